From an optimization exercise on the open Yosys and OpenROAD flow, aimed at small area; shortcuts taken in it are not production practice. At most, simulation tests tie the RTL to the original design; equivalence was not proved. The runs stand in the order in which they began. Some may have run side by side, so a run need not build on the results above it, and the first need not be the original design. The series may have gaps, and a smaller design here may also do less where the tests do not look. Function not checked in runs 3 and 4: the RTL went through the layout flow alone. The clock port is modelled as an ideal driver; clocking choices that lean on that would not hold on a real chip.

$ cat design/flow/design.v
module uart_rx #(parameter CLKS_PER_BIT = 870)(
    input i_Clock,
    input i_Reset,
    input i_Rx_Serial,
    output o_Rx_DV,
    output [7:0] o_Rx_Byte
);
    parameter s_IDLE         = 3'b000;
    parameter s_RX_START_BIT = 3'b001;
    parameter s_RX_DATA_BITS = 3'b010;
    parameter s_RX_STOP_BIT  = 3'b011;
    parameter s_CLEANUP      = 3'b100;
    reg r_Rx_Data_R;
    reg r_Rx_Data;
    reg [31:0] r_Clock_Count;
    reg [2:0] r_Bit_Index;  
    reg [7:0] r_Rx_Byte;
    reg r_Rx_DV;
    reg [2:0] r_SM_Main;
    always @(posedge i_Clock)
    begin
        if (i_Reset)
        begin
            r_Rx_Data_R <= 1'b1;
            r_Rx_Data   <= 1'b1;
        end
        else
        begin
            r_Rx_Data_R <= i_Rx_Serial;
            r_Rx_Data   <= r_Rx_Data_R;
        end
    end
    always @(posedge i_Clock)
    begin
        if (i_Reset)
        begin
            r_Clock_Count <= 0;
            r_Bit_Index   <= 0;
            r_Rx_Byte     <= 0;
            r_Rx_DV       <= 1'b0;
            r_SM_Main     <= s_IDLE;
        end
        else
        case (r_SM_Main)
            s_IDLE :
            begin
                r_Rx_DV       <= 1'b0;
                r_Clock_Count <= 0;
                r_Bit_Index   <= 0;
                if (r_Rx_Data == 1'b0)  
                    r_SM_Main <= s_RX_START_BIT;
                else
                    r_SM_Main <= s_IDLE;
            end
            s_RX_START_BIT :
            begin
                if (r_Clock_Count == (CLKS_PER_BIT-1)/2)
                begin
                    if (r_Rx_Data == 1'b0)
                    begin
                        r_Clock_Count <= 0;  
                        r_SM_Main     <= s_RX_DATA_BITS;
                    end
                    else
                        r_SM_Main <= s_IDLE;
                end
                else
                begin
                    r_Clock_Count <= r_Clock_Count + 1;
                    r_SM_Main     <= s_RX_START_BIT;
                end
            end  
            s_RX_DATA_BITS :
            begin
                if (r_Clock_Count < CLKS_PER_BIT-1)
                begin
                    r_Clock_Count <= r_Clock_Count + 1;
                    r_SM_Main     <= s_RX_DATA_BITS;
                end
                else
                begin
                    r_Clock_Count          <= 0;
                    r_Rx_Byte[r_Bit_Index] <= r_Rx_Data;
                    if (r_Bit_Index < 7)
                    begin
                        r_Bit_Index <= r_Bit_Index + 1;
                        r_SM_Main   <= s_RX_DATA_BITS;
                    end
                    else
                    begin
                        r_Bit_Index <= 0;
                        r_SM_Main   <= s_RX_STOP_BIT;
                    end
                end
            end  
            s_RX_STOP_BIT :
            begin
                if (r_Clock_Count < CLKS_PER_BIT-1)
                begin
                    r_Clock_Count <= r_Clock_Count + 1;
                    r_SM_Main     <= s_RX_STOP_BIT;
                end
                else
                begin
                    r_Rx_DV       <= 1'b1;
                    r_Clock_Count <= 0;
                    r_SM_Main     <= s_CLEANUP;
                end
            end  
            s_CLEANUP :
            begin
                r_SM_Main <= s_IDLE;
                r_Rx_DV   <= 1'b0;
            end
            default :
            r_SM_Main <= s_IDLE;
        endcase
    end
    assign o_Rx_DV   = r_Rx_DV;
    assign o_Rx_Byte = r_Rx_Byte;
endmodule
module uart_tx #(parameter CLKS_PER_BIT = 870) (
    input i_Clock,
    input i_Reset,
    input i_Tx_DV,
    input [7:0] i_Tx_Byte,
    output o_Tx_Active,
    output reg o_Tx_Serial,
    output o_Tx_Done
);
    parameter s_IDLE         = 3'b000;
    parameter s_TX_START_BIT = 3'b001;
    parameter s_TX_DATA_BITS = 3'b010;
    parameter s_TX_STOP_BIT  = 3'b011;
    parameter s_CLEANUP      = 3'b100;
    reg [2:0] r_SM_Main;
    reg [31:0] r_Clock_Count;
    reg [2:0] r_Bit_Index;
    reg [7:0] r_Tx_Data;
    reg r_Tx_Done;
    reg r_Tx_Active;
    always @(posedge i_Clock)
    begin
        if (i_Reset)
        begin
            o_Tx_Serial   <= 1'b1;
            r_SM_Main     <= s_IDLE;
            r_Clock_Count <= 0;
            r_Bit_Index   <= 0;
            r_Tx_Data     <= 0;
            r_Tx_Done     <= 1'b0;
            r_Tx_Active   <= 1'b0;
        end
        else
        case (r_SM_Main)
            s_IDLE :
            begin
                o_Tx_Serial   <= 1'b1;  
                r_Tx_Done     <= 1'b0;
                r_Clock_Count <= 0;
                r_Bit_Index   <= 0;
                if (i_Tx_DV == 1'b1)
                begin
                    r_Tx_Active <= 1'b1;
                    r_Tx_Data   <= i_Tx_Byte;
                    r_SM_Main   <= s_TX_START_BIT;
                end
                else
                    r_SM_Main <= s_IDLE;
            end  
            s_TX_START_BIT :
            begin
                o_Tx_Serial <= 1'b0;
                if (r_Clock_Count < CLKS_PER_BIT-1)
                begin
                    r_Clock_Count <= r_Clock_Count + 1;
                    r_SM_Main     <= s_TX_START_BIT;
                end
                else
                begin
                    r_Clock_Count <= 0;
                    r_SM_Main     <= s_TX_DATA_BITS;
                end
            end  
            s_TX_DATA_BITS :
            begin
                o_Tx_Serial <= r_Tx_Data[r_Bit_Index];
                if (r_Clock_Count < CLKS_PER_BIT-1)
                begin
                    r_Clock_Count <= r_Clock_Count + 1;
                    r_SM_Main     <= s_TX_DATA_BITS;
                end
                else
                begin
                    r_Clock_Count <= 0;
                    if (r_Bit_Index < 7)
                    begin
                        r_Bit_Index <= r_Bit_Index + 1;
                        r_SM_Main   <= s_TX_DATA_BITS;
                    end
                    else
                    begin
                        r_Bit_Index <= 0;
                        r_SM_Main   <= s_TX_STOP_BIT;
                    end
                end
            end  
            s_TX_STOP_BIT :
            begin
                o_Tx_Serial <= 1'b1;
                if (r_Clock_Count < CLKS_PER_BIT-1)
                begin
                    r_Clock_Count <= r_Clock_Count + 1;
                    r_SM_Main     <= s_TX_STOP_BIT;
                end
                else
                begin
                    r_Tx_Done     <= 1'b1;
                    r_Clock_Count <= 0;
                    r_SM_Main     <= s_CLEANUP;
                    r_Tx_Active   <= 1'b0;
                end
            end  
            s_CLEANUP :
            begin
                r_Tx_Done <= 1'b1;
                r_SM_Main <= s_IDLE;
            end
            default :
            r_SM_Main <= s_IDLE;
        endcase
    end
    assign o_Tx_Active = r_Tx_Active;
    assign o_Tx_Done   = r_Tx_Done;
endmodule
module uart_rx_typed_chunker #(
	parameter CONTENT_BUFFER_BYTE_SIZE = 3,
	parameter CONTENT_BUFFER_INDEX_SIZE = 32
)(
	input CLK,
	input rst,
	input [7:0] rx_data,
	input is_rx_ready,
	output [7:0] chunk_type,
	output [(CONTENT_BUFFER_BYTE_SIZE * 8) - 1:0] chunk_bytes,
	output [CONTENT_BUFFER_INDEX_SIZE - 1:0] chunk_byte_size,
	output is_chunk_ready
);
	reg r_is_chunk_done;
	reg [7:0] r_chunk_type;
	reg [(CONTENT_BUFFER_BYTE_SIZE * 8) - 1:0] r_chunk_bytes;
	reg [CONTENT_BUFFER_INDEX_SIZE - 1:0] r_next_byte_index;
	parameter R_CHUNKER_STATE_SIZE = 3;
	parameter R_CHUNKER_IDLE = 0;
	parameter R_CHUNKER_READING_TYPE = 1;
	parameter R_CHUNKER_READING_BYTE = 2;
	parameter R_CHUNKER_READING_ESCAPED_BYTE = 3;
	parameter R_CHUNKER_FINISHED_CHUNK = 4;  
	parameter R_CHUNKER_PARSE_ERROR = 5;	 
	reg [R_CHUNKER_STATE_SIZE - 1:0] r_chunker_state;
	integer buffer_iterator;
	always @(posedge CLK)
	begin
		if (rst) begin
			r_chunk_type <= 0;
			r_chunk_bytes <= 0;
			r_next_byte_index <= 0;
			r_chunker_state <= R_CHUNKER_IDLE;
		end else
		case (r_chunker_state)
			R_CHUNKER_IDLE: begin
				if (is_rx_ready == 1 && rx_data == 0) begin
					r_chunker_state <= R_CHUNKER_READING_TYPE;
				end
			end
			R_CHUNKER_READING_TYPE: begin
				if (is_rx_ready == 1 && rx_data == 0) begin
					r_chunker_state <= R_CHUNKER_PARSE_ERROR;
				end else if (is_rx_ready == 1 && rx_data != 0) begin
					r_chunk_type <= rx_data;
					r_chunker_state <= R_CHUNKER_READING_BYTE;
				end
			end
			R_CHUNKER_READING_BYTE: begin
				if (is_rx_ready == 1 && rx_data == 0) begin
					r_chunker_state <= R_CHUNKER_READING_ESCAPED_BYTE;
				end else if (is_rx_ready == 1 && rx_data != 0) begin
					for (buffer_iterator = 0; buffer_iterator < CONTENT_BUFFER_BYTE_SIZE; buffer_iterator = buffer_iterator + 1)
						if (r_next_byte_index == buffer_iterator) begin
							r_chunk_bytes[buffer_iterator * 8 +: 8] <= rx_data;
							r_next_byte_index <= buffer_iterator + 1;
						end
					r_chunker_state <= R_CHUNKER_READING_BYTE;
				end
			end
			R_CHUNKER_READING_ESCAPED_BYTE: begin
				if (is_rx_ready == 1 && rx_data == 0) begin
					for (buffer_iterator = 0; buffer_iterator < CONTENT_BUFFER_BYTE_SIZE; buffer_iterator = buffer_iterator + 1)
						if (r_next_byte_index == buffer_iterator) begin
							r_chunk_bytes[buffer_iterator * 8 +: 8] <= 0;
							r_next_byte_index <= buffer_iterator + 1;
						end
					r_chunker_state <= R_CHUNKER_READING_BYTE;
				end else if (is_rx_ready == 1 && rx_data == 1) begin
					r_chunker_state <= R_CHUNKER_FINISHED_CHUNK;
				end else if (is_rx_ready) begin
					r_chunker_state <= R_CHUNKER_PARSE_ERROR;
				end
			end
			R_CHUNKER_FINISHED_CHUNK: begin
				r_chunker_state <= R_CHUNKER_IDLE;
				r_next_byte_index <= 0;
			end
			R_CHUNKER_PARSE_ERROR: begin
				r_chunker_state <= R_CHUNKER_IDLE;
				r_next_byte_index <= 0;
			end
		endcase
	end
	assign chunk_type = r_chunk_type;
	assign chunk_bytes = r_chunk_bytes;
	assign chunk_byte_size = r_next_byte_index;
	assign is_chunk_ready = r_chunker_state == R_CHUNKER_FINISHED_CHUNK;
endmodule
module uart_tx_typed_chunker #(
	parameter CONTENT_BUFFER_BYTE_SIZE = 3,
	parameter CONTENT_BUFFER_INDEX_SIZE = 32
)(
	input CLK,
	input rst,
	input is_chunk_ready,
	input [CONTENT_BUFFER_INDEX_SIZE - 1:0] chunk_byte_size,
	input is_tx_done,
	input [(CONTENT_BUFFER_BYTE_SIZE * 8) - 1:0] chunk_bytes,
	input [7:0] chunk_type,
	output is_tx_ready,
	output [7:0] tx_data,
	output is_chunker_done
);
	reg r_tx_ready;
	reg [7:0] r_tx_data;
	reg [CONTENT_BUFFER_INDEX_SIZE - 1:0] r_chunk_final_byte_index;
	reg [CONTENT_BUFFER_INDEX_SIZE - 1:0] r_chunk_byte_index;
	reg r_did_we_escape_null_already;
	reg is_type_escape_sent;
	reg is_type_value_sent;
	reg is_eoc_escape_sent;
	reg is_eoc_value_sent;
	parameter R_CHUNKER_STATE_SIZE = 3;
	parameter R_CHUNKER_IDLE = 0;
	parameter R_CHUNKER_LOADING = 1;
	parameter R_CHUNKER_TRIGGERING = 2;
	parameter R_CHUNKER_TRIGGERED = 3;
	parameter R_CHUNKER_TRANSMITTING = 4;
	reg [R_CHUNKER_STATE_SIZE - 1:0] r_chunker_state;
	wire [7:0] active_chunk;
	assign active_chunk[0] = chunk_bytes[(r_chunk_byte_index * 8) + 0];
	assign active_chunk[1] = chunk_bytes[(r_chunk_byte_index * 8) + 1];
	assign active_chunk[2] = chunk_bytes[(r_chunk_byte_index * 8) + 2];
	assign active_chunk[3] = chunk_bytes[(r_chunk_byte_index * 8) + 3];
	assign active_chunk[4] = chunk_bytes[(r_chunk_byte_index * 8) + 4];
	assign active_chunk[5] = chunk_bytes[(r_chunk_byte_index * 8) + 5];
	assign active_chunk[6] = chunk_bytes[(r_chunk_byte_index * 8) + 6];
	assign active_chunk[7] = chunk_bytes[(r_chunk_byte_index * 8) + 7];
	always @(posedge CLK) begin
		if (rst) begin
			r_tx_ready <= 0;
			r_tx_data <= 0;
			r_chunk_final_byte_index <= 0;
			r_chunk_byte_index <= 0;
			r_did_we_escape_null_already <= 0;
			is_type_escape_sent <= 0;
			is_type_value_sent <= 0;
			is_eoc_escape_sent <= 0;
			is_eoc_value_sent <= 0;
			r_chunker_state <= R_CHUNKER_IDLE;
		end else
		case (r_chunker_state)
			R_CHUNKER_IDLE: begin
				if (is_chunk_ready == 1) begin
					r_chunker_state <= R_CHUNKER_LOADING;
					r_chunk_final_byte_index <= chunk_byte_size - 1;
				end
			end
			R_CHUNKER_LOADING: begin
				if (!is_type_escape_sent) begin
					r_tx_data <= 0;
				end else if (!is_type_value_sent) begin
					r_tx_data <= chunk_type;
				end else if (r_chunk_byte_index == (r_chunk_final_byte_index + 1) && !is_eoc_escape_sent) begin
					r_tx_data <= 0;
					is_eoc_escape_sent <= 1;
				end else if (r_chunk_byte_index == (r_chunk_final_byte_index + 1) && !is_eoc_value_sent) begin
					r_tx_data <= 1;
					is_eoc_value_sent <= 1;
				end else if (active_chunk == 0 && r_did_we_escape_null_already == 0) begin
					r_tx_data <= 0;
				end else begin
					r_tx_data <= active_chunk;
				end
				r_chunker_state <= R_CHUNKER_TRIGGERING;
			end
			R_CHUNKER_TRIGGERING: begin
				r_tx_ready <= 1;
				r_chunker_state <= R_CHUNKER_TRIGGERED;
			end
			R_CHUNKER_TRIGGERED: begin
				r_tx_ready <= 0;
				r_chunker_state <= R_CHUNKER_TRANSMITTING;
			end
			R_CHUNKER_TRANSMITTING: begin
				if (is_tx_done == 1) begin
					if (!is_type_escape_sent) begin
						is_type_escape_sent <= 1;
						r_chunker_state <= R_CHUNKER_LOADING;
					end else if (!is_type_value_sent) begin
						is_type_value_sent <= 1;
						r_chunker_state <= R_CHUNKER_LOADING;
					end else if (active_chunk == 0 && r_did_we_escape_null_already == 0) begin
						r_did_we_escape_null_already <= 1;
						r_chunker_state <= R_CHUNKER_LOADING;
					end else if (r_chunk_byte_index <= r_chunk_final_byte_index) begin
						r_did_we_escape_null_already <= 0;
						r_chunk_byte_index <= r_chunk_byte_index + 1;
						r_chunker_state <= R_CHUNKER_LOADING;
					end else if (r_chunk_byte_index == (r_chunk_final_byte_index + 1)) begin
						if (!is_eoc_escape_sent) begin
							r_chunker_state <= R_CHUNKER_LOADING;
						end else if (!is_eoc_value_sent) begin
							r_chunker_state <= R_CHUNKER_LOADING;
						end else begin
							r_did_we_escape_null_already <= 0;
							r_chunker_state <= R_CHUNKER_IDLE;
							r_chunk_byte_index <= 0;
							is_type_escape_sent <= 0;
							is_type_value_sent <= 0;
							is_eoc_escape_sent <= 0;
							is_eoc_value_sent <= 0;
						end
					end
				end
			end
		endcase
	end
	assign is_tx_ready = r_tx_ready;
	assign tx_data = r_tx_data;
	assign is_chunker_done = r_chunker_state == R_CHUNKER_IDLE;
endmodule
module v_leds #(
	parameter [7:0] INTERFACE_TX_CHUNK_TYPE = 2
)(
	input CLK,
	input rst,
	input [7:0] leds,
	output should_update,
	output [7:0] tx_chunk_type,
	output [7:0] tx_chunk_bytes,
	input reset
);
	reg [7:0] r_last_leds;
	wire [7:0] r_tx_chunk_type = INTERFACE_TX_CHUNK_TYPE;
	parameter R_VLEDS_STATE_SIZE = 1;
	parameter R_VLEDS_IDLE = 0;
	parameter R_VLEDS_SHOULD_UPDATE = 1;
	reg [R_VLEDS_STATE_SIZE - 1:0] r_vleds_state;
	always @(posedge CLK)
	begin
		if (rst) begin
			r_last_leds <= 0;
			r_vleds_state <= R_VLEDS_SHOULD_UPDATE;
		end else
		case (r_vleds_state)
			R_VLEDS_IDLE: begin
				if (leds != r_last_leds) begin
					r_last_leds <= leds;
					r_vleds_state <= R_VLEDS_SHOULD_UPDATE; 
				end
			end
			R_VLEDS_SHOULD_UPDATE: begin
				if (reset) begin
					r_vleds_state <= R_VLEDS_IDLE;
				end
			end
		endcase
	end
	assign should_update = r_vleds_state == R_VLEDS_SHOULD_UPDATE;
	assign tx_chunk_type = r_tx_chunk_type;
	assign tx_chunk_bytes = r_last_leds;
endmodule
module v_switches #(
	parameter [7:0] INTERFACE_RX_CHUNK_TYPE = 4,
	parameter RX_CONTENT_BUFFER_BYTE_SIZE = 3,
	parameter RX_CONTENT_BUFFER_INDEX_SIZE = 32
)(
	input CLK,
	input rst,
	input [7:0] rx_chunk_type,
	input [(RX_CONTENT_BUFFER_BYTE_SIZE * 8) - 1:0] rx_chunk_bytes,
	input [RX_CONTENT_BUFFER_INDEX_SIZE - 1:0] rx_chunk_byte_size,
	input rx_is_chunk_ready,
	output [7:0] switches
);
	reg [7:0] r_last_switches;
	wire [7:0] r_rx_chunk_type = INTERFACE_RX_CHUNK_TYPE;
	always @(posedge CLK)
	begin
		if (rst) begin
			r_last_switches <= 0;
		end else if (rx_is_chunk_ready && rx_chunk_type == r_rx_chunk_type && rx_chunk_byte_size == 1) begin
			r_last_switches[7:0] <= rx_chunk_bytes[7:0];
		end
	end
	assign switches = r_last_switches;
endmodule
module v_display #(
	parameter [7:0] INTERFACE_TX_CHUNK_TYPE = 6,
	parameter DISPLAY_BUFFER_BYTE_SIZE = 64,
	parameter DISPLAY_BUFFER_INDEX_SIZE = 8
)(
	input CLK,
	input rst,
	input [(DISPLAY_BUFFER_BYTE_SIZE * 8) - 1:0] display,
	output should_update,
	output [7:0] tx_chunk_type,
	output [15:0] tx_chunk_bytes,
	input reset
);
	reg [(DISPLAY_BUFFER_BYTE_SIZE * 8) - 1:0] r_new_display;
	reg [(DISPLAY_BUFFER_BYTE_SIZE * 8) - 1:0] r_display;
	reg [DISPLAY_BUFFER_INDEX_SIZE - 1:0] r_update_index;
	reg [15:0] r_update_value;
	wire [7:0] r_tx_chunk_type = INTERFACE_TX_CHUNK_TYPE;
	parameter R_VDISPLAY_STATE_SIZE = 3;
	parameter R_VDISPLAY_IDLE = 0;
	parameter R_VDISPLAY_SHOULD_PREPARE_UPDATE = 1;
	parameter R_VDISPLAY_SHOULD_UPDATE = 2;
	parameter R_VDISPLAY_FINISH = 3;
	reg [R_VDISPLAY_STATE_SIZE - 1:0] r_vdisplay_state;
 	integer buffer_iterator;
	always @(posedge CLK)
	begin
		if (rst) begin
			r_new_display <= 0;
			r_display <= 0;
			r_update_index <= 0;
			r_update_value <= 0;
			r_vdisplay_state <= R_VDISPLAY_IDLE;
		end else
		case (r_vdisplay_state)
			R_VDISPLAY_IDLE: begin
				if (display != r_display) begin
					r_new_display <= display;
					r_update_index <= 0;
					r_vdisplay_state <= R_VDISPLAY_SHOULD_PREPARE_UPDATE;
				end
			end
			R_VDISPLAY_SHOULD_PREPARE_UPDATE: begin
				for (buffer_iterator = 0; buffer_iterator < DISPLAY_BUFFER_BYTE_SIZE; buffer_iterator = buffer_iterator + 1)
					if (r_update_index == buffer_iterator) begin
						r_update_value[7:0] <= r_update_index;
						r_update_value[15:8] <= r_new_display[buffer_iterator * 8 +: 8];
					end
				r_vdisplay_state <= R_VDISPLAY_SHOULD_UPDATE;
			end
			R_VDISPLAY_SHOULD_UPDATE: begin
				if (reset) begin
					if (r_update_index <= (DISPLAY_BUFFER_BYTE_SIZE - 1)) begin
						r_update_index <= r_update_index + 1;
						r_vdisplay_state <= R_VDISPLAY_SHOULD_PREPARE_UPDATE;
					end else begin
						r_vdisplay_state <= R_VDISPLAY_FINISH;
					end
				end
			end
			R_VDISPLAY_FINISH: begin
				r_display <= r_new_display;
				r_vdisplay_state <= R_VDISPLAY_IDLE;
			end
		endcase
	end
	assign should_update = r_vdisplay_state == R_VDISPLAY_SHOULD_UPDATE;
	assign tx_chunk_type = r_tx_chunk_type;
	assign tx_chunk_bytes = r_update_value;
endmodule
module v_buttons #(
	parameter [7:0] INTERFACE_RX_CHUNK_TYPE = 3,
	parameter RX_CONTENT_BUFFER_BYTE_SIZE = 3,
	parameter RX_CONTENT_BUFFER_INDEX_SIZE = 32
)(
	input CLK,
	input rst,
	input [7:0] rx_chunk_type,
	input [(RX_CONTENT_BUFFER_BYTE_SIZE * 8) - 1:0] rx_chunk_bytes,
	input [RX_CONTENT_BUFFER_INDEX_SIZE - 1:0] rx_chunk_byte_size,
	input rx_is_chunk_ready,
	output [7:0] button_index,
	output button_pressed
);
	reg [7:0] r_button_index;
	wire [7:0] r_rx_chunk_type = INTERFACE_RX_CHUNK_TYPE;
	parameter R_VBUTTONS_STATE_SIZE = 1;
	parameter R_VBUTTONS_IDLE = 0;
	parameter R_VBUTTONS_BUTTON_PRESSED = 1;
	reg [R_VBUTTONS_STATE_SIZE - 1:0] r_vbuttons_state;
	always @(posedge CLK)
	begin
		if (rst) begin
			r_button_index <= 0;
			r_vbuttons_state <= R_VBUTTONS_IDLE;
		end else
		case (r_vbuttons_state)
			R_VBUTTONS_IDLE: begin
				if (rx_is_chunk_ready && rx_chunk_type == r_rx_chunk_type && rx_chunk_byte_size == 1) begin
					r_button_index[7:0] <= rx_chunk_bytes[7:0];
					r_vbuttons_state <= R_VBUTTONS_BUTTON_PRESSED;
				end
			end
			R_VBUTTONS_BUTTON_PRESSED: begin
				r_vbuttons_state <= R_VBUTTONS_IDLE;
			end
		endcase
	end
	assign button_index = r_button_index;
	assign button_pressed = r_vbuttons_state == R_VBUTTONS_BUTTON_PRESSED;
endmodule
module min_os(
	input CLK,
	input rst,
	input T19,
	output T20,
	input [7:0] leds,
	input [511:0] display,  
	output [7:0] switches,
	output [7:0] button_index,
	output button_pressed
);
	parameter UART_CLKS_PER_BIT = 16;
	wire [7:0] rx_data;
	wire rx_ready;
	uart_rx #(
		.CLKS_PER_BIT(UART_CLKS_PER_BIT)
	) uart_rx_instance (
		.i_Clock(CLK),
		.i_Reset(rst),
		.i_Rx_Serial(T19),
		.o_Rx_DV(rx_ready),
		.o_Rx_Byte(rx_data)
	);
	parameter RX_CONTENT_BUFFER_BYTE_SIZE = 3;
	parameter RX_CONTENT_BUFFER_INDEX_SIZE = 32;
	wire [7:0] rx_chunk_type;
	wire [(RX_CONTENT_BUFFER_BYTE_SIZE * 8) - 1:0] rx_chunk_bytes;
	wire [RX_CONTENT_BUFFER_INDEX_SIZE - 1:0] rx_chunk_byte_size;
	wire rx_is_chunk_ready;
	uart_rx_typed_chunker #(
		.CONTENT_BUFFER_BYTE_SIZE(RX_CONTENT_BUFFER_BYTE_SIZE),
		.CONTENT_BUFFER_INDEX_SIZE(RX_CONTENT_BUFFER_INDEX_SIZE)
	) uart_rx_typed_chunker_instance (
		.CLK(CLK),
		.rst(rst),
		.rx_data(rx_data),
		.is_rx_ready(rx_ready),
		.chunk_type(rx_chunk_type),
		.chunk_bytes(rx_chunk_bytes),
		.chunk_byte_size(rx_chunk_byte_size),
		.is_chunk_ready(rx_is_chunk_ready)
	);
	wire is_tx_ready;
	wire [7:0] tx_data;
	wire is_tx_done;
	uart_tx #(
		.CLKS_PER_BIT(UART_CLKS_PER_BIT)
	) uart_tx_instance (
		.i_Clock(CLK),
		.i_Reset(rst),
		.i_Tx_DV(is_tx_ready),
		.i_Tx_Byte(tx_data),
		.o_Tx_Active(),
		.o_Tx_Serial(T20),
		.o_Tx_Done(is_tx_done)
	);
	parameter TX_CONTENT_BUFFER_BYTE_SIZE = 5;
	parameter TX_CONTENT_BUFFER_INDEX_SIZE = 32;
	reg r_tx_is_chunk_ready;
	reg [7:0] r_tx_chunk_type;
	reg [TX_CONTENT_BUFFER_INDEX_SIZE - 1:0] r_tx_chunk_byte_size;
	reg [(TX_CONTENT_BUFFER_BYTE_SIZE * 8) - 1:0] r_tx_chunk_bytes;
	wire chunk_is_tx_ready;
	wire [7:0] chunk_tx_data;
	wire is_tx_chunker_done;
	uart_tx_typed_chunker #(
		.CONTENT_BUFFER_BYTE_SIZE(TX_CONTENT_BUFFER_BYTE_SIZE),
		.CONTENT_BUFFER_INDEX_SIZE(TX_CONTENT_BUFFER_INDEX_SIZE)
	) uart_tx_typed_chunker_instance (
		.CLK(CLK),
		.rst(rst),
		.is_chunk_ready(r_tx_is_chunk_ready),
		.chunk_byte_size(r_tx_chunk_byte_size),
		.is_tx_done(is_tx_done),
		.chunk_bytes(r_tx_chunk_bytes),
		.chunk_type(r_tx_chunk_type),
		.is_tx_ready(chunk_is_tx_ready),
		.tx_data(chunk_tx_data),
		.is_chunker_done(is_tx_chunker_done)
	);
	assign is_tx_ready = chunk_is_tx_ready;
	assign tx_data = chunk_tx_data;
	parameter LEDS_INTERFACE_TX_CHUNK_TYPE = 2;
	reg r_leds_reset;
	wire leds_should_update;
	wire [7:0] leds_tx_chunk_type;
	wire [7:0] leds_tx_chunk_bytes;
	v_leds #(
		.INTERFACE_TX_CHUNK_TYPE(LEDS_INTERFACE_TX_CHUNK_TYPE)
	) v_leds_instance (
		.CLK(CLK),
		.rst(rst),
		.leds(leds),
		.should_update(leds_should_update),
		.tx_chunk_type(leds_tx_chunk_type),
		.tx_chunk_bytes(leds_tx_chunk_bytes),
		.reset(r_leds_reset)
	);
	parameter DISPLAY_INTERFACE_TX_CHUNK_TYPE = 6;
	parameter DISPLAY_BUFFER_BYTE_SIZE = 64;
	parameter DISPLAY_BUFFER_INDEX_SIZE = 32;
	reg r_display_reset;
	wire display_should_update;
	wire [7:0] display_tx_chunk_type;
	wire [15:0] display_tx_chunk_bytes;
	v_display #(
		.INTERFACE_TX_CHUNK_TYPE(DISPLAY_INTERFACE_TX_CHUNK_TYPE),
		.DISPLAY_BUFFER_BYTE_SIZE(DISPLAY_BUFFER_BYTE_SIZE),
		.DISPLAY_BUFFER_INDEX_SIZE(DISPLAY_BUFFER_INDEX_SIZE)
	) v_display_instance (
		.CLK(CLK),
		.rst(rst),
		.display(display),
		.should_update(display_should_update),
		.tx_chunk_type(display_tx_chunk_type),
		.tx_chunk_bytes(display_tx_chunk_bytes),
		.reset(r_display_reset)
	);
	parameter SWITCHES_INTERFACE_RX_CHUNK_TYPE = 4;
	v_switches #(
		.INTERFACE_RX_CHUNK_TYPE(SWITCHES_INTERFACE_RX_CHUNK_TYPE),
		.RX_CONTENT_BUFFER_BYTE_SIZE(RX_CONTENT_BUFFER_BYTE_SIZE),
		.RX_CONTENT_BUFFER_INDEX_SIZE(RX_CONTENT_BUFFER_INDEX_SIZE)
	) v_switches_instance (
		.CLK(CLK),
		.rst(rst),
		.rx_chunk_type(rx_chunk_type),
		.rx_chunk_bytes(rx_chunk_bytes),
		.rx_chunk_byte_size(rx_chunk_byte_size),
		.rx_is_chunk_ready(rx_is_chunk_ready),
		.switches(switches)
	);
	parameter BUTTONS_INTERFACE_RX_CHUNK_TYPE = 3;
	v_buttons #(
		.INTERFACE_RX_CHUNK_TYPE(BUTTONS_INTERFACE_RX_CHUNK_TYPE),
		.RX_CONTENT_BUFFER_BYTE_SIZE(RX_CONTENT_BUFFER_BYTE_SIZE),
		.RX_CONTENT_BUFFER_INDEX_SIZE(RX_CONTENT_BUFFER_INDEX_SIZE)
	) v_buttons_instance (
		.CLK(CLK),
		.rst(rst),
		.rx_chunk_type(rx_chunk_type),
		.rx_chunk_bytes(rx_chunk_bytes),
		.rx_chunk_byte_size(rx_chunk_byte_size),
		.rx_is_chunk_ready(rx_is_chunk_ready),
		.button_index(button_index),
		.button_pressed(button_pressed)
	);
	parameter R_MINOS_STATE_SIZE = 4;
	parameter R_MINOS_IDLE = 0;
	parameter R_MINOS_LEDS_CHECK = 1;
	parameter R_MINOS_LEDS_START_WRITING = 2;
	parameter R_MINOS_LEDS_STOP_WRITING = 3;
	parameter R_MINOS_LEDS_WAIT_TRANSMISSION = 4;
	parameter R_MINOS_DISPLAY_CHECK = 5;
	parameter R_MINOS_DISPLAY_START_WRITING = 6;
	parameter R_MINOS_DISPLAY_STOP_WRITING = 7;
	parameter R_MINOS_DISPLAY_WAIT_TRANSMISSION = 8;
	parameter R_MINOS_FINISHED = 9;
	reg [R_MINOS_STATE_SIZE - 1:0] r_minos_state;
	always @(posedge CLK)
	begin
		if (rst) begin
			r_tx_is_chunk_ready <= 0;
			r_tx_chunk_type <= 0;
			r_tx_chunk_byte_size <= 0;
			r_tx_chunk_bytes <= 0;
			r_leds_reset <= 0;
			r_display_reset <= 0;
			r_minos_state <= R_MINOS_IDLE;
		end else
		case (r_minos_state)
			R_MINOS_IDLE: begin
				if (leds_should_update || display_should_update) begin
					r_minos_state <= R_MINOS_LEDS_CHECK;
				end
			end
			R_MINOS_LEDS_CHECK: begin
				if (leds_should_update) begin
					r_minos_state <= R_MINOS_LEDS_START_WRITING;
				end else begin
					r_minos_state <= R_MINOS_DISPLAY_CHECK;
				end
			end
			R_MINOS_LEDS_START_WRITING: begin
				r_tx_chunk_type <= leds_tx_chunk_type;
				r_tx_chunk_bytes[7:0] <= leds_tx_chunk_bytes;
				r_tx_is_chunk_ready <= 1;
				r_tx_chunk_byte_size <= 1;
				r_leds_reset <= 1;
				r_minos_state <= R_MINOS_LEDS_STOP_WRITING;
			end
			R_MINOS_LEDS_STOP_WRITING: begin
				r_tx_is_chunk_ready <= 0;
				r_tx_chunk_byte_size <= 0;
				r_leds_reset <= 0;
				r_minos_state <= R_MINOS_LEDS_WAIT_TRANSMISSION;
			end
			R_MINOS_LEDS_WAIT_TRANSMISSION: begin
				if (is_tx_chunker_done) begin
					r_minos_state <= R_MINOS_DISPLAY_CHECK;
				end
			end
			R_MINOS_DISPLAY_CHECK: begin
				if (display_should_update) begin
					r_minos_state <= R_MINOS_DISPLAY_START_WRITING;
				end else begin
					r_minos_state <= R_MINOS_FINISHED;
				end
			end
			R_MINOS_DISPLAY_START_WRITING: begin
				r_tx_chunk_type <= display_tx_chunk_type;
				r_tx_chunk_bytes[15:0] <= display_tx_chunk_bytes;
				r_tx_is_chunk_ready <= 1;
				r_tx_chunk_byte_size <= 2;
				r_display_reset <= 1;
				r_minos_state <= R_MINOS_DISPLAY_STOP_WRITING;
			end
			R_MINOS_DISPLAY_STOP_WRITING: begin
				r_tx_is_chunk_ready <= 0;
				r_tx_chunk_byte_size <= 0;
				r_display_reset <= 0;
				r_minos_state <= R_MINOS_DISPLAY_WAIT_TRANSMISSION;
			end
			R_MINOS_DISPLAY_WAIT_TRANSMISSION: begin
				if (is_tx_chunker_done) begin
					r_minos_state <= R_MINOS_FINISHED;
				end
			end
			R_MINOS_FINISHED: begin
				r_minos_state <= R_MINOS_IDLE;
			end
		endcase
	end
endmodule
module main(
	input CLK,
	input rst,
	input T19,
	output T20,
	output LD0,
	output LD1,
	output LD2,
	output LD3,
	output LD4,
	output LD5,
	output LD6,
	output LD7
);
	reg [7:0] r_counter; 
	reg r_flipper;
	reg r_flipper_changed;
	parameter sleep_ticks = 32'd20000;
	reg [31:0] r_ticks;
	always @(posedge CLK)
	begin
		if (rst) begin
			r_counter <= 0;
			r_flipper <= 0;
			r_flipper_changed <= 0;
			r_ticks = 0;
		end else if (r_ticks < sleep_ticks) begin
			r_ticks = r_ticks + 1;
		end else if (r_ticks == sleep_ticks) begin
			r_ticks = r_ticks + 1;
			r_counter <= r_counter + 1;
			r_flipper <= !r_flipper;
			r_flipper_changed <= 1;
		end else if (r_ticks > sleep_ticks) begin
			r_ticks = 0;
			r_flipper_changed <= 0;
		end
	end
	wire [7:0] output_byte = switches == 0 ? r_counter : switches;
	reg r_indexes_changed;
	reg [7:0] a_index;
	parameter A_LEFT = 8;
	parameter A_RIGHT = 10;
	parameter A_UP = 1;
	parameter A_DOWN = 9;
	reg [7:0] b_index;
	parameter B_LEFT = 11;
	parameter B_RIGHT = 13;
	parameter B_UP = 4;
	parameter B_DOWN = 12;
	always @(posedge CLK)
	begin
		if (rst) begin
			a_index <= 9;
			b_index <= 14;
			r_indexes_changed <= 0;
		end else if (button_pressed) begin
			if (button_index == A_LEFT && (a_index % 8) > 0) begin
				a_index <= a_index - 1;
			end else if (button_pressed && button_index == A_RIGHT && (a_index % 8) < 7) begin
				a_index <= a_index + 1;
			end else if (button_pressed && button_index == A_UP && (a_index / 8) > 0) begin
				a_index <= a_index - 8;
			end else if (button_pressed && button_index == A_DOWN && (a_index / 8) < 7) begin
				a_index <= a_index + 8;
			end else if (button_index == B_LEFT && (b_index % 8) > 0) begin
				b_index <= b_index - 1;
			end else if (button_pressed && button_index == B_RIGHT && (b_index % 8) < 7) begin
				b_index <= b_index + 1;
			end else if (button_pressed && button_index == B_UP && (b_index / 8) > 0) begin
				b_index <= b_index - 8;
			end else if (button_pressed && button_index == B_DOWN && (b_index / 8) < 7) begin
				b_index <= b_index + 8;
			end 
			r_indexes_changed <= 1;
		end else if (display_logic_changed) begin
			r_indexes_changed <= 0;
		end
	end
	wire display_logic_changed = r_flipper_changed || r_indexes_changed;
	reg [511:0] r_display;  
	integer display_iterator;
	always @(posedge CLK)
	begin
		if (rst)
			r_display <= 0;
		else
		for (display_iterator = 0; display_iterator < 64; display_iterator = display_iterator + 1)
			if (display_logic_changed) begin
				if (a_index == display_iterator) begin
					r_display[display_iterator * 8 +: 8] <= 8'b00111111;
				end else if (b_index == display_iterator) begin
					r_display[display_iterator * 8 +: 8] <= 8'b00010101;
				end else if (0 == display_iterator && r_flipper) begin
					r_display[display_iterator * 8 +: 8] <= 8'b00110000;
				end else if (7 == display_iterator && r_flipper) begin
					r_display[display_iterator * 8 +: 8] <= 8'b00001100;
				end else if (56 == display_iterator && r_flipper) begin
					r_display[display_iterator * 8 +: 8] <= 8'b00000011;
				end else begin
					r_display[display_iterator * 8 +: 8] <= 8'b00000000;
				end
			end
	end
	wire [7:0] switches;
	wire [7:0] button_index;
	wire button_pressed;
	min_os min_os_instance (
		.CLK(CLK),
		.rst(rst),
		.T19(T19),
		.T20(T20),
		.leds(output_byte),
		.display(r_display),
		.switches(switches),
		.button_index(button_index),
		.button_pressed(button_pressed)
	);
	assign LD0 = output_byte[0];
	assign LD1 = output_byte[1];
	assign LD2 = output_byte[2];
	assign LD3 = output_byte[3];
	assign LD4 = output_byte[4];
	assign LD5 = output_byte[5];
	assign LD6 = output_byte[6];
	assign LD7 = output_byte[7];
endmodule
$ cat design/flow/run.sh
#!/bin/bash
# synth_recipe.tcl (not shown) runs the flow's synth.tcl, then flattens the netlist and writes it again
# the make line also repeats each setting of config.mk as NAME=value (left out here)
make -C /OpenROAD-flow-scripts/flow DESIGN_CONFIG=/design/flow/config.mk WORK_HOME=/design/flow/orfs CLKGATE_MAP_FILE= SYNTH_SCRIPT=/design/flow/synth_recipe.tcl finish
$ cat design/flow/config.mk
export PLATFORM = sky130hd
export DESIGN_NAME = main
export DESIGN_NICKNAME = main
export VERILOG_FILES = /design/flow/design.v
export SDC_FILE = /design/flow/constraint.sdc
export NUM_CORES = 4
export LEC_CHECK = 0
export CAP_MARGIN = 20
export CORE_MARGIN = 2
export CORE_UTILIZATION = 40
export SLEW_MARGIN = 20
$ cat design/flow/constraint.sdc
create_clock -name core_clock -period 10.0 [get_ports {CLK}]
set_input_delay 2.0000 -clock core_clock [delete_from_list [all_inputs] [get_ports {CLK}]]
set_output_delay 2.0000 -clock core_clock [all_outputs]
set_load 0.01 [all_outputs]
==> reports/results.txt, run 1 <==
GRT Total Usage -> 0.251
Yosys top cell by area -> dfxtp_1
Post-synth EDFFs -> 0
Final setup skew -> 55.7 ps
CP arrival -> 5580 ps
Final wirelength -> 117000 microns
# setup viols final -> 0
Pre-Repair DR Iteration Count -> 6
Rel. slew slack -> 0.194
Largest net degree at the start of global routing -> 169
Hold Path Origin -> min_os_instance.uart_rx_instance.r_Rx_Data_R
Worst Path Max Fanout -> 124
Synth area leaders -> dfxtp_1 (41%), nor2_1 (6.9%), a21oi_1 (6.3%)
Final period utilization -> 0.511
Syn Inst Count -> 4423
Ports -> 12
Starting Density -> 0.405
Die H -> 301 microns
Core Box Area -> 87200 sq um
Seq/Total Area, Yosys -> 0.414
Total grt overflow -> 0
Leading cell type in the layout, fill and taps excluded -> dfxtp_1
Max Slew Vio Count -> 0
Async set or reset register ratio after synthesis -> 0
Post-DRT Antenna Nets -> 0
Number of DRC markers in iteration 0 -> 3040
CTS Sinks -> 730
Max Cap Viol -> 0
TritonCTS clock tree -> done
Critical path type -> register to register
WHS Endpoint -> min_os_instance.uart_rx_instance.r_Rx_Data
Setup slack, reg-to-reg -> 4890 ps
DR DRC count -> 0
Setup Fix Bufs, Post-CTS -> 0
Distinct cells, synth -> 87
Area growth from synthesis to layout -> 10.7%
Die area -> 90600 sq um
Top FF cell, synth -> dfxtp_1
Post-synthesis register bit count -> 730
Root Driver -> clkbuf_16
Number of global-route vias before repair -> 29200
Clock tree buffer depth -> 3
Top-area cell type share of the netlist area -> 0.414
Yosys warning count -> 10
Hold crit path type -> register to register
FP Rows -> 108
Worst-Margin Slew -> 1210 ps
Worst Reg-to-Reg Cells -> 9
Initial antenna violation count -> 2
DP HPWL -> 80900 microns
Post-CTS sizing -> 0
Routability Congestion -> 1.04
# port buffers -> 11
DR vias/cell -> 5.80
Worst-skew pair later-pin latency -> 670 ps
Die Span X -> 301 microns
Commonest non-fill, non-tap cells in the layout -> dfxtp_1 (729), nor2_1 (647), nand2_1 (570)
Final core utilization -> 0.448
Cell total after placement -> 5363
First-pass GRT wire length -> 179000 microns
Seq. cell area -> 14600 sq um
Mapped Area -> 35300 sq um
N_diodes -> 0
RSZ-0062 raised after global routing -> no
Fmax -> 0.196 GHz
Detailed-route via count -> 32000
Hold Slack -> 407 ps
# fillers -> 8737
Critical Path Start -> r_display[52]
Hold_buf cts -> 0
Nets -> 4362
FF-to-FF Start -> r_display[52]
Critical Path End Type -> register
Worst-path clk slew -> 60 ps
Multi-input logic area -> 19400 sq um
Syn_area_per_cell -> 7.98 sq um
CP startpoint kind -> register
Hold Vio Cnt, Final -> 0
Setup TNS -> 0 ps
CTS HTree Levels -> 3
Status -> timing/DRC/antenna clean
TritonCTS buffer count -> 82
Layout cells sized above 1 -> 0.0532
Post-DR wirelength/cell -> 21.2 microns
WP data required -> 10470 ps
Min Tclk post-route -> 5110 ps
Post-Layout Cell Count -> 5512
Worst hold path cell count -> 1
-- routing by layer --
| layer | track usage | up-vias | share of wire |
|---|---|---|---|
| li1 | - | 15300 | - |
| met1 | 0.349 | 15200 | 0.45 |
| met2 | 0.372 | 1215 | 0.42 |
| met3 | 0.0490 | 309 | 0.078 |
| met4 | 0.122 | 4 | 0.052 |
| met5 | 0 | - | 0.00023 |
-- flip-flops by register name, indices dropped and copies added (netlist names), 14 cells and up, named ones only --
name,count
min_os_instance.r_tx_chunk_bytes,14
min_os_instance.uart_rx_instance.r_Clock_Count,32
min_os_instance.uart_tx_instance.r_Clock_Count,32
min_os_instance.v_display_instance.r_display,134
min_os_instance.v_display_instance.r_new_display,134
min_os_instance.v_display_instance.r_update_index,32
min_os_instance.v_display_instance.r_update_value,14
r_display,134
r_ticks,32
-- critical path, cell delays in order (launching register included) --
cell and delay, ps:
dfxtp_1 370, inv_1 60, a22o_1 220, a2111oi_0 900, nand4_1 460, nor4_1 980, or3_4 640, buf_12 560
mux2i_1 280, nor2_1 70
-- cells by family (layout without fill, tap and decap cells) --
family,after synthesis,in the layout,synth area share
AND/OR/NAND/NOR,1864,1864,0.244
AO/OA/AOI/OAI,993,993,0.170
flip-flops,730,730,0.414
buffers and inverters,368,286,0.0405
XOR/XNOR,208,208,0.0516
multiplexers,192,192,0.0553
adder cells (fa/ha/maj),67,67,0.0238
other,1,17,0.000106
-- worst max path at each step --
stage / to / cells after the start / slack, ps
after detailed placement: register / 9 / 5250
final: register / 9 / 4890
after floorplan: LD0 / 5 / 6370
after global routing: LD6 / 6 / 4820
after CTS: LD5 / 6 / 4960
after global placement: register / 9 / 5260
-- layout make-up --
class,instances,share of cell area
clock buffers,115,0.0614
inverters,82,0.00788
multi-input cells,3341,0.496
repair buffers,55,0.0128
clock inverters,34,0.0110
well taps,1155,0.0370
flip-flops and latches,730,0.374
-- synthesized netlist by cell type, types with 8 or more instances --
cell       number
a2111oi_0      12
a211oi_1       27
a21o_1         12
a21oi_1       444
a22oi_1        14
a311oi_1       11
a31oi_1        47
and2_1         26
and3_1         79
buf_1          22
buf_2          24
clkbuf_1      237
dfxtp_1       730
ha_1           67
inv_1          81
mux2i_1       186
nand2_1       571
nand2b_1       32
nand3_1       101
nand3b_1       26
nand4_1        78
nor2_1        648
nor2b_1        31
nor3_1         73
nor3b_1        15
nor4_1         65
o211ai_1       79
o21a_1         18
o21ai_0       179
o22ai_1        12
o31ai_1        37
o41ai_1         8
or2_2          14
or3_1          29
or3b_2          8
or4_1          31
xnor2_1       166
xor2_1         42
-- per-stage QoR --
| step | instance area (sq um) | setup slack, ps |
|---|---|---|
| floorplan | 35400 | 6370 |
| global placement | 36200 | 5260 |
| detailed placement | 36200 | 5250 |
| CTS | 39100 | 4960 |
| global route | 39100 | 4820 |
| finish | 39100 | 4890 |
Power of run 1 is not shown: the default activity estimate is doubtful for this run.
==> run 2, diff against run 1 <==
==> design/flow/design.v (replaced) <==
module main(
	input CLK,
	input rst,
	input T19,
	output T20,
	output LD0,
	output LD1,
	output LD2,
	output LD3,
	output LD4,
	output LD5,
	output LD6,
	output LD7
);
	localparam RX_IDLE = 3'd0, RX_START = 3'd1, RX_DATA = 3'd2, RX_STOP = 3'd3, RX_CLEAN = 3'd4;
	reg rx_r, rx_d;
	reg [2:0] rx_st;
	reg [6:0] rx_cnt;  
	reg [7:0] rx_byte;
	always @(posedge CLK)
		if (rst) begin
			rx_r <= 1'b1;
			rx_d <= 1'b1;
		end else begin
			rx_r <= T19;
			rx_d <= rx_r;
		end
	always @(posedge CLK)
		if (rst)
			rx_st <= RX_IDLE;
		else case (rx_st)
			RX_IDLE:  if (!rx_d) rx_st <= RX_START;
			RX_START: if (rx_cnt[2:0] == 3'd7) rx_st <= rx_d ? RX_IDLE : RX_DATA;
			RX_DATA:  if (rx_cnt == 7'h7f) rx_st <= RX_STOP;
			RX_STOP:  if (rx_cnt[3:0] == 4'hf) rx_st <= RX_CLEAN;
			default:  rx_st <= RX_IDLE;
		endcase
	always @(posedge CLK)
		if (rx_st == RX_IDLE || (rx_st == RX_START && rx_cnt[2:0] == 3'd7))
			rx_cnt <= 0;
		else
			rx_cnt <= rx_cnt + 1'b1;
	always @(posedge CLK)
		if (rx_st == RX_DATA && rx_cnt[3:0] == 4'hf)
			rx_byte <= {rx_d, rx_byte[7:1]};
	wire rx_dv = rx_st == RX_CLEAN;
	wire rx_zero = rx_byte == 8'd0;
	wire rx_one = rx_byte == 8'd1;
	localparam CK_IDLE = 3'd0, CK_TYPE = 3'd1, CK_BYTE = 3'd2, CK_ESC = 3'd3,
		CK_FIN = 3'd4, CK_F2 = 3'd5, CK_F3 = 3'd6;
	reg [2:0] ck_st;
	reg typ3, typ4;
	reg [1:0] ck_idx;  
	reg [7:0] b0;
	always @(posedge CLK)
		if (rst)
			ck_st <= CK_IDLE;
		else case (ck_st)
			CK_IDLE: if (rx_dv && rx_zero) ck_st <= CK_TYPE;
			CK_TYPE: if (rx_dv) ck_st <= rx_zero ? CK_IDLE : CK_BYTE;
			CK_BYTE: if (rx_dv && rx_zero) ck_st <= CK_ESC;
			CK_ESC:  if (rx_dv) ck_st <= rx_zero ? CK_BYTE : (rx_one ? CK_FIN : CK_IDLE);
			CK_FIN:  ck_st <= CK_F2;
			CK_F2:   ck_st <= CK_F3;
			default: ck_st <= CK_IDLE;
		endcase
	wire ck_write = rx_dv && ((ck_st == CK_BYTE && !rx_zero) || (ck_st == CK_ESC && rx_zero));
	always @(posedge CLK) begin
		if (ck_st == CK_TYPE && rx_dv) begin
			typ3 <= rx_byte == 8'd3;
			typ4 <= rx_byte == 8'd4;
			ck_idx <= 2'd0;
		end else if (ck_write) begin
			ck_idx <= {ck_idx != 2'd0, ck_idx == 2'd0};
		end
		if (ck_write && ck_idx == 2'd0)
			b0 <= rx_byte;
	end
	wire ck_one = ck_idx == 2'd1;
	reg [7:0] sw;
	always @(posedge CLK)
		if (rst)
			sw <= 8'd0;
		else if (ck_st == CK_FIN && typ4 && ck_one)
			sw <= b0;
	wire press = ck_st == CK_F3 && typ3 && ck_one;
	reg [14:0] ticks;  
	reg [7:0] counter;
	wire t20000 = ticks == 15'd20000;
	wire t20001 = ticks == 15'd20001;
	always @(posedge CLK)
		if (rst || t20001)
			ticks <= 0;
		else
			ticks <= ticks + 1'b1;
	always @(posedge CLK)
		if (rst)
			counter <= 0;
		else if (t20000)
			counter <= counter + 1'b1;
	wire [7:0] leds = (sw == 8'd0) ? counter : sw;
	assign {LD7, LD6, LD5, LD4, LD3, LD2, LD1, LD0} = leds;
	reg v, f;
	reg [2:0] ar, ac, br, bc;
	always @(posedge CLK)
		if (rst) begin
			v <= 1'b0;
			f <= 1'b0;
			ar <= 3'd1; ac <= 3'd1;  
			br <= 3'd1; bc <= 3'd6;  
		end else begin
			if (t20001 || press) v <= 1'b1;
			if (t20001) f <= !f;
			if (press) begin
				if (b0 == 8'd8  && ac != 3'd0) ac <= ac - 1'b1;
				if (b0 == 8'd10 && ac != 3'd7) ac <= ac + 1'b1;
				if (b0 == 8'd1  && ar != 3'd0) ar <= ar - 1'b1;
				if (b0 == 8'd9  && ar != 3'd7) ar <= ar + 1'b1;
				if (b0 == 8'd11 && bc != 3'd0) bc <= bc - 1'b1;
				if (b0 == 8'd13 && bc != 3'd7) bc <= bc + 1'b1;
				if (b0 == 8'd4  && br != 3'd0) br <= br - 1'b1;
				if (b0 == 8'd12 && br != 3'd7) br <= br + 1'b1;
			end
		end
	localparam M_IDLE = 4'd0, M_LCHK = 4'd1, M_LSTART = 4'd2, M_LSTOP = 4'd3, M_LWAIT = 4'd4,
		M_DCHK = 4'd5, M_DSTART = 4'd6, M_DSTOP = 4'd7, M_DWAIT = 4'd8, M_FIN = 4'd9;
	reg [3:0] mo;
	reg [7:0] last_leds;
	reg led_su;
	always @(posedge CLK)
		if (rst) begin
			last_leds <= 8'd0;
			led_su <= 1'b1;
		end else if (!led_su) begin
			if (leds != last_leds) begin
				last_leds <= leds;
				led_su <= 1'b1;
			end
		end else if (mo == M_LSTOP)
			led_su <= 1'b0;
	localparam VD_IDLE = 2'd0, VD_PREP = 2'd1, VD_UPD = 2'd2, VD_FIN = 2'd3;
	reg [1:0] vd;
	reg sv, sf;
	reg [5:0] sa, sb;
	reg [6:0] vidx;
	always @(posedge CLK)
		if (rst) begin
			vd <= VD_IDLE;
			sv <= 1'b0;
			sf <= 1'b0;
			sa <= 6'd9;
			sb <= 6'd14;
		end else case (vd)
			VD_IDLE:
				if ({v, ar, ac, br, bc, f} != {sv, sa, sb, sf}) begin
					{sv, sa, sb, sf} <= {v, ar, ac, br, bc, f};
					vidx <= 7'd0;
					vd <= VD_PREP;
				end
			VD_PREP: vd <= VD_UPD;
			VD_UPD:
				if (mo == M_DSTOP) begin
					if (!vidx[6]) begin
						vidx <= vidx + 1'b1;
						vd <= VD_PREP;
					end else
						vd <= VD_FIN;
				end
			default: vd <= VD_IDLE;
		endcase
	wire disp_su = vd == VD_UPD;
	wire [5:0] pix_i = vidx[5:0] | {6{vidx[6]}};  
	wire pix_a = sv && pix_i == sa;
	wire pix_b = sv && !pix_a && pix_i == sb;
	localparam P_IDLE = 4'd0, P_TESC = 4'd1, P_TYPE = 4'd2, P_ESC0 = 4'd3, P_C0 = 4'd4,
		P_ESC1 = 4'd5, P_C1 = 4'd6, P_EESC = 4'd7, P_EOC = 4'd8;
	reg [3:0] pos;
	wire tx_done = pos == P_IDLE;
	reg [7:0] c0;
	reg c1a, c1b, c1f;
	always @(posedge CLK)
		if (rst)
			mo <= M_IDLE;
		else case (mo)
			M_IDLE:   if (led_su || disp_su) mo <= M_LCHK;
			M_LCHK:   mo <= led_su ? M_LSTART : M_DCHK;
			M_LSTART: mo <= M_LSTOP;
			M_LSTOP:  mo <= M_LWAIT;
			M_LWAIT:  if (tx_done) mo <= M_DCHK;
			M_DCHK:   mo <= disp_su ? M_DSTART : M_FIN;
			M_DSTART: mo <= M_DSTOP;
			M_DSTOP:  mo <= M_DWAIT;
			M_DWAIT:  if (tx_done) mo <= M_FIN;
			default:  mo <= M_IDLE;
		endcase
	always @(posedge CLK)
		if (mo == M_LSTART)
			c0 <= last_leds;
		else if (mo == M_DSTART) begin
			c0 <= {2'b00, pix_i};
			c1a <= pix_a;
			c1b <= pix_b;
			c1f <= sv && sf;
		end
	wire is_disp = mo == M_DWAIT;
	wire c0z = c0 == 8'd0;
	reg [7:0] c1;
	always @(*)
		if (c1a) c1 = 8'h3f;
		else if (c1b) c1 = 8'h15;
		else if (c1f && c0 == 8'd0) c1 = 8'h30;
		else if (c1f && c0 == 8'd7) c1 = 8'h0c;
		else if (c1f && c0 == 8'd56) c1 = 8'h03;
		else c1 = 8'h00;
	wire c1z = c1 == 8'd0;
	reg [7:0] tc;
	always @(posedge CLK)
		if (pos == P_IDLE)
			tc <= 8'ha0;
		else if (tc == 8'ha3)
			tc <= 8'h00;
		else
			tc <= tc + 1'b1;
	always @(posedge CLK)
		if (rst)
			pos <= P_IDLE;
		else if (pos == P_IDLE) begin
			if (mo == M_LSTOP || mo == M_DSTOP) pos <= P_TESC;
		end else if (tc == 8'h9f) case (pos)
			P_TESC: pos <= P_TYPE;
			P_TYPE: pos <= c0z ? P_ESC0 : P_C0;
			P_ESC0: pos <= P_C0;
			P_C0:   pos <= is_disp ? (c1z ? P_ESC1 : P_C1) : P_EESC;
			P_ESC1: pos <= P_C1;
			P_C1:   pos <= P_EESC;
			P_EESC: pos <= P_EOC;
			default: pos <= P_IDLE;
		endcase
	reg [7:0] tx_byte;
	always @(*)
		case (pos)
			P_TYPE:  tx_byte = is_disp ? 8'd6 : 8'd2;
			P_C0:    tx_byte = c0;
			P_C1:    tx_byte = c1;
			P_EOC:   tx_byte = 8'd1;
			default: tx_byte = 8'd0;
		endcase
	wire [3:0] slot = tc[7:4];
	assign T20 = (pos == P_IDLE) ? 1'b1 :
		(slot == 4'd0) ? 1'b0 :
		(slot <= 4'd8) ? tx_byte[slot - 1'b1] : 1'b1;
endmodule
==> run 2 against run 1 <==
Net effect:
- still clean on timing, DRC and antenna
- sequential cell count is 591 lower
- hold slack better by 14 ps
- critical path depth decreased by 2
- area after synthesis is 80% lower
- synthesized cell count is 83% lower
- via count shrank 83%
- critical path type is now register to output pin
==> reports/results.txt, run 2 <==
Top reg by flops -> ticks
Post-synth EDFFs -> 36 (+36)
Post-DRT Antenna Nets -> 0 (unchanged)
DR vias/cell -> 5.35 (-7.9%)
GRT Total Usage -> 0.167 (-0.0844)
Critical Path End Type -> output pin
Worst-path clk slew -> 60 ps (about the same)
Number of global-route vias before repair -> 5244 (-82%)
Status -> timing/DRC/antenna clean
Synth area leaders -> dfxtp_1 (29%), edfxtp_1 (15%), nor2_1 (6.3%)
DR DRC count -> 0 (unchanged)
# fillers -> 1658 (-81%)
Flip-flop count of the largest register after layout -> 15
# setup viols final -> 0 (unchanged)
Ports -> 12 (unchanged)
Largest net degree at the start of global routing -> 79 (-53%)
Min Tclk post-route -> 4930 ps (-188 ps)
Detailed-route via count -> 5349 (-83%)
Top FF cell, synth -> dfxtp_1
Post-synthesis compound-gate area fraction -> 0.115 (-0.0553)
Total grt overflow -> 0 (unchanged)
Routability Congestion -> 0.800 (-23%)
Post-CTS sizing -> 0 (unchanged)
Mux contribution to synthesized area -> 0.0483 (-0.00704)
Synth Area in Simple Gates -> 0.238 (-0.00648)
Final WS setup -> 5070 ps (+188 ps)
Top-area cell type share of the netlist area -> 0.287 (-0.127)
Critical path type -> register to output pin
DP HPWL -> 10500 microns (-87%)
Hold Vio Cnt, Final -> 0 (unchanged)
Syn Inst Count -> 762 (-83%)
Post-Synth XOR/XNOR Area -> 0.0927 (+0.0411)
Commonest non-fill, non-tap cells in the layout -> nor2_1 (121), dfxtp_1 (103), xor2_1 (46)
CTS Sinks -> 139 (-81%)
Rel. slew slack -> 0.358 (+0.164)
Final core utilization -> 0.463 (+0.0149)
Die Span X -> 138 microns (-54%)
Worst-skew pair later-pin latency -> 420 ps (-250 ps)
Hold crit path type -> register to register
CTS HTree Levels -> 4 (+1)
First-pass GRT wire length -> 25100 microns (-86%)
Setup Fix Bufs, Post-CTS -> 0 (unchanged)
Pre-Repair DR Iteration Count -> 4 (-2)
Syn_area_per_cell -> 9.42 sq um (+18%)
Post-synthesis register bit count -> 139 (-81%)
Final setup skew -> 12.1 ps (-43.6 ps)
Max Cap Viol -> 0 (unchanged)
TritonCTS clock tree -> done
Most numerous cell in the Yosys netlist -> nor2_1
Area growth from synthesis to layout -> 12.3%
Final period utilization -> 0.493 (-0.0188)
Root Driver -> clkbuf_16
Yosys warning count -> 1 (-9)
Die area -> 19000 sq um (-79%)
Commonest cells post-synth -> nor2_1 (121), dfxtp_1 (103), xor2_1 (46), edfxtp_1 (36), a21oi_1 (34)
Distinct cells, synth -> 70 (-20%)
Worst Path Max Fanout -> 5 (-96%)
Die H -> 138 microns (-54%)
# port buffers -> 11 (unchanged)
Clock tree buffer depth -> 2 (-1)
TritonCTS buffer count -> 17 (-79%)
Core Box Area -> 17400 sq um (-80%)
Nets -> 782 (-82%)
Largest family of logic cells by synthesized area -> simple AND/OR/NAND/NOR gates
Leading cell type in the layout, fill and taps excluded -> nor2_1
Adder-cell area share of the yosys netlist -> 0.0338 (+0.0101)
Worst-Margin Slew -> 956 ps (-254 ps)
RSZ-0062 raised after global routing -> no
Pre-CTS setup slack -> 5530 ps (+286 ps)
N_diodes -> 0 (unchanged)
CP startpoint kind -> register
Mapped Area -> 7180 sq um (-80%)
Seq/Total Area, Yosys -> 0.438 (+0.0236)
Final wirelength -> 14700 microns (-87%)
FP Rows -> 48 (-56%)
Fmax -> 0.203 GHz (+3.8%)
Hold_buf cts -> 0 (unchanged)
Post-DR wirelength/cell -> 14.7 microns (-30%)
Hold Slack -> 420 ps (+13.5 ps)
Async set or reset register ratio after synthesis -> 0 (unchanged)
WP data required -> 8000 ps (-2470 ps)
Layout cells sized above 1 -> 0.0787 (+0.0255)
Yosys top cell by area -> dfxtp_1
Initial antenna violation count -> 0 (-2)
CP arrival -> 2930 ps (-2650 ps)
Number of DRC markers in iteration 0 -> 334 (-89%)
Max Slew Vio Count -> 0 (unchanged)
Setup TNS -> 0 ps (unchanged)
Starting Density -> 0.412 (+0.00735)
run 2: final timing paths:
check	start	to	slack [ps]	cells after the start
max	c0[1]	T20	5070	7
min reg2reg	rx_r	rx_d	420	1
min	rx_r	rx_d	420	1
max reg2reg	rx_byte[7]	b0[3]	7150	5
run 2: metrics by stage:
stage                     area (sq um)  cells
after floorplan                   7180    762
after detailed placement          7460    968
after global placement            7450    968
final                             8070   1000
after CTS                         8060   1000
after global routing              8070   1000
run 2: cell families after synthesis:
family / count (synthesis)
DFF: 139
AOI/OAI and AO/OA: 116
muxes: 32
and+or+nand+nor: 317
buffers and inverters: 65
xor gates and xnor gates: 76
adders and majority gates: 17
run 2: layer usage:
layer  track usage  routed length, microns  vias to the layer above
met3        0.0329                     311                       21
met1         0.198                    6660                     2552
met2         0.294                    7460                       52
met5             0                       0                        -
met4        0.0697                     304                        0
li1              -                       -                     2724
run 2: final cells by class:
cell class,instances,area [sq um],share of cell area
Clock inverter,15,178,0.0220
Tap cell,225,282,0.0349
Sequential cell,139,3140,0.390
Inverter,34,128,0.0158
Multi-Input combinational cell,558,3800,0.471
Clock buffer,17,425,0.0527
Timing Repair Buffer,12,113,0.0140
run 2: worst max-delay path, cell delays in order, from the launching register on:
cell and delay, ps:
edfxtp_1 420, or3_1 470, or3_1 430, o31ai_1 210, a211oi_1 110, nor3_1 170
a221o_1 180, clkdlybuf4s50_1 530
Power of run 2 is not shown: the default activity estimate is doubtful for this run.
==> run 3, diff against run 2 <==
--- a/design/flow/design.v
+++ b/design/flow/design.v
@@ -51,3 +51,3 @@
 	reg [2:0] ck_st;
-	reg typ3, typ4;
+	reg typ3;          
 	reg [1:0] ck_idx;  
@@ -70,4 +70,3 @@
 			typ3 <= rx_byte == 8'd3;
-			typ4 <= rx_byte == 8'd4;
-			ck_idx <= 2'd0;
+			ck_idx <= (rx_byte == 8'd3 || rx_byte == 8'd4) ? 2'd0 : 2'd2;
 		end else if (ck_write) begin
@@ -83,9 +82,9 @@
 			sw <= 8'd0;
-		else if (ck_st == CK_FIN && typ4 && ck_one)
+		else if (ck_st == CK_FIN && !typ3 && ck_one)
 			sw <= b0;
 	wire press = ck_st == CK_F3 && typ3 && ck_one;
-	reg [14:0] ticks;  
+	reg [14:0] ticks;
+	reg t20001;
 	reg [7:0] counter;
-	wire t20000 = ticks == 15'd20000;
-	wire t20001 = ticks == 15'd20001;
+	wire t20000 = ticks == 15'h45e6;
 	always @(posedge CLK)
@@ -94,3 +93,5 @@
 		else
-			ticks <= ticks + 1'b1;
+			ticks <= {ticks[13:0], ~(ticks[14] ^ ticks[13])};
+	always @(posedge CLK)
+		t20001 <= !rst && t20000;
 	always @(posedge CLK)
@@ -146,2 +147,7 @@
 	always @(posedge CLK)
+		if (rst)
+			vidx <= 7'd0;
+		else if (mo == M_DWAIT && tx_done)
+			vidx <= vidx[6] ? 7'd0 : vidx + 1'b1;
+	always @(posedge CLK)
 		if (rst) begin
@@ -149,10 +155,6 @@
 			sv <= 1'b0;
-			sf <= 1'b0;
-			sa <= 6'd9;
-			sb <= 6'd14;
 		end else case (vd)
 			VD_IDLE:
-				if ({v, ar, ac, br, bc, f} != {sv, sa, sb, sf}) begin
+				if (v != sv || (v && {ar, ac, br, bc, f} != {sa, sb, sf})) begin
 					{sv, sa, sb, sf} <= {v, ar, ac, br, bc, f};
-					vidx <= 7'd0;
 					vd <= VD_PREP;
@@ -161,9 +163,4 @@
 			VD_UPD:
-				if (mo == M_DSTOP) begin
-					if (!vidx[6]) begin
-						vidx <= vidx + 1'b1;
-						vd <= VD_PREP;
-					end else
-						vd <= VD_FIN;
-				end
+				if (mo == M_DSTOP)
+					vd <= vidx[6] ? VD_FIN : VD_PREP;
 			default: vd <= VD_IDLE;
@@ -179,3 +176,3 @@
 	reg [7:0] c0;
-	reg c1a, c1b, c1f;
+	reg c1a, c1b, c1c;
 	always @(posedge CLK)
@@ -198,10 +195,12 @@
 			c0 <= last_leds;
-		else if (mo == M_DSTART) begin
-			c0 <= {2'b00, pix_i};
+	always @(posedge CLK)
+		if (mo == M_DSTART) begin
 			c1a <= pix_a;
 			c1b <= pix_b;
-			c1f <= sv && sf;
+			c1c <= sv && sf && !pix_a && !pix_b &&
+				(pix_i == 6'd0 || pix_i == 6'd7 || pix_i == 6'd56);
 		end
 	wire is_disp = mo == M_DWAIT;
-	wire c0z = c0 == 8'd0;
+	wire [7:0] d0 = is_disp ? {2'b00, pix_i} : c0;
+	wire c0z = d0 == 8'd0;
 	reg [7:0] c1;
@@ -210,7 +209,5 @@
 		else if (c1b) c1 = 8'h15;
-		else if (c1f && c0 == 8'd0) c1 = 8'h30;
-		else if (c1f && c0 == 8'd7) c1 = 8'h0c;
-		else if (c1f && c0 == 8'd56) c1 = 8'h03;
+		else if (c1c) c1 = pix_i[5] ? 8'h03 : (pix_i[0] ? 8'h0c : 8'h30);
 		else c1 = 8'h00;
-	wire c1z = c1 == 8'd0;
+	wire c1z = !(c1a || c1b || c1c);
 	reg [7:0] tc;
@@ -242,3 +239,3 @@
 			P_TYPE:  tx_byte = is_disp ? 8'd6 : 8'd2;
-			P_C0:    tx_byte = c0;
+			P_C0:    tx_byte = d0;
 			P_C1:    tx_byte = c1;
==> design/flow/flow/run.sh (new file) <==
#!/bin/bash
# Standard ORFS layout (standard.sh, unchanged synthesis) with small port
# buffers and a clock tree of small buffers without dummy loads.
set -euo pipefail
export BUFFER_PORTS_ARGS="-buffer_cell sky130_fd_sc_hd__buf_1"
export CTS_ARGS="-sink_clustering_enable -repair_clock_nets -dont_use_dummy_load -buf_list sky130_fd_sc_hd__clkbuf_8 -sink_clustering_size 16"
bash standard.sh finish > flow.log 2>&1
==> design/flow/standard.sh (new file) <==
#!/bin/bash
# synth_recipe.tcl (not shown) runs the flow's synth.tcl, then flattens the netlist and writes it again
# the make line also repeats each setting of config.mk as NAME=value (left out here)
make -C /OpenROAD-flow-scripts/flow DESIGN_CONFIG=/design/flow/config.mk WORK_HOME=/design/flow/orfs CLKGATE_MAP_FILE= SYNTH_SCRIPT=/design/flow/synth_recipe.tcl "${@:-finish}"
removed: design/flow/run.sh
==> run 3 against run 2 <==
Net effect:
- die area fell by 5.2%
- first-iteration DRC count fell by 30%
- utilization fell by 2.6 points
- sequential cell count did not move
- setup slack improved by 220 ps
- via count fell by 9.2%
- area after synthesis fell by 5.3%
- hold slack improved by 3.2 ps
- critical endpoint unchanged
- largest cell class unchanged
==> reports/results.txt, run 3 <==
DR vias/cell -> 5.35 (about the same)
Fmax -> 0.212 GHz (+4.7%)
Nets -> 706 (-9.7%)
Setup slack, reg-to-reg -> 7360 ps (+210 ps)
CP arrival -> 2710 ps (-220 ps)
Routability Congestion -> 0.910 (+14%)
Critical path type -> register to output pin
First-pass GRT wire length -> 22600 microns (-9.8%)
Hold crit path type -> register to register
Min Tclk post-route -> 4710 ps (-219 ps)
Post-DR wirelength/cell -> 14.8 microns (about the same)
Worst Path Max Fanout -> 10 (+5)
Number of DRC markers in iteration 0 -> 233 (-30%)
Starting Density -> 0.410 (-0.00237)
Critical Path End Type -> output pin
Final period utilization -> 0.471 (-0.0219)
Hold Vio Cnt, Final -> 0 (unchanged)
Status -> timing/DRC/antenna clean
Ports -> 12 (unchanged)
Die Span X -> 134 microns (-2.6%)
Post-CTS sizing -> 0 (unchanged)
Syn Inst Count -> 689 (-9.6%)
Die H -> 134 microns (-2.6%)
TritonCTS clock tree -> done
Adder-cell area share of the yosys netlist -> 0.0302 (-0.00362)
Setup TNS -> 0 ps (unchanged)
N_diodes -> 0 (unchanged)
FP Rows -> 47 (-2.1%)
Initial antenna violation count -> 0 (unchanged)
Top reg by flops -> ticks
Critical Path Max Stage Delay -> 540 ps (about the same)
Leading cell type in the layout, fill and taps excluded -> dfxtp_1
Async set or reset register ratio after synthesis -> 0 (unchanged)
Setup Fix Bufs, Post-CTS -> 0 (unchanged)
DP HPWL -> 9690 microns (-7.9%)
Pre-Repair DR Iteration Count -> 4 (unchanged)
Largest family of logic cells by synthesized area -> simple AND/OR/NAND/NOR gates
Post-DRT Antenna Nets -> 0 (unchanged)
CP startpoint kind -> register
Post-synthesis register bit count -> 139 (unchanged)
Most numerous cell in the Yosys netlist -> dfxtp_1
Core Box Area -> 16600 sq um (-4.8%)
Final wirelength -> 13400 microns (-9.2%)
Worst-skew pair later-pin latency -> 440 ps (+20 ps)
RSZ-0062 raised after global routing -> no
Final core utilization -> 0.437 (-0.0258)
Worst-path clk slew -> 70 ps (about the same)
Rel. slew slack -> 0.428 (+0.0695)
WP data required -> 8000 ps (about the same)
Syn_area_per_cell -> 9.87 sq um (+4.7%)
# fillers -> 1596 (-3.7%)
Area growth from synthesis to layout -> 6.70%
Die area -> 18100 sq um (-5.2%)
Hold_buf cts -> 0 (unchanged)
# port buffers -> 11 (unchanged)
Total grt overflow -> 0 (unchanged)
Distinct cells, synth -> 75 (+7.1%)
Commonest non-fill, non-tap cells in the layout -> dfxtp_1 (96), nor2_1 (76), edfxtp_1 (43)
Largest net degree at the start of global routing -> 70 (-11%)
DR DRC count -> 0 (unchanged)
Max Slew Vio Count -> 0 (unchanged)
Flip-flop count of the largest register after layout -> 15 (unchanged)
Post-synth EDFFs -> 43 (+19%)
Pre-CTS setup slack -> 5720 ps (+183 ps)
Commonest cells post-synth -> dfxtp_1 (96), nor2_1 (76), edfxtp_1 (43), a21oi_1 (42), xnor2_1 (42)
Synth Area in Simple Gates -> 0.238 (about the same)
Yosys warning count -> 1 (unchanged)
Seq/Total Area, Yosys -> 0.473 (+0.0350)
Max Cap Viol -> 0 (unchanged)
Top-area cell type share of the netlist area -> 0.283 (-0.00444)
CTS HTree Levels -> 4 (unchanged)
Post-Synth XOR/XNOR Area -> 0.0799 (-0.0128)
Clock tree buffer depth -> 2 (unchanged)
Layout cells sized above 1 -> 0.0655 (-0.0132)
CTS Sinks -> 139 (unchanged)
Worst-Margin Slew -> 854 ps (-102 ps)
Slowest-stage cell, CP -> dfxtp_1
GRT Total Usage -> 0.156 (-0.0106)
Detailed-route via count -> 4856 (-9.2%)
Final WS setup -> 5290 ps (+219 ps)
Synth area leaders -> dfxtp_1 (28%), edfxtp_1 (19%), xnor2_1 (5.4%)
Final setup skew -> 36.7 ps (+24.6 ps)
Post-synthesis compound-gate area fraction -> 0.115 (+0.000403)
Root Driver -> clkbuf_8
Top FF cell, synth -> dfxtp_1
Number of global-route vias before repair -> 4700 (-10%)
Mux contribution to synthesized area -> 0.0353 (-0.0129)
CP cell instances -> clkinv_1 -> ha_1 -> nor2b_1 -> nor3_1 -> a21oi_1 -> or4_1 -> o21ai_1 -> buf_1
Mapped Area -> 6800 sq um (-5.3%)
# setup viols final -> 0 (unchanged)
Yosys top cell by area -> dfxtp_1
TritonCTS buffer count -> 17 (unchanged)
-- run 3: cell count changes after synthesis, moves of 7 or more --
cell	change
dfxtp_1	-7
inv_1	-12
nor2_1	-45
o21ai_0	+10
xor2_1	-26
nand4_1	-8
xnor2_1	+12
and2_1	+8
mux2i_1	-11
edfxtp_1	+7
and3_1	-9
o21ai_1	-10
a21oi_1	+8
-- run 3: area by class of cell --
type	instances	area [sq um]	share of cell area
multi-input cells	500	3410	0.470
flip-flops and latches	139	3210	0.443
well taps	220	275	0.0380
clock buffers	17	234	0.0323
inverters	18	67.6	0.00932
repair buffers	13	57.6	0.00794
-- run 3: cells by family after synthesis --
| logic type | count (synthesis) |
|---|---|
| simple gates | 286 |
| flops | 139 |
| compound gates | 117 |
| xor+xnor | 62 |
| buf+inv | 50 |
| mux | 21 |
| fa+ha+maj | 14 |
-- run 3: per-stage QoR --
stage               std cells  instance area, sq um  hold WS (ps)
finish                    907                  7250           423
global route              907                  7250           449
CTS                       907                  7240           428
detailed placement        890                  7000           405
global placement          890                  7000           401
floorplan                 689                  6800           389
-- run 3: worst paths after layout --
kind / endpoint / cells after the start / from
worst max-delay path: T20 / 8 / tc[4]
worst min-delay path: rx_d / 1 / rx_r
worst max register to register: ar[2] / 8 / b0[4]
worst min register to register: rx_d / 1 / rx_r
-- run 3: critical path, delay by kind of cell (launching register included) --
kind	cells	cell delay, ps
and+or+nand+nor	3	780
DFF	1	540
buffers and inverters	2	500
adders and majority gates	1	300
AOI/OAI and AO/OA	2	170
-- run 3: layer usage --
| metal | up-vias | routed length, microns | track usage |
|---|---|---|---|
| li1 | 2467 | - | - |
| met1 | 2323 | 6450 | 0.199 |
| met2 | 52 | 6370 | 0.255 |
| met3 | 14 | 365 | 0.0420 |
| met4 | 0 | 192 | 0.0591 |
| met5 | - | 0 | 0 |
Power of run 3 is not shown: the default activity estimate is doubtful for this run.
==> run 4, diff against run 3 <==
==> design/flow/flow/run.sh (replaced) <==
#!/bin/bash
# Own layout flow: the standard ORFS flow (standard.sh) with
#  - the standard synthesis, whose combinational logic is then re-mapped
#    for area by yosys/abc (flip-flops untouched),
#  - 1x buffers on the ports,
#  - a clock tree of clkbuf_8 without dummy loads.
# Each tool's output goes to a log file in this folder.
set -euo pipefail
HERE=$(pwd)
LIB=$FLOW_HOME/platforms/sky130hd/lib/sky130_fd_sc_hd__tt_025C_1v80.lib
R=$HERE/orfs/results/$FLOW_PLATFORM/main/base
YOSYS=$FLOW_HOME/../tools/install/yosys/bin/yosys
[ -x "$YOSYS" ] || YOSYS=yosys
export BUFFER_PORTS_ARGS="-buffer_cell sky130_fd_sc_hd__buf_1"
export CTS_ARGS="-sink_clustering_enable -repair_clock_nets -dont_use_dummy_load -buf_list sky130_fd_sc_hd__clkbuf_8 -sink_clustering_size 16"

bash standard.sh synth > synth.log 2>&1
python3 flow/libmodels.py "$LIB" > comb_models.v 2> libmodels.log
cp "$R/1_2_yosys.v" std_1_2_yosys.v
sed -e "s#@LIB@#$LIB#g" -e "s#@IN@#std_1_2_yosys.v#" -e "s#@OUT@#$R/1_2_yosys.v#" flow/resyn.ys > resyn.ys
"$YOSYS" -s resyn.ys > resyn.log 2>&1
rm -f "$R/1_synth.odb" "$R/1_synth.sdc"
bash standard.sh finish > flow.log 2>&1
==> design/flow/flow/libmodels.py (new file) <==
# Emit Verilog models of the combinational cells of a liberty file.
import re, sys
src = open(sys.argv[1]).read()
out = []
pos = 0
for m in re.finditer(r'\n\s*cell\s*\(\s*"?(\w+)"?\s*\)\s*\{', src):
    name = m.group(1)
    # find the cell body by brace matching
    i = m.end(); depth = 1
    while depth:
        c = src[i]
        if c == '{': depth += 1
        elif c == '}': depth -= 1
        i += 1
    body = src[m.end():i]
    if re.search(r'\b(ff|latch|statetable)\s*\(', body): continue
    pins = []
    for pm in re.finditer(r'\bpin\s*\(\s*"?(\w+)"?\s*\)\s*\{', body):
        j = pm.end(); d = 1
        while d:
            c = body[j]
            if c == '{': d += 1
            elif c == '}': d -= 1
            j += 1
        pb = body[pm.end():j]
        dm = re.search(r'direction\s*:\s*"?(\w+)"?', pb)
        fm = re.search(r'\bfunction\s*:\s*"([^"]*)"', pb)
        pins.append((pm.group(1), dm.group(1) if dm else None, fm.group(1) if fm else None))
    outs = [p for p in pins if p[1] == 'output']
    ins = [p for p in pins if p[1] == 'input']
    if not outs or any(o[2] is None for o in outs): continue
    def conv(f):
        f = f.replace('!', '~').replace('*', '&').replace('+', '|').replace('^', '^')
        f = re.sub(r"(\w+)'", r"(~\1)", f)
        # implicit AND: "A B" -> "A & B"
        f = re.sub(r'(\w|\))\s+(?=[\w(~])', r'\1 & ', f)
        return f
    ports = ', '.join([p[0] for p in ins] + [p[0] for p in outs])
    out.append('module %s(%s);' % (name, ports))
    for p in ins: out.append('  input %s;' % p[0])
    for p in outs: out.append('  output %s;' % p[0])
    for p in outs: out.append('  assign %s = %s;' % (p[0], conv(p[2])))
    out.append('endmodule')
print('\n'.join(out))
==> design/flow/flow/resyn.ys (new file) <==
# Re-map the combinational logic of the standard synthesis for area.
# The flip-flops stay as they are (same instances, names and cell types).
read_verilog comb_models.v
read_liberty -lib -ignore_redef @LIB@
read_verilog @IN@
hierarchy -check -top main
flatten
techmap
opt -fast -full
abc -liberty @LIB@ -dont_use *lpflow* -dont_use *probe* -dont_use *clkbuf* -dont_use *dly* -dont_use *einv* -dont_use *ebuf* -dont_use *conb* -script +strash;&get,-n;&deepsyn,-T,60;&put;dch,-f;amap;topo
read_liberty -lib -ignore_redef @LIB@
splitnets
opt_clean -purge
hilomap -singleton -hicell sky130_fd_sc_hd__conb_1 HI -locell sky130_fd_sc_hd__conb_1 LO
insbuf -buf sky130_fd_sc_hd__buf_1 A X
check -assert
tee -o resyn_stat.txt stat -liberty @LIB@
write_verilog -noattr -nohex -nodec @OUT@
==> run 4 against run 3 <==
Net effect:
- via count increased by 0.82%
- setup slack got worse by 11 ps
- first-iteration DRC count increased by 96%
- maximum frequency decreased by 0.22%
- design area decreased by 11%
- sequential cell count unchanged
- utilization increased by 0.65 points
- largest cell class is now sequential cells
- register-to-register slack improved by 50 ps
- still clean
- die area decreased by 13%
==> reports/results.txt, run 4 <==
Pre-Repair DR Iteration Count -> 5 (+1)
Post-CTS sizing -> 0 (unchanged)
Syn_area_per_cell -> 8.87 sq um (-10%)
Setup TNS -> 0 ps (unchanged)
Rel. slew slack -> 0.392 (-0.0353)
DR vias/cell -> 5.56 (+3.9%)
DP HPWL -> 9800 microns (+1.2%)
DR DRC count -> 0 (unchanged)
Worst Reg-to-Reg Cells -> 11 (+3)
Design area -> 6430 sq um (-11%)
Starting Density -> 0.407 (-0.00298)
Nets -> 701 (-0.71%)
Clock tree buffer depth -> 2 (unchanged)
CP startpoint kind -> register
Critical path type -> register to output pin
Final setup skew -> 23.6 ps (-13.1 ps)
Status -> timing/DRC/antenna clean
Worst-Margin Slew -> 902 ps (+48.6 ps)
Largest net degree at the start of global routing -> 27 (-61%)
Die Span X -> 125 microns (-6.7%)
Cell total after placement -> 863 (-3.0%)
Ports -> 12 (unchanged)
Setup Fix Bufs, Post-CTS -> 0 (unchanged)
RSZ-0062 raised after global routing -> no
Post-DR wirelength/cell -> 14.7 microns (-0.17%)
# setup viols final -> 0 (unchanged)
Max Slew Vio Count -> 0 (unchanged)
Worst Path Max Fanout -> 13 (+3)
GRT Total Usage -> 0.175 (+0.0189)
Root Driver -> clkbuf_8
Total grt overflow -> 0 (unchanged)
Hold Slack -> 407 ps (-16.3 ps)
Multi-input logic area -> 2320 sq um (-32%)
Number of global-route vias before repair -> 4662 (-0.81%)
Post-Layout Cell Count -> 880 (-3.0%)
Critical Path Start -> mo[2]
Core Box Area -> 14500 sq um (-13%)
Min Tclk post-route -> 4720 ps (+10.6 ps)
Leading cell type in the layout, fill and taps excluded -> nor2_1
Mapped Area -> 5890 sq um (-13%)
Worst-path clk slew -> 70 ps (about the same)
Syn Inst Count -> 664 (-3.6%)
Final wirelength -> 13000 microns (-3.1%)
Setup crit end -> T20
Setup slack, reg-to-reg -> 7410 ps (+50 ps)
Routability Congestion -> 0.864 (-5.0%)
FF-to-FF Start -> ck_idx[1]
Critical Path End Type -> output pin
FF-to-FF End -> bc[1]
Final period utilization -> 0.472 (+0.00106)
Top reg by flops -> ticks
TritonCTS clock tree -> done
Post-DRT Antenna Nets -> 0 (unchanged)
# port buffers -> 11 (unchanged)
Fmax -> 0.212 GHz (-0.22%)
DP Area -> 6190 sq um (-12%)
Initial antenna violation count -> 0 (unchanged)
Number of DRC markers in iteration 0 -> 456 (+96%)
FP Rows -> 44 (-6.4%)
TritonCTS buffer count -> 17 (unchanged)
Hold Vio Cnt, Final -> 0 (unchanged)
Layout cells sized above 1 -> 0.0302 (-0.0353)
CTS HTree Levels -> 4 (unchanged)
Die area -> 15700 sq um (-13%)
Hold crit path type -> register to register
# fillers -> 1454 (-8.9%)
Hold_buf cts -> 0 (unchanged)
N_diodes -> 0 (unchanged)
WP data required -> 8000 ps (about the same)
First-pass GRT wire length -> 22200 microns (-1.9%)
Flip-flop count of the largest register after layout -> 15 (unchanged)
Max Cap Viol -> 0 (unchanged)
Yosys warning count -> 1 (unchanged)
CP arrival -> 2720 ps (about the same)
CTS Sinks -> 139 (unchanged)
Seq. cell area -> 3210 sq um (unchanged)
Worst-skew pair later-pin latency -> 450 ps (about the same)
Die H -> 125 microns (-6.7%)
Area growth from synthesis to layout -> 9.09%
Commonest non-fill, non-tap cells in the layout -> nor2_1 (111), dfxtp_1 (96), clkinv_1 (95)
Detailed-route via count -> 4896 (+0.82%)
==> run 4: worst min-delay path by stage <==
stage / cells past startpoint / to / start
final: 1 / rx_d / rx_r
after global routing: 2 / ticks[1] / ticks[0]
after CTS: 1 / rx_d / rx_r
after detailed placement: 1 / rx_d / rx_r
after global placement: 2 / ticks[5] / ticks[4]
after floorplan: 1 / rx_d / rx_r
==> run 4: layout make-up <==
cell class,instances,share of cell area
clock buffers,17,0.0364
inverters,95,0.0555
multi-input cells,430,0.361
flip-flops and latches,139,0.500
well taps,184,0.0358
repair buffers,15,0.0111
==> run 4: through the flow <==
step / worst slack [ps] / util
CTS: 5300 / 0.444
finish: 5280 / 0.444
floorplan: 6160 / -
global route: 5030 / 0.444
detailed placement: 5550 / 0.428
global placement: 5660 / 0.428
==> run 4: layer usage <==
layer,GRT usage,wire (microns),share of wire,vias to the layer above
met5,0,0,0,-
met4,0.0686,252,0.019,0
met3,0.0509,626,0.048,21
met2,0.294,6250,0.48,121
met1,0.212,5840,0.45,2298
li1,-,-,-,2456
==> run 4: critical path, cell delays in order (launching register included) <==
cell and delay, ps:
dfxtp_1 400, clkinv_1 190, nand4_1 170, clkinv_1 290, nand2_1 190, o22ai_1 80, nand3_1 90, o221ai_1 120
a21oi_1 200, nor2_1 60, nor2_1 90, nor2_1 40, o21ai_0 190, buf_1 180
Power of run 4 is not shown: the default activity estimate is doubtful for this run.
==> run 5, diff against run 4 <==
--- a/design/flow/design.v
+++ b/design/flow/design.v
@@ -14,6 +14,4 @@
 );
-	localparam RX_IDLE = 3'd0, RX_START = 3'd1, RX_DATA = 3'd2, RX_STOP = 3'd3, RX_CLEAN = 3'd4;
 	reg rx_r, rx_d;
-	reg [2:0] rx_st;
-	reg [6:0] rx_cnt;  
+	reg [7:0] rx_c;
 	reg [7:0] rx_byte;
@@ -27,21 +25,11 @@
 		end
-	always @(posedge CLK)
-		if (rst)
-			rx_st <= RX_IDLE;
-		else case (rx_st)
-			RX_IDLE:  if (!rx_d) rx_st <= RX_START;
-			RX_START: if (rx_cnt[2:0] == 3'd7) rx_st <= rx_d ? RX_IDLE : RX_DATA;
-			RX_DATA:  if (rx_cnt == 7'h7f) rx_st <= RX_STOP;
-			RX_STOP:  if (rx_cnt[3:0] == 4'hf) rx_st <= RX_CLEAN;
-			default:  rx_st <= RX_IDLE;
-		endcase
-	always @(posedge CLK)
-		if (rx_st == RX_IDLE || (rx_st == RX_START && rx_cnt[2:0] == 3'd7))
-			rx_cnt <= 0;
+	wire rx_dv = rx_c == 8'ha0;
+	always @(posedge CLK)
+		if (rst || rx_dv || (rx_d && (rx_c == 8'h07 || rx_c == 8'h0f)))
+			rx_c <= 8'h07;
 		else
-			rx_cnt <= rx_cnt + 1'b1;
-	always @(posedge CLK)
-		if (rx_st == RX_DATA && rx_cnt[3:0] == 4'hf)
+			rx_c <= rx_c + 1'b1;
+	always @(posedge CLK)
+		if (rx_c[3:0] == 4'hf && rx_c[7:4] != 4'd0 && rx_c[7:4] <= 4'd8)
 			rx_byte <= {rx_d, rx_byte[7:1]};
-	wire rx_dv = rx_st == RX_CLEAN;
 	wire rx_zero = rx_byte == 8'd0;
@@ -114,16 +102,25 @@
 			if (t20001) f <= !f;
-			if (press) begin
-				if (b0 == 8'd8  && ac != 3'd0) ac <= ac - 1'b1;
-				if (b0 == 8'd10 && ac != 3'd7) ac <= ac + 1'b1;
-				if (b0 == 8'd1  && ar != 3'd0) ar <= ar - 1'b1;
-				if (b0 == 8'd9  && ar != 3'd7) ar <= ar + 1'b1;
-				if (b0 == 8'd11 && bc != 3'd0) bc <= bc - 1'b1;
-				if (b0 == 8'd13 && bc != 3'd7) bc <= bc + 1'b1;
-				if (b0 == 8'd4  && br != 3'd0) br <= br - 1'b1;
-				if (b0 == 8'd12 && br != 3'd7) br <= br + 1'b1;
-			end
-		end
-	localparam M_IDLE = 4'd0, M_LCHK = 4'd1, M_LSTART = 4'd2, M_LSTOP = 4'd3, M_LWAIT = 4'd4,
-		M_DCHK = 4'd5, M_DSTART = 4'd6, M_DSTOP = 4'd7, M_DWAIT = 4'd8, M_FIN = 4'd9;
+			if (mv_ac) ac <= mv_y;
+			if (mv_ar) ar <= mv_y;
+			if (mv_bc) bc <= mv_y;
+			if (mv_br) br <= mv_y;
+		end
+	wire bt = press && b0[7:4] == 4'd0;
+	wire s_ac = bt && (b0[3:0] == 4'd8 || b0[3:0] == 4'd10);
+	wire s_ar = bt && (b0[3:0] == 4'd1 || b0[3:0] == 4'd9);
+	wire s_bc = bt && (b0[3:0] == 4'd11 || b0[3:0] == 4'd13);
+	wire s_br = bt && (b0[3:0] == 4'd4 || b0[3:0] == 4'd12);
+	wire mv_up = b0[3:0] == 4'd10 || b0[3:0] == 4'd9 || b0[3:0] == 4'd13 || b0[3:0] == 4'd12;
+	wire [2:0] mv_x = s_ac ? ac : s_ar ? ar : s_bc ? bc : br;
+	wire mv_ok = mv_up ? mv_x != 3'd7 : mv_x != 3'd0;
+	wire [2:0] mv_y = mv_up ? mv_x + 1'b1 : mv_x - 1'b1;
+	wire mv_ac = s_ac && mv_ok;
+	wire mv_ar = s_ar && mv_ok;
+	wire mv_bc = s_bc && mv_ok;
+	wire mv_br = s_br && mv_ok;
+	localparam M_IDLE = 4'b0000, M_LCHK = 4'b0001, M_LSTART = 4'b0010, M_LSTOP = 4'b0011, M_LWAIT = 4'b0100,
+		M_DCHK = 4'b1001, M_DSTART = 4'b1010, M_DSTOP = 4'b1011, M_DWAIT = 4'b1100, M_FIN = 4'b1000;
 	reg [3:0] mo;
+	wire mo_stop = mo[2:0] == 3'b011;
+	wire mo_wait = mo[2:0] == 3'b100;
 	reg [7:0] last_leds;
@@ -135,6 +132,5 @@
 		end else if (!led_su) begin
-			if (leds != last_leds) begin
-				last_leds <= leds;
+			last_leds <= leds;
+			if (leds != last_leds)
 				led_su <= 1'b1;
-			end
 		end else if (mo == M_LSTOP)
@@ -157,6 +153,7 @@
 			VD_IDLE:
-				if (v != sv || (v && {ar, ac, br, bc, f} != {sa, sb, sf})) begin
-					{sv, sa, sb, sf} <= {v, ar, ac, br, bc, f};
+			begin
+				{sv, sa, sb, sf} <= {v, ar, ac, br, bc, f};
+				if (v != sv || (v && {ar, ac, br, bc, f} != {sa, sb, sf}))
 					vd <= VD_PREP;
-				end
+			end
 			VD_PREP: vd <= VD_UPD;
@@ -171,6 +168,4 @@
 	wire pix_b = sv && !pix_a && pix_i == sb;
-	localparam P_IDLE = 4'd0, P_TESC = 4'd1, P_TYPE = 4'd2, P_ESC0 = 4'd3, P_C0 = 4'd4,
-		P_ESC1 = 4'd5, P_C1 = 4'd6, P_EESC = 4'd7, P_EOC = 4'd8;
 	reg [3:0] pos;
-	wire tx_done = pos == P_IDLE;
+	wire tx_done = !pos[3];
 	reg [7:0] c0;
@@ -202,3 +197,3 @@
 		end
-	wire is_disp = mo == M_DWAIT;
+	wire is_disp = mo[3];
 	wire [7:0] d0 = is_disp ? {2'b00, pix_i} : c0;
@@ -214,3 +209,3 @@
 	always @(posedge CLK)
-		if (pos == P_IDLE)
+		if (!pos[3])
 			tc <= 8'ha0;
@@ -222,26 +217,27 @@
 		if (rst)
-			pos <= P_IDLE;
-		else if (pos == P_IDLE) begin
-			if (mo == M_LSTOP || mo == M_DSTOP) pos <= P_TESC;
-		end else if (tc == 8'h9f) case (pos)
-			P_TESC: pos <= P_TYPE;
-			P_TYPE: pos <= c0z ? P_ESC0 : P_C0;
-			P_ESC0: pos <= P_C0;
-			P_C0:   pos <= is_disp ? (c1z ? P_ESC1 : P_C1) : P_EESC;
-			P_ESC1: pos <= P_C1;
-			P_C1:   pos <= P_EESC;
-			P_EESC: pos <= P_EOC;
-			default: pos <= P_IDLE;
-		endcase
+			pos <= 4'b0000;
+		else if (!pos[3]) begin
+			if (mo_stop) pos <= 4'b1100;  
+		end else if (tc == 8'h9f) begin
+			if (pos[2])                   
+				pos[2] <= 1'b0;
+			else case (pos[1:0])
+				2'd0: pos <= {2'b10 | c0z, 2'd1};
+				2'd1: pos <= is_disp ? {2'b10 | c1z, 2'd2} : 4'b1111;
+				2'd2: pos <= 4'b1111;
+				2'd3: pos <= 4'b0000;
+			endcase
+		end
 	reg [7:0] tx_byte;
 	always @(*)
-		case (pos)
-			P_TYPE:  tx_byte = is_disp ? 8'd6 : 8'd2;
-			P_C0:    tx_byte = d0;
-			P_C1:    tx_byte = c1;
-			P_EOC:   tx_byte = 8'd1;
-			default: tx_byte = 8'd0;
+		if (pos[2])
+			tx_byte = 8'd0;
+		else case (pos[1:0])
+			2'd0: tx_byte = is_disp ? 8'd6 : 8'd2;
+			2'd1: tx_byte = d0;
+			2'd2: tx_byte = c1;
+			default: tx_byte = 8'd1;
 		endcase
 	wire [3:0] slot = tc[7:4];
-	assign T20 = (pos == P_IDLE) ? 1'b1 :
+	assign T20 = !pos[3] ? 1'b1 :
 		(slot == 4'd0) ? 1'b0 :
==> run 5 against run 4 <==
Net effect:
- area after synthesis is 3.0% lower
- first-iteration DRC count is 27% lower
- still clean
- critical path type unchanged
- sequential share of layout area is 0.80 points higher
- critical endpoint unchanged
- sequential cell count is 2 lower
- wire length is 4.2% lower
- critical path depth is 4 lower
- maximum frequency is 2.3% lower
- synthesized cell count is 3.2% lower
- register-to-register slack worse by 270 ps
- count of clock-buffer cells in the layout stayed put
- hold slack worse by 7.4 ps
- non-clock buffer count is 2 lower
==> reports/results.txt, run 5 <==
Max Slew Vio Count -> 0 (unchanged)
Post-CTS sizing -> 0 (unchanged)
Critical path type -> register to output pin
TritonCTS clock tree -> done
Worst-path clk slew -> 80 ps (about the same)
Setup Fix Bufs, Post-CTS -> 0 (unchanged)
Final setup skew -> 20.0 ps (-3.57 ps)
Hold Vio Cnt, Final -> 0 (unchanged)
WP data required -> 8000 ps (about the same)
Top routing layer in use -> met4
Pre-Repair DR Iteration Count -> 7 (+2)
Hold Slack -> 400 ps (-7.40 ps)
Number of DRC markers in iteration 0 -> 333 (-27%)
Flip-flop count of the largest register after layout -> 15 (unchanged)
FP Rows -> 43 (-2.3%)
Area growth from synthesis to layout -> 9.30%
Clock tree buffer depth -> 2 (unchanged)
Top reg by flops -> ticks
Die H -> 124 microns (-1.5%)
Ports -> 12 (unchanged)
DR vias/cell -> 5.49 (-1.3%)
Worst Path Max Fanout -> 11 (-2)
Die Span X -> 124 microns (-1.5%)
CTS HTree Levels -> 4 (unchanged)
Fmax -> 0.207 GHz (-2.3%)
FF-to-FF End -> ac[0]
Detailed-route via count -> 4683 (-4.4%)
Mapped Area -> 5720 sq um (-3.0%)
Layout cells sized above 1 -> 0.0312 (+0.00103)
N_diodes -> 0 (unchanged)
Met3 wire len -> 631 microns (+0.80%)
Post-DRT Antenna Nets -> 0 (unchanged)
CTS Sinks -> 137 (-1.4%)
Final wirelength -> 12400 microns (-4.2%)
Hold crit path type -> register to register
Starting Density -> 0.410 (+0.00323)
Die area -> 15300 sq um (-2.9%)
DP HPWL -> 9330 microns (-4.8%)
Routability Congestion -> 0.904 (+4.5%)
Syn_area_per_cell -> 8.89 sq um (+0.17%)
Pre-CTS setup slack -> 5710 ps (+158 ps)
Commonest non-fill, non-tap cells in the layout -> clkinv_1 (111), nor2_1 (103), dfxtp_1 (94)
# setup viols final -> 0 (unchanged)
Largest net degree at the start of global routing -> 28 (+3.7%)
Worst-skew pair later-pin latency -> 430 ps (-20 ps)
Min Tclk post-route -> 4830 ps (+112 ps)
RSZ-0062 raised after global routing -> no
Leading cell type in the layout, fill and taps excluded -> clkinv_1
Yosys warning count -> 1 (unchanged)
GRT Total Usage -> 0.176 (+0.000510)
Setup slack, reg-to-reg -> 7140 ps (-270 ps)
DR DRC count -> 0 (unchanged)
Rel. slew slack -> 0.486 (+0.0937)
Total grt overflow -> 0 (unchanged)
Worst-Margin Slew -> 763 ps (-139 ps)
Critical Path Start -> mo[3]
Setup crit end -> T20
Syn Inst Count -> 643 (-3.2%)
Final period utilization -> 0.483 (+0.0112)
Status -> timing/DRC/antenna clean
CP startpoint kind -> register
Initial antenna violation count -> 0 (unchanged)
Setup TNS -> 0 ps (unchanged)
Core Box Area -> 13900 sq um (-3.8%)
Max Cap Viol -> 0 (unchanged)
Metal-1 WL -> 5700 microns (-2.4%)
WL met2 -> 5940 microns (-5.0%)
CP arrival -> 2830 ps (+110 ps)
Number of global-route vias before repair -> 4375 (-6.2%)
# port buffers -> 11 (unchanged)
Post-DR wirelength/cell -> 14.6 microns (-1.2%)
Final WS setup -> 5170 ps (-112 ps)
First-pass GRT wire length -> 20700 microns (-6.7%)
FF-to-FF Start -> b0[2]
Critical Path End Type -> output pin
Root Driver -> clkbuf_8
Hold_buf cts -> 0 (unchanged)
TritonCTS buffer count -> 17 (unchanged)
Nets -> 678 (-3.3%)
Worst Reg-to-Reg Cells -> 10 (-1)
## run 5: metrics by stage
| step | instances | utilization | cell area (sq um) |
|---|---|---|---|
| after floorplan | 643 | - | 5720 |
| after global placement | 836 | 0.431 | 6000 |
| after detailed placement | 836 | 0.431 | 6000 |
| after CTS | 853 | 0.448 | 6240 |
| after global routing | 853 | 0.448 | 6250 |
| final | 853 | 0.448 | 6250 |
## run 5: layout make-up
cell class | instances | area, sq um
flip-flops and latches | 137 | 3170
fillers | 1330 | 7690
clock buffers | 17 | 234
multi-input cells | 395 | 2140
well taps | 180 | 225
repair buffers | 13 | 56.3
inverters | 111 | 417
## run 5: worst min path at each step
stage	startpoint	depth (start not counted)	endpoint
2_1_floorplan	rx_c[0]	1	rx_c[0]
3_3_place_gp	rx_c[0]	1	rx_c[0]
3_5_place_dp	rx_c[0]	1	rx_c[0]
4_1_cts	rx_c[0]	1	rx_c[0]
5_1_grt	rx_c[0]	1	rx_c[0]
6_report	rx_c[0]	1	rx_c[0]
## run 5: worst max-delay path, cell delays in order (launching register included)
cell	delay, ps
dfxtp_1	550
clkinv_1	270
nor2_1	190
clkinv_1	150
a221o_1	300
a31oi_1	160
a2111oi_0	80
nor4b_1	370
or3_1	170
buf_1	150
## run 5: layer usage
metal | track usage | up-vias
met1 | 0.225 | 2198
met2 | 0.286 | 101
met3 | 0.0521 | 16
met4 | 0.0533 | 0
met5 | 0 | -
li1 | - | 2368
Power of run 5 is not shown: the default activity estimate is doubtful for this run.
==> run 6, diff against run 5 <==
--- a/design/flow/flow/resyn.ys
+++ b/design/flow/flow/resyn.ys
@@ -9,3 +9,3 @@
 opt -fast -full
-abc -liberty @LIB@ -dont_use *lpflow* -dont_use *probe* -dont_use *clkbuf* -dont_use *dly* -dont_use *einv* -dont_use *ebuf* -dont_use *conb* -script +strash;&get,-n;&deepsyn,-T,60;&put;dch,-f;amap;topo
+abc -liberty @LIB@ -dont_use *lpflow* -dont_use *probe* -dont_use *clkbuf* -dont_use *dly* -dont_use *einv* -dont_use *ebuf* -dont_use *conb* -script +strash;&get,-n;&deepsyn,-J,50,-T,300;&put;dch,-f;amap;topo
 read_liberty -lib -ignore_redef @LIB@
--- a/design/flow/config.mk
+++ b/design/flow/config.mk
@@ -9,3 +9,3 @@
 export CORE_MARGIN = 2
-export CORE_UTILIZATION = 40
+export CORE_UTILIZATION = 65
 export SLEW_MARGIN = 20
==> run 6 against run 5 <==
Net effect:
- utilization is 27 points higher
- hold slack better by 3.6 ps
- final cell count down 7.7%
- sequential share of layout area rose by 0.66 points
- synthesized cell count is 0.78% higher
- area after synthesis increased by 0.28%
==> reports/results.txt, run 6 <==
Fmax -> 0.221 GHz (+6.6%)
Yosys warning count -> 1 (unchanged)
Min Tclk post-route -> 4530 ps (-300 ps)
TritonCTS clock tree -> done
FP Rows -> 34 (-21%)
Largest net degree at the start of global routing -> 29 (+3.6%)
Worst-skew pair later-pin latency -> 440 ps (about the same)
Clock tree buffer depth -> 2 (unchanged)
CP arrival -> 2530 ps (-300 ps)
N_diodes -> 0 (unchanged)
Worst Path Max Fanout -> 12 (+1)
Post-DRT Antenna Nets -> 0 (unchanged)
Die area -> 9590 sq um (-37%)
GRT Total Usage -> 0.273 (+0.0971)
Detailed-route via count -> 4789 (+2.3%)
RSZ-0062 raised after global routing -> no
Slowest-stage cell, CP -> dfxtp_1
Syn_area_per_cell -> 8.85 sq um (-0.49%)
Syn Inst Count -> 648 (+0.78%)
Post-DR wirelength/cell -> 15.8 microns (+8.6%)
Ports -> 12 (unchanged)
CP startpoint kind -> register
Setup TNS -> 0 ps (unchanged)
Critical path type -> register to output pin
Final setup skew -> 29.2 ps (+9.16 ps)
Max Cap Viol -> 0 (unchanged)
DP HPWL -> 9200 microns (-1.4%)
Initial antenna violation count -> 0 (unchanged)
CTS HTree Levels -> 4 (unchanged)
CP cell instances -> clkinv_1 -> nor2_1 -> clkinv_1 -> o221a_1 -> nor3_1 -> nor3_1 -> a21oi_1 -> o21ai_0 -> buf_1
Hold crit path type -> register to register
Mapped Area -> 5730 sq um (+0.28%)
Commonest non-fill, non-tap cells in the layout -> clkinv_1 (117), nor2_1 (104), dfxtp_1 (94)
CTS Sinks -> 137 (unchanged)
Core Box Area -> 8640 sq um (-38%)
Status -> timing/DRC/antenna clean
Area growth from synthesis to layout -> 7.60%
Die Span X -> 97.9 microns (-21%)
Rel. slew slack -> 0.309 (-0.177)
Post-CTS sizing -> 0 (unchanged)
Hold Vio Cnt, Final -> 0 (unchanged)
Root Driver -> clkbuf_8
Hold_buf cts -> 0 (unchanged)
Starting Density -> 0.664 (+0.254)
Max Slew Vio Count -> 0 (unchanged)
# fillers -> 690 (-48%)
TritonCTS buffer count -> 17 (unchanged)
DR DRC count -> 0 (unchanged)
Total grt overflow -> 0 (unchanged)
Critical Path End Type -> output pin
Number of DRC markers in iteration 0 -> 239 (-28%)
Top reg by flops -> ticks
Nets -> 684 (+0.88%)
Worst-path clk slew -> 60 ps (-20 ps)
Final period utilization -> 0.453 (-0.0300)
Leading cell type in the layout, fill and taps excluded -> clkinv_1
# port buffers -> 11 (unchanged)
Final wirelength -> 12400 microns (+0.24%)
Flip-flop count of the largest register after layout -> 15 (unchanged)
Worst-Margin Slew -> 1030 ps (+268 ps)
Critical Path Max Stage Delay -> 550 ps (about the same)
DR vias/cell -> 6.09 (+11%)
Routability Congestion -> 0.952 (+5.3%)
Die H -> 97.9 microns (-21%)
Setup Fix Bufs, Post-CTS -> 0 (unchanged)
Layout cells sized above 1 -> 0.0309 (-0.000276)
WP data required -> 8000 ps (about the same)
Number of global-route vias before repair -> 4600 (+5.1%)
# setup viols final -> 0 (unchanged)
Pre-Repair DR Iteration Count -> 5 (-2)
First-pass GRT wire length -> 20800 microns (+0.63%)
run 6: worst max-delay path: cells and delay by family (launching register included):
family	cells	cell delay [ps]
DFF	1	550
AOI/OAI and AO/OA	3	520
and+or+nand+nor	3	560
buffers and inverters	3	490
run 6: through the flow:
step                      hold slack [ps]  setup WS, ps  std cells  cell area [sq um]  utilization
final                                 403          5470        787               6170        0.714
after global routing                  418          5230        787               6170        0.714
after CTS                             408          5480        786               6160        0.714
after detailed placement              393          5700        769               5930        0.686
after global placement                377          5840        769               5930        0.686
after floorplan                       367          6310        648               5730            -
run 6: path summary, 6_finish.rpt:
path	start	endpoint	slack (ps)	cells after the start
max	mo[3]	T20	5470	9
min reg2reg	rx_c[0]	rx_c[0]	400	1
max reg2reg	b0[2]	bc[2]	6640	13
min	rx_c[0]	rx_c[0]	400	1
run 6: final cells by class:
| type | instances | area [sq um] | area share |
|---|---|---|---|
| Clock buffer | 17 | 234 | 0.0379 |
| Tap cell | 108 | 135 | 0.0219 |
| Sequential cell | 137 | 3170 | 0.515 |
| Inverter | 117 | 439 | 0.0712 |
| Timing Repair Buffer | 14 | 61.3 | 0.00994 |
| Multi-Input combinational cell | 394 | 2120 | 0.344 |
run 6: metal layers:
metal / track usage / vias to the layer above / wire, microns
li1: - / 2385 / -
met1: 0.328 / 2210 / 5250
met2: 0.464 / 161 / 6260
met3: 0.0744 / 33 / 632
met4: 0.113 / 0 / 299
met5: 0 / - / 0
Power of run 6 is not shown: the default activity estimate is doubtful for this run.
==> run 7, diff against run 6 <==
--- a/design/flow/design.v
+++ b/design/flow/design.v
@@ -31,37 +31,46 @@
 			rx_c <= rx_c + 1'b1;
-	always @(posedge CLK)
-		if (rx_c[3:0] == 4'hf && rx_c[7:4] != 4'd0 && rx_c[7:4] <= 4'd8)
+	wire rx_samp = rx_c[3:0] == 4'hf && rx_c[7:4] != 4'd0 && rx_c[7:4] <= 4'd8;
+	wire rx_first = rx_c[7:4] == 4'd1;
+	wire rx_hold;
+	reg rx_z, rx_o;
+	always @(posedge CLK)
+		if (rx_samp) begin
+			rx_z <= !rx_d && (rx_first || rx_z);
+			rx_o <= rx_first ? rx_d : (rx_o && !rx_d);
+		end
+	always @(posedge CLK)
+		if (rx_samp && !rx_hold)
 			rx_byte <= {rx_d, rx_byte[7:1]};
-	wire rx_zero = rx_byte == 8'd0;
-	wire rx_one = rx_byte == 8'd1;
-	localparam CK_IDLE = 3'd0, CK_TYPE = 3'd1, CK_BYTE = 3'd2, CK_ESC = 3'd3,
-		CK_FIN = 3'd4, CK_F2 = 3'd5, CK_F3 = 3'd6;
-	reg [2:0] ck_st;
-	reg typ3;          
-	reg [1:0] ck_idx;  
-	reg [7:0] b0;
-	always @(posedge CLK)
-		if (rst)
-			ck_st <= CK_IDLE;
-		else case (ck_st)
-			CK_IDLE: if (rx_dv && rx_zero) ck_st <= CK_TYPE;
-			CK_TYPE: if (rx_dv) ck_st <= rx_zero ? CK_IDLE : CK_BYTE;
-			CK_BYTE: if (rx_dv && rx_zero) ck_st <= CK_ESC;
-			CK_ESC:  if (rx_dv) ck_st <= rx_zero ? CK_BYTE : (rx_one ? CK_FIN : CK_IDLE);
-			CK_FIN:  ck_st <= CK_F2;
-			CK_F2:   ck_st <= CK_F3;
-			default: ck_st <= CK_IDLE;
-		endcase
-	wire ck_write = rx_dv && ((ck_st == CK_BYTE && !rx_zero) || (ck_st == CK_ESC && rx_zero));
-	always @(posedge CLK) begin
-		if (ck_st == CK_TYPE && rx_dv) begin
-			typ3 <= rx_byte == 8'd3;
-			ck_idx <= (rx_byte == 8'd3 || rx_byte == 8'd4) ? 2'd0 : 2'd2;
-		end else if (ck_write) begin
-			ck_idx <= {ck_idx != 2'd0, ck_idx == 2'd0};
-		end
-		if (ck_write && ck_idx == 2'd0)
-			b0 <= rx_byte;
-	end
-	wire ck_one = ck_idx == 2'd1;
+	wire rx_zero = rx_z;
+	wire rx_one = rx_o;
+	reg [3:0] ck;
+	wire [7:0] b0 = rx_byte;
+	assign rx_hold = (ck[3] && ck[2]) || (!ck[3] && (ck[2] || ck[1]));
+	always @(posedge CLK)
+		if (rst)
+			ck <= 4'b0000;
+		else if (ck[3]) begin
+			if (rx_dv) begin
+				if (!ck[0]) begin
+					if (rx_zero) ck[0] <= 1'b1;
+					else ck <= ck[2] ? 4'b0010 : (4'b1100 | {2'b00, ck[1], 1'b0});
+				end else if (rx_zero)
+					ck <= ck[2] ? 4'b0010 : (4'b1100 | {2'b00, ck[1], 1'b0});
+				else if (rx_one && ck[2])
+					ck <= ck[1] ? 4'b0101 : 4'b0100;
+				else
+					ck <= 4'b0000;
+			end
+		end else case (ck[2:0])
+			3'b000: if (rx_dv && rx_zero) ck <= 4'b0001;
+			3'b001: if (rx_dv)
+					ck <= rx_zero ? 4'b0000 :
+						(rx_byte == 8'd3) ? 4'b1010 :
+						(rx_byte == 8'd4) ? 4'b1000 : 4'b0010;
+			3'b010: if (rx_dv && rx_zero) ck <= 4'b0011;
+			3'b011: if (rx_dv) ck <= rx_zero ? 4'b0010 : 4'b0000;
+			3'b101: ck <= 4'b0110;
+			3'b110: ck <= 4'b0111;
+			default: ck <= 4'b0000;  
+		endcase
 	reg [7:0] sw;
@@ -70,5 +79,5 @@
 			sw <= 8'd0;
-		else if (ck_st == CK_FIN && !typ3 && ck_one)
+		else if (ck == 4'b0100)
 			sw <= b0;
-	wire press = ck_st == CK_F3 && typ3 && ck_one;
+	wire press = ck == 4'b0111;
 	reg [14:0] ticks;
--- a/design/flow/flow/run.sh
+++ b/design/flow/flow/run.sh
@@ -5,3 +5,4 @@
 #  - 1x buffers on the ports,
-#  - a clock tree of clkbuf_8 without dummy loads.
+#  - a clock tree of clkbuf_8 without dummy loads, whose buffers are then
+#    downsized where the flip-flops' clock slew stays low (clk_downsize.tcl).
 # Each tool's output goes to a log file in this folder.
@@ -16,2 +17,4 @@
 
+export POST_CTS_TCL=$HERE/flow/clk_downsize.tcl
+
 bash standard.sh synth > synth.log 2>&1
==> design/flow/flow/clk_downsize.tcl (new file) <==
# Downsize the clock tree's buffers, one at a time, to the smallest of
# clkbuf_2 / clkbuf_4 / clkbuf_8 that keeps every flip-flop clock pin's
# slew (placement estimate) under my_clk_slew_limit.
proc my_worst_clk_slew {} {
  set worst 0
  foreach pin [get_pins -hierarchical */CLK] {
    set s [get_property $pin slew_max]
    if {$s > $worst} { set worst $s }
  }
  return $worst
}
set my_clk_slew_limit 0.110
estimate_parasitics -placement
foreach inst [get_cells clkbuf_*] {
  set orig [get_property $inst ref_name]
  foreach cand {sky130_fd_sc_hd__clkbuf_2 sky130_fd_sc_hd__clkbuf_4 sky130_fd_sc_hd__clkbuf_8} {
    if {$cand eq $orig} { break }
    replace_cell $inst $cand
    estimate_parasitics -placement
    if {[my_worst_clk_slew] <= $my_clk_slew_limit} { break }
    replace_cell $inst $orig
    estimate_parasitics -placement
  }
  puts "clock buffer [get_property $inst full_name]: $orig -> [get_property $inst ref_name]"
}
puts "worst clock pin slew [my_worst_clk_slew]"
--- a/design/flow/config.mk
+++ b/design/flow/config.mk
@@ -9,3 +9,3 @@
 export CORE_MARGIN = 2
-export CORE_UTILIZATION = 65
+export CORE_UTILIZATION = 60
 export SLEW_MARGIN = 20
==> run 7 against run 6 <==
Net effect:
- still clean
- sequential share of layout area decreased by 1.0 points
- non-clock buffer count fell by 1
- maximum frequency shrank 6.8%
- setup slack got worse by 330 ps
- via count fell by 2.7%
- area after synthesis down 5.0%
- hold slack got worse by 2.6 ps
- critical path depth up 3
- count of clock-buffer cells in the layout unchanged
- final cell count down 4.2%
- global-route usage down 0.74 points
- critical endpoint unchanged
- largest cell class unchanged
==> reports/results.txt, run 7 <==
# setup viols final -> 0 (unchanged)
Worst-Margin Slew -> 866 ps (-165 ps)
Core Box Area -> 8760 sq um (+1.5%)
Min Tclk post-route -> 4860 ps (+330 ps)
Number of DRC markers in iteration 0 -> 301 (+26%)
Total grt overflow -> 0 (unchanged)
Hold crit path type -> register to register
Commonest non-fill, non-tap cells in the layout -> nor2_1 (102), dfxtp_1 (95), clkinv_1 (92)
FF-to-FF End -> bc[0]
Nets -> 651 (-4.8%)
Multi-input logic area -> 2200 sq um (+3.4%)
Flip-flop count of the largest register after layout -> 15 (unchanged)
Post-DR wirelength/cell -> 16.3 microns (+3.1%)
DR vias/cell -> 6.18 (+1.5%)
Layout cells sized above 1 -> 0.0325 (+0.00158)
Hold Vio Cnt, Final -> 0 (unchanged)
CP arrival -> 2860 ps (+330 ps)
# fillers -> 739 (+7.1%)
Critical path type -> register to output pin
Critical Path End Type -> output pin
Syn_area_per_cell -> 8.84 sq um (about the same)
Routability Congestion -> 0.879 (-7.6%)
Die Span X -> 99.3 microns (+1.4%)
RSZ-0062 raised after global routing -> no
Setup crit end -> T20
Initial antenna violation count -> 0 (unchanged)
Setup slack, reg-to-reg -> 6980 ps (+340 ps)
Worst Reg-to-Reg Cells -> 10 (-3)
Pre-Repair DR Iteration Count -> 5 (unchanged)
Max Slew Vio Count -> 0 (unchanged)
WP data required -> 8000 ps (about the same)
Worst Path Max Fanout -> 8 (-4)
Die area -> 9860 sq um (+2.8%)
Starting Density -> 0.622 (-0.0421)
Worst-skew pair later-pin latency -> 680 ps (+240 ps)
Fmax -> 0.206 GHz (-6.8%)
DP HPWL -> 9010 microns (-2.1%)
CP startpoint kind -> register
Top reg by flops -> ticks
DR DRC count -> 0 (unchanged)
Setup TNS -> 0 ps (unchanged)
Number of global-route vias before repair -> 4544 (-1.2%)
Final setup skew -> 70.2 ps (+41.0 ps)
N_diodes -> 0 (unchanged)
FP Rows -> 34 (unchanged)
Syn Inst Count -> 616 (-4.9%)
Worst-path clk slew -> 100 ps (+40 ps)
Leading cell type in the layout, fill and taps excluded -> nor2_1
CTS Sinks -> 129 (-5.8%)
GRT Total Usage -> 0.265 (-0.00736)
Largest net degree at the start of global routing -> 29 (unchanged)
Area growth from synthesis to layout -> 6.34%
Rel. slew slack -> 0.417 (+0.108)
Seq. cell area -> 2920 sq um (-7.9%)
FF-to-FF Start -> rx_byte[0]
Ports -> 12 (unchanged)
Final wirelength -> 12300 microns (-1.2%)
Status -> timing/DRC/antenna clean
Die H -> 99.3 microns (+1.4%)
Critical Path Start -> vidx[6]
# port buffers -> 11 (unchanged)
Max Cap Viol -> 0 (unchanged)
First-pass GRT wire length -> 20900 microns (+0.40%)
Yosys warning count -> 1 (unchanged)
Post-DRT Antenna Nets -> 0 (unchanged)
TritonCTS clock tree -> done
Final period utilization -> 0.486 (+0.0330)
Mapped Area -> 5450 sq um (-5.0%)
Detailed-route via count -> 4659 (-2.7%)
==> run 7: changes by cell type in the layout (fill, tap and decap cells not counted), sizes merged, moves of 4 or more <==
cell	before	now
o22ai	38	26
a32o	0	4
nand3	5	13
nor3	26	18
clkinv	117	92
edfxtp	43	34
nand2	49	44
==> run 7: worst min path at each step <==
stage,slack [ps],from,depth (start not counted),to
finish,400,last_leds[3],0,c0[3]
detailed placement,420,ticks[11],2,ticks[12]
floorplan,390,rx_r,1,rx_d
global placement,400,rx_r,1,rx_d
global route,420,last_leds[3],0,c0[3]
==> run 7: worst max-delay path, stage by stage, from the launching register on <==
cell	delay (ps)
dfxtp_1	380
nor2_1	340
clkinv_1	200
o21ai_0	230
a21oi_1	60
a2111o_1	280
o21ai_0	90
a21oi_1	90
a31oi_1	140
nor4_1	70
nor2_1	90
o21ai_0	90
buf_1	130
==> run 7: layout make-up <==
cell class	instances	share of cell area
clock buffer	17	0.0238
multi-input combinational	395	0.379
sequential	129	0.505
inverter	92	0.0596
timing repair buffer	13	0.00972
tap	108	0.0233
==> run 7: per-stage QoR <==
stage	hold WS [ps]	util	cells	worst slack (ps)	instance area [sq um]
finish	401	0.661	754	5140	5790
floorplan	391	-	616	6230	5450
detailed placement	417	0.644	737	5900	5640
global placement	397	0.644	737	5940	5640
global route	423	0.661	754	4800	5790
==> run 7: per-layer routing <==
layer  wire, microns  track usage
met1            5390        0.335
met2            6050        0.436
met3             588       0.0611
met4             262        0.120
met5               0            0
Power of run 7 is not shown: the default activity estimate is doubtful for this run.
==> run 8, diff against run 7 <==
--- a/design/flow/flow/clk_downsize.tcl
+++ b/design/flow/flow/clk_downsize.tcl
@@ -11,3 +11,3 @@
 }
-set my_clk_slew_limit 0.110
+set my_clk_slew_limit 0.105
 estimate_parasitics -placement
==> run 8 against run 7 <==
Net effect:
- via count is 0.60% lower
- hold slack better by 1.9 ps
- maximum frequency is 0.66% higher
- critical endpoint unchanged
- utilization is 0.24 points higher
- global-route usage hardly changed
- clock skew is 9.2 ps lower
- sequential cell count stayed put
- still clean on timing, DRC and antenna
- die area stayed put
- wire length is 0.76% lower
- register-to-register slack worse by 50 ps
- design area is 0.37% higher
==> reports/results.txt, run 8 <==
DR DRC count -> 0 (unchanged)
Top reg by flops -> ticks
RSZ-0062 raised after global routing -> no
CP arrival -> 2830 ps (-30 ps)
Top routing layer in use -> met4
Core Box Area -> 8760 sq um (unchanged)
Fmax -> 0.207 GHz (+0.66%)
Number of global-route vias before repair -> 4527 (-0.37%)
Hold Vio Cnt, Final -> 0 (unchanged)
Number of DRC markers in iteration 0 -> 330 (+9.6%)
Initial antenna violation count -> 0 (unchanged)
Met3 wire len -> 558 microns (-5.1%)
Pre-Repair DR Iteration Count -> 7 (+2)
Critical path type -> register to output pin
Critical path's most frequent cell -> o21ai_0
TritonCTS clock tree -> done
Die area -> 9860 sq um (unchanged)
Routability Congestion -> 0.879 (unchanged)
Syn Inst Count -> 616 (unchanged)
Final wirelength -> 12200 microns (-0.76%)
Syn_area_per_cell -> 8.84 sq um (unchanged)
Layout cells sized above 1 -> 0.0325 (unchanged)
Worst-Margin Slew -> 876 ps (+10.5 ps)
Total grt overflow -> 0 (unchanged)
CP startpoint kind -> register
CP cell instances -> nor2_1 -> clkinv_1 -> o21ai_0 -> a21oi_1 -> a2111o_1 -> o21ai_0 -> a21oi_1 -> a31oi_1 -> nor4_1 -> nor2_1 -> o21ai_0 -> buf_1
Yosys warning count -> 1 (unchanged)
Post-DR wirelength/cell -> 16.2 microns (-0.76%)
Rel. slew slack -> 0.410 (-0.00705)
Mapped Area -> 5450 sq um (unchanged)
Hold crit path type -> register to register
Post-DRT Antenna Nets -> 0 (unchanged)
Metal-1 WL -> 5380 microns (-0.17%)
Worst Path Max Fanout -> 8 (unchanged)
# port buffers -> 11 (unchanged)
Starting Density -> 0.622 (unchanged)
# setup viols final -> 0 (unchanged)
Worst-skew pair later-pin latency -> 690 ps (about the same)
Die Span X -> 99.3 microns (unchanged)
Min Tclk post-route -> 4830 ps (-32.0 ps)
WP data required -> 8000 ps (about the same)
FP Rows -> 34 (unchanged)
Leading cell type in the layout, fill and taps excluded -> nor2_1
Critical Path Max Stage Delay -> 370 ps (about the same)
DP HPWL -> 9010 microns (unchanged)
Commonest non-fill, non-tap cells in the layout -> nor2_1 (102), dfxtp_1 (95), clkinv_1 (92)
Max Cap Viol -> 0 (unchanged)
Nets -> 651 (unchanged)
CTS Sinks -> 129 (unchanged)
WL met2 -> 6020 microns (-0.59%)
Worst-path clk slew -> 90 ps (about the same)
N_diodes -> 0 (unchanged)
Status -> timing/DRC/antenna clean
Critical Path End Type -> output pin
Slowest-stage cell, CP -> dfxtp_1
Detailed-route via count -> 4631 (-0.60%)
Max Slew Vio Count -> 0 (unchanged)
Ports -> 12 (unchanged)
Flip-flop count of the largest register after layout -> 15 (unchanged)
GRT Total Usage -> 0.266 (+0.000299)
Final period utilization -> 0.483 (-0.00320)
Area growth from synthesis to layout -> 6.73%
# fillers -> 737 (-0.27%)
Die H -> 99.3 microns (unchanged)
Final setup skew -> 61.0 ps (-9.17 ps)
DR vias/cell -> 6.14 (-0.60%)
First-pass GRT wire length -> 20900 microns (about the same)
Setup TNS -> 0 ps (unchanged)
Largest net degree at the start of global routing -> 29 (unchanged)
[run 8: critical path, delay by kind of cell, from the launching register on]
kind,cells,cell delay [ps]
AOI/OAI and AO/OA,7,950
buffers and inverters,2,330
DFF,1,370
and+or+nand+nor,3,510
[run 8: cell type report]
class	count	area (sq um)	share of cell area
Inverter	92	345	0.0594
Timing Repair Buffer	13	56.3	0.00968
Sequential cell	129	2920	0.503
Clock buffer	17	159	0.0273
Tap cell	108	135	0.0232
Multi-Input combinational cell	395	2200	0.378
[run 8: final timing paths]
kind | startpoint | endpoint | slack, ps | cells past startpoint
worst max-delay path | vidx[6] | T20 | 5170 | 12
worst min-delay path | last_leds[3] | c0[3] | 400 | 0
worst max register to register | rx_byte[2] | bc[0] | 6930 | 11
worst min register to register | last_leds[3] | c0[3] | 400 | 0
[run 8: routing by layer]
layer / up-vias / track usage
met5: - / 0
met4: 0 / 0.114
met3: 25 / 0.0647
met2: 161 / 0.436
met1: 2144 / 0.336
li1: 2301 / -
[run 8: per-stage QoR]
stage | std cells | utilization | hold slack, ps | setup slack [ps] | instance area [sq um]
after floorplan | 616 | - | 391 | 6230 | 5450
after global placement | 737 | 0.644 | 397 | 5940 | 5640
after detailed placement | 737 | 0.644 | 417 | 5900 | 5640
after global routing | 754 | 0.663 | 421 | 4830 | 5810
final | 754 | 0.663 | 403 | 5170 | 5810
Power of run 8 is not shown: the default activity estimate is doubtful for this run.
==> run 9, diff against run 8 <==
--- a/design/flow/flow/resyn.ys
+++ b/design/flow/flow/resyn.ys
@@ -9,3 +9,3 @@
 opt -fast -full
-abc -liberty @LIB@ -dont_use *lpflow* -dont_use *probe* -dont_use *clkbuf* -dont_use *dly* -dont_use *einv* -dont_use *ebuf* -dont_use *conb* -script +strash;&get,-n;&deepsyn,-J,50,-T,300;&put;dch,-f;amap;topo
+abc -liberty @LIB@ -dont_use *lpflow* -dont_use *probe* -dont_use *clkbuf* -dont_use *dly* -dont_use *einv* -dont_use *ebuf* -dont_use *conb* -script +strash;&get,-n;&deepsyn,-J,50,-T,300;&put;&get,-n;&dch,-f;&nf,-p,-a,-C,32,-R,1000;&put;topo
 read_liberty -lib -ignore_redef @LIB@
==> run 9 against run 8 <==
Net effect:
- setup slack got worse by 280 ps
- still clean on timing, DRC and antenna
- maximum frequency fell by 5.5%
- first-iteration DRC count fell by 29%
- synthesized cell count fell by 7.1%
- count of clock-buffer cells in the layout did not move
- via count fell by 4.7%
- hold slack improved by 18 ps
- final cell count fell by 5.6%
- sequential share of layout area fell by 0.23 points
- global-route usage fell by 2.1 points
- highest routed layer unchanged
==> reports/results.txt, run 9 <==
Initial antenna violation count -> 1 (+1)
Worst-path clk slew -> 90 ps (about the same)
Post-DRT Antenna Nets -> 0 (unchanged)
Syn Inst Count -> 572 (-7.1%)
TritonCTS clock tree -> done
Yosys warning count -> 1 (unchanged)
Core Box Area -> 8760 sq um (unchanged)
Rel. slew slack -> 0.325 (-0.0843)
Min Tclk post-route -> 5110 ps (+279 ps)
Worst-skew pair later-pin latency -> 660 ps (-30 ps)
Pre-Repair DR Iteration Count -> 5 (-2)
# setup viols final -> 0 (unchanged)
CP startpoint kind -> register
Detailed-route via count -> 4413 (-4.7%)
Die Span X -> 99.5 microns (+0.18%)
Hold Vio Cnt, Final -> 0 (unchanged)
Worst-Margin Slew -> 1010 ps (+130 ps)
CTS Sinks -> 129 (unchanged)
# port buffers -> 11 (unchanged)
Commonest non-fill, non-tap cells in the layout -> dfxtp_1 (95), nor2_1 (59), a21oi_1 (46)
Hold crit path type -> register to register
Starting Density -> 0.624 (+0.00228)
GRT Total Usage -> 0.245 (-0.0207)
Total grt overflow -> 0 (unchanged)
Slowest-stage cell, CP -> dfxtp_1
Mapped Area -> 5470 sq um (+0.37%)
Final wirelength -> 11500 microns (-6.1%)
Final period utilization -> 0.511 (+0.0279)
Number of global-route vias before repair -> 4099 (-9.5%)
CP cell instances -> nor2b_1 -> nor2b_1 -> a31oi_1 -> o22ai_1 -> nor2_1 -> o21ai_0 -> a32oi_1 -> a31oi_1 -> or4_1 -> nand3_1 -> buf_1
Layout cells sized above 1 -> 0.0398 (+0.00729)
Fmax -> 0.196 GHz (-5.5%)
Area growth from synthesis to layout -> 6.82% (about the same)
Post-DR wirelength/cell -> 16.1 microns (-0.51%)
Setup slack, reg-to-reg -> 6870 ps (-60 ps)
Flip-flop count of the largest register after layout -> 15 (unchanged)
Critical Path End Type -> output pin
Number of DRC markers in iteration 0 -> 234 (-29%)
WP data required -> 8000 ps (about the same)
Setup TNS -> 0 ps (unchanged)
Critical path type -> register to output pin
Leading cell type in the layout, fill and taps excluded -> dfxtp_1
Status -> timing/DRC/antenna clean
First-pass GRT wire length -> 19400 microns (-7.3%)
Ports -> 12 (unchanged)
Worst Path Max Fanout -> 20 (+12)
Top reg by flops -> ticks
DR vias/cell -> 6.20 (+0.91%)
Syn_area_per_cell -> 9.56 sq um (+8.1%)
DR DRC count -> 0 (unchanged)
Critical Path Max Stage Delay -> 710 ps (+340 ps)
Max Cap Viol -> 0 (unchanged)
Final setup skew -> 55.4 ps (-5.63 ps)
DP HPWL -> 8230 microns (-8.6%)
Largest net degree at the start of global routing -> 52 (+79%)
Max Slew Vio Count -> 0 (unchanged)
Die area -> 9890 sq um (+0.35%)
Die H -> 99.5 microns (+0.18%)
CP arrival -> 3110 ps (+280 ps)
Nets -> 608 (-6.6%)
Routability Congestion -> 0.902 (+2.6%)
RSZ-0062 raised after global routing -> no
FP Rows -> 34 (unchanged)
==> run 9: worst paths after layout <==
| check | from | to | depth (start not counted) |
|---|---|---|---|
| min reg2reg | rx_c[0] | rx_c[0] | 1 |
| min | rx_c[0] | rx_c[0] | 1 |
| max | mo[3] | T20 | 11 |
| max reg2reg | rx_byte[1] | br[2] | 10 |
==> run 9: metal layers <==
metal | share of wire | up-vias | global-route usage
met5 | 0 | - | 0
met4 | 0.015 | 0 | 0.0938
met3 | 0.044 | 17 | 0.0478
met2 | 0.48 | 107 | 0.400
met1 | 0.46 | 2105 | 0.324
li1 | - | 2184 | -
==> run 9: critical path: cells and delay by family (launching register included) <==
| kind | cells | cell delay, ps |
|---|---|---|
| buffers and inverters | 1 | 150 |
| AOI/OAI and AO/OA | 5 | 580 |
| and+or+nand+nor | 5 | 1050 |
| DFF | 1 | 710 |
==> run 9: final cells by class <==
type	instances	area [sq um]
sequential	129	2920
fill	753	2920
multi-input combinational	414	2450
clock buffer	17	154
tap	108	135
inverter	29	109
timing repair buffer	14	65.1
antenna	1	2.50
==> run 9: per-stage QoR <==
stage                util  area, sq um  hold slack (ps)  cells  setup slack, ps
floorplan               -         5470              376    572             5910
global placement    0.647         5670              388    694             5640
detailed placement  0.648         5680              397    694             5570
global route        0.666         5840              438    712             4580
finish              0.666         5840              420    712             4890
Power of run 9 is not shown: the default activity estimate is doubtful for this run.
==> run 10, diff against run 9 <==
--- a/design/flow/flow/run.sh
+++ b/design/flow/flow/run.sh
@@ -3,3 +3,4 @@
 #  - the standard synthesis, whose combinational logic is then re-mapped
-#    for area by yosys/abc (flip-flops untouched),
+#    for area by yosys/abc (flip-flops untouched; the smallest of several
+#    abc runs is kept),
 #  - 1x buffers on the ports,
@@ -22,4 +23,29 @@
 cp "$R/1_2_yosys.v" std_1_2_yosys.v
-sed -e "s#@LIB@#$LIB#g" -e "s#@IN@#std_1_2_yosys.v#" -e "s#@OUT@#$R/1_2_yosys.v#" flow/resyn.ys > resyn.ys
-"$YOSYS" -s resyn.ys > resyn.log 2>&1
+# Several abc runs (deepsyn seeds, two mappers); keep the smallest netlist.
+MAPS=("dch,-f;amap;topo" "&get,-n;&dch,-f;&nf,-p,-a,-C,32,-R,1000;&put;topo")
+runs=()
+for seed in 0 1 2 3; do
+  for m in 0 1; do
+    tag=s${seed}m${m}
+    sed -e "s#@LIB@#$LIB#g" -e "s#@IN@#std_1_2_yosys.v#" -e "s#@OUT@#resyn_$tag.v#" \
+        -e "s#resyn_stat.txt#resyn_stat_$tag.txt#" \
+        -e "s#@SCRIPT@#+strash;\&get,-n;\&deepsyn,-J,50,-S,$seed,-T,300;\&put;${MAPS[$m]}#" \
+        flow/resyn.ys > resyn_$tag.ys
+    runs+=($tag)
+  done
+done
+for tag in "${runs[@]}"; do
+  "$YOSYS" -s resyn_$tag.ys > resyn_$tag.log 2>&1 &
+  while [ "$(jobs -rp | wc -l)" -ge "${NUM_CORES:-4}" ]; do sleep 1; done
+done
+wait
+best=""; best_area=""
+for tag in "${runs[@]}"; do
+  [ -s resyn_$tag.v ] || continue
+  a=$(awk '/Chip area/ {print $NF}' resyn_stat_$tag.txt)
+  echo "$tag $a" >> resyn_areas.txt
+  if [ -z "$best" ] || awk -v a="$a" -v b="$best_area" 'BEGIN {exit !(a < b)}'; then best=$tag; best_area=$a; fi
+done
+echo "best $best $best_area" >> resyn_areas.txt
+cp resyn_$best.v "$R/1_2_yosys.v"
 rm -f "$R/1_synth.odb" "$R/1_synth.sdc"
==> design/flow/flow/resyn.ys (replaced) <==
# Re-map the combinational logic of the standard synthesis for area
# (run.sh fills in the abc script, tries several and keeps the smallest).
# The flip-flops stay as they are (same instances, names and cell types).
read_verilog comb_models.v
read_liberty -lib -ignore_redef @LIB@
read_verilog @IN@
hierarchy -check -top main
flatten
techmap
opt -fast -full
abc -liberty @LIB@ -dont_use *lpflow* -dont_use *probe* -dont_use *clkbuf* -dont_use *dly* -dont_use *einv* -dont_use *ebuf* -dont_use *conb* -script @SCRIPT@
read_liberty -lib -ignore_redef @LIB@
splitnets
opt_clean -purge
hilomap -singleton -hicell sky130_fd_sc_hd__conb_1 HI -locell sky130_fd_sc_hd__conb_1 LO
insbuf -buf sky130_fd_sc_hd__buf_1 A X
check -assert
tee -o resyn_stat.txt stat -liberty @LIB@
write_verilog -noattr -nohex -nodec @OUT@
==> run 10 against run 9 <==
Net effect:
- first-iteration DRC count grew 41%
- utilization shrank 0.30 points
- highest routed layer unchanged
- design area decreased by 0.45%
- final cell count is 5.9% higher
- still clean on timing, DRC and antenna
- sequential cell count unchanged
- critical endpoint unchanged
- synthesized cell count grew 7.7%
- register-to-register slack improved by 60 ps
- wire length is 6.4% higher
==> reports/results.txt, run 10 <==
Min Tclk post-route -> 4830 ps (-279 ps)
Flip-flop count of the largest register after layout -> 15 (unchanged)
Top reg by flops -> ticks
Rel. slew slack -> 0.410 (+0.0843)
Critical path type -> register to output pin
DR DRC count -> 0 (unchanged)
Die area -> 9860 sq um (-0.35%)
CP arrival -> 2830 ps (-280 ps)
Yosys warning count -> 1 (unchanged)
Area growth from synthesis to layout -> 6.73% (about the same)
Critical Path Max Stage Delay -> 370 ps (-340 ps)
Syn_area_per_cell -> 8.84 sq um (-7.5%)
Hold Vio Cnt, Final -> 0 (unchanged)
Seq. cell area -> 2920 sq um (unchanged)
Post-DR wirelength/cell -> 16.2 microns (+0.51%)
Pre-Repair DR Iteration Count -> 7 (+2)
Max Cap Viol -> 0 (unchanged)
DR vias/cell -> 6.14 (-0.91%)
DP Area -> 5640 sq um (-0.62%)
Final setup skew -> 61.0 ps (+5.63 ps)
CTS Sinks -> 129 (unchanged)
Initial antenna violation count -> 0 (-1)
Multi-input logic area -> 2200 sq um (-10%)
Setup slack, reg-to-reg -> 6930 ps (+60 ps)
TritonCTS clock tree -> done
# fillers -> 737 (-2.1%)
Post-DRT Antenna Nets -> 0 (unchanged)
Syn Inst Count -> 616 (+7.7%)
CP startpoint kind -> register
WP data required -> 8000 ps (about the same)
RSZ-0062 raised after global routing -> no
Ports -> 12 (unchanged)
Layout cells sized above 1 -> 0.0325 (-0.00729)
Worst Path Max Fanout -> 8 (-60%)
GRT Total Usage -> 0.266 (+0.0207)
Die H -> 99.3 microns (-0.18%)
Slowest-stage cell, CP -> dfxtp_1
# port buffers -> 11 (unchanged)
Max Slew Vio Count -> 0 (unchanged)
Final period utilization -> 0.483 (-0.0279)
Routability Congestion -> 0.879 (-2.6%)
N_diodes -> 0 (-1)
Setup TNS -> 0 ps (unchanged)
Die Span X -> 99.3 microns (-0.18%)
FP Rows -> 34 (unchanged)
Leading cell type in the layout, fill and taps excluded -> nor2_1
Number of DRC markers in iteration 0 -> 330 (+41%)
DP HPWL -> 9010 microns (+9.4%)
Critical Path End Type -> output pin
Largest net degree at the start of global routing -> 29 (-44%)
Mapped Area -> 5450 sq um (-0.37%)
Nets -> 651 (+7.1%)
Number of global-route vias before repair -> 4527 (+10%)
Fmax -> 0.207 GHz (+5.8%)
Total grt overflow -> 0 (unchanged)
# setup viols final -> 0 (unchanged)
Final wirelength -> 12200 microns (+6.4%)
Critical path's most frequent cell -> o21ai_0
Worst-Margin Slew -> 876 ps (-130 ps)
Hold crit path type -> register to register
Core Box Area -> 8760 sq um (unchanged)
Status -> timing/DRC/antenna clean
CP cell instances -> nor2_1 -> clkinv_1 -> o21ai_0 -> a21oi_1 -> a2111o_1 -> o21ai_0 -> a21oi_1 -> a31oi_1 -> nor4_1 -> nor2_1 -> o21ai_0 -> buf_1
First-pass GRT wire length -> 20900 microns (+7.9%)
Design area -> 5810 sq um (-0.45%)
Worst-skew pair later-pin latency -> 690 ps (+30 ps)
Detailed-route via count -> 4631 (+4.9%)
Starting Density -> 0.622 (-0.00228)
Worst-path clk slew -> 90 ps (about the same)
Commonest non-fill, non-tap cells in the layout -> nor2_1 (102), dfxtp_1 (95), clkinv_1 (92)
==> run 10: changes by cell type in the layout (fill, tap and decap cells not counted), moves of 6 or more <==
cell / delta
clkinv_1: +63
nor2_1: +43
a21oi_1: -24
xnor2_1: -22
o22ai_1: +20
a211oi_1: +17
and2_0: -17
a22o_1: -16
nor2b_1: -11
a221oi_1: +10
nor3_1: -9
and3_1: -7
nand2_1: +7
nand2b_1: -6
==> run 10: worst paths after layout <==
check                from    end  depth (start not counted)
max reg2reg    rx_byte[2]  bc[0]                         11
min          last_leds[3]  c0[3]                          0
min reg2reg  last_leds[3]  c0[3]                          0
max               vidx[6]    T20                         12
==> run 10: routing by layer <==
metal  routed length [microns]  track usage  share of wire
met5                         0            0              0
met4                       243        0.114          0.020
met3                       558       0.0647          0.046
met2                      6020        0.436           0.49
met1                      5380        0.336           0.44
==> run 10: area by class of cell <==
type	count	area share
tap	108	0.0232
sequential	129	0.503
clock buffer	17	0.0273
timing repair buffer	13	0.00968
multi-input combinational	395	0.378
inverter	92	0.0594
==> run 10: stage by stage <==
stage	cells	hold WS [ps]	setup WS, ps	util
floorplan	616	391	6230	-
global placement	737	397	5940	0.644
detailed placement	737	417	5900	0.644
global route	754	421	4830	0.663
finish	754	403	5170	0.663
==> run 10: critical path: cells and delay by family (launching register included) <==
kind	cells	cell delay, ps
AOI/OAI and AO/OA	7	950
and+or+nand+nor	3	510
DFF	1	370
buffers and inverters	2	330
Power of run 10 is not shown: the default activity estimate is doubtful for this run.
==> run 11, diff against run 10 <==
--- a/design/flow/flow/run.sh
+++ b/design/flow/flow/run.sh
@@ -24,5 +24,5 @@
 # Several abc runs (deepsyn seeds, two mappers); keep the smallest netlist.
-MAPS=("dch,-f;amap;topo" "&get,-n;&dch,-f;&nf,-p,-a,-C,32,-R,1000;&put;topo")
+MAPS=("dch,-f;amap;topo" "\&get,-n;\&dch,-f;\&nf,-p,-a,-C,32,-R,1000;\&put;topo")
 runs=()
-for seed in 0 1 2 3; do
+for seed in 0 1 2 3 4 5; do
   for m in 0 1; do
--- a/design/flow/flow/clk_downsize.tcl
+++ b/design/flow/flow/clk_downsize.tcl
@@ -11,3 +11,3 @@
 }
-set my_clk_slew_limit 0.105
+set my_clk_slew_limit 0.110
 estimate_parasitics -placement
==> run 11 against run 10 <==
Net effect:
- wire length fell by 4.5%
- non-clock buffer count fell by 1
- synthesized cell count fell by 7.1%
- critical path type unchanged
==> reports/results.txt, run 11 <==
Die area -> 9830 sq um (-0.28%)
Layout cells sized above 1 -> 0.0316 (-0.000894)
Die Span X -> 99.1 microns (-0.14%)
Fmax -> 0.215 GHz (+3.6%)
Die H -> 99.1 microns (-0.14%)
Status -> timing/DRC/antenna clean
Critical Path End Type -> output pin
Post-DR wirelength/cell -> 16.4 microns (+1.5%)
Largest net degree at the start of global routing -> 36 (+24%)
Mapped Area -> 5430 sq um (-0.30%)
Met2 Resource Use GR -> 0.428 (-0.00780)
Ports -> 12 (unchanged)
Worst-path clk slew -> 80 ps (about the same)
Leading cell type in the layout, fill and taps excluded -> dfxtp_1
Commonest non-fill, non-tap cells in the layout -> dfxtp_1 (95), nand2_1 (54), nor2_1 (53)
Final period utilization -> 0.466 (-0.0169)
# port buffers -> 11 (unchanged)
Nets -> 606 (-6.9%)
RSZ-0062 raised after global routing -> no
FF-to-FF End -> ac[0]
Grt peak-use layer -> met2
Max Cap Viol -> 0 (unchanged)
Core Box Area -> 8760 sq um (unchanged)
Worst-skew pair later-pin latency -> 650 ps (-40 ps)
Rel. slew slack -> 0.465 (+0.0555)
WP data required -> 8000 ps (about the same)
Total grt overflow -> 0 (unchanged)
Number of global-route vias before repair -> 4184 (-7.6%)
CP startpoint kind -> register
Syn Inst Count -> 572 (-7.1%)
FF-to-FF Start -> rx_byte[1]
Met1 usage in global routing -> 0.314 (-0.0226)
DR DRC count -> 0 (unchanged)
Number of DRC markers in iteration 0 -> 260 (-21%)
Top reg by flops -> ticks
CP arrival -> 2660 ps (-170 ps)
Area growth from synthesis to layout -> 6.22%
DR vias/cell -> 6.26 (+1.9%)
Max Slew Vio Count -> 0 (unchanged)
Final setup skew -> 62.8 ps (+1.75 ps)
Worst Reg-to-Reg Cells -> 9 (-2)
Hold Path Origin -> rx_c[0]
CTS Sinks -> 129 (unchanged)
GRT Total Usage -> 0.251 (-0.0143)
Yosys warning count -> 1 (unchanged)
Initial antenna violation count -> 0 (unchanged)
Setup TNS -> 0 ps (unchanged)
WHS Endpoint -> rx_c[0]
FP Rows -> 34 (unchanged)
Routability Congestion -> 0.857 (-2.5%)
Critical path type -> register to output pin
# setup viols final -> 0 (unchanged)
Final wirelength -> 11600 microns (-4.5%)
Detailed-route via count -> 4436 (-4.2%)
Post-DRT Antenna Nets -> 0 (unchanged)
TritonCTS clock tree -> done
Starting Density -> 0.620 (-0.00186)
Pre-Repair DR Iteration Count -> 5 (-2)
N_diodes -> 0 (unchanged)
First-pass GRT wire length -> 19900 microns (-5.0%)
Routing usage on met3 -> 0.0618 (-0.00281)
Hold crit path type -> register to register
Worst hold path cell count -> 1 (+1)
Setup slack, reg-to-reg -> 6940 ps (about the same)
DP HPWL -> 8400 microns (-6.7%)
Flip-flop count of the largest register after layout -> 15 (unchanged)
Hold Vio Cnt, Final -> 0 (unchanged)
Min Tclk post-route -> 4660 ps (-169 ps)
Syn_area_per_cell -> 9.50 sq um (+7.4%)
Worst Path Max Fanout -> 14 (+6)
Worst-Margin Slew -> 796 ps (-80.1 ps)
## run 11: worst max path at each step
| stage | start | to | slack (ps) | cells after the start |
|---|---|---|---|---|
| floorplan | pos[0] | T20 | 6230 | 6 |
| global placement | pos[0] | T20 | 6020 | 7 |
| detailed placement | rst | sw[7] | 5960 | 7 |
| global route | vidx[6] | T20 | 5020 | 9 |
| finish | vidx[6] | T20 | 5340 | 9 |
## run 11: metal layers
| layer | vias up | routed length (microns) |
|---|---|---|
| met4 | 0 | 171 |
| met3 | 22 | 546 |
| met2 | 122 | 5780 |
| met5 | - | 0 |
| li1 | 2181 | - |
| met1 | 2111 | 5150 |
## run 11: worst max-delay path, stage by stage, from the launching register on
cell and delay (ps):
dfxtp_1 600, nor2_1 180, a21oi_1 170, o21ai_0 80, a22oi_1 210, o221ai_1 130
a32oi_1 220, a31oi_1 60, o211ai_1 190, buf_1 170
## run 11: per-stage QoR
step / instances / hold WS (ps) / utilization / cell area [sq um] / setup slack (ps)
final: 709 / 408 / 0.658 / 5770 / 5340
after floorplan: 572 / 376 / - / 5430 / 6230
after detailed placement: 692 / 392 / 0.641 / 5620 / 5960
after global placement: 692 / 389 / 0.641 / 5620 / 6020
after global routing: 709 / 445 / 0.658 / 5770 / 5020
## run 11: area by class of cell
cell class              count  area [sq um]
inverters                  28           105
clock buffers              17           143
fillers                   760          2990
repair buffers             12          48.8
flip-flops and latches    129          2920
multi-input cells         415          2410
well taps                 108           135
Power of run 11 is not shown: the default activity estimate is doubtful for this run.
==> run 12, diff against run 11 <==
--- a/design/flow/config.mk
+++ b/design/flow/config.mk
@@ -9,3 +9,3 @@
 export CORE_MARGIN = 2
-export CORE_UTILIZATION = 60
+export CORE_UTILIZATION = 72
 export SLEW_MARGIN = 20
==> run 12 against run 11 <==
Net effect:
- clock skew fell by 8.8 ps
- wire length increased by 5.4%
- synthesized cell count is the same
- non-clock buffer count up 1
- first-iteration DRC count increased by 53%
- area after synthesis unchanged
- critical path type unchanged
- design area down 0.13%
- setup slack got worse by 120 ps
- critical path depth down 1
- final cell count shrank 1.1%
==> reports/results.txt, run 12 <==
# port buffers -> 11 (unchanged)
First-pass GRT wire length -> 20500 microns (+3.3%)
FF-to-FF End -> ac[0]
Worst-path clk slew -> 100 ps (+20 ps)
Critical Path Start -> mo[3]
Ports -> 12 (unchanged)
Area growth from synthesis to layout -> 6.08%
Pre-Repair DR Iteration Count -> 6 (+1)
N_diodes -> 0 (unchanged)
Die H -> 90.9 microns (-8.4%)
TritonCTS clock tree -> done
DP HPWL -> 8780 microns (+4.6%)
Min Tclk post-route -> 4780 ps (+124 ps)
Post-DR wirelength/cell -> 17.5 microns (+6.6%)
Setup slack, reg-to-reg -> 7070 ps (+130 ps)
Critical Path Max Stage Delay -> 730 ps (+130 ps)
Critical path type -> register to output pin
Mapped Area -> 5430 sq um (unchanged)
WP data required -> 8000 ps (about the same)
Yosys warning count -> 1 (unchanged)
Max Cap Viol -> 0 (unchanged)
Final wirelength -> 12300 microns (+5.4%)
Largest net degree at the start of global routing -> 36 (unchanged)
Setup TNS -> 0 ps (unchanged)
# setup viols final -> 0 (unchanged)
Hold Vio Cnt, Final -> 0 (unchanged)
Die Span X -> 90.9 microns (-8.4%)
Flip-flop count of the largest register after layout -> 15 (unchanged)
Fmax -> 0.209 GHz (-2.6%)
Starting Density -> 0.745 (+0.125)
FP Rows -> 31 (-8.8%)
Initial antenna violation count -> 0 (unchanged)
Final setup skew -> 54.0 ps (-8.76 ps)
Routability Congestion -> 0.915 (+6.7%)
Post-DRT Antenna Nets -> 0 (unchanged)
Slowest-stage cell, CP -> dfxtp_1
Top reg by flops -> ticks
Syn Inst Count -> 572 (unchanged)
FF-to-FF Start -> rx_byte[1]
GRT Total Usage -> 0.311 (+0.0598)
Critical path's most frequent cell -> o221ai_1
Status -> timing/DRC/antenna clean
DR vias/cell -> 6.51 (+4.1%)
Hold crit path type -> register to register
Commonest non-fill, non-tap cells in the layout -> dfxtp_1 (95), nand2_1 (54), nor2_1 (53)
Leading cell type in the layout, fill and taps excluded -> dfxtp_1
RSZ-0062 raised after global routing -> no
Core Box Area -> 7290 sq um (-17%)
Number of global-route vias before repair -> 4416 (+5.5%)
Worst Path Max Fanout -> 22 (+8)
Rel. slew slack -> 0.402 (-0.0630)
Worst Reg-to-Reg Cells -> 9 (unchanged)
DR DRC count -> 0 (unchanged)
Worst-skew pair later-pin latency -> 690 ps (+40 ps)
Final period utilization -> 0.478 (+0.0124)
Number of DRC markers in iteration 0 -> 399 (+53%)
CP arrival -> 2780 ps (+120 ps)
Nets -> 607 (+0.17%)
Max Slew Vio Count -> 0 (unchanged)
CP cell instances -> nand2b_1 -> o221ai_1 -> a22oi_1 -> o221ai_1 -> a32oi_1 -> a31oi_1 -> o211ai_1 -> buf_1
CP startpoint kind -> register
Worst-Margin Slew -> 890 ps (+93.9 ps)
Die area -> 8250 sq um (-16%)
Total grt overflow -> 0 (unchanged)
Worst hold path cell count -> 1 (unchanged)
Detailed-route via count -> 4567 (+3.0%)
Layout cells sized above 1 -> 0.0332 (+0.00161)
Setup crit end -> T20
DP Area -> 5610 sq um (-0.20%)
Design area -> 5760 sq um (-0.13%)
Final core utilization -> 0.790 (+0.132)
Critical Path End Type -> output pin
CTS Sinks -> 129 (unchanged)
Syn_area_per_cell -> 9.50 sq um (unchanged)
[run 12: critical path: cells and delay by family (launching register included)]
family	cells	cell delay, ps
AOI/OAI and AO/OA	6	1020
DFF	1	730
and+or+nand+nor	1	200
buffers and inverters	1	150
[run 12: area by class of cell]
| type | count | area (sq um) |
|---|---|---|
| timing repair buffer | 13 | 56.3 |
| inverter | 28 | 105 |
| tap | 99 | 124 |
| sequential | 129 | 2920 |
| fill | 525 | 1530 |
| clock buffer | 17 | 145 |
| multi-input combinational | 415 | 2410 |
[run 12: through the flow]
stage	hold slack [ps]	cells	worst slack (ps)
finish	428	701	5220
global route	444	701	5010
detailed placement	407	683	5920
global placement	389	683	6040
floorplan	376	572	6230
[run 12: worst min path at each step]
stage | start | end | slack, ps
2_1_floorplan | rx_c[0] | rx_c[0] | 380
6_report | rx_c[0] | rx_c[0] | 430
3_3_place_gp | rx_c[0] | rx_c[0] | 390
3_5_place_dp | rx_c[0] | rx_c[0] | 410
5_1_grt | ticks[2] | ticks[3] | 440
[run 12: layer usage]
metal  global-route usage  routed length [microns]  vias up
li1                     -                        -     2175
met1                0.365                     5010     2125
met2                0.535                     6100      217
met3               0.0785                      785       50
met4                0.145                      389        0
met5                    0                        0        -
Power of run 12 is not shown: the default activity estimate is doubtful for this run.
==> run 13, diff against run 12 <==
--- a/design/flow/design.v
+++ b/design/flow/design.v
@@ -176,3 +176,3 @@
 	wire pix_a = sv && pix_i == sa;
-	wire pix_b = sv && !pix_a && pix_i == sb;
+	wire pix_b = sv && pix_i == sb;
 	reg [3:0] pos;
@@ -203,4 +203,3 @@
 			c1b <= pix_b;
-			c1c <= sv && sf && !pix_a && !pix_b &&
-				(pix_i == 6'd0 || pix_i == 6'd7 || pix_i == 6'd56);
+			c1c <= sv && sf && (pix_i == 6'd0 || pix_i == 6'd7 || pix_i == 6'd56);
 		end
--- a/design/flow/flow/run.sh
+++ b/design/flow/flow/run.sh
@@ -26,8 +26,10 @@
 runs=()
-for seed in 0 1 2 3 4 5; do
+for run in 0 1 2 3 4 5 6 7 8; do
+  # deepsyn: seeds 0-5 with 50 steps without gain, seeds 0-2 with 200
+  seed=$((run % 6)); steps=50; [ $run -ge 6 ] && steps=200
   for m in 0 1; do
-    tag=s${seed}m${m}
+    tag=r${run}m${m}
     sed -e "s#@LIB@#$LIB#g" -e "s#@IN@#std_1_2_yosys.v#" -e "s#@OUT@#resyn_$tag.v#" \
         -e "s#resyn_stat.txt#resyn_stat_$tag.txt#" \
-        -e "s#@SCRIPT@#+strash;\&get,-n;\&deepsyn,-J,50,-S,$seed,-T,300;\&put;${MAPS[$m]}#" \
+        -e "s#@SCRIPT@#+strash;\&get,-n;\&deepsyn,-J,$steps,-S,$seed,-T,300;\&put;${MAPS[$m]}#" \
         flow/resyn.ys > resyn_$tag.ys
==> design/flow/flow/clk_downsize.tcl (replaced) <==
# Downsize the clock tree's buffers, one at a time (leaf buffers first, then
# the ones above them), to the smallest clkbuf that keeps every flip-flop
# clock pin's slew (placement estimate) under my_clk_slew_limit.
proc my_worst_clk_slew {} {
  set worst 0
  foreach pin [get_pins -hierarchical */CLK] {
    set s [get_property $pin slew_max]
    if {$s > $worst} { set worst $s }
  }
  return $worst
}
set my_clk_slew_limit 0.110
estimate_parasitics -placement
set my_bufs {}
foreach c [get_cells clkbuf_*] { lappend my_bufs [get_full_name $c] }
set my_bufs [lsort -decreasing -dictionary $my_bufs]
foreach name $my_bufs {
  set inst [get_cells $name]
  set orig [get_property $inst ref_name]
  foreach cand {sky130_fd_sc_hd__clkbuf_1 sky130_fd_sc_hd__clkbuf_2 sky130_fd_sc_hd__clkbuf_4 sky130_fd_sc_hd__clkbuf_8} {
    if {$cand eq $orig} { break }
    replace_cell $inst $cand
    estimate_parasitics -placement
    if {[my_worst_clk_slew] <= $my_clk_slew_limit} { break }
    replace_cell $inst $orig
    estimate_parasitics -placement
  }
  puts "clock buffer $name: $orig -> [get_property $inst ref_name]"
}
puts "worst clock pin slew [my_worst_clk_slew]"
--- a/design/flow/config.mk
+++ b/design/flow/config.mk
@@ -9,3 +9,3 @@
 export CORE_MARGIN = 2
-export CORE_UTILIZATION = 72
+export CORE_UTILIZATION = 60
 export SLEW_MARGIN = 20
==> run 13 against run 12 <==
Net effect:
- critical path type unchanged
- hold slack got worse by 14 ps
- first-iteration DRC count fell by 55%
- critical path depth fell by 2
- highest routed layer unchanged
- global-route usage fell by 5.9 points
- non-clock buffer count rose by 1
- via count fell by 7.6%
- setup slack improved by 160 ps
- register-to-register slack got worse by 490 ps
==> reports/results.txt, run 13 <==
Status -> timing/DRC/antenna clean
Ports -> 12 (unchanged)
Hold Vio Cnt, Final -> 0 (unchanged)
CP arrival -> 2620 ps (-160 ps)
FP Rows -> 34 (+9.7%)
CP startpoint kind -> register
RSZ-0062 raised after global routing -> no
Top reg by flops -> ticks
Detailed-route via count -> 4218 (-7.6%)
Worst-path clk slew -> 90 ps (about the same)
Number of DRC markers in iteration 0 -> 180 (-55%)
Syn Inst Count -> 546 (-4.5%)
First-pass GRT wire length -> 19600 microns (-4.4%)
Rel. slew slack -> 0.485 (+0.0833)
Die Span X -> 98.4 microns (+8.3%)
WP data required -> 8000 ps (about the same)
Die H -> 98.4 microns (+8.3%)
Hold crit path type -> register to register
Post-DR wirelength/cell -> 16.9 microns (-3.3%)
Initial antenna violation count -> 0 (unchanged)
Number of global-route vias before repair -> 4104 (-7.1%)
Critical path type -> register to output pin
Commonest non-fill, non-tap cells in the layout -> dfxtp_1 (95), nor2_1 (54), a21oi_1 (51)
Max Slew Vio Count -> 0 (unchanged)
Worst-Margin Slew -> 765 ps (-125 ps)
Area growth from synthesis to layout -> 6.41%
DR DRC count -> 0 (unchanged)
Layout cells sized above 1 -> 0.0364 (+0.00317)
Yosys warning count -> 1 (unchanged)
DP HPWL -> 8250 microns (-6.1%)
Mapped Area -> 5350 sq um (-1.5%)
Largest net degree at the start of global routing -> 33 (-8.3%)
Syn_area_per_cell -> 9.80 sq um (+3.2%)
Fmax -> 0.216 GHz (+3.5%)
Max Cap Viol -> 0 (unchanged)
Worst-skew pair later-pin latency -> 650 ps (-40 ps)
DR vias/cell -> 6.16 (-5.5%)
Routability Congestion -> 0.902 (-1.4%)
Setup TNS -> 0 ps (unchanged)
Die area -> 9690 sq um (+17%)
Nets -> 582 (-4.1%)
Min Tclk post-route -> 4620 ps (-160 ps)
N_diodes -> 0 (unchanged)
Core Box Area -> 8680 sq um (+19%)
GRT Total Usage -> 0.252 (-0.0592)
# port buffers -> 11 (unchanged)
# setup viols final -> 0 (unchanged)
Leading cell type in the layout, fill and taps excluded -> dfxtp_1
Final wirelength -> 11600 microns (-5.5%)
Pre-Repair DR Iteration Count -> 5 (-1)
Flip-flop count of the largest register after layout -> 15 (unchanged)
Critical Path End Type -> output pin
CTS Sinks -> 129 (unchanged)
Final setup skew -> 78.4 ps (+24.4 ps)
TritonCTS clock tree -> done
Post-DRT Antenna Nets -> 0 (unchanged)
Total grt overflow -> 0 (unchanged)
Final period utilization -> 0.462 (-0.0161)
Starting Density -> 0.617 (-0.128)
Worst Path Max Fanout -> 7 (-68%)
## run 13: cell count changes in the layout (fill, tap and decap cells not counted), sizes merged, moves of 4 or more
cell,delta
a211oi,+5
a221oi,+6
a222oi,-5
a22o,+7
a31oi,-5
and3,+4
clkinv,-9
nand2,-12
o211ai,-4
o21ai,-10
o221ai,+4
## run 13: worst paths after layout
check | startpoint | to | slack, ps | cells past startpoint
worst max register to register | rx_byte[1] | bc[2] | 6580 | 11
worst min-delay path | rx_c[0] | rx_c[0] | 410 | 1
worst max-delay path | sw[7] | LD4 | 5380 | 6
worst min register to register | rx_c[0] | rx_c[0] | 410 | 1
## run 13: cell type report
type	instances	area, sq um
repair buffers	14	63.8
inverters	19	71.3
clock buffers	17	139
multi-input cells	398	2360
fillers	719	2980
flip-flops and latches	129	2920
well taps	108	135
## run 13: worst max-delay path, cell delays in order, from the launching register on
cell and delay, ps:
dfxtp_1 330, or4_1 510, nor4_1 250, nor2b_1 430, a21oi_1 240, clkinv_1 80
buf_1 150
## run 13: routing by layer
layer / up-vias / wire length, microns / global-route usage
li1: 2093 / - / -
met3: 20 / 357 / 0.0475
met2: 93 / 5720 / 0.418
met4: 0 / 177 / 0.100
met5: - / 0 / 0
met1: 2012 / 5340 / 0.329
## run 13: stage by stage
step	utilization	hold WS (ps)	cells	setup WS [ps]	area (sq um)
2_1_floorplan	-	376	546	6390	5350
3_3_place_gp	0.640	387	668	6110	5550
3_5_place_dp	0.640	402	668	6100	5560
5_1_grt	0.656	458	685	5240	5690
6_report	0.656	414	685	5380	5690
Power of run 13 is not shown: the default activity estimate is doubtful for this run.
==> run 14, diff against run 13 <==
--- a/design/flow/design.v
+++ b/design/flow/design.v
@@ -100,3 +100,4 @@
 	assign {LD7, LD6, LD5, LD4, LD3, LD2, LD1, LD0} = leds;
-	reg v, f;
+	reg v;
+	wire f = counter[0] ^ t20001;
 	reg [2:0] ar, ac, br, bc;
@@ -105,3 +106,2 @@
 			v <= 1'b0;
-			f <= 1'b0;
 			ar <= 3'd1; ac <= 3'd1;  
@@ -110,3 +110,2 @@
 			if (t20001 || press) v <= 1'b1;
-			if (t20001) f <= !f;
 			if (mv_ac) ac <= mv_y;
==> run 14 against run 13 <==
Net effect:
- still clean on timing, DRC and antenna
- sequential cell count shrank 1
- clock skew shrank 6.2 ps
- first-iteration DRC count grew 83%
- die area shrank 0.27%
- non-clock buffer count shrank 2
- hold slack gained 9.6 ps
- design area shrank 0.42%
- via count grew 3.9%
- utilization shrank 0.27 points
- setup slack lost 45 ps
- count of clock-buffer cells in the layout is the same
- highest routed layer unchanged
==> reports/results.txt, run 14 <==
CP arrival -> 2670 ps (+50 ps)
Commonest non-fill, non-tap cells in the layout -> dfxtp_1 (94), nor2_1 (57), a21oi_1 (54)
Total grt overflow -> 0 (unchanged)
Initial antenna violation count -> 0 (unchanged)
Syn_area_per_cell -> 9.56 sq um (-2.4%)
CTS Sinks -> 128 (-0.78%)
Number of global-route vias before repair -> 4185 (+2.0%)
Largest net degree at the start of global routing -> 32 (-3.0%)
Hold crit path type -> register to register
Max Slew Vio Count -> 0 (unchanged)
Leading cell type in the layout, fill and taps excluded -> dfxtp_1
Worst-path clk slew -> 110 ps (+20 ps)
Top reg by flops -> ticks
Fmax -> 0.214 GHz (-0.96%)
DP Area -> 5530 sq um (-0.54%)
Final period utilization -> 0.467 (+0.00446)
Final wirelength -> 11600 microns (-0.28%)
Syn Inst Count -> 558 (+2.2%)
DR vias/cell -> 6.31 (+2.4%)
Ports -> 12 (unchanged)
Area growth from synthesis to layout -> 6.26%
Worst Reg-to-Reg Cells -> 11 (unchanged)
GRT Total Usage -> 0.254 (+0.00250)
Starting Density -> 0.615 (-0.00173)
Critical Path End Type -> output pin
Final core utilization -> 0.653 (-0.00274)
Setup TNS -> 0 ps (unchanged)
Max Cap Viol -> 0 (unchanged)
DR DRC count -> 0 (unchanged)
Design area -> 5670 sq um (-0.42%)
RSZ-0062 raised after global routing -> no
Final setup skew -> 72.2 ps (-6.20 ps)
Setup crit end -> T20
# port buffers -> 11 (unchanged)
Routability Congestion -> 0.924 (+2.5%)
Setup slack, reg-to-reg -> 6990 ps (+410 ps)
FF-to-FF Start -> rx_byte[2]
Post-DR wirelength/cell -> 16.6 microns (-1.7%)
Rel. slew slack -> 0.458 (-0.0276)
Die Span X -> 98.3 microns (-0.14%)
Nets -> 592 (+1.7%)
First-pass GRT wire length -> 20000 microns (+2.2%)
Die area -> 9660 sq um (-0.27%)
Worst-Margin Slew -> 809 ps (+44.7 ps)
Min Tclk post-route -> 4670 ps (+44.6 ps)
DP HPWL -> 8320 microns (+0.85%)
CP startpoint kind -> register
Worst-skew pair later-pin latency -> 500 ps (-150 ps)
WP data required -> 8000 ps (about the same)
Core Box Area -> 8680 sq um (unchanged)
Status -> timing/DRC/antenna clean
Critical Path Start -> mo[3]
Die H -> 98.3 microns (-0.14%)
# setup viols final -> 0 (unchanged)
Post-DRT Antenna Nets -> 0 (unchanged)
Layout cells sized above 1 -> 0.0358 (-0.000620)
N_diodes -> 0 (unchanged)
Yosys warning count -> 1 (unchanged)
TritonCTS clock tree -> done
FF-to-FF End -> ac[2]
FP Rows -> 34 (unchanged)
Critical path type -> register to output pin
Number of DRC markers in iteration 0 -> 329 (+83%)
Worst Path Max Fanout -> 15 (+8)
Flip-flop count of the largest register after layout -> 15 (unchanged)
Mapped Area -> 5340 sq um (-0.28%)
Pre-Repair DR Iteration Count -> 5 (unchanged)
Detailed-route via count -> 4384 (+3.9%)
Hold Vio Cnt, Final -> 0 (unchanged)
[run 14: how the worst min path moves through the flow]
| stage | startpoint | endpoint | slack [ps] | cells after the start |
|---|---|---|---|---|
| floorplan | rx_c[0] | rx_c[0] | 380 | 1 |
| global placement | rx_c[0] | rx_c[0] | 390 | 1 |
| detailed placement | rx_c[0] | rx_c[0] | 400 | 1 |
| global route | rx_c[0] | rx_c[0] | 460 | 1 |
| finish | rx_c[0] | rx_c[0] | 420 | 1 |
[run 14: per-stage QoR]
stage	worst slack [ps]	hold slack, ps	cells
finish	5330	423	695
global route	5060	457	695
detailed placement	5900	404	678
global placement	5970	387	678
floorplan	6070	376	558
[run 14: worst max-delay path: stages, from the launching register on]
cell,delay [ps]
dfxtp_1,630
clkinv_1,300
o311ai_0,400
o211ai_1,150
a21oi_1,150
a21oi_1,50
o311ai_0,300
buf_1,190
[run 14: cell type report]
cell class	count	area (sq um)
clock buffer	17	128
multi-input combinational	404	2360
tap	108	135
timing repair buffer	12	48.8
inverter	26	97.6
sequential	128	2900
fill	758	3010
[run 14: metal layers]
layer / wire [microns] / part of all wire / vias up / track usage
met3: 630 / 0.054 / 12 / 0.0594
met1: 5140 / 0.44 / 2087 / 0.329
met5: 0 / 0 / - / 0
met4: 135 / 0.012 / 0 / 0.0717
met2: 5660 / 0.49 / 139 / 0.430
li1: - / - / 2146 / -
Power of run 14 is not shown: the default activity estimate is doubtful for this run.
==> run 15, diff against run 14 <==
--- a/design/flow/design.v
+++ b/design/flow/design.v
@@ -179,3 +179,3 @@
 	reg [7:0] c0;
-	reg c1a, c1b, c1c;
+	wire c1a = c0[2], c1b = c0[1], c1c = c0[0];
 	always @(posedge CLK)
@@ -198,8 +198,4 @@
 			c0 <= last_leds;
-	always @(posedge CLK)
-		if (mo == M_DSTART) begin
-			c1a <= pix_a;
-			c1b <= pix_b;
-			c1c <= sv && sf && (pix_i == 6'd0 || pix_i == 6'd7 || pix_i == 6'd56);
-		end
+		else if (mo == M_DSTART)
+			c0[2:0] <= {pix_a, pix_b, sv && sf && (pix_i == 6'd0 || pix_i == 6'd7 || pix_i == 6'd56)};
 	wire is_disp = mo[3];
==> run 15 against run 14 <==
Net effect:
- hold slack is essentially flat
- register-to-register slack gained 100 ps
- non-clock buffer count is the same
- clock skew shrank 21 ps
- setup slack lost 30 ps
- utilization shrank 0.53 points
- highest routed layer unchanged
- wire length shrank 1.9%
- still clean
==> reports/results.txt, run 15 <==
First-pass GRT wire length -> 19300 microns (-3.6%)
Family with the most delay on the worst path -> compound AO/OA/AOI/OAI gates
Die H -> 97.7 microns (-0.63%)
Hold Vio Cnt, Final -> 0 (unchanged)
Initial antenna violation count -> 0 (unchanged)
Yosys warning count -> 1 (unchanged)
Syn Inst Count -> 552 (-1.1%)
Largest net degree at the start of global routing -> 36 (+13%)
Final period utilization -> 0.470 (+0.00301)
Worst-skew pair later-pin latency -> 510 ps (about the same)
Routability Congestion -> 0.918 (-0.64%)
Post-DRT Antenna Nets -> 0 (unchanged)
DR vias/cell -> 6.22 (-1.3%)
# setup viols final -> 0 (unchanged)
DP HPWL -> 7980 microns (-4.1%)
TritonCTS clock tree -> done
Total grt overflow -> 0 (unchanged)
Grt peak-use layer -> met2
CP cell instances -> nor2b_1 -> a2111oi_0 -> o221ai_1 -> nand3_1 -> o21ai_0 -> a32oi_1 -> o311ai_0 -> buf_1
Number of DRC markers in iteration 0 -> 299 (-9.1%)
DR DRC count -> 0 (unchanged)
CP startpoint kind -> register
Status -> timing/DRC/antenna clean
Final wirelength -> 11400 microns (-1.9%)
Max Slew Vio Count -> 0 (unchanged)
Leading cell type in the layout, fill and taps excluded -> dfxtp_1
Commonest non-fill, non-tap cells in the layout -> dfxtp_1 (94), nor2_1 (58), a21oi_1 (47)
Setup TNS -> 0 ps (unchanged)
Met2 Resource Use GR -> 0.384 (-0.0461)
Final setup skew -> 51.7 ps (-20.5 ps)
Flip-flop count of the largest register after layout -> 15 (unchanged)
Die Span X -> 97.7 microns (-0.63%)
Fmax -> 0.213 GHz (-0.64%)
Die area -> 9540 sq um (-1.3%)
Design area -> 5600 sq um (-1.3%)
Top reg by flops -> ticks
Critical Path Max Stage Delay -> 690 ps (+60 ps)
CP Buf/Inv Count -> 1 (-1)
N_diodes -> 0 (unchanged)
Detailed-route via count -> 4289 (-2.2%)
Worst-path clk slew -> 80 ps (-30 ps)
Max Cap Viol -> 0 (unchanged)
Min Tclk post-route -> 4700 ps (+30.1 ps)
DP Area -> 5460 sq um (-1.3%)
Hold Slack -> 423 ps (-0.126 ps)
GRT Total Usage -> 0.249 (-0.00531)
Post-DR wirelength/cell -> 16.5 microns (-1.0%)
Layout cells sized above 1 -> 0.0344 (-0.00135)
Hold crit path type -> register to register
Worst Path Max Fanout -> 20 (+5)
Syn_area_per_cell -> 9.54 sq um (-0.24%)
Critical path type -> register to output pin
Area growth from synthesis to layout -> 6.27% (about the same)
Number of global-route vias before repair -> 4020 (-3.9%)
Met1 usage in global routing -> 0.348 (+0.0189)
Rel. slew slack -> 0.306 (-0.152)
Ports -> 12 (unchanged)
Critical Path End Type -> output pin
Nets -> 586 (-1.0%)
FP Rows -> 34 (unchanged)
Pre-Repair DR Iteration Count -> 16 (+11)
Slowest-stage cell, CP -> dfxtp_1
Final WS setup -> 5300 ps (-30.1 ps)
RSZ-0062 raised after global routing -> no
# port buffers -> 11 (unchanged)
Mapped Area -> 5270 sq um (-1.3%)
Starting Density -> 0.610 (-0.00508)
CTS Sinks -> 125 (-2.3%)
WP data required -> 8000 ps (about the same)
CP arrival -> 2700 ps (+30 ps)
Core Box Area -> 8640 sq um (-0.49%)
Worst-Margin Slew -> 1040 ps (+226 ps)
Pre-CTS setup slack -> 5860 ps (-33.3 ps)
Routing usage on met3 -> 0.0619 (+0.00246)
[run 15: cell type report]
| type | count | area [sq um] |
|---|---|---|
| clock buffers | 17 | 136 |
| fillers | 744 | 3040 |
| inverters | 28 | 105 |
| multi-input cells | 399 | 2360 |
| flip-flops and latches | 125 | 2810 |
| well taps | 108 | 135 |
| repair buffers | 12 | 48.8 |
[run 15: stage by stage]
stage / cells / utilization
detailed placement: 672 / 0.632
finish: 689 / 0.648
global placement: 672 / 0.632
floorplan: 552 / -
global route: 689 / 0.648
[run 15: worst paths after layout]
path,cells after the start,to,startpoint,slack [ps]
setup / recovery,8,T20,mo[3],5300
setup reg to reg,10,bc[1],rx_byte[1],7090
hold reg to reg,1,rx_d,rx_r,420
hold / removal,1,rx_d,rx_r,420
[run 15: metal layers]
metal / routed length, microns / share of wire
met1: 5260 / 0.46
met2: 5180 / 0.46
met3: 775 / 0.068
met4: 133 / 0.012
met5: 0 / 0
Power of run 15 is not shown: the default activity estimate is doubtful for this run.

## afterwards: timing with drivers on the ports
The flow's constraints put no driver on any port. The routed layouts listed below were extracted and timed again, unchanged, in two steps.
Step 1 assumes that a clkbuf_16 drives the clock port and a buf_2 every other input.
Step 2, shift: input delay + t, output delay - t, t = (earliest + latest rising clock arrival at the registers) / 2. This alone moves slack from input paths to output paths.
Slacks: no drivers / after step 1 / after step 2; pairs: no drivers / after step 1.
run | t (ns) | setup WS [ns] | hold slack, ns | worst setup path at the end
run 1 | 0.710 | 4.885 / 4.885 / 4.885 | 0.407 / 0.407 / 0.407 | register to register
run 2 | 0.461 | 5.073 / 5.032 / 5.492 | 0.420 / 0.420 / 0.420 | register to output
run 3 | 0.461 | 5.293 / 5.253 / 5.714 | 0.423 / 0.423 / 0.423 | register to output
run 4 | 0.471 | 5.282 / 5.246 / 5.556 | 0.407 / 0.407 / 0.407 | input to register
run 5 | 0.459 | 5.170 / 5.133 / 5.592 | 0.400 / 0.400 / 0.400 | register to output
run 6 | 0.465 | 5.470 / 5.436 / 5.667 | 0.403 / 0.403 / 0.403 | input to register
run 7 | 0.673 | 5.139 / 5.108 / 5.782 | 0.401 / 0.401 / 0.401 | register to output
run 8 | 0.690 | 5.171 / 5.140 / 5.830 | 0.403 / 0.403 / 0.403 | register to output
run 9 | 0.669 | 4.892 / 4.857 / 5.527 | 0.420 / 0.420 / 0.420 | register to output
run 10 | 0.690 | 5.171 / 5.140 / 5.830 | 0.403 / 0.403 / 0.403 | register to output
run 11 | 0.643 | 5.341 / 5.313 / 5.955 | 0.408 / 0.408 / 0.408 | register to output
run 12 | 0.702 | 5.216 / 5.186 / 5.820 | 0.428 / 0.428 / 0.428 | input to register
run 13 | 0.643 | 5.377 / 5.346 / 5.989 | 0.414 / 0.414 / 0.414 | register to output
run 14 | 0.497 | 5.332 / 5.300 / 5.797 | 0.423 / 0.423 / 0.423 | register to output
run 15 | 0.520 | 5.302 / 5.270 / 5.790 | 0.423 / 0.423 / 0.423 | register to output
After both steps setup and hold are still met in every run listed.
